What follows belongs to an exercise in optimizing a design on an open flow for small area and a short achievable clock period; a production flow would make more cautious choices.
Where RTL was checked, it was by simulation tests only, not by an equivalence proof against the original.
Runs are listed by start time; runs that overlapped did not see each other's results, and the first one shown may already differ from the original design.
Not every run is shown, and edits may drop behaviour that the tests do not exercise.
For runs 2 to 13, 23, 27, 30 and 31, only the layout was checked, not whether the RTL still works. The flow treats the clock pin as an ideal source, which a real chip does not have.

## design/flow/design.v

```verilog
module fifo #(
    parameter LENGTH = 32,
    parameter WIDTH  = 16
) (
    input logic reset_i,
    input logic clk_i,
    input logic read_en,
    input logic write_en,
    input logic [WIDTH-1:0] data_i,
    output logic empty_o,
    output logic full_o,
    output logic [WIDTH-1:0] data_o
);
  logic [$clog2(LENGTH):0] write_ptr;
  logic [$clog2(LENGTH):0] read_ptr;
  logic [WIDTH-1:0] mem [LENGTH-1:0];
  assign empty_o = (write_ptr == read_ptr) | reset_i;
  assign full_o = (write_ptr[$clog2(LENGTH)] != read_ptr[$clog2(LENGTH)] && write_ptr[$clog2(LENGTH)-1:0] == read_ptr[$clog2(LENGTH)-1:0]) & ~reset_i;
  always_ff @(posedge clk_i, posedge reset_i) begin
    if (reset_i) begin
      write_ptr <= 0;
      read_ptr  <= 0;
      data_o    <= 0;
    end else begin
      if (read_en & ~empty_o) begin
        data_o          <= mem[read_ptr[$clog2(LENGTH)-1:0]];
        read_ptr        <= read_ptr + 1;
      end
      if (write_en & ~full_o) begin
        mem[write_ptr[$clog2(LENGTH)-1:0]]   <= data_i;
        write_ptr        <= write_ptr + 1;
      end
    end
  end
endmodule
```

## design/flow/run.sh

```bash
#!/bin/bash
# synth_recipe.tcl (not shown) runs the flow's synth.tcl, then flattens the netlist and writes it again
# the make line also repeats each setting of config.mk as NAME=value (left out here)
make -C /OpenROAD-flow-scripts/flow DESIGN_CONFIG=/design/flow/config.mk WORK_HOME=/design/flow/orfs CLKGATE_MAP_FILE= SYNTH_SCRIPT=/design/flow/synth_recipe.tcl finish
```

## design/flow/config.mk

```make
export PLATFORM = sky130hd
export DESIGN_NAME = fifo
export DESIGN_NICKNAME = fifo
export VERILOG_FILES = /design/flow/design.v
export SDC_FILE = /design/flow/constraint.sdc
export NUM_CORES = 4
export LEC_CHECK = 0
export CAP_MARGIN = 20
export CORE_MARGIN = 2
export CORE_UTILIZATION = 40
export SLEW_MARGIN = 20
```

## design/flow/constraint.sdc

```tcl
create_clock -name core_clock -period 4.0 [get_ports {clk_i}]
set_input_delay 0.8000 -clock core_clock [delete_from_list [all_inputs] [get_ports {clk_i}]]
set_output_delay 0.8000 -clock core_clock [all_outputs]
set_load 0.01 [all_outputs]
```

==> flow_summary.toml, run 1 <==
[worst_setup_path]
worst-path-buf-inv = 2
crit_type = "reg2reg"
path_delay_family = "compound AO/OA/AOI/OAI gates"
crit_path_end = "data_o[3]"
rr_endpoint = "data_o[3]"
critPathCaptureType = "flip-flop"
crit_fanout = 18
reg2reg_depth = 8
r2r-start = "read_ptr[0]"
arrival_ns = 4.09
cp.required_ns = 4.48
slowest_delay_ns = 0.74
r2r_slack_ns = 0.40
critPathMostFrequentCell = "inv_1"
cp-start-kind = "flip-flop"
worstSetupPathDepth = 8
path_cells = "inv_1 > ha_1 > inv_1 > a22oi_1 > a311oi_4 > or4_1 > o32ai_1 > o21ai_1"
cpMaxStageDelayCell = "ha_1"
startpoint = "read_ptr[0]"

[sta]
rsz0062_at_grt = "false"
hold_violations = 0
fmax_ghz = 0.278
slew_headroom_pct = 27.1
tightest_slew_ns = 1.08
setup_violations = 0
skew_ns = 0.0257
layout_min_cycle_time_ns = 3.60
maxSlewViolCount = 0
fin_ws_ns = 0.397
totalNegativeSetupSlack_ns = 0
min_period_over_period_pct = 90.1

[floorplanning]
die_w_um = 235
pin_count = 38
die_h_um = 235
dieArea_um2 = 55000
placement_rows = 84
core_um2 = 52600
initial_core_util_pct = 40.4

[yosys]
yosysTopAreaCell = "edfxtp_1"
ys_seq_elements = 540
ys_seq_area_share_pct = 75.6
synth_fp_nets = 1327
synth-async-reset-ratio_pct = 5.19
synth.most_common_cell = "edfxtp_1"
synth_xor_xnor_area_share_pct = 0.577
synth_compound_area_share_pct = 10.0
synth-simple-area-share_pct = 6.95
synth.top_cell.area_share_pct = 72.3
synth_cell_types = 68
synthTopCellsByArea = "edfxtp_1 (72%), dfrtp_1 (3.3%), a22oi_1 (2.9%)"
netlist_instances = 1295
synth_edf_count = 512
ys.flop_type = "edfxtp_1"
synthTopCellsByCount = "edfxtp_1 (512), a22oi_1 (81), nand2_1 (52), nor2_1 (52), mux2i_1 (51)"
syn_avg_cell_area_um2 = 16.4
synth-adder-area-share_pct = 0.706
ys_warn_count = 2
synth_top_family_by_area = "compound AO/OA/AOI/OAI gates"
yosys-mux-area-fraction_pct = 4.08
synth_area_um2 = 21300

[finish]
regArea_um2 = 16100
diodes = 0
layout-drive-gt1-share_pct = 15.2
fin_area_um2 = 24500
utilization_pct = 46.7
final_nets = 1424
fillers = 4517
multi_input_area_um2 = 4810
syn_to_final_growth_pct = 15.4

[clocking]
htree_num_levels = 2
cts_root_buf = "clkbuf_16"
cts_tree = "done"
cts_hold_buf = 0
numCtsBuffers = 53
clk_pin_slew_ns = 0.06
post-cts-setup-buffers = 0
clock_latency_ns = 0.62
clock_sinks = 540
cts_buffer_depth = 3
cts_resized = 0

[routing]
drtIter0Drc = 2142
wirelength_um = 71000
via_per_inst = 6.35
wire_per_inst_um = 33.4
dr.pass1.iters = 8
drtAntennaViolNets = 0
vias = 13500
drc = 0

[job]
drv_cap = 0

[grt]
antenna_found_initial = 0
grt_pass1_vias = 13200
grt_max_degree = 53
grt_usage_pct = 26.0
grt.overflow.total = 0
grt_pass1_wl_um = 99100

[run_status]
status = "finished clean"

[placement]
gp_congestion = 0.941
portBuffers = 37
place_area_um2 = 22900
hpwlAfterDp_um = 44200
pre_cts_slack_ns = 0.474

[min_path]
worstHoldPathCells = 2
hp-class = "reg2reg"
[cells by family after synthesis]
| logic type | after synthesis |
|---|---|
| muxes | 77 |
| buffers and inverters | 96 |
| DFF | 540 |
| AOI/OAI and AO/OA | 272 |
| xor gates and xnor gates | 14 |
| adders and majority gates | 12 |
| and+or+nand+nor | 284 |
[flip-flops by register name, indices dropped and copies added (netlist names)]
signal / cells
read_ptr: 6
data_o: 16
mem: 512
write_ptr: 6
[cell type report]
class | instances | share of cell area, %
inverters | 13 | 0.199
clock buffers | 69 | 5.70
multi-input cells | 659 | 19.6
flip-flops and latches | 540 | 65.6
well taps | 688 | 3.51
clock inverters | 30 | 1.07
repair buffers | 125 | 4.31
[routing by layer]
metal  share of wire [%]  global-route usage [%]  up-vias
met1                  38                    35.7     6839
li1                    -                       -     5452
met2                  44                    38.8      985
met5                   0                       0        -
met4                 5.9                    13.8        0
met3                  12                    5.60      211
[stage by stage]
step                      std cells  hold slack, ns
after floorplan                1295           0.462
after global placement         2025           0.462
after detailed placement       2025           0.471
after CTS                      2124           0.486
after global routing           2124           0.519
final                          2124           0.482
[tightest hold or removal path, delay by kind of cell, from the launching register on]
family / cells / cell delay, ns
compound gates: 1 / 0.05
simple gates: 1 / 0.05
flops: 1 / 0.35
[layout by cell type (no fill, tap or decap), types with 6 or more instances in the layout]
cell             synthesis  final
nand2b_1                11     11
ha_1                    12     12
a32oi_1                 18     18
o22ai_1                 27     27
a221oi_1                11     11
edfxtp_1               512    512
clkdlybuf4s50_1          0     32
clkbuf_16                0     53
a2111oi_0                9      9
o21ai_0                 19     19
inv_1                   13     13
mux2_2                  19     19
a21oi_1                 10     10
and2_1                  20     19
a32o_1                  13     13
and3_1                   6      6
nor2_2                   1     12
a22o_1                  16     16
nand3_1                 49     49
buf_4                    6     84
o31ai_1                 10     10
nor2b_1                 11      7
dfrtp_1                 28     25
a22oi_1                 81     81
clkinv_1                 0     14
xnor2_1                 12     12
mux2i_1                 51     51
o211ai_1                 8      8
clkinv_2                 0      7
nor2_1                  52     41
nand2_1                 52     52
nor3_1                  29     25
clkbuf_1                41     15
nor4_1                  11     11
nand4_1                 16     16
[worst min-delay path by stage]
| stage | from | endpoint | slack, ns |
|---|---|---|---|
| CTS | data_o[8] | data_o[8] | 0.49 |
| finish | data_o[8] | data_o[8] | 0.48 |
| global route | data_o[10] | data_o[10] | 0.52 |
| global placement | data_o[10] | data_o[10] | 0.46 |
| floorplan | read_ptr[5] | read_ptr[5] | 0.46 |
| detailed placement | data_o[8] | data_o[8] | 0.47 |
Power of run 1 is not shown: the default activity estimate is doubtful for this run.
==> run 2: changes to the inputs <==
==> design/flow/design.v (replaced) <==
module fifo #(
    parameter LENGTH = 32,
    parameter WIDTH  = 16
) (
    input logic reset_i,
    input logic clk_i,
    input logic read_en,
    input logic write_en,
    input logic [WIDTH-1:0] data_i,
    output logic empty_o,
    output logic full_o,
    output logic [WIDTH-1:0] data_o
);
  localparam AW = $clog2(LENGTH);
  logic [AW-1:0] write_ptr;
  logic [AW-1:0] read_ptr;
  logic empty_r, full_r;
  logic [WIDTH-1:0] mem [LENGTH-1:0];
  wire rd = read_en & ~empty_r;
  wire wr = write_en & ~full_r;
  wire one_left = (read_ptr + 1'b1) == write_ptr;
  wire one_free = (write_ptr + 1'b1) == read_ptr;
  assign empty_o = empty_r | reset_i;
  assign full_o  = full_r & ~reset_i;
  always_ff @(posedge clk_i, posedge reset_i) begin
    if (reset_i) begin
      write_ptr <= 0;
      read_ptr  <= 0;
      empty_r   <= 1'b1;
      full_r    <= 1'b0;
      data_o    <= 0;
    end else begin
      if (rd) begin
        data_o   <= mem[read_ptr];
        read_ptr <= read_ptr + 1'b1;
      end
      if (wr) write_ptr <= write_ptr + 1'b1;
      empty_r <= ~wr & (empty_r | (rd & one_left));
      full_r  <= ~rd & (full_r | (wr & one_free));
    end
  end
  always_ff @(posedge clk_i) begin
    if (~full_r) mem[write_ptr] <= data_i;
  end
endmodule
==> run 2 against run 1 <==
Non-clock buffer count fell by 32. Worst setup slack improved by 0.35 ns. Core utilization fell by 0.97 points. Still clean. Synthesized area rose by 1.7%. Critical path type unchanged. Sequential share of layout area rose by 0.072 points. Final area fell by 0.12%. Worst hold slack improved by 0.032 ns. Die area rose by 1.7%. Critical endpoint is now data_o[15]. First-iteration DRC count fell by 50%.
==> flow_summary.toml, run 2 <==
[run_status]
status = "finished clean"

[finish]
largest_register_ffs = 512
layout_common_cells = "edfxtp_1 (512), mux2i_1 (171), o22ai_1 (68)"
diodes = 0
layout-drive-gt1-share_pct = 18.9
final_common_cell = "edfxtp_1"
final_nets = 1301
syn_to_final_growth_pct = 13.3
fin_area_um2 = 24500

[clocking]
clock_latency_ns = 0.61
post-cts-setup-buffers = 0
cts_tree = "done"
cts_hold_buf = 0
clk_pin_slew_ns = 0.06
clock_sinks = 540
cts_buffer_depth = 3
htree_num_levels = 2
cts_root_buf = "clkbuf_16"
cts_resized = 0
numCtsBuffers = 54

[worst_setup_path]
cpMaxStageDelayCell = "dfrtp_4"
slowest_delay_ns = 1.00
arrival_ns = 3.70
path_delay_family = "flip-flops"
cp-start-kind = "flip-flop"
startpoint = "read_ptr[0]"
crit_type = "reg2reg"
cp.required_ns = 4.45
critPathCaptureType = "flip-flop"
worst-path-buf-inv = 1
r2r-start = "read_ptr[0]"
path_cells = "buf_4 > mux2i_1 > o22ai_1 > nor3_1 > o41ai_2"
crit_fanout = 49

[floorplanning]
initial_core_util_pct = 40.3
placement_rows = 85
pin_count = 38
die_w_um = 236
die_h_um = 236
core_um2 = 53600
dieArea_um2 = 55900

[routing]
drc = 0
vias = 11200
drtAntennaViolNets = 0
via_per_inst = 5.55
dr.pass1.iters = 5
wirelength_um = 52000
wire_per_inst_um = 25.8
drtIter0Drc = 1063

[sta]
setup_violations = 0
fmax_ghz = 0.307
rsz0062_at_grt = "false"
whs_ns = 0.513
slew_headroom_pct = 31.4
layout_min_cycle_time_ns = 3.25
totalNegativeSetupSlack_ns = 0
maxSlewViolCount = 0
skew_ns = 0.0262
min_period_over_period_pct = 81.3
tightest_slew_ns = 1.02
hold_violations = 0

[yosys]
synth_fp_nets = 1225
synthTopCellsByArea = "edfxtp_1 (71%), mux2i_1 (7.9%), mux2_2 (3.2%)"
synth-async-reset-ratio_pct = 5.19
synthTopCellsByCount = "edfxtp_1 (512), mux2i_1 (171), o22ai_1 (68)"
yosysTopAreaCell = "edfxtp_1"
syn_avg_cell_area_um2 = 18.0
synth_edf_count = 512
ys_seq_area_share_pct = 74.4
synth.top_cell.area_share_pct = 71.1
synth.most_common_cell = "edfxtp_1"
synth_area_um2 = 21600
netlist_instances = 1200
ys_seq_elements = 540
ys.flop_type = "edfxtp_1"
synth_cell_types = 45
ys_warn_count = 1

[placement]
gp_congestion = 0.872
place_area_um2 = 22800
portBuffers = 37
hpwlAfterDp_um = 31600

[grt]
grt_pass1_wl_um = 75700
grt_max_degree = 70
antenna_found_initial = 1
grt.overflow.total = 0
grt_usage_pct = 18.6
grt_pass1_vias = 10900

[min_path]
hp-class = "reg2reg"
min_from = "data_o[2]"

[job]
drv_cap = 0
==> run 2: worst register-to-register path, stage by stage, from the launching register on <==
cell and delay [ns]:
dfrtp_4 1.00, buf_4 0.70, mux2i_1 0.30, o22ai_1 0.10
nor3_1 0.84, o41ai_2 0.15
==> run 2: metrics by stage <==
step	utilization, %	worst slack (ns)	cells
2_1_floorplan	-	1.82	1200
3_3_place_gp	42.5	0.766	1916
3_5_place_dp	42.5	0.758	1916
5_1_grt	45.7	0.691	2015
6_report	45.7	0.746	2015
4_1_cts	45.7	0.744	2015
==> run 2: worst paths after layout <==
kind                               endpoint  slack [ns]  cells past startpoint
worst min-delay path              data_o[2]        0.51                      2
worst min register to register    data_o[2]        0.51                      2
worst max-delay path             data_o[15]        0.75                      5
worst max register to register   data_o[15]        0.75                      5
min in group asynchronous         data_o[2]        0.76                      2
max in group asynchronous       read_ptr[1]        2.56                      2
==> run 2: area by class of cell <==
cell class	count	area, µm²
fill	4642	29100
tap	696	871
sequential	540	16100
clock inverter	28	262
inverter	4	15.0
multi-input combinational	583	5010
clock buffer	71	1440
timing repair buffer	93	808
==> run 2: cell families (layout without fill, tap and decap cells) <==
group,count (synthesis),after routing,share of synthesized area (%)
DFF,540,540,74.4
and+or+nand+nor,152,152,3.29
buffers and inverters,77,196,2.54
adders and majority gates,5,5,0.289
xor gates and xnor gates,17,17,0.689
muxes,248,248,12.7
AOI/OAI and AO/OA,161,161,6.11
==> run 2: layer usage <==
layer | GRT usage (%) | share of wire (%)
met3 | 3.38 | 5.7
met1 | 26.2 | 45
met5 | 0 | 0
met2 | 30.3 | 48
met4 | 4.26 | 1.8
Power of run 2 is not shown: the default activity estimate is doubtful for this run.
==> run 3: changes to the inputs <==
--- a/design/flow/config.mk
+++ b/design/flow/config.mk
@@ -7,5 +7,6 @@
 export LEC_CHECK = 0
 export CAP_MARGIN = 20
 export CORE_MARGIN = 2
-export CORE_UTILIZATION = 40
+export CORE_UTILIZATION = 60
+export SETUP_SLACK_MARGIN = 2.2
 export SLEW_MARGIN = 20
==> run 3 against run 2 <==
Count of clock-buffer cells in the layout increased by 7. Core utilization grew 28 points. Register-to-register slack improved by 1.1 ns. Maximum frequency rose by 52%. Clock skew shrank 0.0074 ns. Worst setup slack improved by 1.1 ns. Final area rose by 7.3%. Sequential cell count is the same. Non-clock buffer count up 76. Largest cell class unchanged.
==> flow_summary.toml, run 3 <==
[grt]
grt_usage_pct = 28.7
grt_pass1_vias = 11600
grt_pass1_wl_um = 77400
antenna_found_initial = 2
grt_max_degree = 33
grt.overflow.total = 0

[finish]
final_nets = 1379
final_common_cell = "edfxtp_1"
regArea_um2 = 16100
largest_register_ffs = 512
multi_input_area_um2 = 5790
syn_to_final_growth_pct = 21.5
fin_cells = 1860
fillers = 2078
layout-drive-gt1-share_pct = 32.3
layout_common_cells = "edfxtp_1 (512), mux2i_1 (166), mux2_2 (60)"

[floorplanning]
initial_core_util_pct = 60.9
dieArea_um2 = 37600
placement_rows = 69
core_um2 = 35500
pin_count = 38
die_w_um = 194
die_h_um = 194

[yosys]
synth-async-reset-ratio_pct = 5.19
yosysTopAreaCell = "edfxtp_1"
ys_seq_elements = 540
synth.most_common_cell = "edfxtp_1"
synth_area_um2 = 21600
synth.top_cell.area_share_pct = 71.1
ys.flop_type = "edfxtp_1"
synth_cell_types = 45
ys_warn_count = 1
ys_seq_area_share_pct = 74.4
synth_edf_count = 512
netlist_instances = 1200
synth_fp_nets = 1225
syn_avg_cell_area_um2 = 18.0
synthTopCellsByArea = "edfxtp_1 (71%), mux2i_1 (7.9%), mux2_2 (3.2%)"
synthTopCellsByCount = "edfxtp_1 (512), mux2i_1 (171), o22ai_1 (68)"

[routing]
wire_per_inst_um = 28.8
wirelength_um = 53500
dr.pass1.iters = 5
drc = 0
drtAntennaViolNets = 0
drtIter0Drc = 1008
vias = 11600
via_per_inst = 6.25

[sta]
slew_headroom_pct = 55.7
totalNegativeSetupSlack_ns = 0
whs_ns = 0.346
hold_violations = 0
min_period_over_period_pct = 53.6
tightest_slew_ns = 0.664
setup_violations = 0
skew_ns = 0.0187
fmax_ghz = 0.467
layout_min_cycle_time_ns = 2.14
rsz0062_at_grt = "true"
maxSlewViolCount = 0
fin_ws_ns = 1.86

[run_status]
status = "finished clean"

[worst_setup_path]
slowest_delay_ns = 0.56
rr_endpoint = "data_o[1]"
reg2reg_depth = 8
r2r-start = "read_ptr[2]"
crit_fanout = 13
cpMaxStageDelayCell = "dfrtp_4"
worst-path-buf-inv = 4
r2r_slack_ns = 1.86
critPathMostFrequentCell = "buf_6"
cp.required_ns = 4.46
path_cells = "buf_12 > buf_16 > buf_6 > nor2_4 > buf_6 > a22oi_1 > a21oi_2 > o41ai_2"
cp-start-kind = "flip-flop"
path_delay_family = "buffers and inverters"
crit_type = "reg2reg"
critPathCaptureType = "flip-flop"
arrival_ns = 2.60

[clocking]
cts_root_buf = "clkbuf_16"
cts_tree = "done"
cts_hold_buf = 0
cts_buffer_depth = 3
htree_num_levels = 2
numCtsBuffers = 53
clk_pin_slew_ns = 0.06
clock_latency_ns = 0.59
clock_sinks = 540

[placement]
hpwlAfterDp_um = 27800
portBuffers = 37
dp.cells = 1673
pre_cts_slack_ns = 1.21
gp_congestion = 0.818

[min_path]
hp-class = "in2async"

[job]
drv_cap = 0
==> run 3: worst max path at each step <==
stage,cells after the start,slack (ns),startpoint,end
after floorplan,4,1.96,write_ptr[0],mem[23][0]
after detailed placement,6,1.21,read_ptr[0],data_o[2]
after global placement,6,1.26,read_ptr[0],data_o[15]
after CTS,2,1.85,empty_r,empty_o
after global routing,9,1.82,read_ptr[1],data_o[7]
final,8,1.86,read_ptr[2],data_o[1]
==> run 3: logic make-up (layout without fill, tap and decap cells) <==
group	Yosys count	in the layout	synth area share, %
other cells	0	2	0
xor+xnor	17	17	0.689
simple gates	152	155	3.29
buf+inv	77	271	2.54
mux	248	248	12.7
flops	540	540	74.4
compound gates	161	161	6.11
fa+ha+maj	5	5	0.289
==> run 3: final cells by class <==
cell class	instances	share of cell area (%)
multi-input cells	586	22.1
clock buffers	78	5.68
diodes	2	0.0191
inverters	4	0.0572
well taps	461	2.20
clock inverters	20	0.548
flip-flops and latches	540	61.3
repair buffers	169	8.16
==> run 3: stage by stage <==
| step | instance area [µm²] | util [%] |
|---|---|---|
| floorplan | 21700 | - |
| global placement | 22500 | 63.3 |
| detailed placement | 22500 | 63.3 |
| CTS | 25900 | 72.9 |
| global route | 26300 | 74.0 |
| finish | 26300 | 74.0 |
==> run 3: worst reg2reg max path, cell delays in order, from the launching register on <==
cell     delay, ns
dfrtp_4       0.56
buf_12        0.16
buf_16        0.14
buf_6         0.12
nor2_4        0.24
buf_6         0.24
a22oi_1       0.13
a21oi_2       0.31
o41ai_2       0.12
==> run 3: what timing repair did <==
item,in CTS,in global routing
setup buffers,59,10
endpoints found under the setup margin,547,368
endpoints found under the hold margin,0,0
resized for setup,257,58
cloned,15,3
pin swaps,64,23
==> run 3: layer usage <==
layer / part of all wire (%) / global-route usage, %
met3: 6.9 / 6.63
met2: 49 / 46.5
met1: 40 / 38.0
met5: 0.047 / 0
met4: 4.0 / 12.3
Power of run 3 is not shown: the default activity estimate is doubtful for this run.
==> run 4: changes to the inputs <==
==> design/flow/design.v (replaced) <==
module fifo #(
    parameter LENGTH = 32,
    parameter WIDTH  = 16
) (
    input logic reset_i,
    input logic clk_i,
    input logic read_en,
    input logic write_en,
    input logic [WIDTH-1:0] data_i,
    output logic empty_o,
    output logic full_o,
    output logic [WIDTH-1:0] data_o
);
  localparam AW = $clog2(LENGTH);
  logic [AW-1:0] last;
  logic empty_r, full_r;
  logic [WIDTH-1:0] mem [LENGTH-1:0];
  wire rd = read_en & ~empty_r;
  wire wr = write_en & ~full_r;
  wire last_zero = (last == 0);
  wire last_top  = (last == LENGTH - 2);
  assign empty_o = empty_r | reset_i;
  assign full_o  = full_r & ~reset_i;
  logic [WIDTH-1:0] rdata;
  always_comb begin
    rdata = '0;
    for (int i = 0; i < LENGTH; i++)
      rdata = rdata | (mem[i] & {WIDTH{last == i}});
  end
  always_ff @(posedge clk_i, posedge reset_i) begin
    if (reset_i) begin
      last    <= '1;
      empty_r <= 1'b1;
      full_r  <= 1'b0;
      data_o  <= 0;
    end else begin
      if (rd) data_o <= rdata;
      if (wr & ~rd) last <= last + 1'b1;
      else if (rd & ~wr) last <= last - 1'b1;
      empty_r <= ~wr & (empty_r | (rd & last_zero));
      full_r  <= ~rd & (full_r | (wr & last_top & ~empty_r));
    end
  end
  always_ff @(posedge clk_i) begin
    if (wr) begin
      mem[0] <= data_i;
      for (int i = 1; i < LENGTH; i++) mem[i] <= mem[i-1];
    end
  end
endmodule
--- a/design/flow/config.mk
+++ b/design/flow/config.mk
@@ -8,5 +8,5 @@
 export CAP_MARGIN = 20
 export CORE_MARGIN = 2
 export CORE_UTILIZATION = 60
-export SETUP_SLACK_MARGIN = 2.2
+export SETUP_SLACK_MARGIN = 1.9
 export SLEW_MARGIN = 20
==> run 4 against run 3 <==
Maximum frequency fell by 14%. Die area fell by 6.0%. Wire length rose by 19%. Critical path depth did not move. Via count rose by 14%. Non-clock buffer count rose by 91. First-iteration DRC count rose by 91%. Highest routed layer unchanged.
==> flow_summary.toml, run 4 <==
[run_status]
status = "finished clean"

[clocking]
clock_latency_ns = 0.62
cts_buffer_depth = 3
clock_sinks = 535
numCtsBuffers = 52
htree_num_levels = 2
cts_tree = "done"
cts_root_buf = "clkbuf_16"
clk_pin_slew_ns = 0.07

[sta]
setup_violations = 0
maxSlewViolCount = 0
tightest_slew_ns = 0.711
skew_ns = 0.0283
fmax_ghz = 0.402
rsz0062_at_grt = "true"
layout_min_cycle_time_ns = 2.49
min_period_over_period_pct = 62.2
fin_ws_ns = 1.51
slew_headroom_pct = 52.6
hold_violations = 0

[worst_setup_path]
path_cells = "clkinvlp_4 > buf_6 > buf_4 > buf_4 > a221oi_4 > nor3_2 > or4_1 > o22a_1"
path_delay_family = "flip-flops"
rr_endpoint = "data_o[10]"
slowest_delay_ns = 0.72
startpoint = "last[4]"
crit_fanout = 6
r2r-start = "last[4]"
worst-path-buf-inv = 4
cp-start-kind = "flip-flop"
crit_type = "reg2reg"
arrival_ns = 2.98
critPathCaptureType = "flip-flop"
critPathMostFrequentCell = "buf_4"
reg2reg_depth = 8
cpMaxStageDelayCell = "dfstp_4"
r2r_slack_ns = 1.51
cp.required_ns = 4.50

[floorplanning]
placement_rows = 67
dieArea_um2 = 35300
initial_core_util_pct = 60.7
pin_count = 38
die_h_um = 188
die_w_um = 188
core_um2 = 33400

[yosys]
synth_area_um2 = 20300
synth.top_cell.area_share_pct = 75.8
syn_avg_cell_area_um2 = 17.5
yosysTopAreaCell = "edfxtp_1"
synth.most_common_cell = "edfxtp_1"
synthTopCellsByArea = "edfxtp_1 (76%), a22oi_1 (3.5%), dfrtp_1 (2.1%)"
synth-adder-area-share_pct = 0.493
synth_edf_count = 512
synth-simple-area-share_pct = 4.15
netlist_instances = 1159
yosys-mux-area-fraction_pct = 2.96
synth_xor_xnor_area_share_pct = 0.173
synth-async-reset-ratio_pct = 4.30
ys.flop_type = "edfxtp_1"
synth_compound_area_share_pct = 11.6
ys_seq_area_share_pct = 78.7
synth_top_family_by_area = "compound AO/OA/AOI/OAI gates"
ys_warn_count = 2
synthTopCellsByCount = "edfxtp_1 (512), a22oi_1 (95), mux2i_1 (42), nor2_1 (42), clkbuf_1 (38)"
synth_fp_nets = 1187
synth_cell_types = 63
ys_seq_elements = 535

[grt]
grt_max_degree = 116
antenna_found_initial = 1
grt_pass1_wl_um = 87900
grt.overflow.total = 0
grt_usage_pct = 35.4
grt_pass1_vias = 12900

[placement]
dp.cells = 1625
portBuffers = 37
hpwlAfterDp_um = 34000
gp_congestion = 0.853
pre_cts_slack_ns = 0.800

[finish]
final_nets = 1430
syn_to_final_growth_pct = 27.5
final_common_cell = "edfxtp_1"
regArea_um2 = 16000
layout-drive-gt1-share_pct = 30.4
utilization_pct = 77.3
largest_register_ffs = 512
fin_cells = 1894
diodes = 0
fillers = 1839
layout_common_cells = "edfxtp_1 (512), buf_4 (134), a22oi_1 (73)"
multi_input_area_um2 = 4670

[routing]
wire_per_inst_um = 33.5
drtAntennaViolNets = 0
dr.pass1.iters = 5
drc = 0
vias = 13200
via_per_inst = 6.98
drtIter0Drc = 1927
wirelength_um = 63500

[min_path]
hp-class = "in2async"

[job]
drv_cap = 0
run 4: changes by cell type after synthesis, sizes merged, moves of 20 or more:
| cell | previous run | this run |
|---|---|---|
| mux2i | 171 | 42 |
| a22oi | 29 | 97 |
| o22ai | 68 | 29 |
| mux2 | 62 | 16 |
| nand3 | 5 | 28 |
| buf | 56 | 36 |
| clkbuf | 17 | 38 |
run 4: cells by family (layout without fill, tap and decap cells):
family | count (synthesis) | after routing
DFF | 535 | 535
AOI/OAI and AO/OA | 301 | 301
and+or+nand+nor | 165 | 168
buffers and inverters | 88 | 372
muxes | 58 | 58
adders and majority gates | 8 | 8
xor gates and xnor gates | 4 | 4
run 4: tightest hold or removal path, delay by kind of cell:
family   cells  cell delay (ns)
buf+inv      3             0.62
run 4: repair_timing:
item,in CTS,in global routing
pin swaps,41,38
buffers inserted,106,54
hold endpoints to repair,0,0
gates cloned,10,1
endpoints found under the setup margin,182,134
resized for setup,193,75
hold buffers,0,0
run 4: worst max-delay path by stage:
stage / endpoint / slack (ns) / cells past startpoint
3_5_place_dp: data_o[5] / 0.80 / 7
6_report: data_o[10] / 1.51 / 8
5_1_grt: data_o[10] / 1.47 / 8
3_3_place_gp: data_o[10] / 0.85 / 7
4_1_cts: data_o[10] / 1.59 / 8
2_1_floorplan: last[2] / -5.71 / 6
run 4: layout make-up:
| class | instances | area share [%] |
|---|---|---|
| flip-flops and latches | 535 | 61.7 |
| clock inverters | 27 | 1.03 |
| multi-input cells | 539 | 18.0 |
| repair buffers | 260 | 11.2 |
| clock buffers | 71 | 5.50 |
| well taps | 448 | 2.17 |
| inverters | 14 | 0.285 |
run 4: stage by stage:
stage | TNS [ns] | hold WS (ns) | area (µm²)
finish | 0 | 0.368 | 25900
global route | 0 | 0.392 | 25900
CTS | 0 | 0.435 | 25100
detailed placement | 0 | 0.433 | 21500
global placement | 0 | 0.422 | 21500
floorplan | -2543.16 | 0.418 | 20500
run 4: per-layer routing:
| layer | vias up | global-route usage, % | part of all wire (%) |
|---|---|---|---|
| met5 | - | 0 | 0.016 |
| met4 | 2 | 17.6 | 5.3 |
| met3 | 234 | 9.28 | 12 |
| met2 | 1035 | 53.7 | 46 |
| met1 | 6626 | 48.3 | 37 |
| li1 | 5317 | - | - |
Power of run 4 is not shown: the default activity estimate is doubtful for this run.
==> run 5: changes to the inputs <==
--- a/design/flow/config.mk
+++ b/design/flow/config.mk
@@ -8,5 +8,5 @@
 export CAP_MARGIN = 20
 export CORE_MARGIN = 2
 export CORE_UTILIZATION = 60
-export SETUP_SLACK_MARGIN = 1.9
+export SETUP_SLACK_MARGIN = 1.6
 export SLEW_MARGIN = 20
==> run 5 against run 4 <==
Worst setup slack better by 0.052 ns. Wire length is 8.4% lower. Clock skew fell by 0.00086 ns. Final area is 6.6% lower. Still clean. Critical endpoint is now data_o[13]. Maximum frequency is 2.1% higher.
==> flow_summary.toml, run 5 <==
[run_status]
status = "finished clean"

[yosys]
synth.most_common_cell = "edfxtp_1"
synthTopCellsByArea = "edfxtp_1 (76%), a22oi_1 (3.5%), dfrtp_1 (2.1%)"
ys.flop_type = "edfxtp_1"
syn_avg_cell_area_um2 = 17.5
netlist_instances = 1159
synth_edf_count = 512
ys_seq_elements = 535
synth-async-reset-ratio_pct = 4.30
synth_fp_nets = 1187
ys_seq_area_share_pct = 78.7
yosysTopAreaCell = "edfxtp_1"
synth_cell_types = 63
synth_area_um2 = 20300
synth.top_cell.area_share_pct = 75.8
ys_warn_count = 2
synthTopCellsByCount = "edfxtp_1 (512), a22oi_1 (95), mux2i_1 (42), nor2_1 (42), clkbuf_1 (38)"

[sta]
fmax_ghz = 0.410
min_period_over_period_pct = 60.9
tightest_slew_ns = 0.826
layout_min_cycle_time_ns = 2.44
rsz0062_at_grt = "true"
slew_headroom_pct = 44.8
skew_ns = 0.0274
whs_ns = 0.444
hold_violations = 0
totalNegativeSetupSlack_ns = 0
setup_violations = 0
maxSlewViolCount = 0
fin_ws_ns = 1.56

[placement]
gp_congestion = 0.848
pre_cts_slack_ns = 0.944
portBuffers = 37
hpwlAfterDp_um = 33400

[routing]
via_per_inst = 7.05
wirelength_um = 58200
drtAntennaViolNets = 0
dr.pass1.iters = 6
drc = 0
wire_per_inst_um = 32.8
drtIter0Drc = 1945
vias = 12500

[grt]
grt.overflow.total = 0
grt_pass1_vias = 12000
grt_usage_pct = 32.9
grt_max_degree = 147
gr-usage-met2_pct = 48.4
use_met1_pct = 46.5
grt.busiest_layer = "met2"
grt_pass1_wl_um = 81800
antenna_found_initial = 0
grt.met3_usage_pct = 8.91

[floorplanning]
pin_count = 38
core_um2 = 33400
initial_core_util_pct = 60.7
die_h_um = 188
placement_rows = 67
die_w_um = 188
dieArea_um2 = 35300

[finish]
final_nets = 1311
diodes = 0
syn_to_final_growth_pct = 19.0
largest_register_ffs = 512
layout-drive-gt1-share_pct = 20.2
final_common_cell = "edfxtp_1"
layout_common_cells = "edfxtp_1 (512), a22oi_1 (90), buf_4 (67)"

[clocking]
numCtsBuffers = 52
clock_sinks = 535
clock_latency_ns = 0.61
cts_tree = "done"
cts_buffer_depth = 3
clk_pin_slew_ns = 0.06
htree_num_levels = 2
cts_root_buf = "clkbuf_16"

[worst_setup_path]
arrival_ns = 2.93
slowest_delay_ns = 0.39
crit_path_end = "data_o[13]"
crit_type = "reg2reg"
startpoint = "last[0]"
critPathCaptureType = "flip-flop"
path_cells = "ha_2 > and3_4 > ha_4 > buf_4 > a221o_1 > a221oi_2 > o2111ai_1 > o32a_1"
worst-path-buf-inv = 1
reg2reg_depth = 8
r2r-start = "last[0]"
r2r_slack_ns = 1.56
rr_endpoint = "data_o[13]"
worstSetupPathDepth = 8
path_delay_family = "compound AO/OA/AOI/OAI gates"
crit_fanout = 8
cp-start-kind = "flip-flop"
cp.required_ns = 4.49
cpMaxStageDelayCell = "dfstp_2"

[job]
drv_cap = 0

[min_path]
hp-class = "reg2reg"
-- run 5: through the flow --
step                      util [%]  instances  cell area, µm²
after CTS                     71.2       1755           23800
final                         72.2       1774           24200
after detailed placement      64.3       1624           21500
after floorplan                  -       1159           20400
after global routing          72.2       1774           24200
after global placement        64.3       1624           21500
-- run 5: what timing repair did --
action                                  in CTS  in global routing
gates cloned                                 3                  2
endpoints found under the setup margin      19                 17
hold buffers                                 0                  0
gates resized for setup                     60                 32
pin swaps                                    3                 13
setup buffers                               31                 17
-- run 5: logic make-up (layout without fill, tap and decap cells) --
group	after synthesis	count (layout)	share of synthesized area, %
flip-flops	535	535	78.7
AO/OA/AOI/OAI	301	301	11.6
buffers and inverters	88	253	2.02
AND/OR/NAND/NOR	165	167	4.15
multiplexers	58	58	2.96
adder cells (fa/ha/maj)	8	8	0.493
XOR/XNOR	4	4	0.173
-- run 5: how the worst min path moves through the flow --
stage	startpoint	end	slack (ns)	depth (start not counted)
6_report	mem[26][8]	mem[27][8]	0.44	0
3_5_place_dp	mem[25][3]	mem[26][3]	0.43	0
2_1_floorplan	mem[1][1]	mem[2][1]	0.42	0
5_1_grt	mem[8][15]	mem[9][15]	0.45	0
4_1_cts	mem[14][4]	mem[15][4]	0.45	0
3_3_place_gp	mem[17][3]	mem[18][3]	0.42	0
-- run 5: cell type report --
| cell class | instances | area (µm²) |
|---|---|---|
| Clock inverter | 22 | 238 |
| Fill cell | 2078 | 9290 |
| Multi-Input combinational cell | 538 | 4280 |
| Tap cell | 448 | 561 |
| Inverter | 14 | 57.6 |
| Sequential cell | 535 | 16000 |
| Clock buffer | 75 | 1510 |
| Timing Repair Buffer | 142 | 1540 |
-- run 5: routing by layer --
| metal | wire length (µm) | up-vias |
|---|---|---|
| met5 | 0 | - |
| met4 | 2520 | 0 |
| met3 | 7180 | 173 |
| met2 | 26100 | 948 |
| met1 | 22300 | 6311 |
| li1 | - | 5073 |
Power of run 5 is not shown: the default activity estimate is doubtful for this run.
==> run 6: changes to the inputs <==
==> design/flow/design.v (replaced) <==
module fifo #(
    parameter LENGTH = 32,
    parameter WIDTH  = 16
) (
    input logic reset_i,
    input logic clk_i,
    input logic read_en,
    input logic write_en,
    input logic [WIDTH-1:0] data_i,
    output logic empty_o,
    output logic full_o,
    output logic [WIDTH-1:0] data_o
);
  localparam AW = $clog2(LENGTH);
  logic [AW-1:0] write_ptr;
  logic [AW-1:0] read_ptr;
  logic empty_r, full_r;
  logic [WIDTH-1:0] mem [LENGTH-1:0];
  wire rd = read_en & ~empty_r;
  wire wr = write_en & ~full_r;
  wire one_left = (read_ptr + 1'b1) == write_ptr;
  wire one_free = (write_ptr + 1'b1) == read_ptr;
  assign empty_o = empty_r | reset_i;
  assign full_o  = full_r & ~reset_i;
  always_ff @(posedge clk_i, posedge reset_i) begin
    if (reset_i) begin
      write_ptr <= 0;
      read_ptr  <= 0;
      empty_r   <= 1'b1;
      full_r    <= 1'b0;
      data_o    <= 0;
    end else begin
      if (rd) begin
        data_o   <= mem[read_ptr];
        read_ptr <= read_ptr + 1'b1;
      end
      if (wr) write_ptr <= write_ptr + 1'b1;
      empty_r <= ~wr & (empty_r | (rd & one_left));
      full_r  <= ~rd & (full_r | (wr & one_free));
    end
  end
  always_ff @(posedge clk_i) begin
    if (~full_r) mem[write_ptr] <= data_i;
  end
endmodule
--- a/design/flow/config.mk
+++ b/design/flow/config.mk
@@ -8,5 +8,5 @@
 export CAP_MARGIN = 20
 export CORE_MARGIN = 2
 export CORE_UTILIZATION = 60
-export SETUP_SLACK_MARGIN = 1.6
+export SETUP_SLACK_MARGIN = 1.9
 export SLEW_MARGIN = 20
==> run 6 against run 5 <==
Still clean. Via count shrank 9.2%. Worst setup slack gained 0.20 ns. Non-clock buffer count shrank 7. Sequential share of layout area shrank 2.1 points. Worst hold slack lost 0.11 ns. Sequential cell count grew 5. Clock skew shrank 0.0094 ns. Core utilization shrank 1.4 points. Global-route usage shrank 5.6 points.
==> flow_summary.toml, run 6 <==
[run_status]
status = "finished clean"

[worst_setup_path]
critPathCaptureType = "primary output"
cp-start-kind = "flip-flop"
arrival_ns = 1.44
cp.required_ns = 3.20
crit_type = "reg2out"
crit_fanout = 4

[finish]
layout_common_cells = "edfxtp_1 (512), mux2i_1 (171), buf_4 (78)"
final_nets = 1345
layout-drive-gt1-share_pct = 26.7
syn_to_final_growth_pct = 16.2
final_common_cell = "edfxtp_1"
largest_register_ffs = 512
fillers = 2251

[routing]
dr.pass1.iters = 5
vias = 11400
wire_per_inst_um = 28.1
via_per_inst = 6.24
drc = 0
wirelength_um = 51100
drtAntennaViolNets = 0
drtIter0Drc = 1007

[clocking]
clock_latency_ns = 0.59
cts_root_buf = "clkbuf_16"
htree_num_levels = 2
clock_sinks = 540
clk_pin_slew_ns = 0.06
cts_buffer_depth = 3
numCtsBuffers = 53
cts_hold_buf = 0
cts_tree = "done"

[yosys]
synthTopCellsByArea = "edfxtp_1 (71%), mux2i_1 (7.9%), mux2_2 (3.2%)"
synth-async-reset-ratio_pct = 5.19
synth_edf_count = 512
ys_warn_count = 1
ys_seq_elements = 540
synthTopCellsByCount = "edfxtp_1 (512), mux2i_1 (171), o22ai_1 (68)"
synth.most_common_cell = "edfxtp_1"
synth_cell_types = 45
ys.flop_type = "edfxtp_1"
syn_avg_cell_area_um2 = 18.0
synth.top_cell.area_share_pct = 71.1
ys_seq_area_share_pct = 74.4
synth_area_um2 = 21600
yosysTopAreaCell = "edfxtp_1"
synth_fp_nets = 1225
netlist_instances = 1200

[sta]
layout_min_cycle_time_ns = 2.24
setup_violations = 0
skew_ns = 0.0180
fmax_ghz = 0.446
maxSlewViolCount = 0
min_period_over_period_pct = 56.0
slew_headroom_pct = 36.0
totalNegativeSetupSlack_ns = 0
rsz0062_at_grt = "true"
hold_violations = 0
tightest_slew_ns = 0.957

[floorplanning]
initial_core_util_pct = 60.9
core_um2 = 35500
die_h_um = 194
dieArea_um2 = 37600
placement_rows = 69
pin_count = 38
die_w_um = 194

[job]
drv_cap = 0

[grt]
grt.met3_usage_pct = 4.52
gr-usage-met2_pct = 45.1
use_met1_pct = 37.4
grt.overflow.total = 0
grt_usage_pct = 27.3
antenna_found_initial = 1
grt_pass1_vias = 11100
grt.busiest_layer = "met2"
grt_max_degree = 38
grt_pass1_wl_um = 73800

[placement]
portBuffers = 37
hpwlAfterDp_um = 28200
gp_congestion = 0.838

[min_path]
hp-class = "in2async"
## run 6: changes by cell type in the layout (fill, tap and decap cells not counted), sizes merged, moves of 14 or more
cell | previous run | this run
clkdlybuf4s50 | 34 | 15
a22oi | 97 | 29
nor3 | 5 | 19
nor2 | 42 | 58
mux2i | 42 | 171
a221o | 15 | 0
mux4 | 0 | 15
o22ai | 29 | 68
nand3 | 28 | 5
o21ai | 18 | 1
mux2 | 16 | 62
## run 6: per-stage QoR
stage	utilization [%]	instance area [µm²]	cells	hold slack [ns]	worst slack, ns
CTS	69.8	24800	1799	0.494	1.61
global route	70.8	25100	1818	0.383	1.75
floorplan	-	21600	1200	0.520	1.82
detailed placement	63.4	22500	1680	0.480	1.19
finish	70.8	25100	1819	0.332	1.76
global placement	63.4	22500	1680	0.496	1.20
## run 6: final cells by class
cell class / instances / area [µm²] / share of cell area [%]
inverter: 4 / 15.0 / 0.0598
clock inverter: 28 / 199 / 0.792
clock buffer: 63 / 1360 / 5.43
tap: 461 / 577 / 2.30
multi-input combinational: 586 / 5490 / 21.9
antenna: 2 / 5.00 / 0.0199
timing repair buffer: 135 / 1380 / 5.48
sequential: 540 / 16100 / 64.1
## run 6: cell families after synthesis
kind of cell	count (synthesis)	share of synthesized area, %
buffers and inverters	77	2.54
adders and majority gates	5	0.289
muxes	248	12.7
AOI/OAI and AO/OA	161	6.11
and+or+nand+nor	152	3.29
DFF	540	74.4
xor gates and xnor gates	17	0.689
## run 6: worst paths after layout
check	startpoint	endpoint	slack (ns)	depth (start not counted)
worst max-delay path	empty_r	empty_o	1.76	2
worst min-delay path	reset_i	data_o[15]	0.33	2
worst max register to register	read_ptr[0]	data_o[6]	1.91	6
worst min register to register	data_o[15]	data_o[15]	0.52	2
max in group asynchronous	reset_i	read_ptr[0]	3.18	2
min in group core_clock	data_o[15]	data_o[15]	0.52	2
## run 6: layer usage
layer / routed length [µm] / share of wire (%) / up-vias
met4: 1500 / 2.9 / 0
li1: - / - / 5022
met5: 0 / 0 / -
met3: 3140 / 6.1 / 89
met2: 25600 / 50 / 381
met1: 20800 / 41 / 5866
## run 6: repair_timing
| action | CTS | global route |
|---|---|---|
| endpoints found under the setup margin | 189 | 105 |
| buffers inserted | 20 | 16 |
| gates cloned | 8 | 2 |
| pin swaps | 16 | 22 |
| resized for setup | 119 | 58 |
## run 6: critical path, stage by stage (launching register included)
cell,delay (ns)
dfstp_2,0.62
or2_4,0.14
buf_6,0.09
Power of run 6 is not shown: the default activity estimate is doubtful for this run.
==> run 7: changes to the inputs <==
--- a/design/flow/config.mk
+++ b/design/flow/config.mk
@@ -7,6 +7,6 @@
 export LEC_CHECK = 0
 export CAP_MARGIN = 20
 export CORE_MARGIN = 2
-export CORE_UTILIZATION = 60
-export SETUP_SLACK_MARGIN = 1.9
+export CORE_UTILIZATION = 70
+export SETUP_SLACK_MARGIN = 1.7
 export SLEW_MARGIN = 20
==> run 7 against run 6 <==
Still clean on timing, DRC and antenna. Non-clock buffer count fell by 22. Critical path depth rose by 4. Count of clock-buffer cells in the layout rose by 7. Synthesized cell count did not move. Synthesized area did not move. Sequential share of layout area rose by 2.0 points. Cell count fell by 4.9%. Critical path type is now reg2reg. Critical endpoint is now data_o[2]. Highest routed layer unchanged.
==> flow_summary.toml, run 7 <==
[run_status]
status = "finished clean"

[sta]
maxSlewViolCount = 0
layout_min_cycle_time_ns = 2.26
slew_headroom_pct = 53.1
rsz0062_at_grt = "true"
totalNegativeSetupSlack_ns = 0
hold_violations = 0
skew_ns = 0.00973
tightest_slew_ns = 0.703
setup_violations = 0
min_period_over_period_pct = 56.6
whs_ns = 0.271
fmax_ghz = 0.442

[worst_setup_path]
arrival_ns = 2.69
cpMaxStageDelayCell = "dfrtp_2"
cp.required_ns = 4.43
crit_type = "reg2reg"
slowest_delay_ns = 0.48
path_cells = "buf_8 > mux2_2 > o22ai_1 > nor2_1 > o22ai_1 > o41ai_2"
cp-start-kind = "flip-flop"
crit_fanout = 38
critPathCaptureType = "flip-flop"
critPathMostFrequentCell = "o22ai_1"

[clocking]
htree_num_levels = 2
numCtsBuffers = 51
clk_pin_slew_ns = 0.06
cts_hold_buf = 0
clock_latency_ns = 0.56
cts_tree = "done"
clock_sinks = 540
cts_buffer_depth = 3
cts_root_buf = "clkbuf_16"

[routing]
drc = 0
wirelength_um = 49400
wire_per_inst_um = 28.5
via_per_inst = 6.59
drtIter0Drc = 1303
dr.pass1.iters = 5
vias = 11400
drtAntennaViolNets = 0

[finish]
final_nets = 1319
layout_common_cells = "edfxtp_1 (512), mux2i_1 (171), o22ai_1 (66)"
syn_to_final_growth_pct = 12.7
final_common_cell = "edfxtp_1"
layout-drive-gt1-share_pct = 21.1
diodes = 0
largest_register_ffs = 512

[floorplanning]
die_w_um = 180
initial_core_util_pct = 70.9
die_h_um = 180
pin_count = 38
dieArea_um2 = 32300
placement_rows = 64
core_um2 = 30500

[yosys]
syn_avg_cell_area_um2 = 18.0
synth-async-reset-ratio_pct = 5.19
synth_fp_nets = 1225
ys_warn_count = 1
synth_area_um2 = 21600
synthTopCellsByCount = "edfxtp_1 (512), mux2i_1 (171), o22ai_1 (68)"
ys_seq_area_share_pct = 74.4
synth_cell_types = 45
synth.top_cell.area_share_pct = 71.1
synthTopCellsByArea = "edfxtp_1 (71%), mux2i_1 (7.9%), mux2_2 (3.2%)"
ys_seq_elements = 540
netlist_instances = 1200
synth.most_common_cell = "edfxtp_1"
ys.flop_type = "edfxtp_1"
yosysTopAreaCell = "edfxtp_1"
synth_edf_count = 512

[placement]
hpwlAfterDp_um = 28300
gp_congestion = 0.935
portBuffers = 37

[job]
drv_cap = 0

[grt]
grt_max_degree = 43
antenna_found_initial = 1
grt.overflow.total = 0
grt_pass1_wl_um = 72600
grt_usage_pct = 30.7
grt_pass1_vias = 11300

[min_path]
hp-class = "in2async"
run 7: kinds of logic after synthesis:
| family | count (synthesis) | share of synthesized area (%) |
|---|---|---|
| simple gates | 152 | 3.29 |
| flops | 540 | 74.4 |
| buf+inv | 77 | 2.54 |
| mux | 248 | 12.7 |
| fa+ha+maj | 5 | 0.289 |
| compound gates | 161 | 6.11 |
| xor+xnor | 17 | 0.689 |
run 7: layout make-up:
type / count / area [µm²]
sequential: 540 / 16100
fill: 1593 / 6140
multi-input combinational: 584 / 5080
clock buffer: 70 / 1390
timing repair buffer: 113 / 1070
tap: 396 / 495
clock inverter: 23 / 231
inverter: 4 / 15.0
run 7: per-layer routing:
metal  vias up  global-route usage, %  share of wire (%)
met3        82                   4.48                7.6
met1      5845                   43.9                 40
met2       511                   51.1                 50
met5         -                      0                  0
li1       4971                      -                  -
met4         0                   7.41                2.2
run 7: timing repair:
item                                   CTS  global route
setup endpoints to repair               85            37
endpoints found under the hold margin    0             0
setup buffers                           11             1
gates cloned                             1             1
resized for setup                       42            17
run 7: worst max-delay path, delay by kind of cell, from the launching register on:
kind,cells,cell delay [ns]
AOI/OAI and AO/OA,3,0.80
DFF,1,0.48
muxes,1,0.38
buffers and inverters,1,0.32
and+or+nand+nor,1,0.14
run 7: worst paths after layout:
check,start,end,slack [ns],cells after the start
max,read_ptr[2],data_o[2],1.74,6
min,reset_i,data_o[14],0.27,2
max reg2reg,read_ptr[2],data_o[2],1.74,6
min reg2reg,data_o[1],data_o[1],0.49,2
max in group asynchronous,reset_i,empty_r,3.02,3
min in group core_clock,data_o[1],data_o[1],0.49,2
run 7: through the flow:
step | cell area (µm²) | setup WS, ns | utilization (%) | instances
detailed placement | 22500 | 1.20 | 73.6 | 1623
CTS | 24300 | 1.44 | 79.7 | 1728
finish | 24400 | 1.74 | 79.9 | 1730
global route | 24400 | 1.68 | 79.9 | 1730
global placement | 22500 | 1.20 | 73.7 | 1623
floorplan | 21600 | 1.82 | - | 1200
Power of run 7 is not shown: the default activity estimate is doubtful for this run.
==> run 8: changes to the inputs <==
--- a/design/flow/design.v
+++ b/design/flow/design.v
@@ -13,26 +13,31 @@
 );
   localparam AW = $clog2(LENGTH);
   logic [AW-1:0] write_ptr;
-  logic [AW-1:0] read_ptr;
+  logic [LENGTH-1:0] rsel;
   logic empty_r, full_r;
   logic [WIDTH-1:0] mem [LENGTH-1:0];
   wire rd = read_en & ~empty_r;
   wire wr = write_en & ~full_r;
-  wire one_left = (read_ptr + 1'b1) == write_ptr;
-  wire one_free = (write_ptr + 1'b1) == read_ptr;
+  wire one_left = rsel[write_ptr - 1'b1];
+  wire one_free = rsel[write_ptr + 1'b1];
   assign empty_o = empty_r | reset_i;
   assign full_o  = full_r & ~reset_i;
+  logic [WIDTH-1:0] rdata;
+  always_comb begin
+    rdata = '0;
+    for (int i = 0; i < LENGTH; i++) rdata = rdata | (mem[i] & {WIDTH{rsel[i]}});
+  end
   always_ff @(posedge clk_i, posedge reset_i) begin
     if (reset_i) begin
       write_ptr <= 0;
-      read_ptr  <= 0;
+      rsel      <= LENGTH'(1);
       empty_r   <= 1'b1;
       full_r    <= 1'b0;
       data_o    <= 0;
     end else begin
       if (rd) begin
-        data_o   <= mem[read_ptr];
-        read_ptr <= read_ptr + 1'b1;
+        data_o <= rdata;
+        rsel   <= {rsel[LENGTH-2:0], rsel[LENGTH-1]};
       end
       if (wr) write_ptr <= write_ptr + 1'b1;
       empty_r <= ~wr & (empty_r | (rd & one_left));
--- a/design/flow/config.mk
+++ b/design/flow/config.mk
@@ -7,6 +7,6 @@
 export LEC_CHECK = 0
 export CAP_MARGIN = 20
 export CORE_MARGIN = 2
-export CORE_UTILIZATION = 70
-export SETUP_SLACK_MARGIN = 1.7
+export CORE_UTILIZATION = 60
+export SETUP_SLACK_MARGIN = 1.9
 export SLEW_MARGIN = 20
==> run 8 against run 7 <==
Synthesized cell count grew 3.7%. Cell count grew 6.5%. Core utilization shrank 8.7 points. Register-to-register slack gained 0.11 ns.
==> flow_summary.toml, run 8 <==
[run_status]
status = "finished clean"

[routing]
wirelength_um = 69400
drc = 0
vias = 13300
highest_layer = "met4"
drtIter0Drc = 1960
m1WireLength_um = 25100
dr_wl_met2_um = 31300
routed-wl-met3_um = 9430
via_per_inst = 7.19
dr.pass1.iters = 5
wire_per_inst_um = 37.7
drtAntennaViolNets = 0

[finish]
diodes = 0
syn_to_final_growth_pct = 16.8
largest_register_ffs = 512
final_nets = 1368
layout-drive-gt1-share_pct = 19.0
final_common_cell = "edfxtp_1"
fillers = 2249
layout_common_cells = "edfxtp_1 (512), a22oi_1 (224), nand2_1 (103)"

[clocking]
numCtsBuffers = 54
htree_num_levels = 2
cts_buffer_depth = 3
clock_sinks = 567
clk_pin_slew_ns = 0.06
cts_tree = "done"
clock_latency_ns = 0.61
cts_root_buf = "clkbuf_16"

[floorplanning]
core_um2 = 34500
initial_core_util_pct = 60.9
die_h_um = 191
dieArea_um2 = 36600
die_w_um = 191
placement_rows = 68
pin_count = 38

[sta]
maxSlewViolCount = 0
slew_headroom_pct = 25.8
totalNegativeSetupSlack_ns = 0
layout_min_cycle_time_ns = 2.15
setup_violations = 0
hold_violations = 0
tightest_slew_ns = 1.11
skew_ns = 0.0262
rsz0062_at_grt = "true"
min_period_over_period_pct = 53.7
fmax_ghz = 0.465

[placement]
gp_congestion = 0.837
portBuffers = 37
hpwlAfterDp_um = 37300

[min_path]
hp-class = "reg2reg"

[yosys]
ys_seq_area_share_pct = 79.6
synth_cell_types = 39
yosysTopAreaCell = "edfxtp_1"
synth_edf_count = 512
ys.flop_type = "edfxtp_1"
synthTopCellsByCount = "edfxtp_1 (512), a22oi_1 (224), nand2_1 (104)"
ys_seq_elements = 567
syn_avg_cell_area_um2 = 16.9
synth_area_um2 = 21000
synth_fp_nets = 1269
synth-async-reset-ratio_pct = 9.70
synth.top_cell.area_share_pct = 73.1
synthTopCellsByArea = "edfxtp_1 (73%), a22oi_1 (8.0%), dfrtp_1 (6.3%)"
netlist_instances = 1244
synth.most_common_cell = "edfxtp_1"
ys_warn_count = 1

[grt]
grt.overflow.total = 0
grt_usage_pct = 39.1
grt_max_degree = 56
grt_pass1_wl_um = 96200
antenna_found_initial = 0
grt_pass1_vias = 12600

[worst_setup_path]
crit_type = "reg2reg"
cp.required_ns = 4.50
crit_fanout = 4
cp-start-kind = "flip-flop"
critPathCaptureType = "flip-flop"
arrival_ns = 2.65
r2r_slack_ns = 1.85

[job]
drv_cap = 0
==> run 8: final cells by class <==
class | instances | area, µm² | share of cell area [%]
tap | 455 | 569 | 2.32
timing repair buffer | 131 | 1220 | 4.96
multi-input combinational | 585 | 4220 | 17.2
inverter | 4 | 23.8 | 0.0967
clock inverter | 27 | 313 | 1.27
clock buffer | 74 | 1470 | 5.97
sequential | 567 | 16800 | 68.2
==> run 8: cell families after synthesis <==
logic type / share of synthesized area (%)
xor+xnor: 0.375
fa+ha+maj: 0.297
mux: 2.20
compound gates: 9.92
simple gates: 5.88
buf+inv: 1.71
flops: 79.6
==> run 8: critical path: stages, from the launching register on <==
cell and delay, ns:
dfrtp_2 0.44, inv_6 0.06, ha_4 0.30, mux4_2 0.50, mux4_2 0.50, o2111ai_2 0.18, o21ai_1 0.09
==> run 8: what timing repair did <==
action,4_1_cts,5_1_grt
pin swaps,9,3
gates resized for setup,67,32
hold buffers,0,0
cloned,0,1
setup endpoints to repair,415,190
buffers inserted,24,3
==> run 8: path summary, 6_finish.rpt <==
| check | end | startpoint | cells past startpoint |
|---|---|---|---|
| hold reg to reg | data_o[7] | data_o[7] | 2 |
| hold / removal | data_o[7] | data_o[7] | 2 |
| min in group asynchronous | write_ptr[2] | reset_i | 3 |
| setup / recovery | empty_r | write_ptr[0] | 6 |
| max in group asynchronous | rsel[11] | reset_i | 3 |
| setup reg to reg | empty_r | write_ptr[0] | 6 |
==> run 8: stage by stage <==
step	instance area (µm²)	setup slack, ns	hold WS [ns]	util (%)	instances
3_3_place_gp	22300	1.13	0.507	64.6	1713
2_1_floorplan	21200	1.38	0.493	-	1244
5_1_grt	24600	1.81	0.541	71.2	1843
6_report	24600	1.85	0.526	71.2	1843
4_1_cts	24500	1.60	0.538	70.9	1838
3_5_place_dp	22300	1.15	0.524	64.6	1713
==> run 8: metal layers <==
| metal | vias up | GRT usage (%) |
|---|---|---|
| met4 | 0 | 18.0 |
| met5 | - | 0 |
| li1 | 5226 | - |
| met1 | 6756 | 56.0 |
| met3 | 214 | 9.60 |
| met2 | 1064 | 57.5 |
Power of run 8 is not shown: the default activity estimate is doubtful for this run.
==> run 9: changes to the inputs <==
--- a/design/flow/config.mk
+++ b/design/flow/config.mk
@@ -8,5 +8,5 @@
 export CAP_MARGIN = 20
 export CORE_MARGIN = 2
 export CORE_UTILIZATION = 60
-export SETUP_SLACK_MARGIN = 1.9
+export SETUP_SLACK_MARGIN = 2.1
 export SLEW_MARGIN = 20
==> run 9 against run 8 <==
Still clean. Clock skew decreased by 0.0062 ns. Non-clock buffer count increased by 37. Sequential cell count unchanged. Sequential share of layout area decreased by 1.5 points. Maximum frequency decreased by 3.4%. Synthesized cell count unchanged. Synthesized area unchanged. Via count increased by 1.5%. Critical path depth increased by 3. Global-route usage increased by 0.11 points. Final area increased by 2.4%.
==> flow_summary.toml, run 9 <==
[worst_setup_path]
cpMaxStageDelayCell = "mux4_2"
critPathMostFrequentCell = "buf_6"
crit_type = "reg2reg"
critPathCaptureType = "flip-flop"
crit_fanout = 6
cp.required_ns = 4.48
path_cells = "buf_12 > inv_8 > ha_4 > buf_6 > buf_6 > mux4_2 > mux2_4 > o32ai_2 > o31ai_1"
slowest_delay_ns = 0.48
cp-start-kind = "flip-flop"
r2r_slack_ns = 1.77
arrival_ns = 2.71

[sta]
setup_violations = 0
rsz0062_at_grt = "true"
fmax_ghz = 0.449
min_period_over_period_pct = 55.6
layout_min_cycle_time_ns = 2.23
tightest_slew_ns = 1.07
hold_violations = 0
maxSlewViolCount = 0
totalNegativeSetupSlack_ns = 0
slew_headroom_pct = 28.4
skew_ns = 0.0200

[yosys]
yosys-mux-area-fraction_pct = 2.20
yosysTopAreaCell = "edfxtp_1"
ys.flop_type = "edfxtp_1"
synth_xor_xnor_area_share_pct = 0.375
synth_cell_types = 39
synth_area_um2 = 21000
synth_compound_area_share_pct = 9.92
synth_edf_count = 512
synth_top_family_by_area = "compound AO/OA/AOI/OAI gates"
ys_warn_count = 1
synth_fp_nets = 1269
synth-async-reset-ratio_pct = 9.70
synth-simple-area-share_pct = 5.88
netlist_instances = 1244
synth.most_common_cell = "edfxtp_1"
synthTopCellsByArea = "edfxtp_1 (73%), a22oi_1 (8.0%), dfrtp_1 (6.3%)"
syn_avg_cell_area_um2 = 16.9
synthTopCellsByCount = "edfxtp_1 (512), a22oi_1 (224), nand2_1 (104)"
ys_seq_elements = 567
synth.top_cell.area_share_pct = 73.1
ys_seq_area_share_pct = 79.6
synth-adder-area-share_pct = 0.297

[floorplanning]
die_h_um = 191
core_um2 = 34500
die_w_um = 191
placement_rows = 68
dieArea_um2 = 36600
pin_count = 38
initial_core_util_pct = 60.9

[run_status]
status = "finished clean"

[routing]
drtIter0Drc = 2099
via_per_inst = 7.17
drtAntennaViolNets = 0
wire_per_inst_um = 37.4
vias = 13500
dr.pass1.iters = 5
wirelength_um = 70100
drc = 0

[clocking]
clock_sinks = 567
clock_latency_ns = 0.61
cts_tree = "done"
clk_pin_slew_ns = 0.06
cts_root_buf = "clkbuf_16"
numCtsBuffers = 54
htree_num_levels = 2
cts_buffer_depth = 3

[grt]
grt_pass1_vias = 12800
antenna_found_initial = 0
grt_usage_pct = 39.2
use_met1_pct = 55.1
grt_max_degree = 56
gr-usage-met2_pct = 59.4
grt.overflow.total = 0
grt_pass1_wl_um = 96500
grt.busiest_layer = "met2"
grt.met3_usage_pct = 8.56

[placement]
portBuffers = 37
hpwlAfterDp_um = 36100
gp_congestion = 0.824
dp.cells = 1696

[finish]
final_nets = 1405
final_common_cell = "edfxtp_1"
diodes = 0
layout_common_cells = "edfxtp_1 (512), a22oi_1 (224), nand2_1 (102)"
syn_to_final_growth_pct = 19.6
largest_register_ffs = 512
layout-drive-gt1-share_pct = 22.8
fin_cells = 1877

[min_path]
hp-class = "reg2reg"

[job]
drv_cap = 0
-- run 9: cell counts after synthesis --
No cell type changed its count.
-- run 9: logic make-up after synthesis --
kind of cell               count (synthesis)
and+or+nand+nor                          262
adders and majority gates                  5
DFF                                      567
buffers and inverters                     93
AOI/OAI and AO/OA                        285
xor gates and xnor gates                   9
muxes                                     23
-- run 9: metal layers --
layer	vias to the layer above	wire (µm)
li1	5294	-
met1	6847	25200
met2	1079	31900
met3	242	9270
met4	0	3840
met5	-	0
-- run 9: worst max-delay path, delay by kind of cell (launching register included) --
kind,cells,cell delay [ns]
AOI/OAI and AO/OA,2,0.20
adders and majority gates,1,0.31
buffers and inverters,4,0.43
DFF,1,0.41
muxes,2,0.76
-- run 9: worst paths after layout --
check / from / to / cells past startpoint
worst max-delay path: write_ptr[0] / full_r / 9
worst min-delay path: empty_r / empty_r / 2
worst max register to register: write_ptr[0] / full_r / 9
worst min register to register: empty_r / empty_r / 2
max in group asynchronous: reset_i / rsel[8] / 3
min in group asynchronous: reset_i / rsel[7] / 3
-- run 9: through the flow --
stage | util (%) | hold slack [ns] | instance area, µm² | worst slack, ns
after floorplan | - | 0.493 | 21300 | 1.38
after global placement | 64.5 | 0.516 | 22300 | 1.13
after detailed placement | 64.5 | 0.530 | 22300 | 1.10
after CTS | 72.2 | 0.519 | 24900 | 1.79
after global routing | 72.9 | 0.511 | 25200 | 1.71
final | 72.9 | 0.496 | 25200 | 1.77
-- run 9: final cells by class --
cell class | count | area, µm²
inverters | 4 | 26.3
repair buffers | 168 | 1790
multi-input cells | 585 | 4290
clock inverters | 23 | 196
clock buffers | 75 | 1500
well taps | 455 | 569
flip-flops and latches | 567 | 16800
fillers | 2133 | 9380
-- run 9: what timing repair did --
action,4_1_cts,5_1_grt
gates cloned,2,1
hold buffers,0,0
resized for setup,126,33
endpoints found under the setup margin,569,200
buffers inserted,66,14
pin swaps,29,8
Power of run 9 is not shown: the default activity estimate is doubtful for this run.
==> run 10: changes to the inputs <==
==> design/flow/design.v (replaced) <==
module fifo #(
    parameter LENGTH = 32,
    parameter WIDTH  = 16
) (
    input logic reset_i,
    input logic clk_i,
    input logic read_en,
    input logic write_en,
    input logic [WIDTH-1:0] data_i,
    output logic empty_o,
    output logic full_o,
    output logic [WIDTH-1:0] data_o
);
  localparam LO = 4;
  localparam HI = LENGTH / LO;
  logic [LO-1:0] wlo, rlo;
  logic [HI-1:0] whi, rhi;
  logic nonempty_r, full_r;
  logic [WIDTH-1:0] mem [LENGTH-1:0];
  wire rd = read_en & nonempty_r;
  wire wr = write_en & ~full_r;
  wire [LO-1:0] rlo_n = {rlo[LO-2:0], rlo[LO-1]};
  wire [HI-1:0] rhi_n = rlo[LO-1] ? {rhi[HI-2:0], rhi[HI-1]} : rhi;
  wire [LO-1:0] wlo_n = {wlo[LO-2:0], wlo[LO-1]};
  wire [HI-1:0] whi_n = wlo[LO-1] ? {whi[HI-2:0], whi[HI-1]} : whi;
  wire one_left = |(rlo_n & wlo) & |(rhi_n & whi);
  wire one_free = |(wlo_n & rlo) & |(whi_n & rhi);
  assign empty_o = ~nonempty_r | reset_i;
  assign full_o  = full_r & ~reset_i;
  logic [WIDTH-1:0] rdata;
  always_comb begin
    rdata = '0;
    for (int j = 0; j < HI; j++)
      for (int i = 0; i < LO; i++)
        rdata = rdata | (mem[LO*j+i] & {WIDTH{rhi[j] & rlo[i]}});
  end
  always_ff @(posedge clk_i, posedge reset_i) begin
    if (reset_i) begin
      wlo        <= LO'(1);
      whi        <= HI'(1);
      rlo        <= LO'(1);
      rhi        <= HI'(1);
      nonempty_r <= 1'b0;
      full_r     <= 1'b0;
      data_o     <= 0;
    end else begin
      if (rd) begin
        data_o <= rdata;
        rlo    <= rlo_n;
        rhi    <= rhi_n;
      end
      if (wr) begin
        wlo <= wlo_n;
        whi <= whi_n;
      end
      nonempty_r <= wr | (nonempty_r & ~(rd & one_left));
      full_r     <= ~rd & (full_r | (wr & one_free));
    end
  end
  always_ff @(posedge clk_i) begin
    for (int j = 0; j < HI; j++)
      for (int i = 0; i < LO; i++)
        if (~full_r & whi[j] & wlo[i]) mem[LO*j+i] <= data_i;
  end
endmodule
--- a/design/flow/config.mk
+++ b/design/flow/config.mk
@@ -8,5 +8,5 @@
 export CAP_MARGIN = 20
 export CORE_MARGIN = 2
 export CORE_UTILIZATION = 60
-export SETUP_SLACK_MARGIN = 2.1
+export SETUP_SLACK_MARGIN = 1.9
 export SLEW_MARGIN = 20
==> run 10 against run 9 <==
Still clean on timing, DRC and antenna. Cell count is 4.6% lower. Global-route usage fell by 3.4 points. Clock skew is 0.0094 ns lower. Sequential cell count decreased by 13. Critical path depth is 5 lower. Worst setup slack improved by 0.088 ns.
==> flow_summary.toml, run 10 <==
[routing]
wire_per_inst_um = 35.6
drc = 0
drtAntennaViolNets = 0
drtIter0Drc = 1807
via_per_inst = 7.07
vias = 12700
wirelength_um = 63700
dr.pass1.iters = 6

[grt]
grt_pass1_vias = 11900
grt_usage_pct = 35.9
antenna_found_initial = 2
grt_pass1_wl_um = 88900
grt_max_degree = 63
grt.overflow.total = 0

[worst_setup_path]
path_cells = "dlygate4sd2_1 > clkinvlp_4 > nand2_2 > clkbuf_2"
cp.required_ns = 3.20
crit_fanout = 2
slowest_delay_ns = 0.26
cpMaxStageDelayCell = "dlygate4sd2_1"
worst-path-buf-inv = 3
crit_type = "in2out"
path_delay_family = "buffers and inverters"
cp-start-kind = "input port"
arrival_ns = 1.34
critPathCaptureType = "primary output"

[sta]
fmax_ghz = 0.468
skew_ns = 0.0106
maxSlewViolCount = 0
hold_violations = 0
slew_headroom_pct = 27.7
layout_min_cycle_time_ns = 2.14
setup_violations = 0
min_period_over_period_pct = 53.4
totalNegativeSetupSlack_ns = 0
tightest_slew_ns = 1.08
rsz0062_at_grt = "true"

[finish]
layout-drive-gt1-share_pct = 18.0
fillers = 2275
largest_register_ffs = 512
final_common_cell = "edfxtp_1"
syn_to_final_growth_pct = 15.1
layout_common_cells = "edfxtp_1 (512), a22oi_1 (148), a22o_1 (76)"
final_nets = 1313

[yosys]
ys_seq_elements = 554
ys.flop_type = "edfxtp_1"
synth_fp_nets = 1219
synthTopCellsByCount = "edfxtp_1 (512), a22oi_1 (148), a22o_1 (76)"
ys_warn_count = 2
netlist_instances = 1199
syn_avg_cell_area_um2 = 17.4
synth_edf_count = 512
synth_area_um2 = 20800
synth-async-reset-ratio_pct = 7.58
synth_cell_types = 43
synth.top_cell.area_share_pct = 73.8
yosysTopAreaCell = "edfxtp_1"
ys_seq_area_share_pct = 78.9
synth.most_common_cell = "edfxtp_1"
synthTopCellsByArea = "edfxtp_1 (74%), a22oi_1 (5.3%), dfrtp_1 (4.6%)"

[run_status]
status = "finished clean"

[clocking]
cts_tree = "done"
cts_buffer_depth = 3
clock_latency_ns = 0.59
numCtsBuffers = 54
clock_sinks = 554
cts_hold_buf = 0
clk_pin_slew_ns = 0.06
htree_num_levels = 2
cts_root_buf = "clkbuf_16"

[floorplanning]
pin_count = 38
placement_rows = 68
die_h_um = 190
die_w_um = 190
core_um2 = 34400
dieArea_um2 = 36200
initial_core_util_pct = 60.6

[placement]
portBuffers = 37
gp_congestion = 0.795
hpwlAfterDp_um = 31100

[min_path]
hp-class = "reg2reg"

[job]
drv_cap = 0
-- run 10: path summary, 6_finish.rpt --
kind / from / to / slack (ns) / depth (start not counted)
setup reg to reg: full_r / mem[9][2] / 1.91 / 2
max in group asynchronous: reset_i / rlo[1] / 2.81 / 3
min in group asynchronous: reset_i / rhi[2] / 0.63 / 3
setup / recovery: reset_i / empty_o / 1.86 / 4
hold reg to reg: wlo[0] / wlo[0] / 0.49 / 2
hold / removal: wlo[0] / wlo[0] / 0.49 / 2
-- run 10: area by class of cell --
class	instances	area (µm²)	share of cell area [%]
sequential	554	16500	68.7
multi-input combinational	545	3960	16.5
clock buffer	75	1490	6.22
timing repair buffer	128	1280	5.32
tap	455	569	2.37
clock inverter	23	158	0.657
inverter	10	48.8	0.203
antenna	1	2.50	0.0104
-- run 10: timing repair --
action,in CTS,in global routing
setup buffers,29,18
pin swaps,1,3
gates resized for setup,61,16
setup endpoints to repair,156,95
-- run 10: kinds of logic after synthesis --
kind of cell / Yosys count / synth area share (%)
AOI/OAI and AO/OA: 356 / 13.5
buffers and inverters: 100 / 2.37
DFF: 554 / 78.9
muxes: 23 / 1.24
and+or+nand+nor: 166 / 3.98
-- run 10: tightest hold or removal path, cell delays in order, from the launching register on --
cell and delay (ns):
dfstp_2 0.39, nand2_1 0.06, nand2_1 0.05
-- run 10: through the flow --
step / hold WS, ns / std cells / utilization (%) / setup slack (ns) / area (µm²)
2_1_floorplan: 0.457 / 1199 / - / 1.57 / 20800
5_1_grt: 0.513 / 1790 / 69.8 / 1.83 / 24000
3_3_place_gp: 0.481 / 1645 / 63.2 / 1.18 / 21700
6_report: 0.493 / 1791 / 69.8 / 1.86 / 24000
3_5_place_dp: 0.479 / 1645 / 63.2 / 1.18 / 21700
4_1_cts: 0.489 / 1772 / 69.2 / 1.72 / 23800
-- run 10: routing by layer --
metal | GRT usage, % | vias up | share of wire, %
met3 | 7.55 | 157 | 11
met4 | 14.0 | 2 | 4.2
met5 | 0 | - | 0.020
li1 | - | 5162 | -
met2 | 57.4 | 839 | 48
met1 | 48.9 | 6498 | 37
Power of run 10 is not shown: the default activity estimate is doubtful for this run.
==> run 11: changes to the inputs <==
--- a/design/flow/config.mk
+++ b/design/flow/config.mk
@@ -7,6 +7,6 @@
 export LEC_CHECK = 0
 export CAP_MARGIN = 20
 export CORE_MARGIN = 2
-export CORE_UTILIZATION = 60
-export SETUP_SLACK_MARGIN = 1.9
+export CORE_UTILIZATION = 70
+export SETUP_SLACK_MARGIN = 2.1
 export SLEW_MARGIN = 20
==> run 11 against run 10 <==
Clock skew grew 0.0055 ns. Worst setup slack lost 0.0065 ns. Critical path depth rose by 2. Register-to-register slack got worse by 0.05 ns. Sequential cell count did not move. Critical path type is now reg2reg.
==> flow_summary.toml, run 11 <==
[grt]
antenna_found_initial = 2
grt_pass1_vias = 12700
grt_pass1_wl_um = 92100
grt.overflow.total = 0
grt_usage_pct = 43.3
grt_max_degree = 43

[sta]
layout_min_cycle_time_ns = 2.14
slew_headroom_pct = 22.6
maxSlewViolCount = 0
rsz0062_at_grt = "true"
tightest_slew_ns = 1.16
fin_ws_ns = 1.86
skew_ns = 0.0162
min_period_over_period_pct = 53.6
setup_violations = 0
fmax_ghz = 0.466
totalNegativeSetupSlack_ns = 0
hold_violations = 0

[routing]
drc = 0
drtIter0Drc = 3149
vias = 13900
wirelength_um = 68500
drtAntennaViolNets = 0
dr.pass1.iters = 8
via_per_inst = 7.68
wire_per_inst_um = 37.9

[floorplanning]
placement_rows = 63
initial_core_util_pct = 70.7
core_um2 = 29500
die_w_um = 177
dieArea_um2 = 31200
pin_count = 38
die_h_um = 177

[worst_setup_path]
slowest_delay_ns = 0.58
crit_fanout = 8
path_cells = "buf_12 > buf_16 > a222oi_1 > inv_1 > a222oi_1 > a31oi_1"
arrival_ns = 2.57
cp-start-kind = "flip-flop"
cpMaxStageDelayCell = "a222oi_1"
critPathCaptureType = "flip-flop"
crit_type = "reg2reg"
critPathMostFrequentCell = "a222oi_1"
cp.required_ns = 4.42

[finish]
utilization_pct = 85.2
final_common_cell = "edfxtp_1"
syn_to_final_growth_pct = 20.6
layout-drive-gt1-share_pct = 25.0
fin_cells = 1807
final_nets = 1396
layout_common_cells = "edfxtp_1 (512), a22oi_1 (137), buf_4 (116)"
largest_register_ffs = 512
fillers = 1335

[placement]
gp_congestion = 0.811
hpwlAfterDp_um = 29300
pre_cts_slack_ns = 1.11
dp.cells = 1588
portBuffers = 37

[clocking]
htree_num_levels = 2
cts_root_buf = "clkbuf_16"
numCtsBuffers = 52
clock_sinks = 554
cts_tree = "done"
clk_pin_slew_ns = 0.06
clock_latency_ns = 0.57
cts_buffer_depth = 3
cts_hold_buf = 0

[yosys]
synth_fp_nets = 1219
yosysTopAreaCell = "edfxtp_1"
netlist_instances = 1199
ys_seq_area_share_pct = 78.9
synth-async-reset-ratio_pct = 7.58
synth.top_cell.area_share_pct = 73.8
synth_edf_count = 512
syn_avg_cell_area_um2 = 17.4
synth_cell_types = 43
synthTopCellsByCount = "edfxtp_1 (512), a22oi_1 (148), a22o_1 (76)"
ys_seq_elements = 554
synthTopCellsByArea = "edfxtp_1 (74%), a22oi_1 (5.3%), dfrtp_1 (4.6%)"
synth.most_common_cell = "edfxtp_1"
ys.flop_type = "edfxtp_1"
synth_area_um2 = 20800
ys_warn_count = 2

[min_path]
hp-class = "in2async"

[run_status]
status = "finished clean"

[job]
drv_cap = 0
run 11: cell families after synthesis:
family / synth area share (%)
flip-flops: 78.9
AO/OA/AOI/OAI: 13.5
AND/OR/NAND/NOR: 3.98
buffers and inverters: 2.37
multiplexers: 1.24
run 11: worst max-delay path: cells and delay by family, from the launching register on:
| family | cells | cell delay [ns] |
|---|---|---|
| AO/OA/AOI/OAI | 3 | 1.12 |
| buffers and inverters | 3 | 0.42 |
| flip-flops | 1 | 0.44 |
run 11: area by class of cell:
class	instances	area, µm²	area share, %
sequential	554	16500	65.6
multi-input combinational	545	4130	16.4
timing repair buffer	213	2340	9.30
clock buffer	74	1490	5.91
tap	390	488	1.94
clock inverter	20	163	0.647
inverter	10	48.8	0.194
antenna	1	2.50	0.00996
run 11: path summary, 6_finish.rpt:
| check | depth (start not counted) | slack, ns | endpoint | from |
|---|---|---|---|---|
| max | 6 | 1.86 | data_o[4] | rlo[2] |
| min | 3 | 0.43 | nonempty_r | reset_i |
| max reg2reg | 6 | 1.86 | data_o[4] | rlo[2] |
| min reg2reg | 2 | 0.49 | wlo[0] | wlo[0] |
| max in group asynchronous | 3 | 3.09 | rlo[3] | reset_i |
| min in group core_clock | 2 | 0.49 | wlo[0] | wlo[0] |
run 11: what timing repair did:
item / CTS / global route
endpoints found under the setup margin: 178 / 246
gates cloned: 7 / 4
gates resized for setup: 153 / 51
buffers inserted: 68 / 45
pin swaps: 26 / 40
run 11: through the flow:
stage / hold WS [ns] / area, µm²
4_1_cts: 0.484 / 24400
3_3_place_gp: 0.474 / 21700
5_1_grt: 0.484 / 25100
3_5_place_dp: 0.476 / 21700
6_report: 0.432 / 25100
2_1_floorplan: 0.457 / 20800
run 11: routing by layer:
layer | GRT usage, % | up-vias | part of all wire (%)
met4 | 22.4 | 2 | 6.3
met1 | 61.3 | 6703 | 32
met3 | 12.0 | 306 | 17
met2 | 62.8 | 1537 | 44
met5 | 0 | - | 0.019
li1 | - | 5330 | -
Power of run 11 is not shown: the default activity estimate is doubtful for this run.
==> run 12: changes to the inputs <==
==> design/flow/flow/run.sh (new file) <==
#!/bin/bash
bash standard.sh MATCH_CELL_FOOTPRINT=0 "BUFFER_PORTS_ARGS=-buffer_cell sky130_fd_sc_hd__buf_4" finish > standard.log 2>&1
==> design/flow/standard.sh (new file) <==
#!/bin/bash
# synth_recipe.tcl (not shown) runs the flow's synth.tcl, then flattens the netlist and writes it again
# the make line also repeats each setting of config.mk as NAME=value (left out here)
make -C /OpenROAD-flow-scripts/flow DESIGN_CONFIG=/design/flow/config.mk WORK_HOME=/design/flow/orfs CLKGATE_MAP_FILE= SYNTH_SCRIPT=/design/flow/synth_recipe.tcl "${@:-finish}"
--- a/design/flow/config.mk
+++ b/design/flow/config.mk
@@ -7,6 +7,6 @@
 export LEC_CHECK = 0
 export CAP_MARGIN = 20
 export CORE_MARGIN = 2
-export CORE_UTILIZATION = 70
-export SETUP_SLACK_MARGIN = 2.1
+export CORE_UTILIZATION = 60
+export SETUP_SLACK_MARGIN = 1.9
 export SLEW_MARGIN = 20
removed: design/flow/run.sh
==> run 12 against run 11 <==
Synthesized cell count stayed put. Wire length is 8.7% lower. Via count is 9.3% lower. Count of clock-buffer cells in the layout is 6 lower. Core utilization is 16 points lower. Non-clock buffer count is 103 lower. Critical path type unchanged. Highest routed layer unchanged.
==> flow_summary.toml, run 12 <==
[sta]
slew_headroom_pct = 36.0
min_period_over_period_pct = 53.0
maxSlewViolCount = 0
setup_violations = 0
fmax_ghz = 0.472
totalNegativeSetupSlack_ns = 0
rsz0062_at_grt = "true"
whs_ns = 0.488
tightest_slew_ns = 0.959
hold_violations = 0
skew_ns = 0.0238
layout_min_cycle_time_ns = 2.12

[floorplanning]
placement_rows = 68
dieArea_um2 = 36200
core_um2 = 34400
pin_count = 38
die_w_um = 190
initial_core_util_pct = 60.6
die_h_um = 190

[run_status]
status = "finished clean"

[placement]
place_area_um2 = 21600
portBuffers = 37
dp.cells = 1643
hpwlAfterDp_um = 31100
gp_congestion = 0.790

[routing]
via_per_inst = 7.10
drtIter0Drc = 1817
vias = 12600
drc = 0
wire_per_inst_um = 35.3
wirelength_um = 62600
drtAntennaViolNets = 0
dr.pass1.iters = 8

[grt]
grt_max_degree = 58
antenna_found_initial = 1
grt_usage_pct = 35.3
grt.overflow.total = 0
grt_pass1_vias = 12100
grt_pass1_wl_um = 88100

[yosys]
synth-simple-area-share_pct = 3.98
ys.flop_type = "edfxtp_1"
synthTopCellsByCount = "edfxtp_1 (512), a22oi_1 (148), a22o_1 (76)"
synth_compound_area_share_pct = 13.5
synth_top_family_by_area = "compound AO/OA/AOI/OAI gates"
yosys-mux-area-fraction_pct = 1.24
synth.top_cell.area_share_pct = 73.8
ys_warn_count = 2
synth_edf_count = 512
syn_avg_cell_area_um2 = 17.4
synthTopCellsByArea = "edfxtp_1 (74%), a22oi_1 (5.3%), dfrtp_1 (4.6%)"
netlist_instances = 1199
synth-adder-area-share_pct = 0
synth_cell_types = 43
synth.most_common_cell = "edfxtp_1"
synth_fp_nets = 1219
ys_seq_area_share_pct = 78.9
synth_area_um2 = 20800
synth-async-reset-ratio_pct = 7.58
ys_seq_elements = 554
yosysTopAreaCell = "edfxtp_1"
synth_xor_xnor_area_share_pct = 0

[worst_setup_path]
arrival_ns = 2.31
crit_type = "reg2reg"
cp-start-kind = "flip-flop"
reg2reg_depth = 2
critPathCaptureType = "flip-flop"
crit_fanout = 16
cp.required_ns = 4.20

[clocking]
cts_tree = "done"
clk_pin_slew_ns = 0.06
numCtsBuffers = 54
cts_buffer_depth = 3
clock_sinks = 554
cts_hold_buf = 0
cts_root_buf = "clkbuf_16"
clock_latency_ns = 0.59
htree_num_levels = 2

[finish]
fin_area_um2 = 23800
layout_common_cells = "edfxtp_1 (512), a22oi_1 (148), buf_4 (86)"
diodes = 0
largest_register_ffs = 512
fin_cells = 1773
layout-drive-gt1-share_pct = 19.4
final_common_cell = "edfxtp_1"
final_nets = 1295
syn_to_final_growth_pct = 14.2

[job]
drv_cap = 0

[min_path]
hp-class = "in2async"
## run 12: cell counts after synthesis
No cell type changed its count.
## run 12: cell families (layout without fill, tap and decap cells)
| logic type | count (synthesis) | in the layout |
|---|---|---|
| flip-flops | 554 | 554 |
| AO/OA/AOI/OAI | 356 | 356 |
| AND/OR/NAND/NOR | 166 | 166 |
| buffers and inverters | 100 | 219 |
| multiplexers | 23 | 23 |
## run 12: per-stage QoR
| stage | worst slack (ns) | utilization [%] |
|---|---|---|
| floorplan | 1.57 | - |
| global placement | 1.12 | 62.9 |
| detailed placement | 1.11 | 62.9 |
| CTS | 1.86 | 68.6 |
| global route | 1.84 | 69.2 |
| finish | 1.88 | 69.2 |
## run 12: worst paths after layout
path                            slack [ns]    start    endpoint
worst max-delay path                  1.88   wlo[1]  mem[25][5]
worst min-delay path                  0.49  reset_i  nonempty_r
worst max register to register        1.88   wlo[1]  mem[25][5]
worst min register to register        0.49   wlo[0]      wlo[0]
max in group asynchronous             2.94  reset_i      rlo[1]
min in group core_clock               0.49   wlo[0]      wlo[0]
## run 12: routing by layer
layer	vias to the layer above	global-route usage (%)	share of wire, %
li1	5113	-	-
met1	6464	50.0	38
met2	878	52.5	46
met3	136	8.67	12
met4	2	15.7	4.2
met5	-	0	0.018
## run 12: final cells by class
type                       count  area [µm²]
multi-input combinational    545        3980
fill                        2292       10600
clock inverter                31         238
clock buffer                  68        1420
timing repair buffer         110        1060
tap                          455         569
sequential                   554       16500
inverter                      10        48.8
## run 12: worst max-delay path: stages, from the launching register on
cell	delay, ns
dfrtp_1	0.41
nor2b_1	0.44
and2_2	0.88
## run 12: timing repair
action / CTS / global route
buffers inserted: 17 / 14
resized for setup: 25 / 19
gates cloned: 0 / 0
endpoints found under the setup margin: 109 / 151
pin swaps: 1 / 0
Power of run 12 is not shown: the default activity estimate is doubtful for this run.
==> run 13: changes to the inputs <==
==> design/flow/flow/run.sh (replaced) <==
#!/bin/bash
bash standard.sh MATCH_CELL_FOOTPRINT=0 "BUFFER_PORTS_ARGS=-buffer_cell sky130_fd_sc_hd__buf_4" \
  "CTS_ARGS=-sink_clustering_enable -repair_clock_nets -dont_use_dummy_load -sink_clustering_size 24 -sink_clustering_max_diameter 80" \
  finish > standard.log 2>&1
==> run 13 against run 12 <==
Sequential cell count is the same. Wire length decreased by 1.2%. Critical path type unchanged. First-iteration DRC count up 17%. Die area unchanged. Final area is 4.1% lower. Register-to-register slack is essentially flat. Non-clock buffer count up 1. Global-route usage fell by 0.64 points. Still clean. Critical endpoint is now mem[25][6]. Synthesized area unchanged. Worst hold slack got worse by 0.019 ns.
==> flow_summary.toml, run 13 <==
[floorplanning]
die_w_um = 190
core_um2 = 34400
placement_rows = 68
dieArea_um2 = 36200
pin_count = 38
initial_core_util_pct = 60.6
die_h_um = 190

[grt]
grt_pass1_wl_um = 87400
grt_pass1_vias = 11700
grt.busiest_layer = "met2"
grt.overflow.total = 0
antenna_found_initial = 1
grt_usage_pct = 34.6
grt_max_degree = 58
grt.met3_usage_pct = 5.50
use_met1_pct = 51.0
gr-usage-met2_pct = 54.4

[worst_setup_path]
cp-start-kind = "flip-flop"
slowest_delay_ns = 0.87
r2r-start = "wlo[1]"
worst-path-buf-inv = 0
rr_endpoint = "mem[25][6]"
crit_fanout = 16
cpMaxStageDelayCell = "and2_2"
r2r_slack_ns = 1.89
crit_type = "reg2reg"
cp.required_ns = 4.20
path_cells = "nor2b_1 > and2_2"
path_delay_family = "simple AND/OR/NAND/NOR gates"
critPathCaptureType = "flip-flop"
reg2reg_depth = 2
arrival_ns = 2.31

[yosys]
ys_warn_count = 2
synthTopCellsByCount = "edfxtp_1 (512), a22oi_1 (148), a22o_1 (76)"
yosysTopAreaCell = "edfxtp_1"
synth_fp_nets = 1219
synth-async-reset-ratio_pct = 7.58
synth_edf_count = 512
ys.flop_type = "edfxtp_1"
synth.top_cell.area_share_pct = 73.8
ys_seq_elements = 554
ys_seq_area_share_pct = 78.9
synth_cell_types = 43
netlist_instances = 1199
synth_area_um2 = 20800
syn_avg_cell_area_um2 = 17.4
synth.most_common_cell = "edfxtp_1"
synthTopCellsByArea = "edfxtp_1 (74%), a22oi_1 (5.3%), dfrtp_1 (4.6%)"

[routing]
drtAntennaViolNets = 0
dr.pass1.iters = 6
wire_per_inst_um = 36.3
vias = 12500
wirelength_um = 61900
via_per_inst = 7.31
drc = 0
drtIter0Drc = 2127

[placement]
gp_congestion = 0.790
portBuffers = 37
pre_cts_slack_ns = 1.11
place_area_um2 = 21600
hpwlAfterDp_um = 31100

[clocking]
htree_num_levels = 1
numCtsBuffers = 28
cts_hold_buf = 0
cts_root_buf = "clkbuf_16"
clk_pin_slew_ns = 0.09
clock_sinks = 554
clock_latency_ns = 0.60
cts_buffer_depth = 3
cts_tree = "done"

[finish]
layout-drive-gt1-share_pct = 17.0
syn_to_final_growth_pct = 9.51
multi_input_area_um2 = 3970
largest_register_ffs = 512
diodes = 0
final_common_cell = "edfxtp_1"
final_nets = 1270
fillers = 2397
regArea_um2 = 16500
fin_area_um2 = 22800
layout_common_cells = "edfxtp_1 (512), a22oi_1 (148), buf_4 (91)"

[sta]
hold_violations = 0
min_period_over_period_pct = 52.7
tightest_slew_ns = 0.951
rsz0062_at_grt = "true"
maxSlewViolCount = 0
slew_headroom_pct = 36.6
layout_min_cycle_time_ns = 2.11
fmax_ghz = 0.474
fin_ws_ns = 1.89
skew_ns = 0.0449
setup_violations = 0
totalNegativeSetupSlack_ns = 0

[min_path]
hp-class = "in2async"

[run_status]
status = "finished clean"

[job]
drv_cap = 0
[run 13: cell counts after synthesis]
Identical to the previous run, type by type.
[run 13: per-stage QoR]
step / hold slack (ns) / std cells / util [%]
after floorplan: 0.457 / 1199 / -
after global placement: 0.476 / 1643 / 62.9
after detailed placement: 0.478 / 1643 / 62.9
after CTS: 0.474 / 1686 / 65.7
after global routing: 0.490 / 1703 / 66.4
final: 0.469 / 1703 / 66.4
[run 13: metal layers]
metal	up-vias	wire, µm
met5	-	13
met4	2	1980
met3	109	6500
met2	849	29300
met1	6471	24100
li1	5020	-
[run 13: cell families after synthesis]
kind of cell | count (synthesis) | share of synthesized area, %
DFF | 554 | 78.9
and+or+nand+nor | 166 | 3.98
buffers and inverters | 100 | 2.37
muxes | 23 | 1.24
AOI/OAI and AO/OA | 356 | 13.5
[run 13: cell type report]
class,instances,share of cell area (%)
inverter,10,0.214
sequential,554,72.2
tap,455,2.50
timing repair buffer,111,4.61
multi-input combinational,545,17.4
clock buffer,28,3.07
[run 13: timing repair]
action,in CTS,in global routing
buffers inserted,15,17
endpoints found under the setup margin,108,110
pin swaps,0,0
resized for setup,27,11
[run 13: worst min-delay path, cell delays in order]
cell        delay (ns)
buf_4             0.12
clkinvlp_4        0.06
buf_4             0.58
[run 13: how the worst max path moves through the flow]
stage / start / endpoint / slack [ns] / cells after the start
2_1_floorplan: reset_i / empty_o / 1.57 / 2
6_report: wlo[1] / mem[25][6] / 1.89 / 2
5_1_grt: wlo[1] / mem[17][7] / 1.86 / 2
4_1_cts: rhi[0] / data_o[4] / 1.83 / 5
3_3_place_gp: rlo[2] / data_o[4] / 1.12 / 5
3_5_place_dp: rlo[2] / data_o[4] / 1.11 / 5
Power of run 13 is not shown: the default activity estimate is doubtful for this run.
==> run 14: changes to the inputs <==
==> design/flow/design.v (replaced) <==
module fifo #(
    parameter LENGTH = 32,
    parameter WIDTH  = 16
) (
    input logic reset_i,
    input logic clk_i,
    input logic read_en,
    input logic write_en,
    input logic [WIDTH-1:0] data_i,
    output logic empty_o,
    output logic full_o,
    output logic [WIDTH-1:0] data_o
);
  localparam LO = 4;
  localparam HI = LENGTH / LO;
  logic [LO-1:0] lo;
  logic [HI-1:0] hi;
  logic nonempty_r, full_r;
  logic [WIDTH-1:0] mem [LENGTH-1:0];
  wire rd = read_en & nonempty_r;
  wire wr = write_en & ~full_r;
  wire one_left = lo[0] & hi[0];           
  wire one_free = lo[LO-2] & hi[HI-1];     
  assign empty_o = ~nonempty_r | reset_i;
  assign full_o  = full_r & ~reset_i;
  logic [WIDTH-1:0] rdata;
  always_comb begin
    rdata = '0;
    for (int j = 0; j < HI; j++)
      for (int i = 0; i < LO; i++)
        rdata = rdata | (mem[LO*j+i] & {WIDTH{hi[j] & lo[i]}});
  end
  always_ff @(posedge clk_i, posedge reset_i) begin
    if (reset_i) begin
      lo         <= LO'(1) << (LO - 1);
      hi         <= HI'(1) << (HI - 1);
      nonempty_r <= 1'b0;
      full_r     <= 1'b0;
      data_o     <= 0;
    end else begin
      if (rd) data_o <= rdata;
      if (wr & ~rd) begin
        lo <= {lo[LO-2:0], lo[LO-1]};
        if (lo[LO-1]) hi <= {hi[HI-2:0], hi[HI-1]};
      end else if (rd & ~wr) begin
        lo <= {lo[0], lo[LO-1:1]};
        if (lo[0]) hi <= {hi[0], hi[HI-1:1]};
      end
      nonempty_r <= wr | (nonempty_r & ~(rd & one_left));
      full_r     <= ~rd & (full_r | (wr & one_free));
    end
  end
  always_ff @(posedge clk_i) begin
    if (wr) begin
      mem[0] <= data_i;
      for (int i = 1; i < LENGTH; i++) mem[i] <= mem[i-1];
    end
  end
endmodule
==> run 14 against run 13 <==
Still clean. Register-to-register slack better by 0.05 ns. Clock skew down 0.023 ns. Synthesized area down 4.5%. Wire length down 27%. Critical endpoint is now mem[31][12]. Highest routed layer is now met4.
==> flow_summary.toml, run 14 <==
[run_status]
status = "finished clean"

[yosys]
syn_avg_cell_area_um2 = 17.5
synth-async-reset-ratio_pct = 5.54
synthTopCellsByArea = "edfxtp_1 (77%), a22oi_1 (6.7%), dfrtp_1 (3.5%)"
ys_seq_elements = 542
synth.most_common_cell = "edfxtp_1"
synth_area_um2 = 19900
netlist_instances = 1140
synth.top_cell.area_share_pct = 77.2
yosysTopAreaCell = "edfxtp_1"
ys_seq_area_share_pct = 81.0
synth_edf_count = 512
ys.flop_type = "edfxtp_1"
synth_fp_nets = 1162
synthTopCellsByCount = "edfxtp_1 (512), a22oi_1 (177), nand3_1 (50)"
ys_warn_count = 2
synth_cell_types = 39

[clocking]
clock_sinks = 542
cts_buffer_depth = 3
numCtsBuffers = 26
clk_pin_slew_ns = 0.10
clock_latency_ns = 0.57
htree_num_levels = 1
cts_tree = "done"
cts_hold_buf = 0
cts_root_buf = "clkbuf_16"

[floorplanning]
die_w_um = 186
die_h_um = 186
pin_count = 38
dieArea_um2 = 34600
core_um2 = 32600
initial_core_util_pct = 61.0
placement_rows = 66

[sta]
layout_min_cycle_time_ns = 2.06
slew_headroom_pct = 40.1
maxSlewViolCount = 0
hold_violations = 0
rsz0062_at_grt = "true"
totalNegativeSetupSlack_ns = 0
skew_ns = 0.0221
setup_violations = 0
min_period_over_period_pct = 51.6
tightest_slew_ns = 0.899
fmax_ghz = 0.485

[finish]
fin_area_um2 = 21500
layout_common_cells = "edfxtp_1 (512), a22oi_1 (177), buf_4 (56)"
syn_to_final_growth_pct = 8.20
largest_register_ffs = 512
utilization_pct = 66.0
fin_cells = 1600
fillers = 2252
diodes = 0
final_nets = 1182
final_common_cell = "edfxtp_1"
layout-drive-gt1-share_pct = 10.3

[grt]
grt_usage_pct = 25.9
antenna_found_initial = 0
grt_pass1_wl_um = 66100
grt_pass1_vias = 10600
grt_max_degree = 205
grt.overflow.total = 0

[worst_setup_path]
crit_fanout = 165
cp-start-kind = "flip-flop"
arrival_ns = 2.25
crit_type = "reg2reg"
critPathCaptureType = "flip-flop"
cp.required_ns = 4.18

[routing]
vias = 11000
drtIter0Drc = 1482
via_per_inst = 6.88
drc = 0
drtAntennaViolNets = 0
wire_per_inst_um = 28.4
dr.pass1.iters = 6
wirelength_um = 45400

[min_path]
hp-class = "in2reg"

[placement]
place_area_um2 = 20700
portBuffers = 37
hpwlAfterDp_um = 24100
dp.cells = 1563
gp_congestion = 0.780

[job]
drv_cap = 0
-- run 14: cell types whose count changed in the layout (fill, tap and decap cells not counted), sizes merged, moves of 23 or more --
| cell | before | now |
|---|---|---|
| o22ai | 4 | 27 |
| buf | 111 | 70 |
| a22o | 76 | 23 |
| and2 | 34 | 0 |
| a22oi | 148 | 177 |
| mux2 | 23 | 0 |
| nand2 | 54 | 27 |
| nor2 | 12 | 37 |
-- run 14: critical path, cell delays in order, from the launching register on --
cell        delay, ns
dfrtp_1          0.39
nand2b_4         0.18
clkinvlp_4       0.35
buf_16           0.53
-- run 14: what timing repair did --
| action | CTS | global route |
|---|---|---|
| setup buffers | 1 | 8 |
| cloned | 1 | 1 |
| gates resized for setup | 7 | 11 |
| endpoints found under the setup margin | 455 | 354 |
-- run 14: final cells by class --
cell class                 instances  area, µm²  share of cell area [%]
sequential                       542      16200                    75.0
multi-input combinational        504       3400                    15.8
timing repair buffer              71        706                    3.28
clock buffer                      26        651                    3.02
tap                              442        553                    2.57
inverter                          14       60.1                   0.279
timing repair inverter             1       5.00                  0.0232
-- run 14: metal layers --
layer,track usage (%),wire length [µm],vias up
li1,-,-,4719
met1,41.0,19500,5673
met2,38.2,20600,560
met3,5.04,4360,59
met4,5.42,824,0
met5,0,0,-
-- run 14: kinds of logic (layout without fill, tap and decap cells) --
logic type	Yosys count	count (layout)	synth area share [%]
flops	542	542	81.0
compound gates	348	348	12.9
simple gates	143	143	3.34
buf+inv	94	112	2.08
mux	11	11	0.553
fa+ha+maj	2	2	0.126
-- run 14: path summary, 6_finish.rpt --
path | startpoint | end | slack (ns) | cells past startpoint
min | data_i[15] | mem[0][15] | 0.40 | 1
max in group asynchronous | reset_i | hi[0] | 3.11 | 3
max reg2reg | full_r | mem[31][12] | 1.94 | 3
max | full_r | mem[31][12] | 1.94 | 3
min in group asynchronous | reset_i | nonempty_r | 0.43 | 3
min reg2reg | mem[29][10] | mem[30][10] | 0.45 | 0
-- run 14: through the flow --
stage,setup slack [ns],hold WS [ns]
detailed placement,0.981,0.433
global route,1.85,0.378
CTS,1.90,0.377
floorplan,-5.84,0.419
global placement,1.01,0.429
finish,1.94,0.398
Power of run 14 is not shown: the default activity estimate is doubtful for this run.
==> run 15: changes to the inputs <==
--- a/design/flow/config.mk
+++ b/design/flow/config.mk
@@ -8,5 +8,5 @@
 export CAP_MARGIN = 20
 export CORE_MARGIN = 2
 export CORE_UTILIZATION = 60
-export SETUP_SLACK_MARGIN = 1.9
+export SETUP_SLACK_MARGIN = 2.2
 export SLEW_MARGIN = 20
==> run 15 against run 14 <==
Count of clock-buffer cells in the layout did not move. Critical endpoint is now full_o. Global-route usage rose by 2.1 points. Via count rose by 6.3%. Sequential cell count did not move. Core utilization rose by 4.1 points.
==> flow_summary.toml, run 15 <==
[routing]
vias = 11700
wirelength_um = 51400
drtAntennaViolNets = 0
m1WireLength_um = 21200
dr.pass1.iters = 8
highest_layer = "met4"
wire_per_inst_um = 30.4
dr_wl_met2_um = 23200
via_per_inst = 6.93
drc = 0
drtIter0Drc = 1776
routed-wl-met3_um = 5830

[worst_setup_path]
cp-start-kind = "flip-flop"
crit_type = "reg2out"
path_cells = "nor2b_4 > buf_6"
critPathCaptureType = "primary output"
r2r_slack_ns = 2.11
cpMaxStageDelayCell = "dfrtp_1"
cp.required_ns = 3.20
slowest_delay_ns = 0.40
crit_fanout = 2
arrival_ns = 1.20
path_delay_family = "flip-flops"
worst-path-buf-inv = 1

[floorplanning]
die_h_um = 186
die_w_um = 186
placement_rows = 66
dieArea_um2 = 34600
core_um2 = 32600
pin_count = 38
initial_core_util_pct = 61.0

[yosys]
synthTopCellsByCount = "edfxtp_1 (512), a22oi_1 (177), nand3_1 (50)"
ys_seq_elements = 542
synth_edf_count = 512
synthTopCellsByArea = "edfxtp_1 (77%), a22oi_1 (6.7%), dfrtp_1 (3.5%)"
synth_area_um2 = 19900
synth_cell_types = 39
yosysTopAreaCell = "edfxtp_1"
ys_seq_area_share_pct = 81.0
synth_fp_nets = 1162
synth.most_common_cell = "edfxtp_1"
netlist_instances = 1140
ys_warn_count = 2
syn_avg_cell_area_um2 = 17.5
synth-async-reset-ratio_pct = 5.54
ys.flop_type = "edfxtp_1"
synth.top_cell.area_share_pct = 77.2

[sta]
layout_min_cycle_time_ns = 2.00
hold_violations = 0
min_period_over_period_pct = 50.1
setup_violations = 0
rsz0062_at_grt = "true"
fmax_ghz = 0.499
maxSlewViolCount = 0
fin_ws_ns = 2.00
tightest_slew_ns = 0.772
slew_headroom_pct = 48.5
skew_ns = 0.0202

[finish]
final_nets = 1271
diodes = 0
syn_to_final_growth_pct = 15.0
largest_register_ffs = 512
layout-drive-gt1-share_pct = 18.1
layout_common_cells = "edfxtp_1 (512), a22oi_1 (174), buf_4 (86)"
final_common_cell = "edfxtp_1"

[clocking]
htree_num_levels = 1
cts_hold_buf = 0
cts_root_buf = "clkbuf_16"
clk_pin_slew_ns = 0.10
cts_buffer_depth = 3
numCtsBuffers = 26
cts_tree = "done"
clock_sinks = 542
clock_latency_ns = 0.57

[grt]
grt_pass1_vias = 11000
grt_pass1_wl_um = 70300
grt_usage_pct = 28.1
grt_max_degree = 84
grt.overflow.total = 0
antenna_found_initial = 0

[placement]
gp_congestion = 0.780
pre_cts_slack_ns = 0.981
hpwlAfterDp_um = 24100
portBuffers = 37

[run_status]
status = "finished clean"

[min_path]
hp-class = "in2reg"

[job]
drv_cap = 0
[run 15: cell counts after synthesis]
Identical to the previous run, type by type.
[run 15: metrics by stage]
step	instance area, µm²	instances	hold WS [ns]	setup TNS, ns	util [%]
finish	22900	1689	0.394	0	70.1
global route	22900	1689	0.378	0	70.1
CTS	22100	1639	0.377	0	67.8
detailed placement	20700	1563	0.433	0	63.4
global placement	20600	1562	0.429	0	63.3
floorplan	20000	1140	0.419	-2615.02	-
[run 15: area by class of cell]
type	instances	area, µm²
flip-flops and latches	542	16200
well taps	442	553
fillers	2086	9740
multi-input cells	504	3460
repair inverters	1	5.00
repair buffers	160	1970
clock buffers	26	651
inverters	14	82.6
[run 15: worst paths after layout]
check	from	to	depth (start not counted)
worst max register to register	hi[1]	data_o[9]	5
worst max-delay path	full_r	full_o	2
max in group asynchronous	reset_i	hi[7]	16
min in group asynchronous	reset_i	data_o[8]	16
worst min-delay path	data_i[15]	mem[0][15]	1
worst min register to register	mem[8][12]	mem[9][12]	0
[run 15: timing repair]
item | 4_1_cts | 5_1_grt
gates resized for setup | 63 | 43
endpoints found under the setup margin | 535 | 358
pin swaps | 5 | 17
buffers inserted | 45 | 37
cloned | 5 | 13
[run 15: routing by layer]
metal	global-route usage (%)	up-vias
met4	6.52	0
met2	41.7	725
met5	0	-
met3	5.86	81
li1	-	4907
met1	43.5	5997
[run 15: logic make-up after synthesis]
kind of cell    synth area share (%)
fa+ha+maj                      0.126
mux                            0.553
flops                           81.0
buf+inv                         2.08
simple gates                    3.34
compound gates                  12.9
Power of run 15 is not shown: the default activity estimate is doubtful for this run.
==> run 16: changes to the inputs <==
--- a/design/flow/config.mk
+++ b/design/flow/config.mk
@@ -8,5 +8,6 @@
 export CAP_MARGIN = 20
 export CORE_MARGIN = 2
 export CORE_UTILIZATION = 60
-export SETUP_SLACK_MARGIN = 2.2
+export GPL_TIMING_DRIVEN = 1
+export SETUP_SLACK_MARGIN = 2.05
 export SLEW_MARGIN = 20
==> run 16 against run 15 <==
Cell count is 3.8% lower. Via count shrank 4.5%. Core utilization decreased by 3.1 points. Still clean on timing, DRC and antenna. Maximum frequency increased by 0.57%. Non-clock buffer count fell by 65. Clock skew decreased by 0.00059 ns. Worst setup slack improved by 0.011 ns. Synthesized cell count is the same. Sequential share of layout area is 3.3 points higher. Wire length is 8.7% lower.
==> flow_summary.toml, run 16 <==
[run_status]
status = "finished clean"

[worst_setup_path]
crit_fanout = 2
cp-start-kind = "flip-flop"
cpMaxStageDelayCell = "dfrtp_1"
critPathCaptureType = "primary output"
arrival_ns = 1.19
slowest_delay_ns = 0.38
crit_type = "reg2out"
r2r-start = "full_r"
path_cells = "nor2b_1 > buf_4"
worst-path-buf-inv = 1
path_delay_family = "flip-flops"
cp.required_ns = 3.20
r2r_slack_ns = 2.04
reg2reg_depth = 4
rr_endpoint = "mem[7][12]"

[yosys]
ys.flop_type = "edfxtp_1"
ys_seq_area_share_pct = 81.0
ys_warn_count = 2
synth-async-reset-ratio_pct = 5.54
synth_area_um2 = 19900
synth_cell_types = 39
netlist_instances = 1140
synth.most_common_cell = "edfxtp_1"
synthTopCellsByCount = "edfxtp_1 (512), a22oi_1 (177), nand3_1 (50)"
synthTopCellsByArea = "edfxtp_1 (77%), a22oi_1 (6.7%), dfrtp_1 (3.5%)"
synth_fp_nets = 1162
ys_seq_elements = 542
synth_edf_count = 512
syn_avg_cell_area_um2 = 17.5
synth.top_cell.area_share_pct = 77.2
yosysTopAreaCell = "edfxtp_1"

[placement]
portBuffers = 37
hpwlAfterDp_um = 24100
gp_congestion = 0.780

[routing]
routed-wl-met3_um = 4870
via_per_inst = 6.88
wire_per_inst_um = 28.9
m1WireLength_um = 20100
drtIter0Drc = 1647
dr.pass1.iters = 5
vias = 11200
highest_layer = "met4"
wirelength_um = 47000
drc = 0
dr_wl_met2_um = 21100
drtAntennaViolNets = 0

[grt]
antenna_found_initial = 0
grt_usage_pct = 26.9
grt_pass1_wl_um = 68000
grt_max_degree = 166
grt_pass1_vias = 10800
grt.overflow.total = 0

[sta]
fmax_ghz = 0.502
min_period_over_period_pct = 49.8
totalNegativeSetupSlack_ns = 0
rsz0062_at_grt = "true"
whs_ns = 0.402
layout_min_cycle_time_ns = 1.99
tightest_slew_ns = 0.873
maxSlewViolCount = 0
slew_headroom_pct = 41.8
hold_violations = 0
skew_ns = 0.0197
setup_violations = 0

[floorplanning]
placement_rows = 66
dieArea_um2 = 34600
core_um2 = 32600
die_w_um = 186
die_h_um = 186
pin_count = 38
initial_core_util_pct = 61.0

[clocking]
clock_latency_ns = 0.56
htree_num_levels = 1
clock_sinks = 542
cts_root_buf = "clkbuf_16"
cts_buffer_depth = 3
cts_hold_buf = 0
clk_pin_slew_ns = 0.10
numCtsBuffers = 26
cts_tree = "done"

[finish]
layout_common_cells = "edfxtp_1 (512), a22oi_1 (177), buf_4 (58)"
layout-drive-gt1-share_pct = 12.4
largest_register_ffs = 512
diodes = 0
final_nets = 1206
final_common_cell = "edfxtp_1"
fillers = 2205
syn_to_final_growth_pct = 9.81
regArea_um2 = 16200
multi_input_area_um2 = 3410

[min_path]
min_delay_worst_endpoint = "mem[0][15]"
min_from = "data_i[15]"
hp-class = "in2reg"
worstHoldPathCells = 1

[job]
drv_cap = 0
run 16: cell counts after synthesis:
Identical to the previous run, type by type.
run 16: cells by family after synthesis:
group	Yosys count	share of synthesized area, %
multiplexers	11	0.553
adder cells (fa/ha/maj)	2	0.126
AND/OR/NAND/NOR	143	3.34
buffers and inverters	94	2.08
AO/OA/AOI/OAI	348	12.9
flip-flops	542	81.0
run 16: routing by layer:
metal / GRT usage (%) / vias to the layer above
li1: - / 4770
met1: 42.2 / 5748
met2: 39.7 / 599
met3: 5.51 / 64
met4: 5.54 / 0
met5: 0 / -
run 16: worst max-delay path by stage:
stage              from      to  slack, ns  depth (start not counted)
2_1_floorplan  write_en   hi[1]      -5.84                          8
3_3_place_gp   write_en   hi[2]       1.01                          7
3_5_place_dp   write_en   hi[4]       0.98                          8
4_1_cts          full_r  full_o       1.97                          2
5_1_grt          full_r  full_o       1.96                          2
6_report         full_r  full_o       2.01                          2
run 16: final cells by class:
class	instances	share of cell area [%]
Clock buffer	26	2.98
Inverter	14	0.309
Multi-Input combinational cell	504	15.6
Sequential cell	542	73.9
Tap cell	442	2.53
Timing Repair Buffer	95	4.64
Timing Repair inverter	1	0.0229
run 16: worst register-to-register path, delay by kind of cell, from the launching register on:
kind	cells	cell delay, ns
buf+inv	3	0.83
flops	1	0.38
simple gates	1	0.16
run 16: through the flow:
step | instances | setup WS, ns | instance area (µm²) | utilization [%]
finish | 1624 | 2.01 | 21900 | 67.0
global route | 1624 | 1.96 | 21900 | 67.0
CTS | 1606 | 1.97 | 21600 | 66.3
detailed placement | 1563 | 0.981 | 20700 | 63.4
global placement | 1562 | 1.01 | 20600 | 63.3
floorplan | 1140 | -5.84 | 20000 | -
run 16: what timing repair did:
item                                    in CTS  in global routing
buffers inserted                            15                 18
cloned                                       2                  0
pin swaps                                    1                  5
resized for setup                           27                 15
endpoints found under the setup margin     527                200
Power of run 16 is not shown: the default activity estimate is doubtful for this run.
==> run 17: changes to the inputs <==
--- a/design/flow/config.mk
+++ b/design/flow/config.mk
@@ -7,7 +7,6 @@
 export LEC_CHECK = 0
 export CAP_MARGIN = 20
 export CORE_MARGIN = 2
-export CORE_UTILIZATION = 60
-export GPL_TIMING_DRIVEN = 1
+export CORE_UTILIZATION = 72
 export SETUP_SLACK_MARGIN = 2.05
 export SLEW_MARGIN = 20
==> run 17 against run 16 <==
Still clean. Wire length down 1.6%. Core utilization up 13 points. First-iteration DRC count up 23%. Critical path type unchanged.
==> flow_summary.toml, run 17 <==
[sta]
tightest_slew_ns = 0.806
hold_violations = 0
fin_ws_ns = 1.99
layout_min_cycle_time_ns = 2.01
fmax_ghz = 0.498
min_period_over_period_pct = 50.2
rsz0062_at_grt = "true"
skew_ns = 0.0277
maxSlewViolCount = 0
totalNegativeSetupSlack_ns = 0
whs_ns = 0.402
setup_violations = 0
slew_headroom_pct = 46.3

[worst_setup_path]
slowest_delay_ns = 0.39
path_cells = "nor2b_1 > buf_4"
cpMaxStageDelayCell = "dfrtp_1"
cp-start-kind = "flip-flop"
arrival_ns = 1.21
critPathCaptureType = "primary output"
cp.required_ns = 3.20
crit_fanout = 2
worst-path-buf-inv = 1
path_delay_family = "flip-flops"
crit_type = "reg2out"

[finish]
syn_to_final_growth_pct = 8.93
multi_input_area_um2 = 3400
final_nets = 1207
diodes = 0
layout_common_cells = "edfxtp_1 (512), a22oi_1 (177), buf_4 (65)"
utilization_pct = 80.2
fillers = 1388
largest_register_ffs = 512
final_common_cell = "edfxtp_1"
layout-drive-gt1-share_pct = 12.7
regArea_um2 = 16200

[floorplanning]
dieArea_um2 = 29000
pin_count = 38
core_um2 = 27000
placement_rows = 60
die_h_um = 170
die_w_um = 170
initial_core_util_pct = 73.6

[routing]
wire_per_inst_um = 30.3
dr.pass1.iters = 6
via_per_inst = 7.58
drc = 0
drtAntennaViolNets = 0
drtIter0Drc = 2024
vias = 11500
wirelength_um = 46200

[placement]
portBuffers = 37
gp_congestion = 0.798
pre_cts_slack_ns = 1.12
hpwlAfterDp_um = 24400

[job]
drv_cap = 0

[yosys]
synth.top_cell.area_share_pct = 77.2
synthTopCellsByCount = "edfxtp_1 (512), a22oi_1 (177), nand3_1 (50)"
yosysTopAreaCell = "edfxtp_1"
synth_fp_nets = 1162
netlist_instances = 1140
ys.flop_type = "edfxtp_1"
syn_avg_cell_area_um2 = 17.5
synth-async-reset-ratio_pct = 5.54
ys_seq_area_share_pct = 81.0
synth_edf_count = 512
ys_seq_elements = 542
ys_warn_count = 2
synth.most_common_cell = "edfxtp_1"
synth_area_um2 = 19900
synth_cell_types = 39
synthTopCellsByArea = "edfxtp_1 (77%), a22oi_1 (6.7%), dfrtp_1 (3.5%)"

[grt]
grt_usage_pct = 32.5
grt.met3_usage_pct = 5.81
antenna_found_initial = 0
grt_pass1_wl_um = 68400
use_met1_pct = 49.4
grt_pass1_vias = 11200
grt.overflow.total = 0
grt.busiest_layer = "met1"
gr-usage-met2_pct = 48.3
grt_max_degree = 160

[min_path]
hp-class = "in2reg"

[clocking]
cts_tree = "done"
cts_hold_buf = 0
cts_root_buf = "clkbuf_16"
clock_sinks = 542
clk_pin_slew_ns = 0.09
clock_latency_ns = 0.57
numCtsBuffers = 26
cts_buffer_depth = 3
htree_num_levels = 1

[run_status]
status = "finished clean"
run 17: cell counts after synthesis:
No cell type changed its count.
run 17: routing by layer:
layer / up-vias / part of all wire, % / wire length (µm)
li1: 4776 / - / -
met1: 5778 / 39 / 18200
met2: 874 / 45 / 20700
met3: 118 / 12 / 5620
met4: 0 / 3.7 / 1730
met5: - / 0 / 0
run 17: timing repair:
item                                    4_1_cts  5_1_grt
gates resized for setup                      32       10
buffers inserted                             24       13
endpoints found under the hold margin         0        0
endpoints found under the setup margin      533      147
cloned                                        1        0
pin swaps                                     1        2
run 17: metrics by stage:
stage	instance area [µm²]	std cells
floorplan	20000	1140
global placement	20500	1460
detailed placement	20500	1460
CTS	21500	1511
global route	21700	1524
finish	21700	1524
run 17: final cells by class:
cell class | count | share of cell area, %
Timing Repair Buffer | 97 | 4.46
Inverter | 14 | 0.329
Clock buffer | 26 | 3.00
Tap cell | 341 | 1.97
Multi-Input combinational cell | 504 | 15.7
Sequential cell | 542 | 74.5
run 17: worst register-to-register path, stage by stage, from the launching register on:
cell and delay (ns):
dfrtp_4 0.61, buf_6 0.24, a222oi_1 0.35, nor2_1 0.11
a2111oi_2 0.38, a31oi_1 0.12
run 17: cell families after synthesis:
logic type                 after synthesis  synth area share [%]
muxes                                   11                 0.553
DFF                                    542                  81.0
buffers and inverters                   94                  2.08
adders and majority gates                2                 0.126
AOI/OAI and AO/OA                      348                  12.9
and+or+nand+nor                        143                  3.34
run 17: final timing paths:
check / from / to / slack, ns / cells past startpoint
worst max-delay path: full_r / full_o / 1.99 / 2
worst min register to register: mem[20][2] / mem[21][2] / 0.45 / 0
worst min-delay path: data_i[7] / mem[0][7] / 0.40 / 1
max in group asynchronous: reset_i / hi[1] / 3.14 / 3
worst max register to register: lo[1] / data_o[1] / 2.09 / 5
min in group asynchronous: reset_i / nonempty_r / 0.42 / 3
Power of run 17 is not shown: the default activity estimate is doubtful for this run.
==> run 18: changes to the inputs <==
==> design/flow/flow/run.sh (replaced) <==
#!/bin/bash
bash standard.sh MATCH_CELL_FOOTPRINT=0 "BUFFER_PORTS_ARGS=-buffer_cell sky130_fd_sc_hd__buf_4" \
  "CTS_ARGS=-sink_clustering_enable -repair_clock_nets -dont_use_dummy_load -sink_clustering_size 32 -sink_clustering_max_diameter 100" \
  finish > standard.log 2>&1
--- a/design/flow/config.mk
+++ b/design/flow/config.mk
@@ -7,6 +7,6 @@
 export LEC_CHECK = 0
 export CAP_MARGIN = 20
 export CORE_MARGIN = 2
-export CORE_UTILIZATION = 72
+export CORE_UTILIZATION = 60
 export SETUP_SLACK_MARGIN = 2.05
 export SLEW_MARGIN = 20
==> run 18 against run 17 <==
Worst setup slack improved by 0.015 ns. Clock skew fell by 0.0016 ns. Maximum frequency rose by 0.74%. Wire length rose by 1.6%. Critical endpoint unchanged. Highest routed layer unchanged.
==> flow_summary.toml, run 18 <==
[worst_setup_path]
crit_type = "reg2out"
reg2reg_depth = 4
arrival_ns = 1.19
crit_fanout = 2
r2r_slack_ns = 2.02
rr_endpoint = "mem[6][3]"
r2r-start = "full_r"
path_cells = "nor2b_1 > buf_4"
slowest_delay_ns = 0.39
cp.required_ns = 3.20
cpMaxStageDelayCell = "dfrtp_1"
critPathCaptureType = "primary output"
cp-start-kind = "flip-flop"

[yosys]
synth_area_um2 = 19900
synth_cell_types = 39
synth-simple-area-share_pct = 3.34
syn_avg_cell_area_um2 = 17.5
ys_seq_elements = 542
ys_seq_area_share_pct = 81.0
synth-adder-area-share_pct = 0.126
yosys-mux-area-fraction_pct = 0.553
ys.flop_type = "edfxtp_1"
yosysTopAreaCell = "edfxtp_1"
synth_fp_nets = 1162
synthTopCellsByCount = "edfxtp_1 (512), a22oi_1 (177), nand3_1 (50)"
netlist_instances = 1140
synth.top_cell.area_share_pct = 77.2
ys_warn_count = 2
synth_edf_count = 512
synthTopCellsByArea = "edfxtp_1 (77%), a22oi_1 (6.7%), dfrtp_1 (3.5%)"
synth_compound_area_share_pct = 12.9
synth.most_common_cell = "edfxtp_1"
synth_xor_xnor_area_share_pct = 0
synth-async-reset-ratio_pct = 5.54
synth_top_family_by_area = "compound AO/OA/AOI/OAI gates"

[placement]
pre_cts_slack_ns = 0.981
gp_congestion = 0.780
hpwlAfterDp_um = 24100
portBuffers = 37

[sta]
fin_ws_ns = 2.01
slew_headroom_pct = 39.5
layout_min_cycle_time_ns = 1.99
tightest_slew_ns = 0.908
min_period_over_period_pct = 49.8
setup_violations = 0
hold_violations = 0
skew_ns = 0.0260
rsz0062_at_grt = "true"
fmax_ghz = 0.502
maxSlewViolCount = 0

[floorplanning]
initial_core_util_pct = 61.0
pin_count = 38
die_w_um = 186
dieArea_um2 = 34600
placement_rows = 66
die_h_um = 186
core_um2 = 32600

[grt]
antenna_found_initial = 0
grt_pass1_wl_um = 68000
grt.overflow.total = 0
grt_pass1_vias = 10800
grt_usage_pct = 26.9
grt_max_degree = 166

[job]
drv_cap = 0

[routing]
via_per_inst = 6.93
drtIter0Drc = 1601
vias = 11200
wirelength_um = 47000
dr.pass1.iters = 6
wire_per_inst_um = 29.0
drtAntennaViolNets = 0
drc = 0

[clocking]
clock_latency_ns = 0.56
clk_pin_slew_ns = 0.12
cts_root_buf = "clkbuf_16"
htree_num_levels = 1
cts_hold_buf = 0
clock_sinks = 542
numCtsBuffers = 20
cts_buffer_depth = 3
cts_tree = "done"

[finish]
layout-drive-gt1-share_pct = 12.5
layout_common_cells = "edfxtp_1 (512), a22oi_1 (175), buf_4 (65)"
diodes = 0
final_common_cell = "edfxtp_1"
utilization_pct = 66.7
final_nets = 1204
largest_register_ffs = 512
syn_to_final_growth_pct = 9.29

[min_path]
worstHoldPathCells = 1
hp-class = "in2reg"
min_from = "data_i[15]"
min_delay_worst_endpoint = "mem[0][15]"

[run_status]
status = "finished clean"
[run 18: logic make-up (layout without fill, tap and decap cells)]
kind of cell	after synthesis	count (layout)
AO/OA/AOI/OAI	348	348
adder cells (fa/ha/maj)	2	2
buffers and inverters	94	134
flip-flops	542	542
multiplexers	11	11
AND/OR/NAND/NOR	143	143
[run 18: cell type report]
cell class                 instances  area [µm²]
clock buffer                      20         500
fill                            2212       10900
inverter                          14        71.3
multi-input combinational        504        3420
sequential                       542       16200
tap                              442         553
timing repair buffer              99        1040
timing repair inverter             1        5.00
[run 18: worst max-delay path by stage]
stage                         from  cells after the start     end  slack [ns]
after global placement    write_en                      7   hi[2]        1.01
after global routing        full_r                      2  full_o        1.96
final                       full_r                      2  full_o        2.01
after floorplan           write_en                      8   hi[1]       -5.84
after detailed placement  write_en                      8   hi[4]        0.98
after CTS                   full_r                      2  full_o        1.97
[run 18: per-layer routing]
metal / global-route usage [%] / wire (µm)
met1: 42.0 / 20000
met2: 39.9 / 21200
met3: 5.61 / 4860
met4: 5.70 / 887
met5: 0 / 0
[run 18: critical path: cells and delay by family (launching register included)]
family                 cells  cell delay [ns]
and+or+nand+nor            1             0.12
buffers and inverters      1             0.13
DFF                        1             0.39
[run 18: repair_timing]
item	in CTS	in global routing
setup endpoints to repair	522	197
cloned	2	0
pin swaps	0	6
resized for setup	22	23
setup buffers	15	22
[run 18: per-stage QoR]
step	hold slack [ns]	cells	TNS, ns	cell area (µm²)
6_report	0.413	1622	0	21800
5_1_grt	0.395	1622	0	21800
3_3_place_gp	0.429	1562	0	20600
3_5_place_dp	0.433	1563	0	20700
4_1_cts	0.399	1600	0	21500
2_1_floorplan	0.419	1140	-2615.02	20000
Power of run 18 is not shown: the default activity estimate is doubtful for this run.
==> run 19: changes to the inputs <==
==> design/flow/flow/run.sh (replaced) <==
#!/bin/bash
bash standard.sh MATCH_CELL_FOOTPRINT=0 "BUFFER_PORTS_ARGS=-buffer_cell sky130_fd_sc_hd__buf_4" \
  "CTS_ARGS=-sink_clustering_enable -repair_clock_nets -dont_use_dummy_load -sink_clustering_size 24 -sink_clustering_max_diameter 80" \
  finish > standard.log 2>&1
==> run 19 against run 18 <==
Die area is the same. First-iteration DRC count grew 2.9%. Critical path depth is the same.
==> flow_summary.toml, run 19 <==
[sta]
min_period_over_period_pct = 49.8
tightest_slew_ns = 0.873
totalNegativeSetupSlack_ns = 0
rsz0062_at_grt = "true"
maxSlewViolCount = 0
whs_ns = 0.402
skew_ns = 0.0197
hold_violations = 0
layout_min_cycle_time_ns = 1.99
setup_violations = 0
fmax_ghz = 0.502
slew_headroom_pct = 41.8

[finish]
layout_common_cells = "edfxtp_1 (512), a22oi_1 (177), buf_4 (58)"
largest_register_ffs = 512
fin_cells = 1624
final_common_cell = "edfxtp_1"
diodes = 0
fillers = 2205
multi_input_area_um2 = 3410
final_nets = 1206
regArea_um2 = 16200
layout-drive-gt1-share_pct = 12.4
syn_to_final_growth_pct = 9.81

[grt]
grt_pass1_vias = 10800
antenna_found_initial = 0
grt.overflow.total = 0
grt_usage_pct = 26.9
grt_pass1_wl_um = 68000
grt_max_degree = 166

[yosys]
synth-adder-area-share_pct = 0.126
ys_warn_count = 2
netlist_instances = 1140
synth_xor_xnor_area_share_pct = 0
synth-async-reset-ratio_pct = 5.54
synth_compound_area_share_pct = 12.9
synth.most_common_cell = "edfxtp_1"
ys.flop_type = "edfxtp_1"
synth-simple-area-share_pct = 3.34
synth_edf_count = 512
synth_top_family_by_area = "compound AO/OA/AOI/OAI gates"
synth.top_cell.area_share_pct = 77.2
synth_cell_types = 39
synthTopCellsByCount = "edfxtp_1 (512), a22oi_1 (177), nand3_1 (50)"
synth_fp_nets = 1162
synth_area_um2 = 19900
ys_seq_area_share_pct = 81.0
yosysTopAreaCell = "edfxtp_1"
ys_seq_elements = 542
synthTopCellsByArea = "edfxtp_1 (77%), a22oi_1 (6.7%), dfrtp_1 (3.5%)"
yosys-mux-area-fraction_pct = 0.553
syn_avg_cell_area_um2 = 17.5

[clocking]
numCtsBuffers = 26
clk_pin_slew_ns = 0.10
clock_sinks = 542
cts_hold_buf = 0
cts_tree = "done"
htree_num_levels = 1
clock_latency_ns = 0.56
cts_root_buf = "clkbuf_16"
cts_buffer_depth = 3

[routing]
via_per_inst = 6.88
wire_per_inst_um = 28.9
drtAntennaViolNets = 0
vias = 11200
drtIter0Drc = 1647
dr.pass1.iters = 5
drc = 0
wirelength_um = 47000

[floorplanning]
pin_count = 38
die_w_um = 186
core_um2 = 32600
die_h_um = 186
dieArea_um2 = 34600
placement_rows = 66
initial_core_util_pct = 61.0

[worst_setup_path]
arrival_ns = 1.19
cpMaxStageDelayCell = "dfrtp_1"
critPathCaptureType = "primary output"
crit_fanout = 2
r2r_slack_ns = 2.04
path_cells = "nor2b_1 > buf_4"
cp.required_ns = 3.20
slowest_delay_ns = 0.38
crit_type = "reg2out"
cp-start-kind = "flip-flop"

[placement]
dp.cells = 1563
hpwlAfterDp_um = 24100
portBuffers = 37
gp_congestion = 0.780

[run_status]
status = "finished clean"

[min_path]
hp-class = "in2reg"

[job]
drv_cap = 0
[run 19: logic make-up after synthesis]
family / count (synthesis)
DFF: 542
AOI/OAI and AO/OA: 348
and+or+nand+nor: 143
buffers and inverters: 94
muxes: 11
adders and majority gates: 2
[run 19: critical path, delay by kind of cell (launching register included)]
kind	cells	cell delay (ns)
buffers and inverters	1	0.13
AND/OR/NAND/NOR	1	0.13
flip-flops	1	0.38
[run 19: layout make-up]
class	count	share of cell area [%]
flip-flops and latches	542	73.9
multi-input cells	504	15.6
repair buffers	95	4.64
clock buffers	26	2.98
well taps	442	2.53
inverters	14	0.309
repair inverters	1	0.0229
[run 19: path summary, 6_finish.rpt]
path | from | end | depth (start not counted)
setup / recovery | full_r | full_o | 2
hold / removal | data_i[15] | mem[0][15] | 1
setup reg to reg | full_r | mem[7][12] | 4
hold reg to reg | mem[17][2] | mem[18][2] | 0
max in group asynchronous | reset_i | hi[0] | 4
min in group asynchronous | reset_i | data_o[10] | 4
[run 19: stage by stage]
stage | area (µm²) | util (%) | worst slack [ns]
CTS | 21600 | 66.3 | 1.97
detailed placement | 20700 | 63.4 | 0.981
finish | 21900 | 67.0 | 2.01
global route | 21900 | 67.0 | 1.96
floorplan | 20000 | - | -5.84
global placement | 20600 | 63.3 | 1.01
[run 19: per-layer routing]
| metal | GRT usage, % | routed length (µm) | up-vias |
|---|---|---|---|
| met5 | 0 | 0 | - |
| met4 | 5.54 | 907 | 0 |
| met3 | 5.51 | 4870 | 64 |
| met2 | 39.7 | 21100 | 599 |
| met1 | 42.2 | 20100 | 5748 |
| li1 | - | - | 4770 |
[run 19: what timing repair did]
| item | in CTS | in global routing |
|---|---|---|
| buffers inserted | 15 | 18 |
| endpoints found under the setup margin | 527 | 200 |
| gates resized for setup | 27 | 15 |
| gates cloned | 2 | 0 |
| pin swaps | 1 | 5 |
Power of run 19 is not shown: the default activity estimate is doubtful for this run.
==> run 20: changes to the inputs <==
--- a/design/flow/config.mk
+++ b/design/flow/config.mk
@@ -8,5 +8,5 @@
 export CAP_MARGIN = 20
 export CORE_MARGIN = 2
 export CORE_UTILIZATION = 60
-export SETUP_SLACK_MARGIN = 2.05
+export SETUP_SLACK_MARGIN = 2.12
 export SLEW_MARGIN = 20
==> run 20 against run 19 <==
Still clean. Wire length grew 2.2%. Core utilization grew 1.1 points. Worst setup slack is essentially flat. Sequential cell count unchanged. Worst hold slack got worse by 0.0049 ns. Non-clock buffer count rose by 26.
==> flow_summary.toml, run 20 <==
[run_status]
status = "finished clean"

[floorplanning]
die_w_um = 186
die_h_um = 186
dieArea_um2 = 34600
pin_count = 38
core_um2 = 32600
initial_core_util_pct = 61.0
placement_rows = 66

[finish]
layout-drive-gt1-share_pct = 14.6
syn_to_final_growth_pct = 11.6
final_common_cell = "edfxtp_1"
utilization_pct = 68.1
final_nets = 1232
fin_cells = 1650
diodes = 0
regArea_um2 = 16200
largest_register_ffs = 512
fillers = 2158
layout_common_cells = "edfxtp_1 (512), a22oi_1 (176), buf_4 (69)"
multi_input_area_um2 = 3410

[clocking]
cts_root_buf = "clkbuf_16"
cts_tree = "done"
clock_sinks = 542
clock_latency_ns = 0.57
cts_hold_buf = 0
cts_buffer_depth = 3
htree_num_levels = 1
clk_pin_slew_ns = 0.10
numCtsBuffers = 26

[sta]
totalNegativeSetupSlack_ns = 0
min_period_over_period_pct = 49.8
whs_ns = 0.397
tightest_slew_ns = 0.885
layout_min_cycle_time_ns = 1.99
maxSlewViolCount = 0
hold_violations = 0
slew_headroom_pct = 41.0
setup_violations = 0
skew_ns = 0.0192
fmax_ghz = 0.502
rsz0062_at_grt = "true"

[yosys]
synthTopCellsByCount = "edfxtp_1 (512), a22oi_1 (177), nand3_1 (50)"
synth_fp_nets = 1162
netlist_instances = 1140
ys_seq_area_share_pct = 81.0
yosysTopAreaCell = "edfxtp_1"
ys.flop_type = "edfxtp_1"
synth_area_um2 = 19900
synth-async-reset-ratio_pct = 5.54
synth_cell_types = 39
synth_edf_count = 512
synth.most_common_cell = "edfxtp_1"
ys_warn_count = 2
synth.top_cell.area_share_pct = 77.2
synthTopCellsByArea = "edfxtp_1 (77%), a22oi_1 (6.7%), dfrtp_1 (3.5%)"
syn_avg_cell_area_um2 = 17.5
ys_seq_elements = 542

[placement]
hpwlAfterDp_um = 24100
gp_congestion = 0.780
portBuffers = 37
dp.cells = 1563

[routing]
via_per_inst = 6.87
vias = 11300
wire_per_inst_um = 29.1
wirelength_um = 48000
drc = 0
drtIter0Drc = 1755
drtAntennaViolNets = 0
dr.pass1.iters = 6

[worst_setup_path]
r2r-start = "full_r"
cp-start-kind = "flip-flop"
arrival_ns = 1.19
rr_endpoint = "mem[4][12]"
reg2reg_depth = 4
crit_fanout = 2
cp.required_ns = 3.20
crit_type = "reg2out"
r2r_slack_ns = 2.03
critPathCaptureType = "primary output"

[grt]
grt.overflow.total = 0
antenna_found_initial = 0
grt_pass1_wl_um = 68900
grt_usage_pct = 27.3
grt_max_degree = 166
grt_pass1_vias = 11000

[job]
drv_cap = 0

[min_path]
min_from = "data_i[15]"
hp-class = "in2reg"
worstHoldPathCells = 1
min_delay_worst_endpoint = "mem[0][15]"
run 20: cell counts after synthesis:
Identical to the previous run, type by type.
run 20: metrics by stage:
| stage | area (µm²) | worst slack [ns] |
|---|---|---|
| global route | 22200 | 1.96 |
| detailed placement | 20700 | 0.981 |
| floorplan | 20000 | -5.84 |
| CTS | 21900 | 1.97 |
| global placement | 20600 | 1.01 |
| finish | 22200 | 2.01 |
run 20: cell families after synthesis:
family          count (synthesis)  share of synthesized area (%)
compound gates                348                           12.9
fa+ha+maj                       2                          0.126
buf+inv                        94                           2.08
flops                         542                           81.0
mux                            11                          0.553
simple gates                  143                           3.34
run 20: worst max path at each step:
stage / from / endpoint / slack (ns) / depth (start not counted)
floorplan: write_en / hi[1] / -5.84 / 8
global placement: write_en / hi[2] / 1.01 / 7
detailed placement: write_en / hi[4] / 0.98 / 8
CTS: full_r / full_o / 1.97 / 2
global route: full_r / full_o / 1.96 / 2
finish: full_r / full_o / 2.01 / 2
run 20: area by class of cell:
cell class / instances / area share [%]
flip-flops and latches: 542 / 72.8
multi-input cells: 504 / 15.4
repair inverters: 1 / 0.0225
inverters: 14 / 0.338
well taps: 442 / 2.49
repair buffers: 121 / 6.10
clock buffers: 26 / 2.93
run 20: timing repair:
item,in CTS,in global routing
gates resized for setup,39,26
cloned,2,2
pin swaps,2,8
endpoints found under the setup margin,535,358
setup buffers,37,20
run 20: routing by layer:
| layer | global-route usage (%) | wire length (µm) | up-vias |
|---|---|---|---|
| met5 | 0 | 0 | - |
| met4 | 6.43 | 1150 | 0 |
| met3 | 5.53 | 5030 | 79 |
| met2 | 40.2 | 21500 | 615 |
| met1 | 42.8 | 20400 | 5829 |
| li1 | - | - | 4820 |
run 20: worst max-delay path, cell delays in order, from the launching register on:
cell and delay [ns]:
dfrtp_1 0.38, nor2b_1 0.12, buf_4 0.13
Power of run 20 is not shown: the default activity estimate is doubtful for this run.
==> run 21: changes to the inputs <==
==> design/flow/flow/run.sh (replaced) <==
#!/bin/bash
bash standard.sh MATCH_CELL_FOOTPRINT=0 "BUFFER_PORTS_ARGS=-buffer_cell sky130_fd_sc_hd__buf_4" \
  "CTS_ARGS=-sink_clustering_enable -repair_clock_nets -dont_use_dummy_load -sink_clustering_size 16 -sink_clustering_max_diameter 60 -buf_list sky130_fd_sc_hd__clkbuf_8" \
  finish > standard.log 2>&1
--- a/design/flow/config.mk
+++ b/design/flow/config.mk
@@ -8,5 +8,5 @@
 export CAP_MARGIN = 20
 export CORE_MARGIN = 2
 export CORE_UTILIZATION = 60
-export SETUP_SLACK_MARGIN = 2.12
+export SETUP_SLACK_MARGIN = 2.05
 export SLEW_MARGIN = 20
==> run 21 against run 20 <==
Non-clock buffer count down 20. Worst setup slack worse by 0.038 ns. Maximum frequency down 1.9%. Sequential share of layout area up 1.3 points. Final area down 1.7%. Global-route usage down 0.16 points. Synthesized cell count unchanged. Die area unchanged. Critical path depth unchanged. Clock skew up 0.020 ns. Cell count down 0.30%. Register-to-register slack worse by 0.04 ns. Largest cell class unchanged.
==> flow_summary.toml, run 21 <==
[run_status]
status = "finished clean"

[yosys]
ys_seq_elements = 542
synth_compound_area_share_pct = 12.9
synth_xor_xnor_area_share_pct = 0
synth_edf_count = 512
synth-simple-area-share_pct = 3.34
synthTopCellsByCount = "edfxtp_1 (512), a22oi_1 (177), nand3_1 (50)"
ys_seq_area_share_pct = 81.0
synthTopCellsByArea = "edfxtp_1 (77%), a22oi_1 (6.7%), dfrtp_1 (3.5%)"
netlist_instances = 1140
synth.top_cell.area_share_pct = 77.2
synth.most_common_cell = "edfxtp_1"
synth-adder-area-share_pct = 0.126
yosysTopAreaCell = "edfxtp_1"
yosys-mux-area-fraction_pct = 0.553
ys_warn_count = 2
synth_top_family_by_area = "compound AO/OA/AOI/OAI gates"
synth-async-reset-ratio_pct = 5.54
synth_fp_nets = 1162
synth_area_um2 = 19900
ys.flop_type = "edfxtp_1"
syn_avg_cell_area_um2 = 17.5
synth_cell_types = 39

[sta]
layout_min_cycle_time_ns = 2.03
min_period_over_period_pct = 50.8
rsz0062_at_grt = "true"
totalNegativeSetupSlack_ns = 0
tightest_slew_ns = 1.08
fmax_ghz = 0.493
skew_ns = 0.0391
slew_headroom_pct = 27.8
setup_violations = 0
hold_violations = 0
maxSlewViolCount = 0

[job]
drv_cap = 0

[floorplanning]
placement_rows = 66
pin_count = 38
initial_core_util_pct = 61.0
die_w_um = 186
die_h_um = 186
core_um2 = 32600
dieArea_um2 = 34600

[routing]
vias = 11300
drtIter0Drc = 1543
wirelength_um = 47300
dr.pass1.iters = 6
via_per_inst = 6.89
drc = 0
wire_per_inst_um = 28.7
drtAntennaViolNets = 0

[worst_setup_path]
cp.required_ns = 3.20
cp-start-kind = "flip-flop"
critPathCaptureType = "primary output"
slowest_delay_ns = 0.40
path_delay_family = "flip-flops"
crit_path_end = "full_o"
rr_endpoint = "mem[27][11]"
crit_fanout = 3
worst-path-buf-inv = 1
worstSetupPathDepth = 2
reg2reg_depth = 3
cpMaxStageDelayCell = "dfrtp_1"
startpoint = "full_r"
path_cells = "nor2b_1 > buf_4"
r2r_slack_ns = 1.99
r2r-start = "full_r"
arrival_ns = 1.23
crit_type = "reg2out"

[clocking]
cts_root_buf = "clkbuf_8"
clock_latency_ns = 0.60
numCtsBuffers = 40
htree_num_levels = 2
clk_pin_slew_ns = 0.10
clock_sinks = 542
cts_tree = "done"
cts_buffer_depth = 3

[grt]
grt_pass1_vias = 11000
grt.overflow.total = 0
antenna_found_initial = 0
grt_max_degree = 205
grt_usage_pct = 27.2
grt_pass1_wl_um = 68400

[finish]
diodes = 0
fillers = 2220
layout-drive-gt1-share_pct = 14.2
final_nets = 1227
largest_register_ffs = 512
layout_common_cells = "edfxtp_1 (512), a22oi_1 (176), buf_4 (63)"
final_common_cell = "edfxtp_1"
syn_to_final_growth_pct = 9.68

[placement]
gp_congestion = 0.780
portBuffers = 37
hpwlAfterDp_um = 24100

[min_path]
hp-class = "in2reg"
[run 21: changes by cell type in the layout (fill, tap and decap cells not counted), sizes merged]
cell,change
buf,-18
clkbuf,+12
a22o,+1
clkinvlp,-1
inv,+1
[run 21: cell families after synthesis]
kind of cell	count (synthesis)
AND/OR/NAND/NOR	143
multiplexers	11
AO/OA/AOI/OAI	348
buffers and inverters	94
adder cells (fa/ha/maj)	2
flip-flops	542
[run 21: worst min-delay path by stage]
| stage | from | end | slack (ns) | depth (start not counted) |
|---|---|---|---|---|
| floorplan | mem[18][6] | mem[19][6] | 0.42 | 0 |
| global placement | mem[12][5] | mem[13][5] | 0.43 | 0 |
| detailed placement | mem[5][12] | mem[6][12] | 0.43 | 0 |
| CTS | data_i[15] | mem[0][15] | 0.34 | 1 |
| global route | data_i[13] | mem[0][13] | 0.35 | 1 |
| finish | data_i[13] | mem[0][13] | 0.38 | 1 |
[run 21: layout make-up]
type / instances / area, µm² / share of cell area [%]
Clock buffer: 40 / 551 / 2.52
Inverter: 14 / 71.3 / 0.327
Multi-Input combinational cell: 505 / 3430 / 15.7
Sequential cell: 542 / 16200 / 74.0
Tap cell: 442 / 553 / 2.53
Timing Repair Buffer: 101 / 1060 / 4.84
Timing Repair inverter: 1 / 5.00 / 0.0229
[run 21: layer usage]
layer / share of wire [%] / GRT usage (%) / vias up
met1: 43 / 41.9 / 5848
met2: 45 / 39.7 / 618
met4: 2.2 / 7.53 / 0
met5: 0 / 0 / -
met3: 9.7 / 5.94 / 72
li1: - / - / 4804
[run 21: stage by stage]
stage / instances / instance area [µm²] / hold WS (ns) / util, % / worst slack, ns
2_1_floorplan: 1140 / 20000 / 0.419 / - / -5.84
3_3_place_gp: 1562 / 20600 / 0.429 / 63.3 / 1.01
3_5_place_dp: 1563 / 20700 / 0.433 / 63.4 / 0.981
4_1_cts: 1622 / 21500 / 0.345 / 66.0 / 1.95
5_1_grt: 1645 / 21800 / 0.353 / 66.9 / 1.92
6_report: 1645 / 21800 / 0.378 / 66.9 / 1.97
[run 21: what timing repair did]
action / CTS / global route
cloned: 1 / 1
endpoints found under the setup margin: 532 / 404
pin swaps: 1 / 4
resized for setup: 30 / 18
hold buffers: 0 / 0
setup buffers: 18 / 22
Power of run 21 is not shown: the default activity estimate is doubtful for this run.
==> run 22: changes to the inputs <==
==> design/flow/flow/run.sh (replaced) <==
#!/bin/bash
bash standard.sh MATCH_CELL_FOOTPRINT=0 "BUFFER_PORTS_ARGS=-buffer_cell sky130_fd_sc_hd__buf_2" \
  "CTS_ARGS=-sink_clustering_enable -repair_clock_nets -dont_use_dummy_load -sink_clustering_size 24 -sink_clustering_max_diameter 80" \
  finish > standard.log 2>&1
==> run 22 against run 21 <==
Wire length is 1.1% higher. Worst hold slack better by 0.012 ns. Non-clock buffer count rose by 1. Count of clock-buffer cells in the layout fell by 13. Critical path depth is the same. Critical path type unchanged. Final area up 0.15%. Sequential cell count stayed put.
==> flow_summary.toml, run 22 <==
[sta]
maxSlewViolCount = 0
fmax_ghz = 0.490
rsz0062_at_grt = "true"
setup_violations = 0
hold_violations = 0
skew_ns = 0.0321
totalNegativeSetupSlack_ns = 0
min_period_over_period_pct = 51.0
fin_ws_ns = 1.96
slew_headroom_pct = 48.5
tightest_slew_ns = 0.772
layout_min_cycle_time_ns = 2.04

[finish]
utilization_pct = 67.0
layout-drive-gt1-share_pct = 13.0
largest_register_ffs = 512
fin_cells = 1632
fillers = 2164
syn_to_final_growth_pct = 9.85
final_nets = 1214
layout_common_cells = "edfxtp_1 (512), a22oi_1 (177), nand3_1 (50)"
regArea_um2 = 16200
diodes = 0
multi_input_area_um2 = 3400
final_common_cell = "edfxtp_1"

[placement]
dp.cells = 1565
hpwlAfterDp_um = 24400
portBuffers = 37
gp_congestion = 0.761
pre_cts_slack_ns = 1.00

[floorplanning]
die_h_um = 186
pin_count = 38
initial_core_util_pct = 61.0
core_um2 = 32600
die_w_um = 186
dieArea_um2 = 34600
placement_rows = 66

[yosys]
ys.flop_type = "edfxtp_1"
synth.top_cell.area_share_pct = 77.2
synth_fp_nets = 1162
synth_area_um2 = 19900
synthTopCellsByCount = "edfxtp_1 (512), a22oi_1 (177), nand3_1 (50)"
ys_seq_elements = 542
ys_seq_area_share_pct = 81.0
synth_edf_count = 512
netlist_instances = 1140
syn_avg_cell_area_um2 = 17.5
synth_cell_types = 39
synth-async-reset-ratio_pct = 5.54
yosysTopAreaCell = "edfxtp_1"
ys_warn_count = 2
synthTopCellsByArea = "edfxtp_1 (77%), a22oi_1 (6.7%), dfrtp_1 (3.5%)"
synth.most_common_cell = "edfxtp_1"

[grt]
grt.busiest_layer = "met1"
grt_usage_pct = 27.7
grt_pass1_vias = 10800
gr-usage-met2_pct = 40.8
grt.met3_usage_pct = 5.00
grt_max_degree = 163
grt.overflow.total = 0
antenna_found_initial = 0
use_met1_pct = 43.6
grt_pass1_wl_um = 69500

[clocking]
clock_latency_ns = 0.57
numCtsBuffers = 27
clock_sinks = 542
cts_tree = "done"
cts_root_buf = "clkbuf_16"
cts_buffer_depth = 3
clk_pin_slew_ns = 0.09
htree_num_levels = 1

[worst_setup_path]
cp-start-kind = "flip-flop"
cp.required_ns = 3.20
startpoint = "full_r"
critPathCaptureType = "primary output"
r2r-start = "lo[3]"
arrival_ns = 1.24
cpMaxStageDelayCell = "dfrtp_1"
crit_fanout = 3
slowest_delay_ns = 0.41
path_cells = "nor2b_1 > buf_2"
crit_type = "reg2out"

[routing]
wire_per_inst_um = 29.3
dr.pass1.iters = 7
drtAntennaViolNets = 0
vias = 11400
drtIter0Drc = 1498
wirelength_um = 47800
drc = 0
via_per_inst = 6.96

[run_status]
status = "finished clean"

[job]
drv_cap = 0

[min_path]
hp-class = "in2reg"
min_from = "data_i[6]"
[run 22: cell counts after synthesis]
Identical to the previous run, type by type.
[run 22: worst max-delay path: cells and delay by family (launching register included)]
kind                   cells  cell delay [ns]
buffers and inverters      1             0.13
DFF                        1             0.41
and+or+nand+nor            1             0.13
[run 22: timing repair]
action                     4_1_cts  5_1_grt
hold buffers                     0        0
pin swaps                        2        2
cloned                           2        1
setup endpoints to repair      475      270
gates resized for setup         30       13
buffers inserted                22       15
[run 22: stage by stage]
stage,cell area [µm²],hold WS (ns)
CTS,21600,0.371
floorplan,20000,0.419
global placement,20600,0.427
finish,21900,0.391
detailed placement,20600,0.432
global route,21900,0.379
[run 22: per-layer routing]
| layer | part of all wire [%] | up-vias |
|---|---|---|
| li1 | - | 4791 |
| met1 | 43 | 5861 |
| met2 | 45 | 635 |
| met3 | 10 | 65 |
| met4 | 2.3 | 0 |
| met5 | 0 | - |
[run 22: path summary, 6_finish.rpt]
check                        endpoint  slack [ns]  cells past startpoint
max reg2reg                 data_o[1]        2.10                      5
min reg2reg                mem[10][1]        0.43                      0
max                            full_o        1.96                      2
max in group asynchronous       hi[0]        3.10                      3
min                         mem[0][6]        0.39                      1
min in group asynchronous       hi[3]        0.44                      3
[run 22: logic make-up (layout without fill, tap and decap cells)]
| group | after synthesis | count (layout) | share of synthesized area, % |
|---|---|---|---|
| AOI/OAI and AO/OA | 348 | 348 | 12.9 |
| muxes | 11 | 11 | 0.553 |
| DFF | 542 | 542 | 81.0 |
| adders and majority gates | 2 | 2 | 0.126 |
| buffers and inverters | 94 | 144 | 2.08 |
| and+or+nand+nor | 143 | 143 | 3.34 |
[run 22: area by class of cell]
| type | count | share of cell area [%] |
|---|---|---|
| Clock buffer | 27 | 3.09 |
| Inverter | 14 | 0.343 |
| Multi-Input combinational cell | 504 | 15.6 |
| Sequential cell | 542 | 73.9 |
| Tap cell | 442 | 2.53 |
| Timing Repair Buffer | 102 | 4.52 |
| Timing Repair inverter | 1 | 0.0229 |
Power of run 22 is not shown: the default activity estimate is doubtful for this run.
==> run 23: changes to the inputs <==
--- a/design/flow/design.v
+++ b/design/flow/design.v
@@ -15,14 +15,14 @@
   localparam HI = LENGTH / LO;
   logic [LO-1:0] lo;
   logic [HI-1:0] hi;
-  logic nonempty_r, full_r;
+  logic empty_r, full_r;
   logic [WIDTH-1:0] mem [LENGTH-1:0];
-  wire rd = read_en & nonempty_r;
+  wire rd = read_en & ~empty_r;
   wire wr = write_en & ~full_r;
   wire one_left = lo[0] & hi[0];           
   wire one_free = lo[LO-2] & hi[HI-1];     
-  assign empty_o = ~nonempty_r | reset_i;
-  assign full_o  = full_r & ~reset_i;
+  assign empty_o = empty_r;
+  assign full_o  = full_r;
   logic [WIDTH-1:0] rdata;
   always_comb begin
     rdata = '0;
@@ -34,7 +34,7 @@
     if (reset_i) begin
       lo         <= LO'(1) << (LO - 1);
       hi         <= HI'(1) << (HI - 1);
-      nonempty_r <= 1'b0;
+      empty_r    <= 1'b1;
       full_r     <= 1'b0;
       data_o     <= 0;
     end else begin
@@ -46,7 +46,7 @@
         lo <= {lo[0], lo[LO-1:1]};
         if (lo[0]) hi <= {hi[0], hi[HI-1:1]};
       end
-      nonempty_r <= wr | (nonempty_r & ~(rd & one_left));
+      empty_r    <= ~wr & (empty_r | (rd & one_left));
       full_r     <= ~rd & (full_r | (wr & one_free));
     end
   end
==> design/flow/flow/run.sh (replaced) <==
#!/bin/bash
bash standard.sh MATCH_CELL_FOOTPRINT=0 "BUFFER_PORTS_ARGS=-buffer_cell sky130_fd_sc_hd__buf_4" \
  "CTS_ARGS=-sink_clustering_enable -repair_clock_nets -dont_use_dummy_load -sink_clustering_size 24 -sink_clustering_max_diameter 80" \
  finish > standard.log 2>&1
==> run 23 against run 22 <==
Worst hold slack lost 0.0050 ns. Count of clock-buffer cells in the layout is the same. Cell count up 0.37%. Core utilization up 0.79 points. Worst setup slack better by 0.012 ns. Highest routed layer unchanged. Register-to-register slack is essentially flat. Synthesized cell count unchanged. Via count hardly changed.
==> flow_summary.toml, run 23 <==
[placement]
place_area_um2 = 20600
portBuffers = 37
gp_congestion = 0.757
pre_cts_slack_ns = 1.03
hpwlAfterDp_um = 25100

[sta]
rsz0062_at_grt = "true"
setup_violations = 0
skew_ns = 0.0495
whs_ns = 0.386
totalNegativeSetupSlack_ns = 0
slew_headroom_pct = 36.9
maxSlewViolCount = 0
fin_ws_ns = 1.97
hold_violations = 0
tightest_slew_ns = 0.946
layout_min_cycle_time_ns = 2.03
fmax_ghz = 0.493
min_period_over_period_pct = 50.7

[grt]
antenna_found_initial = 0
grt_usage_pct = 28.1
grt.overflow.total = 0
grt_pass1_vias = 11000
grt_pass1_wl_um = 70100
grt_max_degree = 174

[routing]
dr.pass1.iters = 8
via_per_inst = 6.93
wire_per_inst_um = 29.7
drc = 0
wirelength_um = 48700
drtIter0Drc = 1755
vias = 11400
drtAntennaViolNets = 0

[clocking]
clock_latency_ns = 0.58
htree_num_levels = 1
cts_buffer_depth = 3
cts_root_buf = "clkbuf_16"
clk_pin_slew_ns = 0.09
clock_sinks = 542
numCtsBuffers = 27
cts_tree = "done"

[run_status]
status = "finished clean"

[min_path]
worstHoldPathCells = 1
min_from = "data_i[15]"
hp-class = "in2reg"
min_delay_worst_endpoint = "mem[0][15]"

[worst_setup_path]
crit_fanout = 3
worst-path-buf-inv = 1
r2r-start = "hi[6]"
critPathCaptureType = "primary output"
path_delay_family = "flip-flops"
cp-start-kind = "flip-flop"
cpMaxStageDelayCell = "dfstp_2"
reg2reg_depth = 4
rr_endpoint = "data_o[8]"
slowest_delay_ns = 0.56
crit_type = "reg2out"
cp.required_ns = 3.20
path_cells = "buf_6"
arrival_ns = 1.23
r2r_slack_ns = 2.09

[yosys]
yosysTopAreaCell = "edfxtp_1"
synth-simple-area-share_pct = 3.38
yosys-mux-area-fraction_pct = 0.553
ys_seq_area_share_pct = 81.0
synth.most_common_cell = "edfxtp_1"
synth_top_family_by_area = "compound AO/OA/AOI/OAI gates"
synthTopCellsByCount = "edfxtp_1 (512), a22oi_1 (169), nand3_1 (50)"
synth-adder-area-share_pct = 0.126
ys.flop_type = "edfxtp_1"
synth.top_cell.area_share_pct = 77.2
synth_area_um2 = 19900
synth_fp_nets = 1162
synth_edf_count = 512
synth_compound_area_share_pct = 12.8
synthTopCellsByArea = "edfxtp_1 (77%), a22oi_1 (6.4%), dfrtp_1 (3.4%)"
ys_warn_count = 2
ys_seq_elements = 542
syn_avg_cell_area_um2 = 17.5
synth-async-reset-ratio_pct = 5.54
synth_cell_types = 39
netlist_instances = 1140
synth_xor_xnor_area_share_pct = 0

[finish]
final_common_cell = "edfxtp_1"
fillers = 2208
multi_input_area_um2 = 3430
syn_to_final_growth_pct = 11.0
final_nets = 1220
layout-drive-gt1-share_pct = 14.6
diodes = 0
fin_area_um2 = 22100
largest_register_ffs = 512
layout_common_cells = "edfxtp_1 (512), a22oi_1 (167), buf_4 (72)"
regArea_um2 = 16200

[floorplanning]
die_w_um = 186
die_h_um = 186
initial_core_util_pct = 61.1
pin_count = 38
dieArea_um2 = 34700
placement_rows = 66
core_um2 = 32600

[job]
drv_cap = 0
-- run 23: how the worst max path moves through the flow --
stage,from,endpoint,cells after the start
2_1_floorplan,write_en,hi[0],8
3_3_place_gp,write_en,hi[0],7
3_5_place_dp,write_en,hi[0],8
4_1_cts,empty_r,empty_o,1
5_1_grt,empty_r,empty_o,1
6_report,empty_r,empty_o,1
-- run 23: timing repair --
action,in CTS,in global routing
resized for setup,43,23
gates cloned,2,2
pin swaps,0,2
hold buffers,0,0
setup endpoints to repair,216,45
buffers inserted,31,16
-- run 23: cells by family (layout without fill, tap and decap cells) --
| group | Yosys count | after routing |
|---|---|---|
| AOI/OAI and AO/OA | 348 | 348 |
| DFF | 542 | 542 |
| muxes | 11 | 11 |
| adders and majority gates | 2 | 2 |
| buffers and inverters | 98 | 154 |
| and+or+nand+nor | 139 | 139 |
-- run 23: cell type report --
cell class / count / area share, %
flip-flops and latches: 542 / 73.1
repair inverters: 1 / 0.0226
inverters: 15 / 0.373
multi-input cells: 500 / 15.5
repair buffers: 111 / 5.43
clock buffers: 27 / 3.05
well taps: 442 / 2.50
-- run 23: metal layers --
| layer | wire length (µm) | vias up | part of all wire (%) | track usage (%) |
|---|---|---|---|---|
| li1 | - | 4805 | - | - |
| met1 | 20200 | 5799 | 42 | 43.0 |
| met2 | 22000 | 668 | 45 | 42.4 |
| met3 | 5060 | 83 | 10 | 4.77 |
| met4 | 1460 | 0 | 3.0 | 7.87 |
| met5 | 0 | - | 0 | 0 |
-- run 23: metrics by stage --
step / std cells / util (%)
6_report: 1638 / 67.8
5_1_grt: 1638 / 67.8
4_1_cts: 1620 / 66.9
3_5_place_dp: 1560 / 63.3
3_3_place_gp: 1560 / 63.3
2_1_floorplan: 1140 / -
Power of run 23 is not shown: the default activity estimate is doubtful for this run.
==> run 24: changes to the inputs <==
--- a/design/flow/design.v
+++ b/design/flow/design.v
@@ -15,13 +15,13 @@
   localparam HI = LENGTH / LO;
   logic [LO-1:0] lo;
   logic [HI-1:0] hi;
-  logic empty_r, full_r;
+  logic nonempty_r, full_r;
   logic [WIDTH-1:0] mem [LENGTH-1:0];
-  wire rd = read_en & ~empty_r;
+  wire rd = read_en & nonempty_r;
   wire wr = write_en & ~full_r;
   wire one_left = lo[0] & hi[0];           
   wire one_free = lo[LO-2] & hi[HI-1];     
-  assign empty_o = empty_r;
+  assign empty_o = ~nonempty_r;
   assign full_o  = full_r;
   logic [WIDTH-1:0] rdata;
   always_comb begin
@@ -34,7 +34,7 @@
     if (reset_i) begin
       lo         <= LO'(1) << (LO - 1);
       hi         <= HI'(1) << (HI - 1);
-      empty_r    <= 1'b1;
+      nonempty_r <= 1'b0;
       full_r     <= 1'b0;
       data_o     <= 0;
     end else begin
@@ -46,7 +46,7 @@
         lo <= {lo[0], lo[LO-1:1]};
         if (lo[0]) hi <= {hi[0], hi[HI-1:1]};
       end
-      empty_r    <= ~wr & (empty_r | (rd & one_left));
+      nonempty_r <= wr | (nonempty_r & ~(rd & one_left));
       full_r     <= ~rd & (full_r | (wr & one_free));
     end
   end
--- a/design/flow/config.mk
+++ b/design/flow/config.mk
@@ -8,5 +8,5 @@
 export CAP_MARGIN = 20
 export CORE_MARGIN = 2
 export CORE_UTILIZATION = 60
-export SETUP_SLACK_MARGIN = 2.05
+export SETUP_SLACK_MARGIN = 2.12
 export SLEW_MARGIN = 20
==> run 24 against run 23 <==
Cell count up 0.31%. Maximum frequency up 5.3%. Register-to-register slack about the same. Synthesized area up 0.11%. Critical path depth unchanged. Critical path type unchanged. Critical endpoint is now data_o[0]. Clock skew down 0.033 ns. Worst setup slack better by 0.10 ns. Still clean on timing, DRC and antenna.
==> flow_summary.toml, run 24 <==
[run_status]
status = "finished clean"

[sta]
whs_ns = 0.403
layout_min_cycle_time_ns = 1.93
fmax_ghz = 0.519
hold_violations = 0
slew_headroom_pct = 33.1
tightest_slew_ns = 1.00
maxSlewViolCount = 0
skew_ns = 0.0166
fin_ws_ns = 2.07
min_period_over_period_pct = 48.2
totalNegativeSetupSlack_ns = 0
rsz0062_at_grt = "true"
setup_violations = 0

[worst_setup_path]
cp-start-kind = "flip-flop"
arrival_ns = 1.13
slowest_delay_ns = 0.43
worst-path-buf-inv = 1
path_delay_family = "flip-flops"
path_cells = "buf_6"
critPathCaptureType = "primary output"
crit_type = "reg2out"
cpMaxStageDelayCell = "dfrtp_1"
cp.required_ns = 3.20
crit_fanout = 2

[yosys]
ys_seq_area_share_pct = 80.9
synth.most_common_cell = "edfxtp_1"
synth_edf_count = 512
synth-async-reset-ratio_pct = 5.54
ys.flop_type = "edfxtp_1"
synthTopCellsByCount = "edfxtp_1 (512), a22oi_1 (184), nand3_1 (57)"
synth_fp_nets = 1185
netlist_instances = 1163
synth_cell_types = 32
ys_seq_elements = 542
ys_warn_count = 2
yosysTopAreaCell = "edfxtp_1"
syn_avg_cell_area_um2 = 17.1
synth_area_um2 = 19900
synthTopCellsByArea = "edfxtp_1 (77%), a22oi_1 (6.9%), dfrtp_1 (3.5%)"
synth.top_cell.area_share_pct = 77.1

[finish]
fin_area_um2 = 21900
syn_to_final_growth_pct = 10.0
multi_input_area_um2 = 3460
fillers = 2181
largest_register_ffs = 512
regArea_um2 = 16200
layout_common_cells = "edfxtp_1 (512), a22oi_1 (182), nand3_1 (57)"
layout-drive-gt1-share_pct = 12.6
final_common_cell = "edfxtp_1"
final_nets = 1225
diodes = 0

[floorplanning]
pin_count = 38
core_um2 = 32600
placement_rows = 66
dieArea_um2 = 34700
die_h_um = 186
die_w_um = 186
initial_core_util_pct = 61.1

[job]
drv_cap = 0

[clocking]
cts_buffer_depth = 3
clk_pin_slew_ns = 0.10
htree_num_levels = 1
clock_sinks = 542
cts_root_buf = "clkbuf_16"
cts_tree = "done"
clock_latency_ns = 0.57
numCtsBuffers = 26

[routing]
drtAntennaViolNets = 0
wire_per_inst_um = 28.5
vias = 11200
drtIter0Drc = 1672
via_per_inst = 6.84
drc = 0
dr.pass1.iters = 5
wirelength_um = 46900

[grt]
antenna_found_initial = 0
grt_usage_pct = 26.6
grt_pass1_vias = 11000
grt_pass1_wl_um = 69600
grt_max_degree = 179
grt.overflow.total = 0

[placement]
hpwlAfterDp_um = 23900
gp_congestion = 0.759
place_area_um2 = 20600
portBuffers = 37
pre_cts_slack_ns = 1.21

[min_path]
hp-class = "in2reg"
==> run 24: cell types whose count changed in the layout (fill, tap and decap cells not counted), sizes merged, moves of 4 or more <==
cell and delta:
buf -15, a22oi +12, a222oi -9, nand3 +7
nor3 +7, a21oi +4, nor2 +4
==> run 24: final cells by class <==
cell class | instances | share of cell area, %
multi-input cells | 522 | 15.8
repair buffers | 95 | 4.69
clock buffers | 26 | 2.96
well taps | 442 | 2.52
inverters | 16 | 0.411
flip-flops and latches | 542 | 73.6
==> run 24: stage by stage <==
step / cells / utilization, %
floorplan: 1163 / -
global placement: 1579 / 63.2
detailed placement: 1579 / 63.2
CTS: 1635 / 66.7
global route: 1643 / 67.3
finish: 1643 / 67.3
==> run 24: layer usage <==
layer,GRT usage (%),share of wire (%),vias up
met5,0,0,-
met4,5.26,1.7,0
met3,3.97,9.0,62
met2,40.2,46,553
met1,42.1,43,5811
li1,-,-,4818
==> run 24: path summary, 6_finish.rpt <==
check | slack, ns | cells past startpoint | end | startpoint
worst max-delay path | 2.07 | 1 | data_o[0] | data_o[0]
worst min-delay path | 0.40 | 1 | mem[0][9] | data_i[9]
worst max register to register | 2.09 | 3 | mem[8][6] | full_r
worst min register to register | 0.45 | 0 | mem[28][12] | mem[27][12]
max in group asynchronous | 2.79 | 2 | lo[0] | reset_i
min in group asynchronous | 0.47 | 2 | data_o[4] | reset_i
==> run 24: cell families (layout without fill, tap and decap cells) <==
group / Yosys count / in the layout / synth area share [%]
flops: 542 / 542 / 80.9
compound gates: 352 / 352 / 12.6
simple gates: 157 / 157 / 3.76
buf+inv: 99 / 137 / 2.09
mux: 11 / 11 / 0.552
fa+ha+maj: 2 / 2 / 0.125
==> run 24: what timing repair did <==
action | CTS | global route
gates cloned | 0 | 0
buffers inserted | 30 | 8
hold buffers | 0 | 0
gates resized for setup | 50 | 24
setup endpoints to repair | 115 | 495
pin swaps | 1 | 6
Power of run 24 is not shown: the default activity estimate is doubtful for this run.
==> run 25: changes to the inputs <==
--- a/design/flow/config.mk
+++ b/design/flow/config.mk
@@ -8,5 +8,5 @@
 export CAP_MARGIN = 20
 export CORE_MARGIN = 2
 export CORE_UTILIZATION = 60
-export SETUP_SLACK_MARGIN = 2.12
+export SETUP_SLACK_MARGIN = 2.05
 export SLEW_MARGIN = 20
==> run 25 against run 24 <==
Synthesized area unchanged. Count of clock-buffer cells in the layout is the same. Synthesized cell count is the same. Global-route usage shrank 0.30 points. Clock skew decreased by 0.0010 ns. Core utilization fell by 0.54 points. Sequential cell count stayed put. Maximum frequency shrank 0.15%. Critical path depth unchanged. Critical path type unchanged.
==> flow_summary.toml, run 25 <==
[yosys]
synth_cell_types = 32
yosys-mux-area-fraction_pct = 0.552
synth-simple-area-share_pct = 3.76
ys_seq_area_share_pct = 80.9
syn_avg_cell_area_um2 = 17.1
yosysTopAreaCell = "edfxtp_1"
ys_seq_elements = 542
ys.flop_type = "edfxtp_1"
synth_edf_count = 512
synth_area_um2 = 19900
synth-async-reset-ratio_pct = 5.54
ys_warn_count = 2
synth_xor_xnor_area_share_pct = 0
synth.most_common_cell = "edfxtp_1"
synthTopCellsByCount = "edfxtp_1 (512), a22oi_1 (184), nand3_1 (57)"
synth-adder-area-share_pct = 0.125
synth.top_cell.area_share_pct = 77.1
netlist_instances = 1163
synth_compound_area_share_pct = 12.6
synth_top_family_by_area = "compound AO/OA/AOI/OAI gates"
synthTopCellsByArea = "edfxtp_1 (77%), a22oi_1 (6.9%), dfrtp_1 (3.5%)"
synth_fp_nets = 1185

[placement]
gp_congestion = 0.759
portBuffers = 37
hpwlAfterDp_um = 23900
dp.cells = 1579
pre_cts_slack_ns = 1.21

[clocking]
htree_num_levels = 1
cts_buffer_depth = 3
clock_sinks = 542
cts_root_buf = "clkbuf_16"
clk_pin_slew_ns = 0.09
cts_hold_buf = 0
numCtsBuffers = 26
clock_latency_ns = 0.57
cts_tree = "done"

[sta]
slew_headroom_pct = 33.1
fmax_ghz = 0.518
fin_ws_ns = 2.07
tightest_slew_ns = 1.00
skew_ns = 0.0156
min_period_over_period_pct = 48.2
setup_violations = 0
hold_violations = 0
rsz0062_at_grt = "true"
layout_min_cycle_time_ns = 1.93
maxSlewViolCount = 0

[routing]
via_per_inst = 6.81
vias = 11100
drtIter0Drc = 1735
dr.pass1.iters = 5
drtAntennaViolNets = 0
drc = 0
wire_per_inst_um = 28.3
wirelength_um = 46300

[floorplanning]
core_um2 = 32600
placement_rows = 66
pin_count = 38
die_h_um = 186
dieArea_um2 = 34700
initial_core_util_pct = 61.1
die_w_um = 186

[min_path]
hp-class = "in2reg"

[worst_setup_path]
arrival_ns = 1.13
crit_type = "reg2out"
crit_fanout = 2
worst-path-buf-inv = 1
slowest_delay_ns = 0.43
cpMaxStageDelayCell = "dfrtp_1"
cp-start-kind = "flip-flop"
critPathCaptureType = "primary output"
path_delay_family = "flip-flops"
path_cells = "buf_6"
cp.required_ns = 3.20

[grt]
grt_usage_pct = 26.3
grt.overflow.total = 0
use_met1_pct = 42.1
grt.met3_usage_pct = 3.71
grt_pass1_wl_um = 69000
antenna_found_initial = 0
gr-usage-met2_pct = 39.5
grt_max_degree = 179
grt_pass1_vias = 10900
grt.busiest_layer = "met1"

[run_status]
status = "finished clean"

[finish]
syn_to_final_growth_pct = 9.15
largest_register_ffs = 512
final_nets = 1217
fin_cells = 1635
layout-drive-gt1-share_pct = 11.6
fillers = 2205
diodes = 0
layout_common_cells = "edfxtp_1 (512), a22oi_1 (184), nand3_1 (57), buf_4 (57), a21oi_1 (52)"
final_common_cell = "edfxtp_1"

[job]
drv_cap = 0
## run 25: layout make-up
cell class / instances / area (µm²) / area share (%)
inverters: 16 / 86.3 / 0.397
clock buffers: 26 / 651 / 2.99
well taps: 442 / 553 / 2.54
repair buffers: 87 / 881 / 4.05
multi-input cells: 522 / 3440 / 15.8
flip-flops and latches: 542 / 16200 / 74.2
## run 25: path summary, 6_finish.rpt
| check | start | end | slack, ns | cells past startpoint |
|---|---|---|---|---|
| worst max register to register | full_r | mem[9][14] | 2.09 | 3 |
| max in group asynchronous | reset_i | lo[0] | 2.79 | 2 |
| worst min-delay path | data_i[13] | mem[0][13] | 0.41 | 1 |
| min in group asynchronous | reset_i | data_o[4] | 0.48 | 2 |
| worst max-delay path | data_o[6] | data_o[6] | 2.07 | 1 |
| worst min register to register | mem[27][12] | mem[28][12] | 0.45 | 0 |
## run 25: layer usage
layer  vias up  wire length, µm
met1      5750            20400
met3        48             3870
met5         -                0
li1       4808                -
met4         0              682
met2       533            21400
## run 25: what timing repair did
item	in CTS	in global routing
gates resized for setup	29	20
hold endpoints to repair	0	0
endpoints found under the setup margin	97	180
buffers inserted	14	16
pin swaps	0	3
## run 25: stage by stage
stage / setup TNS, ns / utilization, % / hold slack [ns] / area, µm²
after floorplan: -2614.71 / - / 0.426 / 20000
after global placement: 0 / 63.2 / 0.429 / 20600
after detailed placement: 0 / 63.2 / 0.433 / 20600
after CTS: 0 / 66.1 / 0.386 / 21500
after global routing: 0 / 66.7 / 0.389 / 21800
final: 0 / 66.7 / 0.405 / 21800
## run 25: logic make-up after synthesis
logic type / after synthesis
AOI/OAI and AO/OA: 352
adders and majority gates: 2
buffers and inverters: 99
DFF: 542
muxes: 11
and+or+nand+nor: 157
Power of run 25 is not shown: the default activity estimate is doubtful for this run.
==> run 26: changes to the inputs <==
--- a/design/flow/config.mk
+++ b/design/flow/config.mk
@@ -8,5 +8,5 @@
 export CAP_MARGIN = 20
 export CORE_MARGIN = 2
 export CORE_UTILIZATION = 60
-export SETUP_SLACK_MARGIN = 2.05
-export SLEW_MARGIN = 20
+export SETUP_SLACK_MARGIN = 2.1
+export SLEW_MARGIN = 60
==> run 26 against run 25 <==
Sequential cell count unchanged. First-iteration DRC count up 8.5%. Count of clock-buffer cells in the layout grew 1. Sequential share of layout area is 0.84 points lower. Clock skew is 0.017 ns higher. Worst hold slack worse by 0.17 ns. Highest routed layer unchanged.
==> flow_summary.toml, run 26 <==
[sta]
setup_violations = 0
layout_min_cycle_time_ns = 1.93
min_period_over_period_pct = 48.3
slew_headroom_pct = 59.7
maxSlewViolCount = 0
hold_violations = 0
fmax_ghz = 0.518
skew_ns = 0.0324
fin_ws_ns = 2.07
tightest_slew_ns = 0.605
rsz0062_at_grt = "true"

[clocking]
cts_tree = "done"
numCtsBuffers = 27
cts_buffer_depth = 3
clock_sinks = 542
clock_latency_ns = 0.56
cts_root_buf = "clkbuf_16"
htree_num_levels = 1
clk_pin_slew_ns = 0.10

[finish]
final_nets = 1223
fillers = 2149
layout-drive-gt1-share_pct = 12.3
syn_to_final_growth_pct = 10.4
regArea_um2 = 16200
layout_common_cells = "edfxtp_1 (512), a22oi_1 (183), nand3_1 (57)"
multi_input_area_um2 = 3450
final_common_cell = "edfxtp_1"
largest_register_ffs = 512
diodes = 0

[grt]
grt_pass1_vias = 10900
grt_pass1_wl_um = 69400
antenna_found_initial = 0
grt_usage_pct = 26.5
grt_max_degree = 71
grt.overflow.total = 0

[min_path]
hp-class = "in2async"

[yosys]
synth_area_um2 = 19900
synthTopCellsByCount = "edfxtp_1 (512), a22oi_1 (184), nand3_1 (57)"
syn_avg_cell_area_um2 = 17.1
yosysTopAreaCell = "edfxtp_1"
synthTopCellsByArea = "edfxtp_1 (77%), a22oi_1 (6.9%), dfrtp_1 (3.5%)"
ys_warn_count = 2
synth.most_common_cell = "edfxtp_1"
synth_edf_count = 512
synth.top_cell.area_share_pct = 77.1
ys_seq_area_share_pct = 80.9
ys.flop_type = "edfxtp_1"
synth-async-reset-ratio_pct = 5.54
netlist_instances = 1163
synth_cell_types = 32
synth_fp_nets = 1185
ys_seq_elements = 542

[routing]
wire_per_inst_um = 28.3
drtAntennaViolNets = 0
drc = 0
via_per_inst = 6.91
drtIter0Drc = 1882
wirelength_um = 46500
dr.pass1.iters = 5
vias = 11300

[floorplanning]
placement_rows = 66
initial_core_util_pct = 61.1
pin_count = 38
core_um2 = 32600
die_w_um = 186
dieArea_um2 = 34700
die_h_um = 186

[worst_setup_path]
cp.required_ns = 3.20
cpMaxStageDelayCell = "dfrtp_1"
critPathCaptureType = "primary output"
crit_fanout = 2
arrival_ns = 1.13
path_cells = "buf_6"
slowest_delay_ns = 0.43
path_delay_family = "flip-flops"
crit_type = "reg2out"
worst-path-buf-inv = 1
cp-start-kind = "flip-flop"

[placement]
gp_congestion = 0.759
portBuffers = 37
hpwlAfterDp_um = 24300
pre_cts_slack_ns = 1.38

[job]
drv_cap = 0

[run_status]
status = "finished clean"
run 26: cell counts after synthesis:
Identical to the previous run, type by type.
run 26: area by class of cell:
cell class | count | area share, %
inverters | 16 | 0.318
clock buffers | 27 | 3.07
flip-flops and latches | 542 | 73.4
repair buffers | 92 | 5.07
well taps | 442 | 2.51
multi-input cells | 522 | 15.7
run 26: repair_timing:
| action | 4_1_cts | 5_1_grt |
|---|---|---|
| setup endpoints to repair | 185 | 154 |
| hold buffers | 0 | 0 |
| cloned | 2 | 2 |
| pin swaps | 0 | 6 |
| setup buffers | 16 | 10 |
| gates resized for setup | 29 | 13 |
run 26: routing by layer:
metal | GRT usage, % | up-vias | share of wire [%]
li1 | - | 4834 | -
met1 | 42.8 | 5808 | 44
met2 | 39.6 | 631 | 45
met3 | 3.03 | 61 | 9.2
met4 | 5.82 | 0 | 2.0
met5 | 0 | - | 0
run 26: cell families after synthesis:
| group | count (synthesis) | share of synthesized area (%) |
|---|---|---|
| muxes | 11 | 0.552 |
| AOI/OAI and AO/OA | 352 | 12.6 |
| adders and majority gates | 2 | 0.125 |
| DFF | 542 | 80.9 |
| and+or+nand+nor | 157 | 3.76 |
| buffers and inverters | 99 | 2.09 |
run 26: path summary, 6_finish.rpt:
check / startpoint / endpoint / slack [ns] / cells past startpoint
setup / recovery: data_o[0] / data_o[0] / 2.07 / 1
max in group asynchronous: reset_i / hi[6] / 3.37 / 2
setup reg to reg: hi[6] / data_o[13] / 2.12 / 5
min in group core_clock: data_i[5] / mem[0][5] / 0.40 / 1
hold reg to reg: mem[27][13] / mem[28][13] / 0.43 / 0
hold / removal: reset_i / data_o[4] / 0.24 / 2
run 26: metrics by stage:
step	setup TNS, ns	instances	hold slack, ns	instance area, µm²	util (%)
after floorplan	-2614.71	1163	0.426	20000	-
after global placement	0	1579	0.429	20600	63.2
after detailed placement	0	1583	0.433	20800	63.7
after CTS	0	1628	0.232	21800	66.9
after global routing	0	1641	0.235	22000	67.5
final	0	1641	0.238	22000	67.5
Power of run 26 is not shown: the default activity estimate is doubtful for this run.
==> run 27: changes to the inputs <==
--- a/design/flow/design.v
+++ b/design/flow/design.v
@@ -1,3 +1,27 @@
+module fifo_rmux #(
+    parameter LENGTH = 32,
+    parameter WIDTH  = 16,
+    parameter LO     = 4
+) (
+    input  logic [LENGTH*WIDTH-1:0] mem_flat,
+    input  logic [LO-1:0]           lo,
+    input  logic [LENGTH/LO-1:0]    hi,
+    output logic [WIDTH-1:0]        rdata
+);
+  always_comb begin
+    rdata = '0;
+    for (int j = 0; j < LENGTH / LO; j++)
+      for (int i = 0; i < LO; i++)
+        rdata = rdata | (mem_flat[(LO*j+i)*WIDTH +: WIDTH] & {WIDTH{hi[j] & lo[i]}});
+  end
+endmodule
+module fifo_wen (
+    input  logic write_en,
+    input  logic full,
+    output logic wr
+);
+  assign wr = write_en & ~full;
+endmodule
 module fifo #(
     parameter LENGTH = 32,
     parameter WIDTH  = 16
@@ -13,23 +37,28 @@
 );
   localparam LO = 4;
   localparam HI = LENGTH / LO;
+  localparam NG = 4;               
+  localparam GR = LENGTH / NG;
   logic [LO-1:0] lo;
   logic [HI-1:0] hi;
   logic nonempty_r, full_r;
   logic [WIDTH-1:0] mem [LENGTH-1:0];
+  logic [LENGTH*WIDTH-1:0] mem_flat;
+  logic [WIDTH-1:0] rdata;
+  logic [NG:0] wr_g;
   wire rd = read_en & nonempty_r;
-  wire wr = write_en & ~full_r;
+  wire wr = wr_g[NG];
+  for (genvar g = 0; g <= NG; g++) begin : g_wen
+    fifo_wen u_wen (.write_en(write_en), .full(full_r), .wr(wr_g[g]));
+  end
   wire one_left = lo[0] & hi[0];           
   wire one_free = lo[LO-2] & hi[HI-1];     
   assign empty_o = ~nonempty_r;
   assign full_o  = full_r;
-  logic [WIDTH-1:0] rdata;
-  always_comb begin
-    rdata = '0;
-    for (int j = 0; j < HI; j++)
-      for (int i = 0; i < LO; i++)
-        rdata = rdata | (mem[LO*j+i] & {WIDTH{hi[j] & lo[i]}});
-  end
+  always_comb
+    for (int i = 0; i < LENGTH; i++) mem_flat[i*WIDTH +: WIDTH] = mem[i];
+  fifo_rmux #(.LENGTH(LENGTH), .WIDTH(WIDTH), .LO(LO)) u_rmux (
+      .mem_flat(mem_flat), .lo(lo), .hi(hi), .rdata(rdata));
   always_ff @(posedge clk_i, posedge reset_i) begin
     if (reset_i) begin
       lo         <= LO'(1) << (LO - 1);
@@ -51,9 +80,8 @@
     end
   end
   always_ff @(posedge clk_i) begin
-    if (wr) begin
-      mem[0] <= data_i;
-      for (int i = 1; i < LENGTH; i++) mem[i] <= mem[i-1];
-    end
+    if (wr_g[0]) mem[0] <= data_i;
+    for (int i = 1; i < LENGTH; i++)
+      if (wr_g[i / GR]) mem[i] <= mem[i-1];
   end
 endmodule
--- a/design/flow/config.mk
+++ b/design/flow/config.mk
@@ -8,5 +8,7 @@
 export CAP_MARGIN = 20
 export CORE_MARGIN = 2
 export CORE_UTILIZATION = 60
-export SETUP_SLACK_MARGIN = 2.1
-export SLEW_MARGIN = 60
+export SETUP_SLACK_MARGIN = 2.05
+export SLEW_MARGIN = 20
+export SYNTH_HIERARCHICAL = 1
+export SYNTH_MINIMUM_KEEP_SIZE = 0
==> run 27 against run 26 <==
Still clean on timing, DRC and antenna. Worst hold slack improved by 0.15 ns. First-iteration DRC count fell by 14%. Global-route usage rose by 2.0 points. Worst setup slack got worse by 0.059 ns. Register-to-register slack got worse by 0.11 ns. Count of clock-buffer cells in the layout did not move. Die area rose by 0.83%. Core utilization rose by 0.55 points. Critical path type unchanged. Critical endpoint is now empty_o. Largest cell class unchanged.
==> flow_summary.toml, run 27 <==
[run_status]
status = "finished clean"

[placement]
portBuffers = 37
place_area_um2 = 21000
gp_congestion = 0.778
hpwlAfterDp_um = 24000

[sta]
layout_min_cycle_time_ns = 1.99
skew_ns = 0.0242
totalNegativeSetupSlack_ns = 0
fmax_ghz = 0.503
hold_violations = 0
setup_violations = 0
min_period_over_period_pct = 49.7
rsz0062_at_grt = "true"
whs_ns = 0.391
tightest_slew_ns = 0.733
slew_headroom_pct = 50.9
maxSlewViolCount = 0

[routing]
vias = 11300
wire_per_inst_um = 31.0
drc = 0
drtIter0Drc = 1614
via_per_inst = 6.93
wirelength_um = 50600
dr.pass1.iters = 7
drtAntennaViolNets = 0

[clocking]
clock_sinks = 542
cts_buffer_depth = 3
clock_latency_ns = 0.58
htree_num_levels = 1
cts_hold_buf = 0
cts_root_buf = "clkbuf_16"
cts_tree = "done"
clk_pin_slew_ns = 0.09
numCtsBuffers = 27

[yosys]
synth.most_common_cell = "edfxtp_1"
syn_avg_cell_area_um2 = 18.1
synth_cell_types = 27
synthTopCellsByArea = "edfxtp_1 (76%), a22oi_1 (6.6%), a22o_1 (3.5%)"
synth.top_cell.area_share_pct = 76.4
yosysTopAreaCell = "edfxtp_1"
synth_fp_nets = 1134
ys_seq_area_share_pct = 80.2
ys_warn_count = 9
ys.flop_type = "edfxtp_1"
synthTopCellsByCount = "edfxtp_1 (512), a22oi_1 (176), nand2_1 (84)"
ys_seq_elements = 542
synth_edf_count = 512
synth_area_um2 = 20100
netlist_instances = 1112
synth-async-reset-ratio_pct = 5.54

[finish]
final_common_cell = "edfxtp_1"
regArea_um2 = 16200
syn_to_final_growth_pct = 12.6
largest_register_ffs = 512
fin_area_um2 = 22600
layout-drive-gt1-share_pct = 18.4
utilization_pct = 68.1
final_nets = 1212
multi_input_area_um2 = 3710
layout_common_cells = "edfxtp_1 (512), a22oi_1 (166), nand2_1 (84)"
diodes = 0
fillers = 2225

[grt]
grt_usage_pct = 28.5
grt_pass1_vias = 11100
grt.overflow.total = 0
grt_max_degree = 82
antenna_found_initial = 0
grt_pass1_wl_um = 73200

[floorplanning]
die_h_um = 187
pin_count = 38
placement_rows = 67
core_um2 = 33300
die_w_um = 187
dieArea_um2 = 35000
initial_core_util_pct = 60.4

[worst_setup_path]
critPathCaptureType = "primary output"
cp-start-kind = "flip-flop"
crit_type = "reg2out"
cp.required_ns = 3.20
crit_fanout = 3
arrival_ns = 1.19

[min_path]
hp-class = "in2async"

[job]
drv_cap = 0
run 27: kinds of logic after synthesis:
| group | Yosys count | share of synthesized area (%) |
|---|---|---|
| DFF | 542 | 80.2 |
| and+or+nand+nor | 109 | 2.55 |
| adders and majority gates | 2 | 0.124 |
| muxes | 37 | 2.06 |
| buffers and inverters | 95 | 2.05 |
| AOI/OAI and AO/OA | 327 | 13.0 |
run 27: routing by layer:
metal	GRT usage [%]	vias to the layer above	part of all wire [%]
li1	-	4754	-
met1	41.5	5825	40
met2	44.6	672	47
met3	4.84	88	9.5
met4	9.43	0	3.3
met5	0	-	0
run 27: critical path: stages (launching register included):
cell and delay, ns:
dfrtp_2 0.46, inv_2 0.07, buf_6 0.09
run 27: path summary, 6_finish.rpt:
check	cells past startpoint	from	slack, ns	endpoint
worst min register to register	0	mem[4][12]	0.43	mem[5][12]
worst max register to register	6	lo[2]	2.01	data_o[10]
max in group asynchronous	3	reset_i	3.13	hi[4]
min in group core_clock	1	data_i[13]	0.39	mem[0][13]
worst max-delay path	2	nonempty_r	2.01	empty_o
worst min-delay path	3	reset_i	0.39	data_o[15]
run 27: timing repair:
item                                    4_1_cts  5_1_grt
endpoints found under the setup margin      204      194
endpoints found under the hold margin         0        0
cloned                                        2        4
pin swaps                                    13       31
setup buffers                                38       17
resized for setup                            27       28
run 27: area by class of cell:
cell class                 count  area share (%)
timing repair buffer         125            6.52
multi-input combinational    476            16.4
sequential                   542            71.4
clock buffer                  27            2.98
inverter                      18           0.298
tap                          448            2.47
run 27: per-stage QoR:
stage	cells	setup WS [ns]
3_3_place_gp	1548	1.55
4_1_cts	1615	1.96
6_report	1636	2.01
2_1_floorplan	1112	0.844
5_1_grt	1636	1.89
3_5_place_dp	1548	1.51
run 27: per-module statistics from Yosys (local to each module, per instance), excerpt:
module	flip-flops and latches	cells inside	times used
fifo_wen	0	1	5
fifo	542	600	1
Power of run 27 is not shown: the default activity estimate is doubtful for this run.
==> run 28: changes to the inputs <==
==> design/flow/design.v (replaced) <==
module fifo #(
    parameter LENGTH = 32,
    parameter WIDTH  = 16
) (
    input logic reset_i,
    input logic clk_i,
    input logic read_en,
    input logic write_en,
    input logic [WIDTH-1:0] data_i,
    output logic empty_o,
    output logic full_o,
    output logic [WIDTH-1:0] data_o
);
  localparam LO = 4;
  localparam HI = LENGTH / LO;
  logic [LO-1:0] lo;
  logic [HI-1:0] hi;
  logic nonempty_r, full_r;
  logic [WIDTH-1:0] mem [LENGTH-1:0];
  wire rd = read_en & nonempty_r;
  wire wr = write_en & ~full_r;
  wire one_left = lo[0] & hi[0];           
  wire one_free = lo[LO-2] & hi[HI-1];     
  assign empty_o = ~nonempty_r;
  assign full_o  = full_r;
  logic [WIDTH-1:0] rdata;
  always_comb begin
    rdata = '0;
    for (int j = 0; j < HI; j++)
      for (int i = 0; i < LO; i++)
        rdata = rdata | (mem[LO*j+i] & {WIDTH{hi[j] & lo[i]}});
  end
  always_ff @(posedge clk_i, posedge reset_i) begin
    if (reset_i) begin
      lo         <= LO'(1) << (LO - 1);
      hi         <= HI'(1) << (HI - 1);
      nonempty_r <= 1'b0;
      full_r     <= 1'b0;
      data_o     <= 0;
    end else begin
      if (rd) data_o <= rdata;
      if (wr & ~rd) begin
        lo <= {lo[LO-2:0], lo[LO-1]};
        if (lo[LO-1]) hi <= {hi[HI-2:0], hi[HI-1]};
      end else if (rd & ~wr) begin
        lo <= {lo[0], lo[LO-1:1]};
        if (lo[0]) hi <= {hi[0], hi[HI-1:1]};
      end
      nonempty_r <= wr | (nonempty_r & ~(rd & one_left));
      full_r     <= ~rd & (full_r | (wr & one_free));
    end
  end
  always_ff @(posedge clk_i) begin
    if (wr) begin
      mem[0] <= data_i;
      for (int i = 1; i < LENGTH; i++) mem[i] <= mem[i-1];
    end
  end
endmodule
==> design/flow/flow/run.sh (replaced) <==
#!/bin/bash
bash standard.sh MATCH_CELL_FOOTPRINT=0 "BUFFER_PORTS_ARGS=-buffer_cell sky130_fd_sc_hd__buf_4" \
  "CTS_ARGS=-sink_clustering_enable -repair_clock_nets -dont_use_dummy_load -sink_clustering_size 24 -sink_clustering_max_diameter 80" \
  "PRE_RESIZE_TCL=$PWD/flow/fanout.tcl" \
  finish > standard.log 2>&1
==> design/flow/flow/fanout.tcl (new file) <==
set_max_fanout 20 [current_design]
--- a/design/flow/config.mk
+++ b/design/flow/config.mk
@@ -10,5 +10,3 @@
 export CORE_UTILIZATION = 60
 export SETUP_SLACK_MARGIN = 2.05
 export SLEW_MARGIN = 20
-export SYNTH_HIERARCHICAL = 1
-export SYNTH_MINIMUM_KEEP_SIZE = 0
==> run 28 against run 27 <==
Critical path depth is 3 higher. Maximum frequency is 1.4% higher. Core utilization increased by 1.1 points. Synthesized area decreased by 0.84%. Sequential share of layout area is 0.16 points higher. Largest cell class unchanged.
==> flow_summary.toml, run 28 <==
[worst_setup_path]
crit_fanout = 12
reg2reg_depth = 5
critPathCaptureType = "flip-flop"
arrival_ns = 2.41
cp.required_ns = 4.45
crit_type = "reg2reg"
cp-start-kind = "flip-flop"

[sta]
fmax_ghz = 0.510
tightest_slew_ns = 0.922
hold_violations = 0
skew_ns = 0.0372
slew_headroom_pct = 38.5
setup_violations = 0
layout_min_cycle_time_ns = 1.96
fin_ws_ns = 2.04
maxSlewViolCount = 0
totalNegativeSetupSlack_ns = 0
min_period_over_period_pct = 49.1
rsz0062_at_grt = "true"

[job]
drv_cap = 0

[yosys]
netlist_instances = 1163
synth_fp_nets = 1185
ys_seq_elements = 542
synth_edf_count = 512
synthTopCellsByCount = "edfxtp_1 (512), a22oi_1 (184), nand3_1 (57)"
ys_warn_count = 2
syn_avg_cell_area_um2 = 17.1
synth_cell_types = 32
ys_seq_area_share_pct = 80.9
synth_area_um2 = 19900
ys.flop_type = "edfxtp_1"
yosysTopAreaCell = "edfxtp_1"
synth.most_common_cell = "edfxtp_1"
synth.top_cell.area_share_pct = 77.1
synthTopCellsByArea = "edfxtp_1 (77%), a22oi_1 (6.9%), dfrtp_1 (3.5%)"
synth-async-reset-ratio_pct = 5.54

[min_path]
hp-class = "in2async"

[placement]
hpwlAfterDp_um = 29200
portBuffers = 37
dp.cells = 1643
pre_cts_slack_ns = -1.19
gp_congestion = 0.759

[floorplanning]
die_w_um = 186
initial_core_util_pct = 61.1
die_h_um = 186
placement_rows = 66
core_um2 = 32600
dieArea_um2 = 34700
pin_count = 38

[finish]
layout-drive-gt1-share_pct = 17.3
syn_to_final_growth_pct = 13.2
fin_cells = 1708
largest_register_ffs = 512
final_common_cell = "edfxtp_1"
utilization_pct = 69.2
layout_common_cells = "edfxtp_1 (512), a22oi_1 (181), buf_4 (78)"
fillers = 2112
final_nets = 1290
diodes = 0

[clocking]
cts_hold_buf = 0
htree_num_levels = 1
cts_buffer_depth = 3
clock_latency_ns = 0.57
numCtsBuffers = 27
clk_pin_slew_ns = 0.10
cts_root_buf = "clkbuf_16"
cts_tree = "done"
clock_sinks = 542

[routing]
dr.pass1.iters = 6
drtIter0Drc = 1582
via_per_inst = 6.90
vias = 11800
drc = 0
drtAntennaViolNets = 0
wire_per_inst_um = 28.9
wirelength_um = 49400

[grt]
grt_usage_pct = 27.6
antenna_found_initial = 0
grt_max_degree = 25
grt_pass1_vias = 11300
grt_pass1_wl_um = 71900
grt.overflow.total = 0

[run_status]
status = "finished clean"
## run 28: final cells by class
class | instances | area, µm² | area share, %
Timing Repair Buffer | 159 | 1630 | 7.24
Clock buffer | 27 | 676 | 2.99
Sequential cell | 542 | 16100 | 71.5
Tap cell | 442 | 553 | 2.45
Inverter | 16 | 90.1 | 0.399
Multi-Input combinational cell | 522 | 3480 | 15.4
## run 28: repair_timing
action	in CTS	in global routing
pin swaps	8	20
gates resized for setup	281	64
setup buffers	12	20
setup endpoints to repair	557	289
gates cloned	2	4
## run 28: metrics by stage
stage	hold slack (ns)	instance area, µm²
CTS	0.381	22200
floorplan	0.426	20000
detailed placement	0.433	21300
global route	0.362	22600
finish	0.364	22600
global placement	0.429	20600
## run 28: cell families (layout without fill, tap and decap cells)
kind of cell,count (synthesis),in the layout,share of synthesized area (%)
compound gates,352,352,12.6
simple gates,157,157,3.76
mux,11,11,0.552
fa+ha+maj,2,2,0.125
buf+inv,99,202,2.09
flops,542,542,80.9
## run 28: critical path, stage by stage, from the launching register on
cell,delay [ns]
dfrtp_2,0.40
inv_1,0.49
buf_4,0.40
o22ai_1,0.15
nor4_1,0.31
a31oi_1,0.12
## run 28: path summary, 6_finish.rpt
path / start / end / slack [ns]
min reg2reg: mem[1][4] / mem[2][4] / 0.43
max: lo[1] / data_o[6] / 2.04
min in group core_clock: data_i[9] / mem[0][9] / 0.39
max in group asynchronous: reset_i / hi[6] / 2.47
min: reset_i / data_o[4] / 0.36
max reg2reg: lo[1] / data_o[6] / 2.04
## run 28: per-layer routing
layer / vias up / GRT usage, % / wire (µm)
met1: 6064 / 43.3 / 20600
li1: 4976 / - / -
met3: 82 / 4.04 / 5110
met5: - / 0 / 0
met2: 669 / 41.7 / 22600
met4: 0 / 6.31 / 1080
Power of run 28 is not shown: the default activity estimate is doubtful for this run.
==> run 29: changes to the inputs <==
==> design/flow/flow/fanout.tcl (replaced) <==
set_max_fanout 32 [current_design]
==> run 29 against run 28 <==
Still clean on timing, DRC and antenna. Worst setup slack better by 0.011 ns. First-iteration DRC count is 9.7% higher. Count of clock-buffer cells in the layout stayed put. Critical path depth is 1 lower.
==> flow_summary.toml, run 29 <==
[clocking]
clk_pin_slew_ns = 0.10
htree_num_levels = 1
cts_buffer_depth = 3
cts_root_buf = "clkbuf_16"
numCtsBuffers = 27
cts_tree = "done"
clock_latency_ns = 0.57
clock_sinks = 542

[routing]
wire_per_inst_um = 29.1
via_per_inst = 6.90
drtIter0Drc = 1735
vias = 11600
drtAntennaViolNets = 0
wirelength_um = 48800
dr.pass1.iters = 5
drc = 0

[finish]
largest_register_ffs = 512
final_common_cell = "edfxtp_1"
fillers = 2139
syn_to_final_growth_pct = 11.9
layout-drive-gt1-share_pct = 14.9
diodes = 0
final_nets = 1260
layout_common_cells = "edfxtp_1 (512), a22oi_1 (182), buf_4 (74)"

[sta]
tightest_slew_ns = 1.11
slew_headroom_pct = 25.6
setup_violations = 0
fmax_ghz = 0.512
min_period_over_period_pct = 48.8
maxSlewViolCount = 0
hold_violations = 0
layout_min_cycle_time_ns = 1.95
skew_ns = 0.0326
totalNegativeSetupSlack_ns = 0
rsz0062_at_grt = "true"

[grt]
grt.overflow.total = 0
grt_usage_pct = 27.3
grt_max_degree = 33
antenna_found_initial = 0
grt_pass1_vias = 11100
grt_pass1_wl_um = 71000

[min_path]
hp-class = "in2reg"

[placement]
portBuffers = 37
gp_congestion = 0.759
hpwlAfterDp_um = 26500

[floorplanning]
die_w_um = 186
initial_core_util_pct = 61.1
dieArea_um2 = 34700
die_h_um = 186
core_um2 = 32600
placement_rows = 66
pin_count = 38

[worst_setup_path]
critPathCaptureType = "flip-flop"
r2r_slack_ns = 2.05
crit_type = "reg2reg"
cp.required_ns = 4.45
crit_fanout = 15
cp-start-kind = "flip-flop"
arrival_ns = 2.40

[yosys]
ys.flop_type = "edfxtp_1"
synthTopCellsByArea = "edfxtp_1 (77%), a22oi_1 (6.9%), dfrtp_1 (3.5%)"
synth-async-reset-ratio_pct = 5.54
yosysTopAreaCell = "edfxtp_1"
ys_seq_elements = 542
syn_avg_cell_area_um2 = 17.1
synth_edf_count = 512
synth_fp_nets = 1185
synth.top_cell.area_share_pct = 77.1
synth_area_um2 = 19900
ys_seq_area_share_pct = 80.9
netlist_instances = 1163
synth_cell_types = 32
ys_warn_count = 2
synth.most_common_cell = "edfxtp_1"
synthTopCellsByCount = "edfxtp_1 (512), a22oi_1 (184), nand3_1 (57)"

[run_status]
status = "finished clean"

[job]
drv_cap = 0
[run 29: cell counts after synthesis]
Identical to the previous run, type by type.
[run 29: critical path, stage by stage (launching register included)]
cell	delay, ns
dfstp_2	0.37
inv_1	0.79
o22ai_1	0.24
nor4_1	0.31
a31oi_1	0.14
[run 29: per-layer routing]
layer	global-route usage [%]	share of wire [%]	vias to the layer above
li1	-	-	4896
met1	43.4	42	5947
met2	40.9	46	658
met3	3.82	9.9	72
met4	6.15	2.0	0
met5	0	0	-
[run 29: cell type report]
cell class | instances | area [µm²] | share of cell area (%)
clock buffer | 27 | 676 | 3.03
inverter | 16 | 82.6 | 0.370
multi-input combinational | 522 | 3460 | 15.5
sequential | 542 | 16200 | 72.4
tap | 442 | 553 | 2.48
timing repair buffer | 129 | 1380 | 6.20
[run 29: kinds of logic (layout without fill, tap and decap cells)]
group,Yosys count,count (layout),synth area share [%]
AO/OA/AOI/OAI,352,352,12.6
flip-flops,542,542,80.9
adder cells (fa/ha/maj),2,2,0.125
buffers and inverters,99,172,2.09
multiplexers,11,11,0.552
AND/OR/NAND/NOR,157,157,3.76
[run 29: path summary, 6_finish.rpt]
check,startpoint,to,depth (start not counted)
setup / recovery,lo[3],data_o[4],4
hold / removal,data_i[9],mem[0][9],1
setup reg to reg,lo[3],data_o[4],4
hold reg to reg,mem[27][13],mem[28][13],0
max in group asynchronous,reset_i,hi[6],2
min in group asynchronous,reset_i,data_o[4],2
[run 29: timing repair]
action | in CTS | in global routing
gates cloned | 3 | 3
buffers inserted | 13 | 24
resized for setup | 103 | 49
endpoints found under the setup margin | 329 | 306
hold buffers | 0 | 0
pin swaps | 1 | 10
[run 29: through the flow]
step	hold slack (ns)	util [%]	setup slack [ns]	instance area (µm²)	cells
after floorplan	0.426	-	-5.84	20000	1163
after global placement	0.429	63.2	1.25	20600	1579
after global routing	0.383	68.4	2.02	22300	1678
after CTS	0.388	67.1	1.90	21900	1651
final	0.396	68.4	2.05	22300	1678
after detailed placement	0.433	63.8	-1.00	20800	1608
Power of run 29 is not shown: the default activity estimate is doubtful for this run.
==> run 30: changes to the inputs <==
--- a/design/flow/design.v
+++ b/design/flow/design.v
@@ -50,10 +50,14 @@
       full_r     <= ~rd & (full_r | (wr & one_free));
     end
   end
+  logic [HI-1:0] grp_live;
+  always_comb begin
+    grp_live[0] = 1'b1;
+    for (int j = 1; j < HI; j++) grp_live[j] = |(hi >> (j - 1));
+  end
   always_ff @(posedge clk_i) begin
-    if (wr) begin
-      mem[0] <= data_i;
-      for (int i = 1; i < LENGTH; i++) mem[i] <= mem[i-1];
-    end
+    if (wr) mem[0] <= data_i;
+    for (int i = 1; i < LENGTH; i++)
+      if (wr & grp_live[i / LO]) mem[i] <= mem[i-1];
   end
 endmodule
==> design/flow/flow/run.sh (replaced) <==
#!/bin/bash
bash standard.sh MATCH_CELL_FOOTPRINT=0 "BUFFER_PORTS_ARGS=-buffer_cell sky130_fd_sc_hd__buf_4" \
  "CTS_ARGS=-sink_clustering_enable -repair_clock_nets -dont_use_dummy_load -sink_clustering_size 24 -sink_clustering_max_diameter 80" \
  finish > standard.log 2>&1
removed: design/flow/flow/fanout.tcl
==> run 30 against run 29 <==
Still clean on timing, DRC and antenna. Cell count down 1.5%. Maximum frequency is 0.28% lower. Global-route usage up 1.8 points. Core utilization increased by 0.19 points. Critical path type is now reg2out. Highest routed layer unchanged.
==> flow_summary.toml, run 30 <==
[sta]
fmax_ghz = 0.511
layout_min_cycle_time_ns = 1.96
setup_violations = 0
maxSlewViolCount = 0
slew_headroom_pct = 28.6
hold_violations = 0
rsz0062_at_grt = "true"
min_period_over_period_pct = 48.9
skew_ns = 0.0272
tightest_slew_ns = 1.07
totalNegativeSetupSlack_ns = 0

[floorplanning]
core_um2 = 32700
placement_rows = 66
pin_count = 38
die_h_um = 187
die_w_um = 187
dieArea_um2 = 34800
initial_core_util_pct = 61.2

[placement]
gp_congestion = 0.789
hpwlAfterDp_um = 26900
portBuffers = 37

[worst_setup_path]
r2r_slack_ns = 2.04
cp.required_ns = 3.20
crit_type = "reg2out"
cpMaxStageDelayCell = "dfrtp_1"
slowest_delay_ns = 0.44
rr_endpoint = "mem[20][6]"
critPathCaptureType = "primary output"
crit_fanout = 2
arrival_ns = 1.16
worst-path-buf-inv = 1
reg2reg_depth = 6
r2r-start = "hi[5]"
path_cells = "buf_6"
cp-start-kind = "flip-flop"
path_delay_family = "flip-flops"

[yosys]
synth-async-reset-ratio_pct = 5.54
yosysTopAreaCell = "edfxtp_1"
ys_warn_count = 2
ys_seq_elements = 542
synth_edf_count = 512
synth_cell_types = 39
synth_fp_nets = 1161
synthTopCellsByCount = "edfxtp_1 (512), a22oi_1 (134), nand3_1 (61)"
syn_avg_cell_area_um2 = 17.6
ys_seq_area_share_pct = 80.5
synth_area_um2 = 20000
synthTopCellsByArea = "edfxtp_1 (77%), a22oi_1 (5.0%), dfrtp_1 (3.5%)"
synth.most_common_cell = "edfxtp_1"
ys.flop_type = "edfxtp_1"
synth.top_cell.area_share_pct = 76.8
netlist_instances = 1140

[routing]
drc = 0
drtAntennaViolNets = 0
dr.pass1.iters = 7
wirelength_um = 52300
vias = 11800
wire_per_inst_um = 31.6
via_per_inst = 7.12
drtIter0Drc = 1663

[finish]
largest_register_ffs = 512
final_common_cell = "edfxtp_1"
syn_to_final_growth_pct = 12.0
diodes = 0
layout_common_cells = "edfxtp_1 (512), a22oi_1 (134), buf_4 (82)"
final_nets = 1234
layout-drive-gt1-share_pct = 15.9

[clocking]
htree_num_levels = 1
clock_sinks = 542
numCtsBuffers = 26
clock_latency_ns = 0.58
cts_buffer_depth = 3
clk_pin_slew_ns = 0.10
cts_tree = "done"
cts_root_buf = "clkbuf_16"

[grt]
grt_max_degree = 66
grt_pass1_vias = 11400
antenna_found_initial = 0
grt.overflow.total = 0
grt_pass1_wl_um = 75100
grt_usage_pct = 29.1

[min_path]
min_from = "data_i[14]"
min_delay_worst_endpoint = "mem[0][14]"
worstHoldPathCells = 1
hp-class = "in2reg"

[run_status]
status = "finished clean"

[job]
drv_cap = 0
==> run 30: cell count changes after synthesis, moves of 5 or more <==
cell	before	now
a21oi_1	52	30
a221oi_1	2	13
a222oi_1	22	47
a22o_1	21	58
a22oi_1	184	134
buf_6	0	6
clkbuf_1	33	25
nand2_1	17	44
nor2_1	44	30
nor3_1	13	2
nor4_1	14	3
o211ai_1	6	1
o22ai_1	29	0
==> run 30: what timing repair did <==
item,in CTS,in global routing
setup endpoints to repair,481,254
resized for setup,58,29
pin swaps,5,7
endpoints found under the hold margin,0,0
gates cloned,3,3
hold buffers,0,0
buffers inserted,33,26
==> run 30: cell families (layout without fill, tap and decap cells) <==
group | count (synthesis) | count (layout) | synth area share [%]
AND/OR/NAND/NOR | 158 | 160 | 3.62
AO/OA/AOI/OAI | 325 | 326 | 12.8
adder cells (fa/ha/maj) | 1 | 1 | 0.0625
flip-flops | 542 | 542 | 80.5
multiplexers | 13 | 13 | 0.650
buffers and inverters | 101 | 169 | 2.36
==> run 30: area by class of cell <==
class | count | area [µm²]
sequential | 542 | 16200
fill | 2198 | 10300
multi-input combinational | 500 | 3560
timing repair buffer | 130 | 1440
clock buffer | 26 | 651
tap | 442 | 553
inverter | 13 | 60.1
==> run 30: layer usage <==
metal	up-vias	global-route usage, %	part of all wire (%)
met4	0	6.93	2.0
met2	803	44.0	46
met5	-	0	0
li1	4844	-	-
met3	73	4.78	11
met1	6044	45.2	41
==> run 30: how the worst max path moves through the flow <==
stage                     from         end  slack [ns]  cells past startpoint
global route         data_o[9]   data_o[9]        2.02                      1
global placement      write_en  mem[12][2]        0.96                      7
finish               data_o[9]   data_o[9]        2.04                      1
CTS                 data_o[14]  data_o[14]        2.02                      1
detailed placement    write_en  mem[15][6]        0.88                      7
floorplan             write_en  mem[20][0]        0.42                      4
==> run 30: metrics by stage <==
stage / hold WS [ns] / std cells / setup slack, ns / cell area [µm²] / util [%]
2_1_floorplan: 0.426 / 1140 / 0.423 / 20100 / -
3_5_place_dp: 0.432 / 1562 / 0.879 / 20800 / 63.6
4_1_cts: 0.377 / 1624 / 2.02 / 22000 / 67.4
3_3_place_gp: 0.429 / 1562 / 0.959 / 20800 / 63.6
5_1_grt: 0.377 / 1653 / 2.02 / 22400 / 68.6
6_report: 0.391 / 1653 / 2.04 / 22400 / 68.6
Power of run 30 is not shown: the default activity estimate is doubtful for this run.
==> run 31: changes to the inputs <==
--- a/design/flow/config.mk
+++ b/design/flow/config.mk
@@ -8,5 +8,5 @@
 export CAP_MARGIN = 20
 export CORE_MARGIN = 2
 export CORE_UTILIZATION = 60
-export SETUP_SLACK_MARGIN = 2.05
+export SETUP_SLACK_MARGIN = 2.12
 export SLEW_MARGIN = 20
==> run 31 against run 30 <==
Still clean. Critical path depth is the same. Count of clock-buffer cells in the layout is the same. Via count grew 2.0%. Core utilization grew 1.8 points. Wire length grew 4.6%. Sequential cell count is the same. Final area grew 2.6%. First-iteration DRC count grew 9.9%. Register-to-register slack gained 0.02 ns. Worst hold slack lost 0.0028 ns. Non-clock buffer count grew 24. Highest routed layer unchanged.
==> flow_summary.toml, run 31 <==
[yosys]
synthTopCellsByCount = "edfxtp_1 (512), a22oi_1 (134), nand3_1 (61)"
ys_seq_area_share_pct = 80.5
yosysTopAreaCell = "edfxtp_1"
syn_avg_cell_area_um2 = 17.6
ys.flop_type = "edfxtp_1"
synth_fp_nets = 1161
ys_seq_elements = 542
netlist_instances = 1140
ys_warn_count = 2
synth.most_common_cell = "edfxtp_1"
synth_cell_types = 39
synth-async-reset-ratio_pct = 5.54
synth.top_cell.area_share_pct = 76.8
synth_area_um2 = 20000
synthTopCellsByArea = "edfxtp_1 (77%), a22oi_1 (5.0%), dfrtp_1 (3.5%)"
synth_edf_count = 512

[sta]
layout_min_cycle_time_ns = 1.97
setup_violations = 0
min_period_over_period_pct = 49.3
fmax_ghz = 0.507
skew_ns = 0.0163
totalNegativeSetupSlack_ns = 0
rsz0062_at_grt = "true"
tightest_slew_ns = 1.06
hold_violations = 0
slew_headroom_pct = 29.2
maxSlewViolCount = 0

[worst_setup_path]
worst-path-buf-inv = 1
arrival_ns = 1.17
path_cells = "buf_6"
critPathCaptureType = "primary output"
r2r-start = "hi[1]"
cpMaxStageDelayCell = "dfrtp_1"
startpoint = "data_o[9]"
crit_type = "reg2out"
crit_fanout = 2
cp.required_ns = 3.20
path_delay_family = "flip-flops"
cp-start-kind = "flip-flop"
slowest_delay_ns = 0.45

[min_path]
min_from = "data_i[10]"
hp-class = "in2reg"

[finish]
layout_common_cells = "edfxtp_1 (512), a22oi_1 (134), buf_4 (75)"
final_nets = 1258
final_common_cell = "edfxtp_1"
syn_to_final_growth_pct = 15.0
largest_register_ffs = 512
diodes = 0
fillers = 2147
layout-drive-gt1-share_pct = 18.7

[routing]
dr.pass1.iters = 6
wire_per_inst_um = 32.6
drc = 0
wirelength_um = 54700
via_per_inst = 7.16
drtAntennaViolNets = 0
vias = 12000
drtIter0Drc = 1828

[floorplanning]
core_um2 = 32700
initial_core_util_pct = 61.2
die_h_um = 187
placement_rows = 66
dieArea_um2 = 34800
pin_count = 38
die_w_um = 187

[clocking]
cts_root_buf = "clkbuf_16"
cts_tree = "done"
clock_sinks = 542
htree_num_levels = 1
cts_buffer_depth = 3
numCtsBuffers = 26
clk_pin_slew_ns = 0.10
clock_latency_ns = 0.58

[grt]
grt.met3_usage_pct = 6.38
gr-usage-met2_pct = 44.0
grt_usage_pct = 29.5
antenna_found_initial = 0
grt_pass1_wl_um = 75800
grt.busiest_layer = "met1"
use_met1_pct = 45.2
grt_max_degree = 66
grt_pass1_vias = 11500
grt.overflow.total = 0

[placement]
portBuffers = 37
hpwlAfterDp_um = 26900
gp_congestion = 0.789

[run_status]
status = "finished clean"

[job]
drv_cap = 0
[run 31: cell count changes in the layout (fill, tap and decap cells not counted), sizes merged]
cell / change
inv: -1
buf: +14
clkinvlp: +1
clkbuf: +10
[run 31: repair_timing]
action,in CTS,in global routing
buffers inserted,46,26
pin swaps,8,16
endpoints found under the hold margin,0,0
gates cloned,4,13
resized for setup,87,50
endpoints found under the setup margin,496,380
hold buffers,0,0
[run 31: worst register-to-register path, stage by stage (launching register included)]
cell	delay (ns)
dfrtp_2	0.48
buf_6	0.22
a222oi_1	0.51
nand3_1	0.13
a222oi_1	0.36
a21oi_1	0.12
[run 31: cell families after synthesis]
group                    synth area share [%]
flip-flops                               80.5
AO/OA/AOI/OAI                            12.8
AND/OR/NAND/NOR                          3.62
buffers and inverters                    2.36
multiplexers                            0.650
adder cells (fa/ha/maj)                0.0625
[run 31: metrics by stage]
step,worst slack (ns),hold slack [ns],instance area [µm²],util [%],std cells
after CTS,2.02,0.377,22300,68.1,1638
after floorplan,0.423,0.426,20100,-,1140
after global routing,2.02,0.377,23000,70.4,1677
final,2.03,0.389,23000,70.4,1677
after global placement,0.959,0.429,20800,63.6,1562
after detailed placement,0.879,0.432,20800,63.6,1562
[run 31: cell type report]
type                       count  area (µm²)  share of cell area [%]
sequential                   542       16200                    70.2
multi-input combinational    500        3660                    15.9
timing repair buffer         154        1930                    8.40
clock buffer                  26         651                    2.83
tap                          442         553                    2.40
inverter                      13        63.8                   0.277
[run 31: path summary, 6_finish.rpt]
path | endpoint | slack, ns | cells after the start
max reg2reg | data_o[11] | 2.06 | 5
min in group asynchronous | data_o[0] | 0.48 | 2
max | data_o[9] | 2.03 | 1
max in group asynchronous | hi[2] | 2.74 | 2
min reg2reg | mem[2][3] | 0.44 | 0
min | mem[0][10] | 0.39 | 1
[run 31: per-layer routing]
metal / share of wire [%] / up-vias
li1: - / 4889
met1: 41 / 6170
met2: 45 / 848
met3: 11 / 97
met4: 2.6 / 0
met5: 0 / -
Power of run 31 is not shown: the default activity estimate is doubtful for this run.

[what the ideal ports hide]
Ports are ideal in the flow. The routed layouts listed here were re-timed in OpenROAD.
Step 1 (the two cells are an assumption about what drives the block):
set clk [get_ports {clk_i}]
set_driving_cell -lib_cell sky130_fd_sc_hd__clkbuf_16 $clk
set_driving_cell -lib_cell sky130_fd_sc_hd__buf_2 [delete_from_list [all_inputs] $clk]
Step 2 times the ports against the registers' clock, not the clock port: input delays grow and output delays shrink by t, the midpoint of the rising clock arrivals with the driver on.
a / b / c = no drivers / after step 1 / after step 2; a / b = the first two.
| run | t (ns) | slack for setup (ns) | clock arrival spread, ns |
|---|---|---|---|
| run 1 | 0.663 | 0.397 / 0.397 / 0.397 | 0.025 / 0.026 |
| run 2 | 0.649 | 0.746 / 0.746 / 0.746 | 0.027 / 0.027 |
| run 3 | 0.643 | 1.857 / 1.814 / 1.624 | 0.021 / 0.021 |
| run 4 | 0.657 | 1.512 / 1.512 / 1.037 | 0.031 / 0.031 |
| run 5 | 0.647 | 1.564 / 1.564 / 1.010 | 0.031 / 0.031 |
| run 6 | 0.639 | 1.760 / 1.705 / 1.552 | 0.018 / 0.018 |
| run 7 | 0.607 | 1.737 / 1.710 / 1.428 | 0.014 / 0.013 |
| run 8 | 0.655 | 1.850 / 1.797 / 1.585 | 0.029 / 0.029 |
| run 9 | 0.657 | 1.774 / 1.774 / 1.539 | 0.022 / 0.022 |
| run 10 | 0.643 | 1.862 / 1.809 / 1.278 | 0.013 / 0.013 |
| run 11 | 0.614 | 1.856 / 1.856 / 1.565 | 0.017 / 0.016 |
| run 12 | 0.633 | 1.882 / 1.865 / 1.522 | 0.025 / 0.024 |
| run 13 | 0.628 | 1.891 / 1.856 / 1.551 | 0.047 / 0.046 |
| run 14 | 0.611 | 1.937 / 1.937 / 1.439 | 0.025 / 0.025 |
| run 15 | 0.615 | 1.997 / 1.943 / 1.633 | 0.025 / 0.025 |
| run 16 | 0.609 | 2.008 / 1.956 / 1.645 | 0.024 / 0.024 |
| run 17 | 0.604 | 1.993 / 1.942 / 1.723 | 0.030 / 0.030 |
| run 18 | 0.598 | 2.008 / 1.955 / 1.614 | 0.027 / 0.028 |
| run 19 | 0.609 | 2.008 / 1.956 / 1.645 | 0.024 / 0.024 |
| run 20 | 0.613 | 2.008 / 1.955 / 1.651 | 0.025 / 0.025 |
| run 21 | 0.624 | 1.970 / 1.920 / 1.557 | 0.042 / 0.042 |
| run 22 | 0.611 | 1.959 / 1.908 / 1.635 | 0.038 / 0.038 |
| run 23 | 0.613 | 1.971 / 1.918 / 1.671 | 0.056 / 0.057 |
| run 24 | 0.615 | 2.073 / 2.020 / 1.678 | 0.018 / 0.017 |
| run 25 | 0.614 | 2.071 / 2.017 / 1.669 | 0.016 / 0.016 |
| run 26 | 0.601 | 2.069 / 2.018 / 1.627 | 0.036 / 0.037 |
| run 27 | 0.618 | 2.011 / 1.956 / 1.631 | 0.026 / 0.026 |
| run 28 | 0.609 | 2.038 / 2.007 / 1.587 | 0.039 / 0.039 |
| run 29 | 0.609 | 2.049 / 2.003 / 1.627 | 0.033 / 0.032 |
| run 30 | 0.619 | 2.043 / 1.990 / 1.597 | 0.028 / 0.027 |
| run 31 | 0.623 | 2.026 / 1.974 / 1.673 | 0.019 / 0.019 |
After both steps setup and hold are still met in every run listed. The setup slack of run 10, which loses most, moves by -0.053 ns with the drivers and by -0.584 ns with both steps. Setup slack includes reset recovery checks.
